From an optimization exercise on the open Yosys and OpenROAD flow, aimed at small area; shortcuts taken in it are not production practice. Where RTL was checked, it was by simulation tests only, not by an equivalence proof against the original. Order is by start time. A run may have started before the one above it ended, and the first run may already hold edits. Not every run is shown, and edits may drop behaviour that the tests do not exercise. For runs 5, 21, 22, 25 to 27 and 30, only the layout was checked, not whether the RTL still works.

<file path="design/flow/run.sh">
#!/bin/bash
# synth_recipe.tcl (not shown) runs the flow's synth.tcl, then flattens the netlist and writes it again
# the make line also repeats each setting of config.mk as NAME=value (left out here)
make -C /OpenROAD-flow-scripts/flow DESIGN_CONFIG=/design/flow/config.mk WORK_HOME=/design/flow/orfs CLKGATE_MAP_FILE= SYNTH_SCRIPT=/design/flow/synth_recipe.tcl finish
</file>
<file path="design/flow/config.mk">
export PLATFORM = sky130hd
export DESIGN_NAME = MouseHandler
export DESIGN_NICKNAME = MouseHandler
export VERILOG_FILES = /design/flow/design.v
export SDC_FILE = /design/flow/constraint.sdc
export NUM_CORES = 4
export LEC_CHECK = 0
export CAP_MARGIN = 20
export CORE_MARGIN = 2
export CORE_UTILIZATION = 40
export SLEW_MARGIN = 20
</file>
<file path="design/flow/constraint.sdc">
create_clock -name core_clock -period 10.0 [get_ports {clk}]
set_input_delay 2.0000 -clock core_clock [delete_from_list [all_inputs] [get_ports {clk}]]
set_output_delay 2.0000 -clock core_clock [all_outputs]
set_load 0.01 [all_outputs]
</file>
<file path="design/flow/design.v">
`timescale 1ns / 1ps
module FiltroRuido8bits(input rst, input clk, input ps2_c_mouse, output wire fall_edge);
reg [7:0] filter_reg;
wire [7:0] next_filter;
wire edge_c_next;
reg edge_c;
always @(posedge clk or posedge rst)
		if (rst)
			begin
				filter_reg <= 0;
				edge_c <= 0;
			end 
		else 
			begin
				filter_reg <= next_filter;
				edge_c <= edge_c_next;
			end
assign next_filter = {ps2_c_mouse,filter_reg[7:1]};
assign edge_c_next = (filter_reg == 8'b11111111) ? 1'b1 :
							(filter_reg == 8'b00000000) ? 1'b0 :	
							edge_c;
assign fall_edge = edge_c & !edge_c_next;
endmodule
`timescale 1ns / 1ps
module CuentaBitsEnvio(input rst, input clr, input clk, output tiempo, input enable);
reg [3:0] cuenta;
assign tiempo = (cuenta==4'd10);
always @(posedge clk, posedge rst)
begin
	if (rst)
		cuenta <= 4'b0;
	else if (clr)
		cuenta <= 4'b0;
	else if (enable)
		cuenta <= cuenta + 4'd1;
		else
		cuenta <= cuenta;
end
endmodule
`timescale 1ns / 1ps
module Contador100us(input rst, input clk, input enable, output wire tiempo);
reg [12:0] cuenta;
wire  Loco;
assign Loco = (cuenta==13'h1490);
assign tiempo = (cuenta==13'h1388);
always @(posedge clk, posedge rst)
	if (rst)
		cuenta <= 13'b0;
	else if (Loco)
		cuenta <= 13'b0;
	else
		if(enable)
			cuenta <= cuenta + 13'd1;
		else
			cuenta <= cuenta;
endmodule
`timescale 1ns / 1ps
module Contador100us2(input rst, input clr, input clk, input enable, output wire tiempo, output wire tx_done);
reg [15:0] cuenta;
assign tiempo = (cuenta==16'hFDE8);
assign tx_done =  (cuenta==16'hFDE7);
always @(posedge clk, posedge rst)
	if (rst)
		cuenta <= 16'b0;
	else if (clr)
		cuenta <= 16'b0;
	else
		if(enable)
			cuenta <= cuenta + 16'd1;
		else
			cuenta <= cuenta;
endmodule
`timescale 1ns / 1ps
module FSM_tx_ps2(clk, rst,ps2_c_oe, ps2_d_oe, ps2_d_out,ps2_write,trama_terminada, fall_edge, ready_seg, cont_enasec,ps2_tx_idle, tx_done);
output wire ps2_c_oe, ps2_d_oe, ps2_d_out;
input clk,rst,fall_edge, ready_seg, ps2_write, trama_terminada;
output wire ps2_tx_idle, cont_enasec,tx_done;
reg [9:0] RegOut, RegOut_Next;
wire Par, cont_enasec2, tempo, rstc;
reg ps2c_out, ps2d_out,tri_c, tri_d;
assign Par = !(^(8'hF4));
assign ps2_d_oe = tri_d;
assign ps2_d_out = ps2d_out;
assign ps2_c_oe = tri_c;
parameter[1:0] 
	S0 = 2'b00,
	S1 = 2'b01,
	S2 = 2'b10,
	S3 = 2'b11;
reg [1:0] E_Presente, E_Siguiente;
assign ps2_tx_idle = (E_Presente == S0);
assign cont_enasec = (E_Presente == S1);
assign cont_enasec2 = (E_Presente == S3);
assign rstc = (E_Presente == S2);
Contador100us2 CC(rst, rstc, clk, cont_enasec2, tempo, tx_done);
always @(posedge clk, posedge rst)
	if (rst)
		begin
			E_Presente <= S0;
			RegOut <= 0;
		end
	else
		begin
			E_Presente <= E_Siguiente;
			RegOut <= RegOut_Next;
		end
always @*
	begin
	E_Siguiente = E_Presente;
	RegOut_Next = RegOut;
	ps2c_out = 1'b1;
	ps2d_out = 1'b1;
	tri_c = 1'b0;
	tri_d = 1'b0;
		case (E_Presente)
			S0: begin
			RegOut_Next = {Par, 8'hF4, 1'b0};
				if (ps2_write)	
					E_Siguiente = S1;					
			end
			S1: begin
			tri_c = 1'b1;
			ps2c_out = 1'b0;
				if (ready_seg)
					begin
					E_Siguiente = S2;
					end
			end
			S2: begin
			tri_d = 1'b1;
			ps2d_out = RegOut[0];
				if (fall_edge)
					begin
						RegOut_Next = {1'b1, RegOut[9:1]};
						if (trama_terminada)
							E_Siguiente = S3;
					end
			end
			S3: begin
					if (tempo)
					begin
					E_Siguiente = S0;
					end
				end
		endcase
	end
endmodule
`timescale 1ns / 1ps
module PS2_Tx(clk, rst, ps2_write, ps2_c_oe, ps2_d_oe, ps2_d_out, ps2_tx_idle,trama_terminada,fall_edge,tx_done);
input clk, rst, ps2_write, trama_terminada,fall_edge;
output ps2_tx_idle, tx_done;
output ps2_c_oe, ps2_d_oe, ps2_d_out;
wire cont_enasec,ready_seg;
Contador100us Segundos(rst,clk,cont_enasec, ready_seg);
FSM_tx_ps2 FSM(clk, rst,ps2_c_oe, ps2_d_oe, ps2_d_out,ps2_write,trama_terminada, fall_edge, ready_seg, cont_enasec,ps2_tx_idle,tx_done);
endmodule
`timescale 1ns / 1ps
module NewFSM_rx_ps2(clk, rst, ps2_d, ps2_c,fall_edge,trama_terminada, tx_idle, rx_done, ShiftEna, resetCbits);
input ps2_d, ps2_c;
input clk, rst, fall_edge, trama_terminada, tx_idle;
output wire resetCbits,ShiftEna, rx_done;
wire dato_entrante;
reg [2:0] E_Presente;
   parameter S0 = 3'b000;
   parameter S1 = 3'b001;
   parameter S2 = 3'b010;
   parameter S3 = 3'b011;  
	parameter S4 = 3'b100;
   parameter S5 = 3'b101;
   parameter S6 = 3'b110;
   parameter S7 = 3'b111;
assign dato_entrante = !ps2_d&&ps2_c;
assign resetCbits = (E_Presente==S0)&&tx_idle;
assign ShiftEna = (E_Presente==S2)&&(!trama_terminada);
assign rx_done = (E_Presente==S4);
   always@(posedge clk, posedge rst)
      if (rst) begin
         E_Presente <= S0;
      end
      else
				case (E_Presente)
            S0 : begin
               if (dato_entrante&&tx_idle)
                  E_Presente <= S1;
               else 
                  E_Presente <= S0;
            end
            S1 : begin
               if (fall_edge)
                  E_Presente <= S2;
               else
                  E_Presente <= S1;
            end
				S2 : begin
						E_Presente <= S3;	
            end
				S3 : begin
               if (trama_terminada)
                  E_Presente <= S4;
               else 
                  E_Presente <= S1;  
				end
				S4 : begin
					E_Presente <= S0;  
            end
            default: begin   
               E_Presente <= S0;
               end
         endcase
endmodule
`timescale 1ns / 1ps
module ShiftRightReg(input clk,input rst,input enable,input In, output reg[7:0] Dataout);
always @(posedge clk, posedge rst)
	begin
		if (rst)
			Dataout <= 8'b0;
		else  
			if (enable)
				Dataout <= {In, Dataout[7:1]};
			else
				Dataout <= Dataout;
	end
endmodule
`timescale 1ns / 1ps
module RxRxRx(clk, rst, ps2_d, ps2_c,fall_edge,trama_terminada, tx_idle, rx_done, RegOut, resetCbits);
input clk, rst, fall_edge, trama_terminada, tx_idle;
input ps2_d, ps2_c;
output rx_done, resetCbits;
output [7:0] RegOut;
wire ShiftEna;
NewFSM_rx_ps2 FSM(clk, rst, ps2_d, ps2_c,fall_edge,trama_terminada, tx_idle, rx_done, ShiftEna, resetCbits);
ShiftRightReg Shift(clk,rst,ShiftEna, ps2_d,RegOut);
endmodule
`timescale 1ns / 1ps
module FFD(clk,rst,datain,enable,dataout);
input clk, rst, datain, enable;
output reg dataout;
   always @(posedge clk, posedge rst)
      if (rst) begin
         dataout <= 1'b0;
      end else if (enable) begin
         dataout <= datain;
      end
endmodule
`timescale 1ns / 1ps
module ControlPS2Replica(clk, rst, ps2_d, ps2_c, ps2_c_oe, ps2_d_oe, ps2_d_out, dataout, rx_done);
input ps2_c, ps2_d;
output ps2_c_oe, ps2_d_oe, ps2_d_out;
input clk,rst;
output wire [7:0] dataout;
output rx_done;
wire fall_edge,resetCbitsRx, tx_write, tx_done, trama_terminada, tx_idle;
CuentaBitsEnvio Trama(rst, resetCbitsRx, clk, trama_terminada, fall_edge);
FiltroRuido8bits Flanco(rst, clk, ps2_c, fall_edge);
PS2_Tx Envio(clk, rst, tx_write, ps2_c_oe, ps2_d_oe, ps2_d_out, tx_idle,trama_terminada,fall_edge, tx_done);
RxRxRx FSMBLABLA(clk, rst, ps2_d, ps2_c,fall_edge,trama_terminada, tx_idle,rx_done, dataout,resetCbitsRx);
wire A;
assign A = 1'b1;
wire temp;
assign tx_write = !temp;
 FFD Subhandler(clk,rst,A,tx_done	,temp);
endmodule
`timescale 1ns / 1ps
module Contador4bits(input rst, input clr, input clk, input enable, output listo);
reg [1:0]cuenta;
assign listo = (cuenta==2'd3);
always @(posedge clk, posedge rst)
begin
	if (rst)
		cuenta <= 2'b0;
	else if (clr)
		cuenta <= 2'b0;
	else  if (enable)
			 	cuenta <= cuenta + 2'd1;
			else
				cuenta <= cuenta;
end
endmodule
`timescale 1ns / 1ps
module Reg8bits(input clk,input rst,input ena,input [7:0] DataIn,output reg [7:0] DataOut);
always @(posedge clk, posedge rst)
	begin
		if (rst)
			DataOut <= 8'b0;
		else
			begin
				if (ena)
					DataOut <= DataIn;
			end
	end
endmodule
`timescale 1ns / 1ps
module Reg5bits(input clk,input rst,input ena,input [4:0] DataIn,output reg [4:0] DataOut);
always @(posedge clk, posedge rst)
	begin
		if (rst)
			DataOut <= 5'b0;
		else
			begin
				if (ena)
					DataOut <= DataIn;
			end
	end
endmodule
`timescale 1ns / 1ps
module RegistrosTemporalesMouse(
    input [7:0] ByteEntrante,
    input RxListo, clk, rst,
    output wire DatosListos,
    output wire [8:0] XMouseTemp,
    output wire [8:0] YMouseTemp,
    output wire [2:0] Botones
    );
wire [7:0] Data1,Data2;
wire [4:0] Data3;
 Contador4bits GOGO(rst,DatosListos,clk,RxListo,DatosListos);
Reg8bits RegTemp3(clk,rst,RxListo,ByteEntrante,Data1);
Reg8bits RegTemp2(clk,rst,RxListo,Data1,Data2);
Reg5bits RegTemp1(clk,rst,RxListo,{Data2[5:4],Data2[2:0]},Data3);
assign XMouseTemp = {Data3[3],Data2};
assign YMouseTemp = {Data3[4],Data1};
assign Botones = Data3[2:0];
endmodule
`timescale 1ns / 1ps
module Reg10bits(input clk,input rst,input ena,input [9:0] DataIn,output reg [9:0] DataOut);
always @(posedge clk, posedge rst)
	begin
		if (rst)
			DataOut <= 10'b0;
		else
			begin
				if (ena)
					DataOut <= DataIn;
			end
	end
endmodule
`timescale 1ns / 1ps
module Reg3bits(input clk,input rst,input ena,input [2:0] DataIn,output reg [2:0] DataOut);
always @(posedge clk, posedge rst)
	begin
		if (rst)
			DataOut <= 3'b0;
		else
			begin
				if (ena)
					DataOut <= DataIn;
			end
	end
endmodule
`timescale 1ns / 1ps
module Subber(A, B, Sum);
   parameter ADDER_WIDTH = 10;
   input wire signed [ADDER_WIDTH-1:0] A;
   input wire signed [ADDER_WIDTH-1:0] B;
   output wire signed [ADDER_WIDTH-1:0] Sum;
   assign Sum = A - B; 
endmodule
`timescale 1ns / 1ps
module PosicionCursor(rst, clk, DatosListos, XMouseTemp, YMouseTemp, BotonesTemp, PosicionActualX, PosicionActualY, Botones);
input rst, clk, DatosListos;
input [8:0] XMouseTemp, YMouseTemp;
input [2:0] BotonesTemp;
wire [9:0] XMouseVGA, YMouseVGA;
output [2:0] Botones;
output  [9:0] PosicionActualX, PosicionActualY;
wire SignoX, SignoY;
assign SignoX = XMouseTemp[8];
assign SignoY = YMouseTemp[8];
wire [9:0] MenosX, MenosY;
assign MenosX = {SignoX,XMouseTemp};
assign MenosY = {SignoY,YMouseTemp};
Reg10bits PosicionPresenteX(clk,rst,DatosListos,XMouseVGA,PosicionActualX);
Reg10bits PosicionPresenteY(clk,rst,DatosListos,YMouseVGA,PosicionActualY);
Reg3bits Botones1(clk,rst,DatosListos,BotonesTemp,Botones);
Subber RestaX(PosicionActualX,MenosX,XMouseVGA);
Subber RestaY(PosicionActualY,MenosY,YMouseVGA);
endmodule
`timescale 1ns / 1ps
module MouseHandler(clk,rst,ps2_c_in,ps2_d_in,ps2_c_oe,ps2_d_oe,ps2_d_out,XMouseVGA,YMouseVGA,Botones);
input ps2_c_in, ps2_d_in;
output ps2_c_oe, ps2_d_oe, ps2_d_out;
input clk, rst;
output [9:0]XMouseVGA,YMouseVGA;
output [2:0]Botones;
wire [8:0] YMouseTemp;
wire [8:0] XMouseTemp;
wire [7:0]ByteEntrante;
wire [2:0] BotonesTemp;
wire rx_done, DatosListos;
ControlPS2Replica Control(clk, rst,ps2_d_in, ps2_c_in, ps2_c_oe, ps2_d_oe, ps2_d_out, ByteEntrante, rx_done);
RegistrosTemporalesMouse RegTemp(ByteEntrante,rx_done, clk, rst, DatosListos,XMouseTemp, YMouseTemp,BotonesTemp);
PosicionCursor PosCursor(rst, clk, DatosListos, XMouseTemp, YMouseTemp,BotonesTemp, XMouseVGA, YMouseVGA, Botones);
endmodule
</file>
==> results of run 1 <==
-- area by class of cell --
cell class	instances	area (um^2)
fillers	1335	7480
flip-flops and latches	112	2800
multi-input cells	386	2660
repair buffers	31	309
clock buffers	13	250
well taps	180	225
inverters	36	138
clock inverters	3	17.5
-- worst reg2reg max path, cell delays in order (launching register included) --
cell	delay, ns
dfrtp_1	0.37
ha_1	0.83
clkinv_1	0.99
or3_1	0.62
o31a_1	0.25
nand4_1	0.07
-- routing by layer --
| layer | part of all wire (%) | wire length (um) | GRT usage (%) |
|---|---|---|---|
| met5 | 0 | 0 | 0 |
| met4 | 1.0 | 115 | 4.05 |
| met3 | 3.0 | 335 | 3.27 |
| met2 | 46 | 5060 | 24.2 |
| met1 | 50 | 5490 | 21.6 |
-- cells by family after synthesis --
group           synth area share (%)
buf+inv                         3.77
xor+xnor                        5.09
fa+ha+maj                       7.32
simple gates                    16.6
flops                           49.4
compound gates                  13.2
mux                             4.70
-- placed cells by master (no fill, tap or decap), types with 6 or more instances in the layout --
cell,instances
dfrtp_1,112
nand2_1,57
nor2_1,47
inv_1,34
ha_1,30
clkdlybuf4s50_1,29
o21ai_0,26
mux2_2,20
xor2_1,19
a21oi_1,18
nand4_1,17
nor3_1,15
xnor2_1,14
o21a_1,9
clkbuf_16,9
a22o_1,8
nand3_1,7
o31ai_1,7
and3_1,6
nor2b_1,6
or3_1,6
-- path summary, 6_finish.rpt --
check | to | cells past startpoint | slack, ns | start
worst max register to register | PosCursor.PosicionPresenteY.DataOut[9]$_DFFE_PP0P_ | 5 | 6.82 | RegTemp.GOGO.cuenta[0]$_DFFE_PP0P_
worst min register to register | Control.Flanco.filter_reg[2]$_DFF_PP0_ | 0 | 0.41 | Control.Flanco.filter_reg[3]$_DFF_PP0_
worst max-delay path | ps2_d_oe | 3 | 5.55 | Control.Envio.FSM.E_Presente[0]$_DFFE_PP0P_
min in group asynchronous | PosCursor.PosicionPresenteY.DataOut[4]$_DFFE_PP0P_ | 2 | 1.98 | rst
worst min-delay path | Control.Flanco.filter_reg[2]$_DFF_PP0_ | 0 | 0.41 | Control.Flanco.filter_reg[3]$_DFF_PP0_
max in group asynchronous | Control.Envio.Segundos.cuenta[3]$_DFFE_PP0P_ | 3 | 6.96 | rst
-- stage by stage --
step	area, um^2	util [%]	std cells	setup slack, ns
6_report	6400	46.1	761	5.55
5_1_grt	6400	46.1	761	5.38
4_1_cts	6400	46.1	761	5.50
3_5_place_dp	6130	44.2	745	5.90
3_3_place_gp	6130	44.2	745	6.00
2_1_floorplan	5680	-	551	5.04
==> flow_metrics.py, run 1 <==
metrics = {
    "clocking": {
        "cts_buffers": 9,
        "clockBufferDepth": 2,
        "insertion_delay_ns": 0.35,
        "post_cts_resized": 0,
        "post_cts_buffers": 0,
        "cts_tree": "done",
        "clkTransAtPathRegs_ns": 0.07,
        "root_buffer": "clkbuf_16",
        "cts_hold_buf": 0,
        "cts.htree.levels": 3,
        "cts_num_sinks": 112,
    },
    "critical_path": {
        "worstPathArrival_ns": 2.45,
        "critPathMaxFanout": 29,
        "worstPathCellList": "inv_1 > ha_1 > clkdlybuf4s50_1",
        "crit_family": "adder cells",
        "cp-start-kind": "register",
        "end_kind": "output port",
        "crit_buf_inv": 2,
        "cp_slowest_cell": "ha_1",
        "critPathRequiredTime_ns": 8.00,
        "worstSetupPathType": "reg -> out",
        "critPathMaxStageDelay_ns": 0.87,
    },
    "floorplan": {
        "pin_count": 30,
        "coreArea_um2": 13900,
        "die-width_um": 123,
        "start_util_pct": 40.9,
        "row_count": 43,
        "die_y_um": 123,
        "dieArea_um2": 15200,
    },
    "yosys": {
        "synth_cells": 551,
        "synth_top_flop_cell": "dfrtp_1",
        "synth_area_per_cell_um2": 10.3,
        "seq_area_frac_synth_pct": 49.4,
        "synth_area_leaders": "dfrtp_1, ha_1, mux2_2",
        "syn_area_um2": 5680,
        "synthDistinctLibCells": 62,
        "synth_edf_count": 0,
        "ys_warn_count": 13,
        "yosysTopAreaCell": "dfrtp_1",
        "synth_common_cells": "dfrtp_1, nand2_1, nor2_1",
        "synth-seq-cells": 112,
        "synth.most_common_cell": "dfrtp_1",
        "async_flop_share_pct": 100,
        "syn_nets": 587,
        "synth_top_cell_area_share_pct": 49.4,
    },
    "layout": {
        "drive_above_1_share_pct": 7.57,
        "top_regs": "Control.Envio.FSM.CC.cuenta: 16 flops, Control.Envio.Segundos.cuenta: 13 flops",
        "fin_nets": 612,
        "top_register": "Control.Envio.FSM.CC.cuenta",
        "antenna_cells": 0,
        "synthToLayoutAreaGrowth_pct": 12.8,
        "largest_register_ffs": 16,
    },
    "global_routing": {
        "grt_pass1_vias": 3892,
        "antenna_found_initial": 0,
        "grt_pass1_wl_um": 18400,
        "grt_use_total_pct": 15.3,
        "overflow": 0,
        "grt_start_max_net_pins": 85,
    },
    "route": {
        "drt_iter0_markers": 195,
        "post-route-drc-count": 0,
        "viasPerCell": 5.30,
        "wirelength_um": 11000,
        "antenna_left": 0,
        "wire_per_inst_um": 14.5,
        "drt-pass1-iter-count": 4,
        "vias": 4030,
    },
    "timing": {
        "period_needed_ns": 4.45,
        "fin_crit_sh_pct": 44.5,
        "worst_slew_pin_slew_ns": 1.04,
        "timing.hold.ws_ns": 0.406,
        "finalHoldViolCount": 0,
        "setup_viol": 0,
        "timing.setup.tns_ns": 0,
        "max_freq_ghz": 0.225,
        "drv_slew": 0,
        "grt_setup_unrepaired": "false",
        "clock_skew_ns": 0.00744,
        "relSlewSlack_pct": 30.4,
    },
    "place": {
        "io_buffers": 29,
        "gp_congestion": 0.850,
        "dpl.hpwl_um": 7680,
    },
    "run": {
        "maxCapViolations": 0,
    },
    "min_path": {
        "holdCritPathClass": "reg -> reg",
    },
    "run_status": {
        "status": "finished clean",
    },
}
Power of run 1 is not shown: the default activity estimate is doubtful for this run.
==> run 2, diff against run 1 <==
==> design/flow/design.v (replaced) <==
`timescale 1ns / 1ps
module MouseHandler(clk,rst,ps2_c_in,ps2_d_in,ps2_c_oe,ps2_d_oe,ps2_d_out,XMouseVGA,YMouseVGA,Botones);
input clk, rst;
input ps2_c_in, ps2_d_in;
output ps2_c_oe, ps2_d_oe, ps2_d_out;
output reg [9:0] XMouseVGA, YMouseVGA;
output reg [2:0] Botones;
reg [7:0] filter_reg;
reg edge_c;
wire all1 = &filter_reg;
wire all0 = ~|filter_reg;
wire fall_edge = edge_c & all0;
always @(posedge clk or posedge rst)
	if (rst) begin
		filter_reg <= 8'b0;
		edge_c <= 1'b0;
	end else begin
		filter_reg <= {ps2_c_in, filter_reg[7:1]};
		edge_c <= all1 | (edge_c & ~all0);
	end
reg go, s1, s2, s3;
wire tx_idle = ~(s1 | s2 | s3);
assign ps2_c_oe = s1;
assign ps2_d_oe = s2;
localparam [15:0] LFSR_A = 16'hbbe8;   
localparam [15:0] LFSR_B = 16'hbbf8;   
localparam [15:0] LFSR_T = 16'h05bd;
reg [15:0] tmr;
wire hit = (tmr == LFSR_T);
always @(posedge clk)
	if (~go)
		tmr <= LFSR_A;
	else if (s2)
		tmr <= LFSR_B;
	else
		tmr <= {tmr[0] ^ tmr[2] ^ tmr[3] ^ tmr[5], tmr[15:1]};
reg [3:0] cuenta;
wire trama = (cuenta == 4'd10);
reg [3:0] txk;
always @(posedge clk)
	if (~s2)
		txk <= 4'd0;
	else if (fall_edge)
		txk <= txk + 4'd1;
reg txbit;
always @* begin
	case (txk)
		4'd3, 4'd5, 4'd6, 4'd7, 4'd8: txbit = 1'b1;
		4'd0, 4'd1, 4'd2, 4'd4, 4'd9: txbit = 1'b0;
		default: txbit = 1'b1;
	endcase
end
assign ps2_d_out = txbit;
always @(posedge clk or posedge rst)
	if (rst) begin
		go <= 1'b0;
		s1 <= 1'b0;
		s2 <= 1'b0;
		s3 <= 1'b0;
	end else begin
		go <= 1'b1;
		s1 <= ~go | (s1 & ~hit);
		s2 <= (s1 & hit) | (s2 & ~(fall_edge & trama));
		s3 <= (s2 & fall_edge & trama) | (s3 & ~hit);
	end
localparam R0 = 3'd0, R1 = 3'd1, R2 = 3'd2, R3 = 3'd3, R4 = 3'd4;
reg [2:0] rxs;
wire rx_start = ~ps2_d_in & ps2_c_in & tx_idle;
wire clr_bits = (rxs == R0) & tx_idle;
wire shift = (rxs == R2) & ~trama;
wire rx_done = (rxs == R4);
always @(posedge clk or posedge rst)
	if (rst)
		rxs <= R0;
	else
		case (rxs)
			R0: rxs <= rx_start ? R1 : R0;
			R1: rxs <= fall_edge ? R2 : R1;
			R2: rxs <= R3;
			R3: rxs <= trama ? R4 : R1;
			default: rxs <= R0;
		endcase
always @(posedge clk)
	if (clr_bits)
		cuenta <= 4'd0;
	else if (fall_edge)
		cuenta <= cuenta + 4'd1;
reg [1:0] nbyte;
wire listo = (nbyte == 2'd3);
always @(posedge clk or posedge rst)
	if (rst)
		nbyte <= 2'd0;
	else if (listo)
		nbyte <= 2'd0;
	else if (rx_done)
		nbyte <= nbyte + 2'd1;
reg [5:0] st;    
reg [7:0] dx, dy;
always @(posedge clk) begin
	if (shift & (nbyte == 2'd0) & ~cuenta[3])
		st <= {ps2_d_in, st[5:1]};
	if (shift & (nbyte == 2'd1))
		dx <= {ps2_d_in, dx[7:1]};
	if (shift & (nbyte == 2'd2))
		dy <= {ps2_d_in, dy[7:1]};
end
always @(posedge clk or posedge rst)
	if (rst) begin
		XMouseVGA <= 10'b0;
		YMouseVGA <= 10'b0;
		Botones <= 3'b0;
	end else if (listo) begin
		XMouseVGA <= XMouseVGA - {{2{st[4]}}, dx};
		YMouseVGA <= YMouseVGA - {{2{st[5]}}, dy};
		Botones <= st[2:0];
	end
endmodule
==> flow_metrics.py, run 2 <==
metrics = {
    "run_status": {
        "status": "finished clean",
    },
    "yosys": {
        "async_flop_share_pct": 46.6,
        "ys_warn_count": 1,
        "yosysTopAreaCell": "dfrtp_1",
        "syn_nets": 412,
        "synth.most_common_cell": "dfrtp_1",
        "synth_common_cells": "dfrtp_1, nand2_1, inv_1",
        "synth_area_per_cell_um2": 10.9,
        "seq_area_frac_synth_pct": 52.9,
        "syn_area_um2": 4130,
        "synthDistinctLibCells": 56,
        "synth_cells": 381,
        "synth_top_cell_area_share_pct": 24.8,
        "synth_top_flop_cell": "dfrtp_1",
        "synth_area_leaders": "dfrtp_1, edfxtp_1, dfxtp_1",
        "synth_edf_count": 22,
        "synth-seq-cells": 88,
    },
    "route": {
        "viasPerCell": 5.07,
        "vias": 2819,
        "wirelength_um": 7300,
        "drt-pass1-iter-count": 4,
        "wire_per_inst_um": 13.1,
        "drt_iter0_markers": 124,
        "antenna_left": 0,
        "post-route-drc-count": 0,
    },
    "floorplan": {
        "row_count": 37,
        "dieArea_um2": 11200,
        "coreArea_um2": 10200,
        "die_y_um": 106,
        "start_util_pct": 40.6,
        "pin_count": 30,
        "die-width_um": 106,
    },
    "layout": {
        "largest_register_ffs": 16,
        "top_regs": "tmr: 16 flops, XMouseVGA: 10 flops, YMouseVGA: 10 flops",
        "fin_nets": 446,
        "drive_above_1_share_pct": 8.33,
        "antenna_cells": 0,
        "n_fill_cell": 968,
        "layout_commonest_cell": "dfrtp_1",
        "synthToLayoutAreaGrowth_pct": 15.1,
        "final_cell_mix": "dfrtp_1, nand2_1, inv_1, clkdlybuf4s50_1",
        "top_register": "tmr",
        "fin_util_pct": 46.7,
    },
    "critical_path": {
        "crit_buf_inv": 1,
        "critPathRequiredTime_ns": 8.00,
        "end_kind": "output port",
        "crit_family": "buffers and inverters",
        "cp_slowest_cell": "clkdlybuf4s50_1",
        "worstSetupPathType": "reg -> out",
        "critPathMaxFanout": 13,
        "worstPathArrival_ns": 1.54,
        "r2r_cells": 9,
        "critPathMaxStageDelay_ns": 0.61,
        "r2r_start": "XMouseVGA[0]$_DFFE_PP0P_",
        "cp-start-kind": "register",
        "r2r-end": "XMouseVGA[8]$_DFFE_PP0P_",
        "worstPathCellList": "clkdlybuf4s50_1",
        "reg2reg_slack_ns": 7.78,
    },
    "timing": {
        "setup_viol": 0,
        "timing.setup.tns_ns": 0,
        "worst_slew_pin_slew_ns": 0.847,
        "finalHoldViolCount": 0,
        "max_freq_ghz": 0.283,
        "relSlewSlack_pct": 43.4,
        "fin_crit_sh_pct": 35.4,
        "period_needed_ns": 3.54,
        "drv_slew": 0,
        "grt_setup_unrepaired": "false",
        "clock_skew_ns": 0.0164,
    },
    "clocking": {
        "cts_num_sinks": 88,
        "cts.htree.levels": 3,
        "clockBufferDepth": 2,
        "post_cts_buffers": 0,
        "cts_hold_buf": 0,
        "post_cts_resized": 0,
        "cts_tree": "done",
        "cts_buffers": 9,
        "insertion_delay_ns": 0.37,
        "clkTransAtPathRegs_ns": 0.10,
        "root_buffer": "clkbuf_8",
    },
    "global_routing": {
        "grt_pass1_wl_um": 12800,
        "overflow": 0,
        "grt_start_max_net_pins": 42,
        "grt_pass1_vias": 2746,
        "grt_use_total_pct": 14.5,
        "antenna_found_initial": 0,
    },
    "min_path": {
        "holdPathEnd": "filter_reg[2]$_DFF_PP0_",
        "hp-start": "filter_reg[3]$_DFF_PP0_",
        "holdCritPathClass": "reg -> reg",
        "whs_path_depth": 0,
    },
    "place": {
        "dpl.hpwl_um": 5150,
        "io_buffers": 29,
        "gp_congestion": 0.810,
    },
    "run": {
        "maxCapViolations": 0,
    },
}
-- run 2: cell types whose count changed after synthesis, sizes merged, moves of 7 or more --
cell	before	now
nor2	47	23
xor2	19	6
dfrtp	112	41
nand4	18	8
a22o	8	1
o21ai	26	9
dfxtp	0	25
nand2b	2	11
clkbuf	14	5
edfxtp	0	22
nand2	57	31
mux2	21	8
xnor2	14	6
-- run 2: per-layer routing --
| layer | share of wire [%] | up-vias | GRT usage (%) |
|---|---|---|---|
| met3 | 3.1 | 7 | 4.70 |
| met2 | 46 | 30 | 23.0 |
| met4 | 1.3 | 0 | 5.17 |
| met5 | 0 | - | 0 |
| li1 | - | 1426 | - |
| met1 | 49 | 1356 | 18.8 |
-- run 2: area by class of cell --
class	count	area [um^2]	share of cell area, %
clock buffers	9	124	2.60
repair buffers	31	305	6.42
flip-flops and latches	88	2190	46.0
well taps	136	170	3.58
inverters	31	116	2.45
multi-input cells	254	1790	37.7
clock inverters	7	62.6	1.32
-- run 2: cell families after synthesis --
| family | share of synthesized area (%) |
|---|---|
| AOI/OAI and AO/OA | 12.3 |
| xor gates and xnor gates | 2.54 |
| adders and majority gates | 8.54 |
| buffers and inverters | 3.75 |
| DFF | 52.9 |
| muxes | 3.09 |
| other | 0.0907 |
| and+or+nand+nor | 16.8 |
-- run 2: how the worst max path moves through the flow --
stage | start | to | slack (ns) | cells after the start
after floorplan | rst | Botones[0]$_DFFE_PP0P_ | 7.05 | 1
after global placement | s2$_DFF_PP0_ | ps2_d_oe | 6.87 | 1
after detailed placement | s2$_DFF_PP0_ | ps2_d_oe | 6.87 | 1
after CTS | s2$_DFF_PP0_ | ps2_d_oe | 6.43 | 1
after global routing | s2$_DFF_PP0_ | ps2_d_oe | 6.33 | 1
final | s2$_DFF_PP0_ | ps2_d_oe | 6.46 | 1
-- run 2: worst reg2reg max path, stage by stage (launching register included) --
cell and delay, ns:
dfrtp_1 0.40, inv_1 0.07, ha_1 0.16, inv_1 0.06, fa_1 0.40, a21oi_1 0.36, o211ai_1 0.18, a31oi_1 0.23
xor2_1 0.16, o21ai_0 0.08
-- run 2: per-stage QoR --
step / std cells / worst slack [ns] / area [um^2] / hold WS, ns
finish: 556 / 6.46 / 4760 / 0.426
global placement: 540 / 6.87 / 4570 / 0.401
CTS: 556 / 6.43 / 4760 / 0.424
detailed placement: 540 / 6.87 / 4570 / 0.402
floorplan: 381 / 7.05 / 4130 / 0.392
global route: 556 / 6.33 / 4760 / 0.435
Power of run 2 is not shown: the default activity estimate is doubtful for this run.
==> run 3, diff against run 2 <==
--- a/design/flow/config.mk
+++ b/design/flow/config.mk
@@ -5,7 +5,8 @@
 export SDC_FILE = /design/flow/constraint.sdc
 export NUM_CORES = 4
 export LEC_CHECK = 0
+export ABC_AREA = 1
 export CAP_MARGIN = 20
 export CORE_MARGIN = 2
-export CORE_UTILIZATION = 40
+export CORE_UTILIZATION = 70
 export SLEW_MARGIN = 20
==> flow_metrics.py, run 3 <==
metrics = {
    "timing": {
        "max_freq_ghz": 0.283,
        "drv_slew": 0,
        "relSlewSlack_pct": 39.5,
        "grt_setup_unrepaired": "false",
        "setup_viol": 0,
        "worst_slew_pin_slew_ns": 0.907,
        "fin_crit_sh_pct": 35.4,
        "clock_skew_ns": 0.00541,
        "finalHoldViolCount": 0,
        "period_needed_ns": 3.54,
        "timing.setup.tns_ns": 0,
    },
    "clocking": {
        "post_cts_buffers": 0,
        "cts.htree.levels": 3,
        "post_cts_resized": 0,
        "cts_buffers": 9,
        "cts_tree": "done",
        "clockBufferDepth": 2,
        "cts_hold_buf": 0,
        "insertion_delay_ns": 0.36,
        "root_buffer": "clkbuf_8",
        "clkTransAtPathRegs_ns": 0.09,
        "cts_num_sinks": 88,
    },
    "global_routing": {
        "grt_pass1_vias": 3141,
        "grt_pass1_wl_um": 13700,
        "overflow": 0,
        "grt_start_max_net_pins": 42,
        "grt_use_total_pct": 27.9,
        "antenna_found_initial": 0,
    },
    "critical_path": {
        "critPathMaxFanout": 11,
        "r2r_start": "nbyte[0]$_DFFE_PP0P_",
        "end_kind": "output port",
        "crit_buf_inv": 1,
        "cp_slowest_cell": "clkdlybuf4s50_1",
        "cp-start-kind": "register",
        "r2r-end": "nbyte[0]$_DFFE_PP0P_",
        "critPathRequiredTime_ns": 8.00,
        "crit_family": "buffers and inverters",
        "critPathMaxStageDelay_ns": 0.61,
        "worstPathCellList": "clkdlybuf4s50_1",
        "worstPathArrival_ns": 1.54,
        "r2r_cells": 5,
        "reg2reg_slack_ns": 7.71,
        "worstSetupPathType": "reg -> out",
    },
    "layout": {
        "synthToLayoutAreaGrowth_pct": 14.1,
        "top_register": "tmr",
        "layout_commonest_cell": "nand2_1",
        "largest_register_ffs": 16,
        "antenna_cells": 0,
        "drive_above_1_share_pct": 6.41,
        "top_regs": "tmr: 16 flops, XMouseVGA: 10 flops, YMouseVGA: 10 flops",
        "fin_nets": 525,
        "final_cell_mix": "nand2_1, inv_1, dfrtp_1, nor2_1, clkdlybuf4s50_1",
    },
    "yosys": {
        "synth_common_cells": "nand2_1, inv_1, dfrtp_1",
        "async_flop_share_pct": 46.6,
        "synth-seq-cells": 88,
        "synth_area_per_cell_um2": 8.97,
        "syn_nets": 492,
        "syn_area_um2": 4140,
        "synth_cells": 461,
        "synth_top_flop_cell": "dfrtp_1",
        "synth_area_leaders": "dfrtp_1, edfxtp_1, dfxtp_1",
        "synthDistinctLibCells": 37,
        "synth_edf_count": 22,
        "ys_warn_count": 1,
        "seq_area_frac_synth_pct": 52.9,
        "synth.most_common_cell": "nand2_1",
        "synth_top_cell_area_share_pct": 24.8,
        "yosysTopAreaCell": "dfrtp_1",
    },
    "min_path": {
        "whs_path_depth": 0,
        "holdCritPathClass": "reg -> reg",
        "hp-start": "filter_reg[3]$_DFF_PP0_",
        "holdPathEnd": "filter_reg[2]$_DFF_PP0_",
    },
    "place": {
        "gp_congestion": 0.883,
        "dpl.hpwl_um": 5570,
        "io_buffers": 29,
    },
    "floorplan": {
        "row_count": 27,
        "pin_count": 30,
        "coreArea_um2": 5610,
        "die_y_um": 80.9,
        "start_util_pct": 73.8,
        "die-width_um": 80.9,
        "dieArea_um2": 6540,
    },
    "route": {
        "drt-pass1-iter-count": 4,
        "wirelength_um": 8390,
        "vias": 3184,
        "antenna_left": 0,
        "post-route-drc-count": 0,
        "wire_per_inst_um": 14.7,
        "drt_iter0_markers": 175,
        "viasPerCell": 5.58,
    },
    "run_status": {
        "status": "finished clean",
    },
    "run": {
        "maxCapViolations": 0,
    },
}
==> run 3: changes by cell type in the layout (fill, tap and decap cells not counted), moves of 7 or more <==
cell      previous run  this run
and2_1               7         0
inv_1               29        72
mux2_2               7         0
nand2_1             31        97
nand2b_1            11         0
nand3_1              7        27
nor2_1              23        40
nor2b_1              9         0
nor3_1              12         3
o21a_1              12         0
o21ai_0              9        19
o21ai_1              0         8
==> run 3: stage by stage <==
stage                     worst slack, ns  util, %  hold slack, ns  std cells  area [um^2]
after floorplan                      7.05        -           0.374        461         4140
final                                6.46     84.2           0.416        571         4720
after global routing                 6.40     84.2           0.427        571         4720
after detailed placement             6.85     80.0           0.392        555         4490
after global placement               6.88     80.0           0.383        555         4490
after CTS                            6.46     84.2           0.414        571         4720
==> run 3: final cells by class <==
| type | instances | area (um^2) |
|---|---|---|
| flip-flops and latches | 88 | 2190 |
| multi-input cells | 291 | 1630 |
| fillers | 337 | 888 |
| repair buffers | 30 | 298 |
| inverters | 74 | 278 |
| clock buffers | 9 | 124 |
| clock inverters | 7 | 109 |
| well taps | 72 | 90.1 |
==> run 3: worst max-delay path by stage <==
stage | start | end | slack, ns | cells past startpoint
after floorplan | rst | Botones[0]$_DFFE_PP0P_ | 7.05 | 1
after global placement | s2$_DFF_PP0_ | ps2_d_oe | 6.88 | 1
after detailed placement | s2$_DFF_PP0_ | ps2_d_oe | 6.85 | 1
after CTS | s2$_DFF_PP0_ | ps2_d_oe | 6.46 | 1
after global routing | s2$_DFF_PP0_ | ps2_d_oe | 6.40 | 1
final | s2$_DFF_PP0_ | ps2_d_oe | 6.46 | 1
==> run 3: cell families (layout without fill, tap and decap cells) <==
kind of cell	count (synthesis)	in the layout	share of synthesized area, %
fa+ha+maj	27	27	8.53
buf+inv	82	120	7.62
compound gates	57	57	7.41
simple gates	195	195	21.1
other cells	1	1	0.0907
xor+xnor	11	11	2.33
flops	88	88	52.9
==> run 3: routing by layer <==
metal / track usage (%) / routed length [um] / vias to the layer above
met2: 50.4 / 4440 / 87
met5: 0 / 0 / -
met1: 31.9 / 3430 / 1529
met3: 4.67 / 311 / 23
met4: 13.4 / 217 / 0
li1: - / - / 1545
Power of run 3 is not shown: the default activity estimate is doubtful for this run.
==> run 4, diff against run 3 <==
--- a/design/flow/design.v
+++ b/design/flow/design.v
@@ -104,14 +104,31 @@
 	if (shift & (nbyte == 2'd2))
 		dy <= {ps2_d_in, dy[7:1]};
 end
+wire [9:0] subx = listo ? {{2{st[4]}}, dx} : 10'd0;
+wire [9:0] suby = listo ? {{2{st[5]}}, dy} : 10'd0;
+reg [9:0] xn, yn;
+reg bx, by;
+integer i;
+always @* begin
+	bx = 1'b0; by = 1'b0;
+	for (i = 0; i < 10; i = i + 1) begin
+		xn[i] = XMouseVGA[i] ^ subx[i] ^ bx;
+		bx = (~XMouseVGA[i] & (subx[i] | bx)) | (subx[i] & bx);
+		yn[i] = YMouseVGA[i] ^ suby[i] ^ by;
+		by = (~YMouseVGA[i] & (suby[i] | by)) | (suby[i] & by);
+	end
+end
 always @(posedge clk or posedge rst)
 	if (rst) begin
 		XMouseVGA <= 10'b0;
 		YMouseVGA <= 10'b0;
+	end else begin
+		XMouseVGA <= xn;
+		YMouseVGA <= yn;
+	end
+always @(posedge clk or posedge rst)
+	if (rst)
 		Botones <= 3'b0;
-	end else if (listo) begin
-		XMouseVGA <= XMouseVGA - {{2{st[4]}}, dx};
-		YMouseVGA <= YMouseVGA - {{2{st[5]}}, dy};
+	else if (listo)
 		Botones <= st[2:0];
-	end
 endmodule
==> design/flow/flow/run.sh (new file) <==
#!/bin/bash
set -euo pipefail
export BUFFER_PORTS_ARGS="-buffer_cell sky130_fd_sc_hd__buf_1"
bash standard.sh finish > standard_flow.log 2>&1
==> design/flow/standard.sh (new file) <==
#!/bin/bash
# synth_recipe.tcl (not shown) runs the flow's synth.tcl, then flattens the netlist and writes it again
# the make line also repeats each setting of config.mk as NAME=value (left out here)
make -C /OpenROAD-flow-scripts/flow DESIGN_CONFIG=/design/flow/config.mk WORK_HOME=/design/flow/orfs CLKGATE_MAP_FILE= SYNTH_SCRIPT=/design/flow/synth_recipe.tcl "${@:-finish}"
--- a/design/flow/config.mk
+++ b/design/flow/config.mk
@@ -5,8 +5,7 @@
 export SDC_FILE = /design/flow/constraint.sdc
 export NUM_CORES = 4
 export LEC_CHECK = 0
-export ABC_AREA = 1
 export CAP_MARGIN = 20
 export CORE_MARGIN = 2
-export CORE_UTILIZATION = 70
+export CORE_UTILIZATION = 40
 export SLEW_MARGIN = 20
removed: design/flow/run.sh
==> flow_metrics.py, run 4 <==
metrics = {
    "clocking": {
        "post_cts_buffers": 0,
        "clockBufferDepth": 2,
        "cts_buffers": 9,
        "cts.htree.levels": 3,
        "clkTransAtPathRegs_ns": 0.08,
        "insertion_delay_ns": 0.35,
        "cts_hold_buf": 0,
        "cts_tree": "done",
        "post_cts_resized": 0,
        "root_buffer": "clkbuf_8",
        "cts_num_sinks": 88,
    },
    "timing": {
        "finalHoldViolCount": 0,
        "clock_skew_ns": 0.00776,
        "drv_slew": 0,
        "fin_crit_sh_pct": 46.7,
        "max_freq_ghz": 0.214,
        "worst_slew_pin_slew_ns": 0.949,
        "worst_slack_ns": 5.33,
        "relSlewSlack_pct": 36.6,
        "setup_viol": 0,
        "grt_setup_unrepaired": "false",
        "timing.setup.tns_ns": 0,
        "period_needed_ns": 4.67,
    },
    "layout": {
        "seqCellArea_um2": 2190,
        "fin_nets": 347,
        "layout_commonest_cell": "inv_1",
        "drive_above_1_share_pct": 8.36,
        "multi_input_area_um2": 1240,
        "largest_register_ffs": 16,
        "top_register": "tmr",
        "n_fill_cell": 810,
        "final_cell_mix": "inv_1, dfrtp_1, buf_1, and2_1, dfxtp_1",
        "antenna_cells": 0,
        "top_regs": "tmr: 16 flops, XMouseVGA: 10 flops, YMouseVGA: 10 flops",
        "synthToLayoutAreaGrowth_pct": 11.7,
        "final_cells": 431,
    },
    "yosys": {
        "ys_warn_count": 1,
        "synth.most_common_cell": "inv_1",
        "synth_area_leaders": "dfrtp_1, edfxtp_1, dfxtp_1",
        "synth-seq-cells": 88,
        "yosysTopAreaCell": "dfrtp_1",
        "synth_cells": 282,
        "synth_top_cell_area_share_pct": 28.2,
        "synth_common_cells": "inv_1, dfrtp_1, and2_1",
        "synth_edf_count": 22,
        "syn_nets": 311,
        "synth_area_per_cell_um2": 12.9,
        "synth_top_flop_cell": "dfrtp_1",
        "syn_area_um2": 3630,
        "seq_area_frac_synth_pct": 60.2,
        "async_flop_share_pct": 46.6,
        "synthDistinctLibCells": 41,
    },
    "route": {
        "wire_per_inst_um": 12.4,
        "wirelength_um": 5340,
        "drt_iter0_markers": 41,
        "viasPerCell": 4.58,
        "post-route-drc-count": 0,
        "vias": 1976,
        "antenna_left": 0,
        "drt-pass1-iter-count": 4,
    },
    "floorplan": {
        "coreArea_um2": 8760,
        "pin_count": 30,
        "row_count": 34,
        "dieArea_um2": 9860,
        "die-width_um": 99.3,
        "die_y_um": 99.3,
        "start_util_pct": 41.4,
    },
    "critical_path": {
        "critPathRequiredTime_ns": 10.27,
        "setup.worst_path.start": "nbyte[0]$_DFFE_PP0P_",
        "end_kind": "register",
        "worstPathArrival_ns": 4.94,
        "worstSetupPathType": "reg -> reg",
        "r2r_start": "nbyte[0]$_DFFE_PP0P_",
        "critPathMaxFanout": 23,
        "cp-start-kind": "register",
    },
    "global_routing": {
        "grt_start_max_net_pins": 42,
        "grt_pass1_wl_um": 9530,
        "grt_use_total_pct": 12.4,
        "grt_pass1_vias": 2026,
        "antenna_found_initial": 0,
        "overflow": 0,
    },
    "run_status": {
        "status": "finished clean",
    },
    "place": {
        "gp_congestion": 0.714,
        "post-place-ws_ns": 5.24,
        "io_buffers": 29,
        "place_inst": 415,
        "dpl.hpwl_um": 3740,
    },
    "min_path": {
        "holdCritPathClass": "reg -> reg",
        "hp-start": "filter_reg[4]$_DFF_PP0_",
    },
    "run": {
        "maxCapViolations": 0,
    },
}
==> run 4: changes by cell type in the layout (fill, tap and decap cells not counted), moves of 24 or more <==
cell,before,now
inv_1,72,44
nand2_1,97,13
clkdlybuf4s50_1,29,0
and2_1,0,26
nor2_1,40,10
nand3_1,27,3
buf_1,0,29
==> run 4: path summary, 6_finish.rpt <==
path                                            to  slack, ns  depth (start not counted)
max                         YMouseVGA[9]$_DFF_PP0_       5.33                         15
min                        filter_reg[3]$_DFF_PP0_       0.41                          0
max reg2reg                 YMouseVGA[9]$_DFF_PP0_       5.33                         15
min reg2reg                filter_reg[3]$_DFF_PP0_       0.41                          0
max in group asynchronous             s3$_DFF_PP0_       7.87                          3
min in group asynchronous   Botones[0]$_DFFE_PP0N_       1.75                          3
==> run 4: kinds of logic after synthesis <==
family                     count (synthesis)  share of synthesized area (%)
buffers and inverters                     49                           5.55
and+or+nand+nor                           85                           14.1
DFF                                       88                           60.2
AOI/OAI and AO/OA                         15                           3.24
adders and majority gates                 25                           11.9
other                                      1                          0.103
xor gates and xnor gates                  14                           3.38
muxes                                      5                           1.55
==> run 4: worst max-delay path, cell delays in order, from the launching register on <==
cell	delay, ns
dfrtp_1	0.41
ha_1	0.43
and2_1	0.25
ha_1	0.19
fa_1	0.38
inv_1	0.08
fa_1	0.15
inv_1	0.05
fa_1	0.38
fa_1	0.39
fa_1	0.38
fa_1	0.39
fa_1	0.39
fa_1	0.38
xnor2_1	0.20
xnor2_1	0.14
==> run 4: cell type report <==
| cell class | instances | share of cell area (%) |
|---|---|---|
| Clock buffer | 13 | 4.19 |
| Clock inverter | 3 | 0.956 |
| Inverter | 44 | 4.07 |
| Multi-Input combinational cell | 145 | 30.7 |
| Sequential cell | 88 | 53.9 |
| Tap cell | 108 | 3.33 |
| Timing Repair Buffer | 30 | 2.87 |
==> run 4: routing by layer <==
layer	vias up	share of wire, %	GRT usage, %	wire length [um]
li1	970	-	-	-
met1	969	45	16.0	2400
met2	31	50	19.6	2670
met3	6	4.2	4.64	225
met4	0	0.99	4.11	53
met5	-	0	0	0
==> run 4: through the flow <==
stage / hold WS (ns) / utilization, % / area (um^2)
floorplan: 0.374 / - / 3630
global placement: 0.381 / 43.9 / 3850
detailed placement: 0.396 / 43.9 / 3850
CTS: 0.415 / 46.3 / 4060
global route: 0.427 / 46.3 / 4060
finish: 0.410 / 46.3 / 4060
Power of run 4 is not shown: the default activity estimate is doubtful for this run.
==> run 5, diff against run 4 <==
--- a/design/flow/design.v
+++ b/design/flow/design.v
@@ -3,19 +3,26 @@
 input clk, rst;
 input ps2_c_in, ps2_d_in;
 output ps2_c_oe, ps2_d_oe, ps2_d_out;
-output reg [9:0] XMouseVGA, YMouseVGA;
+output [9:0] XMouseVGA, YMouseVGA;
 output reg [2:0] Botones;
-reg [7:0] filter_reg;
+reg fb;
+reg [2:0] frun;
 reg edge_c;
-wire all1 = &filter_reg;
-wire all0 = ~|filter_reg;
+wire fsat = (frun == 3'd0);
+wire all1 = fb & fsat;
+wire all0 = ~fb & fsat;
 wire fall_edge = edge_c & all0;
 always @(posedge clk or posedge rst)
 	if (rst) begin
-		filter_reg <= 8'b0;
+		fb <= 1'b0;
+		frun <= 3'd0;
 		edge_c <= 1'b0;
 	end else begin
-		filter_reg <= {ps2_c_in, filter_reg[7:1]};
+		fb <= ps2_c_in;
+		if (ps2_c_in != fb)
+			frun <= 3'b001;
+		else
+			frun <= {frun[1:0], (~frun[2] & frun[1]) | (frun[2] & ~frun[1] & frun[0])};
 		edge_c <= all1 | (edge_c & ~all0);
 	end
 reg go, s1, s2, s3;
@@ -40,8 +47,8 @@
 always @(posedge clk)
 	if (~s2)
 		txk <= 4'd0;
-	else if (fall_edge)
-		txk <= txk + 4'd1;
+	else
+		txk <= txk ^ {&{txk[2:0], fall_edge}, &{txk[1:0], fall_edge}, txk[0] & fall_edge, fall_edge};
 reg txbit;
 always @* begin
 	case (txk)
@@ -83,48 +90,54 @@
 always @(posedge clk)
 	if (clr_bits)
 		cuenta <= 4'd0;
-	else if (fall_edge)
-		cuenta <= cuenta + 4'd1;
+	else
+		cuenta <= cuenta ^ {&{cuenta[2:0], fall_edge}, &{cuenta[1:0], fall_edge}, cuenta[0] & fall_edge, fall_edge};
 reg [1:0] nbyte;
-wire listo = (nbyte == 2'd3);
+wire listo = nbyte[1] & ~nbyte[0];
+wire slot0 = ~nbyte[1] & ~nbyte[0];
+wire slot1 = ~nbyte[1] & nbyte[0];
+wire slot2 = nbyte[1] & nbyte[0];
 always @(posedge clk or posedge rst)
 	if (rst)
-		nbyte <= 2'd0;
-	else if (listo)
-		nbyte <= 2'd0;
-	else if (rx_done)
-		nbyte <= nbyte + 2'd1;
+		nbyte <= 2'b00;
+	else begin
+		nbyte[0] <= rx_done ? ~nbyte[1] : nbyte[0];
+		nbyte[1] <= nbyte[0] & (rx_done | nbyte[1]);
+	end
 reg [5:0] st;    
 reg [7:0] dx, dy;
 always @(posedge clk) begin
-	if (shift & (nbyte == 2'd0) & ~cuenta[3])
+	if (shift & slot0 & ~cuenta[3])
 		st <= {ps2_d_in, st[5:1]};
-	if (shift & (nbyte == 2'd1))
+	if (shift & slot1)
 		dx <= {ps2_d_in, dx[7:1]};
-	if (shift & (nbyte == 2'd2))
+	if (shift & slot2)
 		dy <= {ps2_d_in, dy[7:1]};
 end
-wire [9:0] subx = listo ? {{2{st[4]}}, dx} : 10'd0;
-wire [9:0] suby = listo ? {{2{st[5]}}, dy} : 10'd0;
+reg [9:0] nx, ny;
+assign XMouseVGA = ~nx;
+assign YMouseVGA = ~ny;
+wire [9:0] gdx = {10{listo}} & {{2{st[4]}}, dx};
+wire [9:0] gdy = {10{listo}} & {{2{st[5]}}, dy};
 reg [9:0] xn, yn;
-reg bx, by;
+reg cx, cy;
 integer i;
 always @* begin
-	bx = 1'b0; by = 1'b0;
+	cx = 1'b0; cy = 1'b0;
 	for (i = 0; i < 10; i = i + 1) begin
-		xn[i] = XMouseVGA[i] ^ subx[i] ^ bx;
-		bx = (~XMouseVGA[i] & (subx[i] | bx)) | (subx[i] & bx);
-		yn[i] = YMouseVGA[i] ^ suby[i] ^ by;
-		by = (~YMouseVGA[i] & (suby[i] | by)) | (suby[i] & by);
+		xn[i] = nx[i] ^ gdx[i] ^ cx;
+		cx = (nx[i] & gdx[i]) | (nx[i] & cx) | (gdx[i] & cx);
+		yn[i] = ny[i] ^ gdy[i] ^ cy;
+		cy = (ny[i] & gdy[i]) | (ny[i] & cy) | (gdy[i] & cy);
 	end
 end
 always @(posedge clk or posedge rst)
 	if (rst) begin
-		XMouseVGA <= 10'b0;
-		YMouseVGA <= 10'b0;
+		nx <= 10'h3ff;
+		ny <= 10'h3ff;
 	end else begin
-		XMouseVGA <= xn;
-		YMouseVGA <= yn;
+		nx <= xn;
+		ny <= yn;
 	end
 always @(posedge clk or posedge rst)
 	if (rst)
==> flow_metrics.py, run 5 <==
metrics = {
    "timing": {
        "fin_crit_sh_pct": 44.6,
        "clock_skew_ns": 0.00599,
        "setup_viol": 0,
        "grt_setup_unrepaired": "false",
        "finalHoldViolCount": 0,
        "drv_slew": 0,
        "max_freq_ghz": 0.224,
        "relSlewSlack_pct": 43.2,
        "period_needed_ns": 4.46,
        "worst_slew_pin_slew_ns": 0.850,
        "timing.setup.tns_ns": 0,
    },
    "place": {
        "gp_congestion": 0.751,
        "dpl.hpwl_um": 3290,
        "io_buffers": 29,
    },
    "clocking": {
        "insertion_delay_ns": 0.34,
        "cts_hold_buf": 0,
        "clkTransAtPathRegs_ns": 0.08,
        "cts.htree.levels": 3,
        "post_cts_buffers": 0,
        "cts_buffers": 9,
        "cts_num_sinks": 84,
        "post_cts_resized": 0,
        "root_buffer": "clkbuf_8",
        "cts_tree": "done",
        "clockBufferDepth": 2,
    },
    "critical_path": {
        "critPathMaxFanout": 21,
        "worstSetupPathType": "reg -> reg",
        "r2r_cells": 16,
        "r2r_start": "nbyte[1]$_DFF_PP0_",
        "critPathMaxStageDelay_ns": 0.44,
        "cp_common_cell": "fa_1",
        "reg2reg_slack_ns": 5.54,
        "critPathRequiredTime_ns": 10.27,
        "worstPathArrival_ns": 4.73,
        "cp_slowest_cell": "dfrtp_1",
        "r2r-end": "ny[9]$_DFF_PP1_",
        "end_kind": "register",
        "worstPathCellList": "nor2b_1 > buf_4 > and2_1 > ha_1 > fa_1 > inv_1 > fa_1 > inv_1 > fa_1 > fa_1 > fa_1 > fa_1 > fa_1 > fa_1 > xnor2_1 > xnor2_1",
        "cp-start-kind": "register",
    },
    "floorplan": {
        "die-width_um": 96.1,
        "pin_count": 30,
        "coreArea_um2": 8220,
        "start_util_pct": 41.3,
        "dieArea_um2": 9230,
        "row_count": 33,
        "die_y_um": 96.1,
    },
    "yosys": {
        "yosysTopAreaCell": "edfxtp_1",
        "synth_cells": 249,
        "synth_top_cell_area_share_pct": 19.5,
        "syn_area_um2": 3390,
        "synth-seq-cells": 84,
        "ys_warn_count": 1,
        "synth_edf_count": 22,
        "synth_top_flop_cell": "dfxtp_1",
        "synth.most_common_cell": "inv_1",
        "seq_area_frac_synth_pct": 62.3,
        "synth_area_leaders": "edfxtp_1, dfstp_2, dfxtp_1",
        "async_flop_share_pct": 44.0,
        "synthDistinctLibCells": 40,
        "synth_area_per_cell_um2": 13.6,
        "syn_nets": 275,
        "synth_common_cells": "inv_1, and2_1, dfxtp_1",
    },
    "min_path": {
        "holdPathEnd": "st[2]$_DFFE_PP_",
        "holdCritPathClass": "reg -> reg",
        "whs_path_depth": 0,
        "hp-start": "st[3]$_DFFE_PP_",
    },
    "layout": {
        "n_fill_cell": 744,
        "antenna_cells": 0,
        "top_regs": "tmr: 16 flops, nx: 10 flops, ny: 10 flops",
        "layout_commonest_cell": "inv_1",
        "fin_nets": 313,
        "drive_above_1_share_pct": 16.4,
        "synthToLayoutAreaGrowth_pct": 13.1,
        "final_cell_mix": "inv_1, buf_1, and2_1, dfxtp_1, edfxtp_1",
        "largest_register_ffs": 16,
        "top_register": "tmr",
    },
    "global_routing": {
        "overflow": 0,
        "use_met3_pct": 5.25,
        "busiest_layer": "met2",
        "use_met1_pct": 16.1,
        "grtUsageMet2_pct": 18.2,
        "grt_pass1_wl_um": 8380,
        "grt_use_total_pct": 12.3,
        "grt_start_max_net_pins": 38,
        "antenna_found_initial": 0,
        "grt_pass1_vias": 1825,
    },
    "run_status": {
        "status": "finished clean",
    },
    "route": {
        "antenna_left": 0,
        "wire_per_inst_um": 12.0,
        "vias": 1821,
        "drt-pass1-iter-count": 5,
        "wirelength_um": 4760,
        "drt_iter0_markers": 52,
        "post-route-drc-count": 0,
        "viasPerCell": 4.59,
    },
    "run": {
        "maxCapViolations": 0,
    },
}
## run 5: changes by cell type after synthesis, sizes merged, moves of 3 or more
cell and delta:
nand4 -4, nor2b +3, nand2 -6, dfstp +20, nand2b +3, nor2 -4
dfrtp -24, inv -10, ha -3
## run 5: cell families after synthesis
kind of cell	share of synthesized area, %
AOI/OAI and AO/OA	2.66
xor gates and xnor gates	2.84
adders and majority gates	11.7
buffers and inverters	4.28
DFF	62.3
muxes	1.62
other	0.111
and+or+nand+nor	14.5
## run 5: worst max-delay path, delay by kind of cell, from the launching register on
| family | cells | cell delay (ns) |
|---|---|---|
| AND/OR/NAND/NOR | 2 | 0.32 |
| buffers and inverters | 3 | 0.32 |
| XOR/XNOR | 2 | 0.31 |
| flip-flops | 1 | 0.44 |
| adder cells (fa/ha/maj) | 9 | 2.99 |
## run 5: how the worst max path moves through the flow
stage	slack, ns	startpoint	endpoint
floorplan	5.72	nbyte[1]$_DFF_PP0_	nx[9]$_DFF_PP1_
global placement	5.58	nbyte[1]$_DFF_PP0_	ny[9]$_DFF_PP1_
detailed placement	5.51	nbyte[1]$_DFF_PP0_	ny[9]$_DFF_PP1_
CTS	5.52	nbyte[1]$_DFF_PP0_	ny[9]$_DFF_PP1_
global route	5.29	nbyte[1]$_DFF_PP0_	nx[9]$_DFF_PP1_
finish	5.54	nbyte[1]$_DFF_PP0_	ny[9]$_DFF_PP1_
## run 5: cell type report
class	instances	area (um^2)	share of cell area, %
Inverter	34	128	3.33
Clock buffer	11	163	4.24
Clock inverter	5	38.8	1.01
Multi-Input combinational cell	127	1140	29.7
Timing Repair Buffer	31	124	3.23
Sequential cell	84	2110	55.1
Tap cell	105	131	3.43
## run 5: stage by stage
stage	utilization (%)	hold slack (ns)	cell area, um^2	std cells	setup slack [ns]
6_report	46.7	0.431	3830	397	5.54
2_1_floorplan	-	0.400	3390	249	5.72
4_1_cts	46.6	0.437	3830	397	5.52
3_3_place_gp	44.1	0.410	3630	381	5.58
3_5_place_dp	44.1	0.417	3630	381	5.51
5_1_grt	46.7	0.452	3830	397	5.29
## run 5: layer usage
| layer | wire, um | vias up |
|---|---|---|
| met2 | 2170 | 43 |
| li1 | - | 886 |
| met5 | 0 | - |
| met4 | 72 | 0 |
| met1 | 2260 | 886 |
| met3 | 261 | 6 |
Power of run 5 is not shown: the default activity estimate is doubtful for this run.
==> run 6, diff against run 5 <==
--- a/design/flow/design.v
+++ b/design/flow/design.v
@@ -29,35 +29,29 @@
 wire tx_idle = ~(s1 | s2 | s3);
 assign ps2_c_oe = s1;
 assign ps2_d_oe = s2;
-localparam [15:0] LFSR_A = 16'hbbe8;   
-localparam [15:0] LFSR_B = 16'hbbf8;   
-localparam [15:0] LFSR_T = 16'h05bd;
+reg [3:0] cuenta;
+wire trama = (cuenta == 4'd10);
+localparam [15:0] LFSR_A = 16'h5d4b;
+localparam [15:0] LFSR_B = 16'h5e0f;
+localparam [15:0] LFSR_T = 16'hfbd0;
 reg [15:0] tmr;
 wire hit = (tmr == LFSR_T);
-always @(posedge clk)
-	if (~go)
-		tmr <= LFSR_A;
-	else if (s2)
-		tmr <= LFSR_B;
-	else
-		tmr <= {tmr[0] ^ tmr[2] ^ tmr[3] ^ tmr[5], tmr[15:1]};
-reg [3:0] cuenta;
-wire trama = (cuenta == 4'd10);
-reg [3:0] txk;
-always @(posedge clk)
-	if (~s2)
-		txk <= 4'd0;
-	else
-		txk <= txk ^ {&{txk[2:0], fall_edge}, &{txk[1:0], fall_edge}, txk[0] & fall_edge, fall_edge};
-reg txbit;
-always @* begin
-	case (txk)
-		4'd3, 4'd5, 4'd6, 4'd7, 4'd8: txbit = 1'b1;
-		4'd0, 4'd1, 4'd2, 4'd4, 4'd9: txbit = 1'b0;
-		default: txbit = 1'b1;
-	endcase
+wire done = go & tx_idle;
+wire tmr_load = ~go | (s2 & fall_edge & trama);
+wire tmr_step = s1 | s3 | (s2 & fall_edge);
+wire lfsr_fb = tmr[0] ^ tmr[3] ^ tmr[4] ^ tmr[5];
+wire shift_x, shift_y;
+wire [15:0] tmr_next = tmr_load ? (go ? LFSR_B : LFSR_A) :
+	{done ? ps2_d_in : lfsr_fb, tmr[15:9], done ? ps2_d_in : tmr[8], tmr[7:1]};
+always @(posedge clk) begin
+	if (tmr_load | tmr_step | shift_x)
+		tmr[7:0] <= tmr_next[7:0];
+	if (tmr_load | tmr_step | shift_y)
+		tmr[15:8] <= tmr_next[15:8];
 end
-assign ps2_d_out = txbit;
+assign ps2_d_out = tmr[0];
+wire [7:0] dx = tmr[7:0];
+wire [7:0] dy = tmr[15:8];
 always @(posedge clk or posedge rst)
 	if (rst) begin
 		go <= 1'b0;
@@ -105,14 +99,11 @@
 		nbyte[1] <= nbyte[0] & (rx_done | nbyte[1]);
 	end
 reg [5:0] st;    
-reg [7:0] dx, dy;
+assign shift_x = done & shift & slot1;
+assign shift_y = done & shift & slot2;
 always @(posedge clk) begin
 	if (shift & slot0 & ~cuenta[3])
 		st <= {ps2_d_in, st[5:1]};
-	if (shift & slot1)
-		dx <= {ps2_d_in, dx[7:1]};
-	if (shift & slot2)
-		dy <= {ps2_d_in, dy[7:1]};
 end
 reg [9:0] nx, ny;
 assign XMouseVGA = ~nx;
==> flow_metrics.py, run 6 <==
metrics = {
    "yosys": {
        "synth-seq-cells": 63,
        "synth_area_per_cell_um2": 13.2,
        "seq_area_frac_synth_pct": 57.4,
        "synthDistinctLibCells": 47,
        "synth_cells": 223,
        "synth_common_cells": "inv_1, edfxtp_1, dfstp_2",
        "synth_top_flop_cell": "edfxtp_1",
        "synth_top_cell_area_share_pct": 22.4,
        "syn_area_um2": 2950,
        "yosysTopAreaCell": "edfxtp_1",
        "synth_area_leaders": "edfxtp_1, dfstp_2, dfrtp_1",
        "synth_edf_count": 22,
        "async_flop_share_pct": 58.7,
        "ys_warn_count": 1,
        "syn_nets": 247,
        "synth.most_common_cell": "inv_1",
    },
    "clocking": {
        "cts_num_sinks": 63,
        "clockBufferDepth": 2,
        "post_cts_resized": 0,
        "root_buffer": "clkbuf_8",
        "cts.htree.levels": 3,
        "post_cts_buffers": 0,
        "insertion_delay_ns": 0.34,
        "cts_hold_buf": 0,
        "cts_buffers": 9,
        "clkTransAtPathRegs_ns": 0.07,
        "cts_tree": "done",
    },
    "floorplan": {
        "die-width_um": 89.9,
        "die_y_um": 89.9,
        "start_util_pct": 40.9,
        "coreArea_um2": 7210,
        "pin_count": 30,
        "row_count": 31,
        "dieArea_um2": 8080,
    },
    "global_routing": {
        "grt_pass1_vias": 1766,
        "antenna_found_initial": 0,
        "use_met3_pct": 4.36,
        "use_met1_pct": 17.9,
        "grtUsageMet2_pct": 21.1,
        "grt_start_max_net_pins": 38,
        "overflow": 0,
        "grt_use_total_pct": 13.8,
        "busiest_layer": "met2",
        "grt_pass1_wl_um": 8630,
    },
    "timing": {
        "timing.setup.tns_ns": 0,
        "grt_setup_unrepaired": "false",
        "finalHoldViolCount": 0,
        "drv_slew": 0,
        "max_freq_ghz": 0.218,
        "relSlewSlack_pct": 35.3,
        "worst_slew_pin_slew_ns": 0.957,
        "fin_crit_sh_pct": 45.8,
        "setup_viol": 0,
        "clock_skew_ns": 0.00794,
        "period_needed_ns": 4.58,
    },
    "critical_path": {
        "end_kind": "register",
        "worstSetupPathType": "reg -> reg",
        "critPathRequiredTime_ns": 10.26,
        "critPathMaxFanout": 19,
        "cp_slowest_cell": "dfrtp_1",
        "worstPathCellList": "nor2b_1 > buf_4 > and2_1 > ha_1 > fa_1 > inv_1 > fa_1 > inv_1 > fa_1 > fa_1 > fa_1 > fa_1 > fa_1 > fa_1 > xnor2_1 > xnor2_1",
        "critPathMaxStageDelay_ns": 0.43,
        "cp_common_cell": "fa_1",
        "crit_family": "adder cells",
        "cp-start-kind": "register",
        "crit_buf_inv": 3,
        "worstPathArrival_ns": 4.84,
    },
    "layout": {
        "fin_nets": 286,
        "antenna_cells": 0,
        "top_register": "tmr",
        "drive_above_1_share_pct": 18.4,
        "synthToLayoutAreaGrowth_pct": 14.5,
        "layout_commonest_cell": "inv_1",
        "multi_input_area_um2": 1110,
        "final_cell_mix": "inv_1, buf_1, edfxtp_1, dfstp_2, and2_1",
        "seqCellArea_um2": 1690,
        "largest_register_ffs": 16,
        "n_fill_cell": 684,
        "top_regs": "tmr: 16 flops, nx: 10 flops, ny: 10 flops",
    },
    "route": {
        "wirelength_um": 4860,
        "drt-pass1-iter-count": 4,
        "vias": 1707,
        "antenna_left": 0,
        "viasPerCell": 4.66,
        "wire_per_inst_um": 13.3,
        "post-route-drc-count": 0,
        "drt_iter0_markers": 70,
    },
    "min_path": {
        "holdCritPathClass": "reg -> reg",
    },
    "place": {
        "io_buffers": 29,
        "gp_congestion": 0.698,
        "dpl.hpwl_um": 3430,
    },
    "run_status": {
        "status": "finished clean",
    },
    "run": {
        "maxCapViolations": 0,
    },
}
[run 6: metrics by stage]
| stage | std cells | setup WS, ns | hold slack [ns] | util, % | instance area [um^2] |
|---|---|---|---|---|---|
| 3_3_place_gp | 350 | 5.47 | 0.410 | 44.2 | 3190 |
| 5_1_grt | 366 | 5.25 | 0.455 | 46.8 | 3380 |
| 4_1_cts | 366 | 5.39 | 0.443 | 46.8 | 3380 |
| 6_report | 366 | 5.42 | 0.439 | 46.8 | 3380 |
| 2_1_floorplan | 223 | 5.58 | 0.400 | - | 2950 |
| 3_5_place_dp | 350 | 5.43 | 0.427 | 44.2 | 3190 |
[run 6: logic make-up (layout without fill, tap and decap cells)]
| family | count (synthesis) | in the layout | synth area share [%] |
|---|---|---|---|
| AOI/OAI and AO/OA | 18 | 18 | 4.16 |
| other | 1 | 1 | 0.127 |
| muxes | 5 | 5 | 1.87 |
| and+or+nand+nor | 67 | 67 | 15.9 |
| xor gates and xnor gates | 10 | 10 | 2.97 |
| buffers and inverters | 39 | 83 | 5.05 |
| DFF | 63 | 63 | 57.4 |
| adders and majority gates | 20 | 20 | 12.6 |
[run 6: layer usage]
layer / part of all wire, % / up-vias
met3: 4.2 / 5
met2: 47 / 34
met5: 0 / -
met1: 47 / 854
met4: 1.5 / 0
li1: - / 814
[run 6: worst paths after layout]
| check | from | endpoint | slack [ns] | depth (start not counted) |
|---|---|---|---|---|
| worst max-delay path | nbyte[1]$_DFF_PP0_ | ny[9]$_DFF_PP1_ | 5.42 | 16 |
| worst min-delay path | st[3]$_DFFE_PP_ | st[2]$_DFFE_PP_ | 0.44 | 0 |
| worst max register to register | nbyte[1]$_DFF_PP0_ | ny[9]$_DFF_PP1_ | 5.42 | 16 |
| worst min register to register | st[3]$_DFFE_PP_ | st[2]$_DFFE_PP_ | 0.44 | 0 |
| max in group asynchronous | rst | nx[8]$_DFF_PP1_ | 7.89 | 3 |
| min in group asynchronous | rst | s2$_DFF_PP0_ | 1.75 | 3 |
[run 6: final cells by class]
type	count	share of cell area, %
multi-input cells	121	32.8
flip-flops and latches	63	50.1
clock inverters	4	1.33
repair buffers	32	3.89
clock buffers	12	4.30
inverters	35	3.89
well taps	99	3.67
Power of run 6 is not shown: the default activity estimate is doubtful for this run.
==> run 7, diff against run 6 <==
--- a/design/flow/config.mk
+++ b/design/flow/config.mk
@@ -8,4 +8,5 @@
 export CAP_MARGIN = 20
 export CORE_MARGIN = 2
 export CORE_UTILIZATION = 40
+export CTS_BUF_LIST = sky130_fd_sc_hd__clkbuf_8
 export SLEW_MARGIN = 20
==> flow_metrics.py, run 7 <==
metrics = {
    "route": {
        "post-route-drc-count": 0,
        "wirelength_um": 4860,
        "drt-pass1-iter-count": 4,
        "wire_per_inst_um": 13.3,
        "viasPerCell": 4.66,
        "antenna_left": 0,
        "vias": 1707,
        "drt_iter0_markers": 70,
    },
    "yosys": {
        "async_flop_share_pct": 58.7,
        "ys_warn_count": 1,
        "synth_area_leaders": "edfxtp_1, dfstp_2, dfrtp_1",
        "syn_area_um2": 2950,
        "synth.most_common_cell": "inv_1",
        "yosysTopAreaCell": "edfxtp_1",
        "seq_area_frac_synth_pct": 57.4,
        "synth_area_per_cell_um2": 13.2,
        "synth-seq-cells": 63,
        "synth_common_cells": "inv_1, edfxtp_1, dfstp_2",
        "synth_cells": 223,
        "synth_top_cell_area_share_pct": 22.4,
        "synthDistinctLibCells": 47,
        "syn_nets": 247,
        "synth_top_flop_cell": "edfxtp_1",
        "synth_edf_count": 22,
    },
    "critical_path": {
        "r2r-end": "ny[9]$_DFF_PP1_",
        "end_kind": "register",
        "critPathRequiredTime_ns": 10.26,
        "cp-endpoint": "ny[9]$_DFF_PP1_",
        "cp-start-kind": "register",
        "worstPathArrival_ns": 4.84,
        "setup.worst_path.start": "nbyte[1]$_DFF_PP0_",
        "critPathMaxFanout": 19,
        "worstSetupPathType": "reg -> reg",
        "reg2reg_slack_ns": 5.42,
        "r2r_cells": 16,
        "r2r_start": "nbyte[1]$_DFF_PP0_",
    },
    "clocking": {
        "clockBufferDepth": 2,
        "cts_num_sinks": 63,
        "cts_buffers": 9,
        "insertion_delay_ns": 0.34,
        "clkTransAtPathRegs_ns": 0.07,
        "cts_tree": "done",
        "post_cts_resized": 0,
        "cts_hold_buf": 0,
        "post_cts_buffers": 0,
        "cts.htree.levels": 3,
        "root_buffer": "clkbuf_8",
    },
    "place": {
        "io_buffers": 29,
        "dpl.hpwl_um": 3430,
        "gp_congestion": 0.698,
    },
    "timing": {
        "fin_crit_sh_pct": 45.8,
        "worst_slew_pin_slew_ns": 0.957,
        "setup_viol": 0,
        "finalHoldViolCount": 0,
        "drv_slew": 0,
        "grt_setup_unrepaired": "false",
        "clock_skew_ns": 0.00802,
        "timing.setup.tns_ns": 0,
        "max_freq_ghz": 0.218,
        "period_needed_ns": 4.58,
        "relSlewSlack_pct": 35.3,
    },
    "global_routing": {
        "grt_use_total_pct": 13.8,
        "grt_pass1_wl_um": 8630,
        "overflow": 0,
        "antenna_found_initial": 0,
        "grt_start_max_net_pins": 38,
        "grt_pass1_vias": 1766,
    },
    "run_status": {
        "status": "finished clean",
    },
    "layout": {
        "layout_commonest_cell": "inv_1",
        "largest_register_ffs": 16,
        "synthToLayoutAreaGrowth_pct": 14.5,
        "n_fill_cell": 684,
        "antenna_cells": 0,
        "top_register": "tmr",
        "fin_nets": 286,
        "top_regs": "tmr: 16 flops, nx: 10 flops, ny: 10 flops",
        "final_cell_mix": "inv_1, buf_1, edfxtp_1, dfstp_2, and2_1",
        "drive_above_1_share_pct": 18.4,
    },
    "min_path": {
        "holdCritPathClass": "reg -> reg",
    },
    "floorplan": {
        "start_util_pct": 40.9,
        "pin_count": 30,
        "dieArea_um2": 8080,
        "die-width_um": 89.9,
        "die_y_um": 89.9,
        "row_count": 31,
        "coreArea_um2": 7210,
    },
    "run": {
        "maxCapViolations": 0,
    },
}
[run 7: cell counts after synthesis]
Identical to the previous run, type by type.
[run 7: through the flow]
step | setup slack, ns | utilization (%) | cell area [um^2] | std cells | hold slack [ns]
CTS | 5.39 | 46.8 | 3380 | 366 | 0.443
floorplan | 5.58 | - | 2950 | 223 | 0.400
finish | 5.42 | 46.8 | 3380 | 366 | 0.439
detailed placement | 5.43 | 44.2 | 3190 | 350 | 0.427
global placement | 5.47 | 44.2 | 3190 | 350 | 0.410
global route | 5.26 | 46.8 | 3380 | 366 | 0.455
[run 7: worst min path at each step]
stage | startpoint | endpoint | slack [ns] | cells past startpoint
2_1_floorplan | st[3]$_DFFE_PP_ | st[2]$_DFFE_PP_ | 0.40 | 0
3_3_place_gp | st[3]$_DFFE_PP_ | st[2]$_DFFE_PP_ | 0.41 | 0
3_5_place_dp | st[5]$_DFFE_PP_ | st[4]$_DFFE_PP_ | 0.43 | 0
4_1_cts | st[5]$_DFFE_PP_ | st[4]$_DFFE_PP_ | 0.44 | 0
5_1_grt | st[3]$_DFFE_PP_ | st[2]$_DFFE_PP_ | 0.46 | 0
6_report | st[3]$_DFFE_PP_ | st[2]$_DFFE_PP_ | 0.44 | 0
[run 7: worst max-delay path: stages (launching register included)]
cell and delay (ns):
dfrtp_1 0.43, nor2b_1 0.15, buf_4 0.19, and2_1 0.18, ha_1 0.19, fa_1 0.40, inv_1 0.10, fa_1 0.16
inv_1 0.05, fa_1 0.37, fa_1 0.38, fa_1 0.39, fa_1 0.40, fa_1 0.40, fa_1 0.39, xnor2_1 0.19
xnor2_1 0.15
[run 7: routing by layer]
layer	share of wire, %	global-route usage (%)
met5	0	0
met4	1.5	6.54
met3	4.2	4.36
met2	47	21.1
met1	47	17.9
[run 7: cells by family (layout without fill, tap and decap cells)]
group,after synthesis,in the layout,synth area share [%]
AND/OR/NAND/NOR,67,67,15.9
XOR/XNOR,10,10,2.97
other,1,1,0.127
flip-flops,63,63,57.4
adder cells (fa/ha/maj),20,20,12.6
buffers and inverters,39,83,5.05
multiplexers,5,5,1.87
AO/OA/AOI/OAI,18,18,4.16
[run 7: final cells by class]
type                       count  area (um^2)  area share (%)
sequential                    63         1690            50.1
multi-input combinational    121         1110            32.8
clock buffer                  10          138            4.08
timing repair buffer          32          131            3.89
inverter                      35          131            3.89
tap                           99          124            3.67
clock inverter                 6         52.6            1.56
Power of run 7 is not shown: the default activity estimate is doubtful for this run.
==> run 8, diff against run 7 <==
==> design/flow/flow/run.sh (replaced) <==
#!/bin/bash
set -euo pipefail
export BUFFER_PORTS_ARGS="-buffer_cell sky130_fd_sc_hd__buf_1"
export CTS_ARGS="-sink_clustering_enable -repair_clock_nets -dont_use_dummy_load -buf_list sky130_fd_sc_hd__clkbuf_16 -sink_clustering_size 64 -sink_clustering_max_diameter 300"
bash standard.sh finish > standard_flow.log 2>&1
--- a/design/flow/config.mk
+++ b/design/flow/config.mk
@@ -8,5 +8,4 @@
 export CAP_MARGIN = 20
 export CORE_MARGIN = 2
 export CORE_UTILIZATION = 40
-export CTS_BUF_LIST = sky130_fd_sc_hd__clkbuf_8
 export SLEW_MARGIN = 20
==> flow_metrics.py, run 8 <==
metrics = {
    "yosys": {
        "syn_area_um2": 2950,
        "yosysTopAreaCell": "edfxtp_1",
        "synth_top_cell_area_share_pct": 22.4,
        "synth_area_per_cell_um2": 13.2,
        "synth_cells": 223,
        "synth.most_common_cell": "inv_1",
        "synth-seq-cells": 63,
        "seq_area_frac_synth_pct": 57.4,
        "synth_common_cells": "inv_1, edfxtp_1, dfstp_2",
        "synth_area_leaders": "edfxtp_1, dfstp_2, dfrtp_1",
        "syn_nets": 247,
        "async_flop_share_pct": 58.7,
        "ys_warn_count": 1,
        "synth_top_flop_cell": "edfxtp_1",
        "synthDistinctLibCells": 47,
        "synth_edf_count": 22,
    },
    "floorplan": {
        "dieArea_um2": 8080,
        "coreArea_um2": 7210,
        "pin_count": 30,
        "row_count": 31,
        "die-width_um": 89.9,
        "die_y_um": 89.9,
        "start_util_pct": 40.9,
    },
    "critical_path": {
        "r2r_start": "nbyte[1]$_DFF_PP0_",
        "reg2reg_slack_ns": 5.42,
        "critPathMaxFanout": 19,
        "cp_common_cell": "fa_1",
        "critPathMaxStageDelay_ns": 0.42,
        "cp_slowest_cell": "dfrtp_1",
        "r2r-end": "ny[9]$_DFF_PP1_",
        "worstPathArrival_ns": 4.82,
        "critPathRequiredTime_ns": 10.24,
        "worstSetupPathType": "reg -> reg",
        "end_kind": "register",
        "r2r_cells": 16,
        "cp-start-kind": "register",
        "worstPathCellList": "nor2b_1 > buf_4 > and2_1 > ha_1 > fa_1 > inv_1 > fa_1 > inv_1 > fa_1 > fa_1 > fa_1 > fa_1 > fa_1 > fa_1 > xnor2_1 > xnor2_1",
    },
    "global_routing": {
        "antenna_found_initial": 0,
        "grt_use_total_pct": 13.8,
        "grt_start_max_net_pins": 38,
        "grt_pass1_wl_um": 8580,
        "grt_pass1_vias": 1753,
        "overflow": 0,
    },
    "route": {
        "drt_iter0_markers": 72,
        "wirelength_um": 4870,
        "vias": 1675,
        "post-route-drc-count": 0,
        "viasPerCell": 4.67,
        "antenna_left": 0,
        "drt-pass1-iter-count": 4,
        "wire_per_inst_um": 13.6,
    },
    "clocking": {
        "post_cts_resized": 0,
        "cts.htree.levels": 3,
        "root_buffer": "clkbuf_16",
        "clockBufferDepth": 2,
        "clkTransAtPathRegs_ns": 0.05,
        "cts_tree": "done",
        "cts_num_sinks": 63,
        "cts_buffers": 9,
        "insertion_delay_ns": 0.32,
        "cts_hold_buf": 0,
        "post_cts_buffers": 0,
    },
    "min_path": {
        "hp-start": "st[5]$_DFFE_PP_",
        "whs_path_depth": 0,
        "holdPathEnd": "st[4]$_DFFE_PP_",
        "holdCritPathClass": "reg -> reg",
    },
    "place": {
        "gp_congestion": 0.698,
        "io_buffers": 29,
        "post-place-ws_ns": 5.43,
        "dpl.hpwl_um": 3430,
    },
    "run_status": {
        "status": "finished clean",
    },
    "timing": {
        "relSlewSlack_pct": 37.1,
        "timing.setup.tns_ns": 0,
        "worst_slew_pin_slew_ns": 0.932,
        "worst_slack_ns": 5.42,
        "finalHoldViolCount": 0,
        "fin_crit_sh_pct": 45.8,
        "drv_slew": 0,
        "max_freq_ghz": 0.219,
        "period_needed_ns": 4.58,
        "clock_skew_ns": 0.0125,
        "timing.hold.ws_ns": 0.436,
        "grt_setup_unrepaired": "false",
        "setup_viol": 0,
    },
    "run": {
        "maxCapViolations": 0,
    },
    "layout": {
        "synthToLayoutAreaGrowth_pct": 15.7,
        "fin_nets": 286,
        "final_cell_mix": "inv_1, buf_1, edfxtp_1, dfstp_2, and2_1",
        "drive_above_1_share_pct": 16.9,
        "layout_commonest_cell": "inv_1",
        "top_register": "tmr",
        "top_regs": "tmr: 16 flops, nx: 10 flops, ny: 10 flops",
        "antenna_cells": 0,
        "largest_register_ffs": 16,
    },
}
[run 8: kinds of logic after synthesis]
group                      Yosys count  share of synthesized area (%)
AOI/OAI and AO/OA                   18                           4.16
muxes                                5                           1.87
and+or+nand+nor                     67                           15.9
xor gates and xnor gates            10                           2.97
other                                1                          0.127
DFF                                 63                           57.4
buffers and inverters               39                           5.05
adders and majority gates           20                           12.6
[run 8: layout make-up]
type	instances	area, um^2
Fill cell	673	3800
Clock buffer	9	225
Multi-Input combinational cell	121	1110
Tap cell	99	124
Sequential cell	63	1690
Inverter	35	131
Timing Repair Buffer	32	131
[run 8: critical path, delay by kind of cell (launching register included)]
| family | cells | cell delay, ns |
|---|---|---|
| DFF | 1 | 0.42 |
| buffers and inverters | 3 | 0.34 |
| and+or+nand+nor | 2 | 0.33 |
| adders and majority gates | 9 | 3.07 |
| xor gates and xnor gates | 2 | 0.34 |
[run 8: through the flow]
step	std cells	area, um^2	utilization, %
after floorplan	223	2950	-
after global placement	350	3190	44.2
after detailed placement	350	3190	44.2
after CTS	359	3410	47.3
after global routing	359	3410	47.3
final	359	3410	47.3
[run 8: worst max path at each step]
stage | startpoint | end | slack, ns | cells past startpoint
after CTS | nbyte[1]$_DFF_PP0_ | ny[9]$_DFF_PP1_ | 5.40 | 16
after floorplan | nbyte[1]$_DFF_PP0_ | nx[9]$_DFF_PP1_ | 5.58 | 17
after global routing | nbyte[1]$_DFF_PP0_ | ny[9]$_DFF_PP1_ | 5.26 | 16
after detailed placement | nbyte[1]$_DFF_PP0_ | ny[9]$_DFF_PP1_ | 5.43 | 16
after global placement | nbyte[1]$_DFF_PP0_ | ny[9]$_DFF_PP1_ | 5.47 | 16
final | nbyte[1]$_DFF_PP0_ | ny[9]$_DFF_PP1_ | 5.42 | 16
[run 8: metal layers]
layer	GRT usage, %	vias up	wire length, um
met5	0	-	0
met3	4.61	2	164
met1	17.6	837	2350
met4	6.15	0	29
met2	21.5	30	2330
li1	-	806	-
Power of run 8 is not shown: the default activity estimate is doubtful for this run.
==> run 9, diff against run 8 <==
==> design/flow/flow/run.sh (replaced) <==
#!/bin/bash
set -euo pipefail
export BUFFER_PORTS_ARGS="-buffer_cell sky130_fd_sc_hd__buf_1"
export CTS_ARGS="-sink_clustering_enable -repair_clock_nets -dont_use_dummy_load -buf_list sky130_fd_sc_hd__clkbuf_8 -sink_clustering_size 32 -sink_clustering_max_diameter 200"
bash standard.sh finish > standard_flow.log 2>&1
==> flow_metrics.py, run 9 <==
metrics = {
    "run_status": {
        "status": "finished clean",
    },
    "yosys": {
        "yosys-mux-area-fraction_pct": 1.87,
        "yosysTopAreaCell": "edfxtp_1",
        "syn_nets": 247,
        "synth_edf_count": 22,
        "synth_top_family_by_area": "simple AND/OR/NAND/NOR gates",
        "synthDistinctLibCells": 47,
        "synth_common_cells": "inv_1, edfxtp_1, dfstp_2",
        "synth_compound_area_share_pct": 4.16,
        "post_synth_fa_ha_maj_area_fraction_pct": 12.6,
        "syn_area_um2": 2950,
        "synth_area_leaders": "edfxtp_1, dfstp_2, dfrtp_1",
        "ys_warn_count": 1,
        "synth-seq-cells": 63,
        "synth_top_flop_cell": "edfxtp_1",
        "synth_area_per_cell_um2": 13.2,
        "synth_top_cell_area_share_pct": 22.4,
        "async_flop_share_pct": 58.7,
        "seq_area_frac_synth_pct": 57.4,
        "synth_cells": 223,
        "synth.most_common_cell": "inv_1",
        "yosys.area_share.xor_xnor_pct": 2.97,
        "synth-simple-area-share_pct": 15.9,
    },
    "clocking": {
        "cts_tree": "done",
        "cts_buffers": 9,
        "post_cts_buffers": 0,
        "cts_hold_buf": 0,
        "clkTransAtPathRegs_ns": 0.06,
        "clockBufferDepth": 2,
        "root_buffer": "clkbuf_8",
        "insertion_delay_ns": 0.33,
        "cts.htree.levels": 3,
        "cts_num_sinks": 63,
        "post_cts_resized": 0,
    },
    "route": {
        "drt-pass1-iter-count": 4,
        "top_layer": "met4",
        "wl_met2_um": 2270,
        "wirelength_um": 4860,
        "antenna_left": 0,
        "wire_per_inst_um": 13.5,
        "vias": 1699,
        "met1Wirelength_um": 2330,
        "viasPerCell": 4.73,
        "drt_iter0_markers": 77,
        "post-route-drc-count": 0,
        "wl_met3_um": 187,
    },
    "layout": {
        "synthToLayoutAreaGrowth_pct": 12.3,
        "final_cell_mix": "inv_1, buf_1, edfxtp_1, dfstp_2, and2_1",
        "drive_above_1_share_pct": 16.9,
        "fin_nets": 286,
        "layout_commonest_cell": "inv_1",
        "antenna_cells": 0,
        "n_fill_cell": 686,
        "largest_register_ffs": 16,
        "top_register": "tmr",
        "top_regs": "tmr: 16 flops, nx: 10 flops, ny: 10 flops",
    },
    "floorplan": {
        "pin_count": 30,
        "start_util_pct": 40.9,
        "die-width_um": 89.9,
        "dieArea_um2": 8080,
        "coreArea_um2": 7210,
        "die_y_um": 89.9,
        "row_count": 31,
    },
    "place": {
        "gp_congestion": 0.698,
        "dpl.hpwl_um": 3430,
        "io_buffers": 29,
        "post-place-ws_ns": 5.43,
    },
    "run": {
        "maxCapViolations": 0,
    },
    "timing": {
        "period_needed_ns": 4.58,
        "relSlewSlack_pct": 34.9,
        "finalHoldViolCount": 0,
        "timing.setup.tns_ns": 0,
        "fin_crit_sh_pct": 45.8,
        "drv_slew": 0,
        "timing.hold.ws_ns": 0.438,
        "setup_viol": 0,
        "worst_slew_pin_slew_ns": 0.964,
        "worst_slack_ns": 5.42,
        "clock_skew_ns": 0.0169,
        "max_freq_ghz": 0.218,
        "grt_setup_unrepaired": "false",
    },
    "global_routing": {
        "grt_start_max_net_pins": 38,
        "grt_pass1_wl_um": 8570,
        "grt_pass1_vias": 1753,
        "overflow": 0,
        "antenna_found_initial": 0,
        "grt_use_total_pct": 13.7,
    },
    "min_path": {
        "holdCritPathClass": "reg -> reg",
    },
    "critical_path": {
        "critPathMaxFanout": 19,
        "end_kind": "register",
        "worstPathArrival_ns": 4.83,
        "critPathRequiredTime_ns": 10.25,
        "worstSetupPathType": "reg -> reg",
        "cp-start-kind": "register",
    },
}
[run 9: cell count changes in the layout (fill, tap and decap cells not counted)]
cell,before,now
clkbuf_16,9,0
clkbuf_8,0,9
[run 9: area by class of cell]
class	instances	area (um^2)	share of cell area [%]
clock buffers	9	124	3.74
inverters	35	131	3.97
well taps	99	124	3.74
multi-input cells	121	1110	33.5
flip-flops and latches	63	1690	51.1
repair buffers	32	131	3.97
[run 9: worst max-delay path: stages, from the launching register on]
cell and delay (ns):
dfrtp_1 0.42, nor2b_1 0.15, buf_4 0.19, and2_1 0.18
ha_1 0.19, fa_1 0.40, inv_1 0.10, fa_1 0.16
inv_1 0.05, fa_1 0.37, fa_1 0.38, fa_1 0.39
fa_1 0.40, fa_1 0.40, fa_1 0.39, xnor2_1 0.19
xnor2_1 0.15
[run 9: final timing paths]
| path | from | end | slack (ns) | cells after the start |
|---|---|---|---|---|
| setup reg to reg | nbyte[1]$_DFF_PP0_ | ny[9]$_DFF_PP1_ | 5.42 | 16 |
| hold reg to reg | st[3]$_DFFE_PP_ | st[2]$_DFFE_PP_ | 0.44 | 0 |
| setup / recovery | nbyte[1]$_DFF_PP0_ | ny[9]$_DFF_PP1_ | 5.42 | 16 |
| max in group asynchronous | rst | nx[0]$_DFF_PP1_ | 7.88 | 3 |
| hold / removal | st[3]$_DFFE_PP_ | st[2]$_DFFE_PP_ | 0.44 | 0 |
| min in group asynchronous | rst | s2$_DFF_PP0_ | 1.76 | 3 |
[run 9: routing by layer]
layer  vias to the layer above  GRT usage [%]
met4                         0           4.62
met2                        39           21.1
met1                       850           17.7
li1                        806              -
met5                         -              0
met3                         4           5.36
[run 9: metrics by stage]
step                util [%]  instances  cell area (um^2)
CTS                     45.9        359              3310
detailed placement      44.2        350              3190
global route            45.9        359              3310
floorplan                  -        223              2950
finish                  45.9        359              3310
global placement        44.2        350              3190
[run 9: logic make-up (layout without fill, tap and decap cells)]
logic type,Yosys count,count (layout)
other,1,1
DFF,63,63
and+or+nand+nor,67,67
buffers and inverters,39,76
muxes,5,5
AOI/OAI and AO/OA,18,18
xor gates and xnor gates,10,10
adders and majority gates,20,20
Power of run 9 is not shown: the default activity estimate is doubtful for this run.
==> run 10, diff against run 9 <==
==> design/flow/flow/run.sh (replaced) <==
#!/bin/bash
set -euo pipefail
export BUFFER_PORTS_ARGS="-buffer_cell sky130_fd_sc_hd__buf_1"
export CTS_ARGS="-sink_clustering_enable -repair_clock_nets -dont_use_dummy_load -buf_list sky130_fd_sc_hd__clkbuf_4"
bash standard.sh finish > standard_flow.log 2>&1
==> flow_metrics.py, run 10 <==
metrics = {
    "timing": {
        "drv_slew": 0,
        "relSlewSlack_pct": 35.8,
        "fin_crit_sh_pct": 45.8,
        "setup_viol": 0,
        "worst_slew_pin_slew_ns": 0.951,
        "timing.setup.tns_ns": 0,
        "period_needed_ns": 4.58,
        "finalHoldViolCount": 0,
        "timing.hold.ws_ns": 0.444,
        "grt_setup_unrepaired": "false",
        "clock_skew_ns": 0.0304,
        "max_freq_ghz": 0.218,
    },
    "global_routing": {
        "overflow": 0,
        "grt_pass1_vias": 1751,
        "grt_pass1_wl_um": 8580,
        "antenna_found_initial": 0,
        "grt_start_max_net_pins": 38,
        "grt_use_total_pct": 13.5,
    },
    "yosys": {
        "synth_area_leaders": "edfxtp_1, dfstp_2, dfrtp_1",
        "synth-seq-cells": 63,
        "synth_cells": 223,
        "post_synth_fa_ha_maj_area_fraction_pct": 12.6,
        "yosysTopAreaCell": "edfxtp_1",
        "synth_edf_count": 22,
        "syn_area_um2": 2950,
        "yosys.area_share.xor_xnor_pct": 2.97,
        "synth_top_flop_cell": "edfxtp_1",
        "synth_area_per_cell_um2": 13.2,
        "synth-simple-area-share_pct": 15.9,
        "synth_top_family_by_area": "simple AND/OR/NAND/NOR gates",
        "synth_compound_area_share_pct": 4.16,
        "synth_top_cell_area_share_pct": 22.4,
        "seq_area_frac_synth_pct": 57.4,
        "async_flop_share_pct": 58.7,
        "syn_nets": 247,
        "synth.most_common_cell": "inv_1",
        "synthDistinctLibCells": 47,
        "synth_common_cells": "inv_1, edfxtp_1, dfstp_2",
        "ys_warn_count": 1,
        "yosys-mux-area-fraction_pct": 1.87,
    },
    "clocking": {
        "cts_hold_buf": 0,
        "cts_tree": "done",
        "cts_buffers": 9,
        "cts_num_sinks": 63,
        "post_cts_resized": 0,
        "insertion_delay_ns": 0.40,
        "cts.htree.levels": 3,
        "post_cts_buffers": 0,
        "clkTransAtPathRegs_ns": 0.09,
        "clockBufferDepth": 2,
        "root_buffer": "clkbuf_4",
    },
    "floorplan": {
        "coreArea_um2": 7210,
        "start_util_pct": 40.9,
        "pin_count": 30,
        "dieArea_um2": 8080,
        "row_count": 31,
        "die_y_um": 89.9,
        "die-width_um": 89.9,
    },
    "route": {
        "drt_iter0_markers": 73,
        "wire_per_inst_um": 13.5,
        "drt-pass1-iter-count": 4,
        "antenna_left": 0,
        "viasPerCell": 4.74,
        "wirelength_um": 4840,
        "post-route-drc-count": 0,
        "vias": 1703,
    },
    "layout": {
        "top_register": "tmr",
        "antenna_cells": 0,
        "fin_nets": 286,
        "drive_above_1_share_pct": 16.9,
        "synthToLayoutAreaGrowth_pct": 10.4,
        "largest_register_ffs": 16,
        "top_regs": "tmr: 16 flops, nx: 10 flops, ny: 10 flops",
        "final_cell_mix": "inv_1, buf_1, edfxtp_1, dfstp_2, and2_1",
        "layout_commonest_cell": "inv_1",
        "final_area_um2": 3250,
        "n_fill_cell": 694,
    },
    "critical_path": {
        "cp-start-kind": "register",
        "critPathMaxFanout": 19,
        "worstSetupPathType": "reg -> reg",
        "worstPathArrival_ns": 4.90,
        "critPathRequiredTime_ns": 10.31,
        "end_kind": "register",
    },
    "place": {
        "place_area_um2": 3190,
        "io_buffers": 29,
        "dpl.hpwl_um": 3430,
        "gp_congestion": 0.698,
    },
    "run_status": {
        "status": "finished clean",
    },
    "min_path": {
        "holdCritPathClass": "reg -> reg",
    },
    "run": {
        "maxCapViolations": 0,
    },
}
## run 10: through the flow
| stage | std cells | setup slack, ns | utilization (%) |
|---|---|---|---|
| floorplan | 223 | 5.58 | - |
| global placement | 350 | 5.47 | 44.2 |
| detailed placement | 350 | 5.43 | 44.2 |
| CTS | 359 | 5.40 | 45.1 |
| global route | 359 | 5.26 | 45.1 |
| finish | 359 | 5.42 | 45.1 |
## run 10: critical path, cell delays in order (launching register included)
cell,delay (ns)
dfrtp_1,0.43
nor2b_1,0.15
buf_4,0.19
and2_1,0.18
ha_1,0.19
fa_1,0.39
inv_1,0.10
fa_1,0.16
inv_1,0.05
fa_1,0.37
fa_1,0.39
fa_1,0.39
fa_1,0.40
fa_1,0.40
fa_1,0.39
xnor2_1,0.19
xnor2_1,0.15
## run 10: kinds of logic (layout without fill, tap and decap cells)
group,count (synthesis),in the layout
AOI/OAI and AO/OA,18,18
other,1,1
muxes,5,5
and+or+nand+nor,67,67
adders and majority gates,20,20
buffers and inverters,39,76
xor gates and xnor gates,10,10
DFF,63,63
## run 10: routing by layer
metal / vias up / GRT usage (%) / routed length (um) / share of wire (%)
met3: 6 / 4.86 / 199 / 4.1
met5: - / 0 / 0 / 0
li1: 809 / - / - / -
met1: 854 / 17.8 / 2290 / 47
met2: 34 / 21.4 / 2300 / 47
met4: 0 / 3.85 / 58 / 1.2
## run 10: final timing paths
| check | start | to | slack [ns] | cells after the start |
|---|---|---|---|---|
| worst max register to register | nbyte[1]$_DFF_PP0_ | ny[9]$_DFF_PP1_ | 5.42 | 16 |
| worst min register to register | st[3]$_DFFE_PP_ | st[2]$_DFFE_PP_ | 0.44 | 0 |
| min in group asynchronous | rst | rxs[2]$_DFF_PP0_ | 1.69 | 3 |
| worst max-delay path | nbyte[1]$_DFF_PP0_ | ny[9]$_DFF_PP1_ | 5.42 | 16 |
| worst min-delay path | st[3]$_DFFE_PP_ | st[2]$_DFFE_PP_ | 0.44 | 0 |
| max in group asynchronous | rst | nx[0]$_DFF_PP1_ | 7.94 | 3 |
## run 10: area by class of cell
cell class,count,area (um^2),share of cell area (%)
timing repair buffer,32,131,4.04
clock buffer,9,67.6,2.08
inverter,35,131,4.04
multi-input combinational,121,1110,34.1
sequential,63,1690,52.0
tap,99,124,3.81
Power of run 10 is not shown: the default activity estimate is doubtful for this run.
==> run 11, diff against run 10 <==
==> design/flow/flow/run.sh (replaced) <==
#!/bin/bash
set -euo pipefail
export BUFFER_PORTS_ARGS="-buffer_cell sky130_fd_sc_hd__buf_1"
export CTS_ARGS="-sink_clustering_enable -repair_clock_nets -dont_use_dummy_load -buf_list sky130_fd_sc_hd__clkbuf_8 -sink_buffer_max_cap_derate 1.0 -sink_clustering_size 30 -sink_clustering_max_diameter 300"
bash standard.sh finish > standard_flow.log 2>&1
==> flow_metrics.py, run 11 <==
metrics = {
    "run_status": {
        "status": "finished clean",
    },
    "route": {
        "drt-pass1-iter-count": 4,
        "wirelength_um": 4860,
        "post-route-drc-count": 0,
        "drt_iter0_markers": 77,
        "antenna_left": 0,
        "viasPerCell": 4.73,
        "vias": 1699,
        "wire_per_inst_um": 13.5,
    },
    "critical_path": {
        "worstPathArrival_ns": 4.83,
        "cp_common_cell": "fa_1",
        "cp_slowest_cell": "dfrtp_1",
        "end_kind": "register",
        "cp-start-kind": "register",
        "crit_buf_inv": 3,
        "critPathRequiredTime_ns": 10.25,
        "crit_family": "adder cells",
        "critPathMaxStageDelay_ns": 0.42,
        "worstPathCellList": "nor2b_1 > buf_4 > and2_1 > ha_1 > fa_1 > inv_1 > fa_1 > inv_1 > fa_1 > fa_1 > fa_1 > fa_1 > fa_1 > fa_1 > xnor2_1 > xnor2_1",
        "critPathMaxFanout": 19,
        "worstSetupPathType": "reg -> reg",
    },
    "timing": {
        "period_needed_ns": 4.58,
        "finalHoldViolCount": 0,
        "max_freq_ghz": 0.218,
        "grt_setup_unrepaired": "false",
        "setup_viol": 0,
        "clock_skew_ns": 0.0169,
        "relSlewSlack_pct": 34.9,
        "drv_slew": 0,
        "timing.setup.tns_ns": 0,
        "worst_slew_pin_slew_ns": 0.964,
        "fin_crit_sh_pct": 45.8,
    },
    "yosys": {
        "async_flop_share_pct": 58.7,
        "synth_edf_count": 22,
        "seq_area_frac_synth_pct": 57.4,
        "synth_top_cell_area_share_pct": 22.4,
        "synth_cells": 223,
        "ys_warn_count": 1,
        "synth_area_per_cell_um2": 13.2,
        "synthDistinctLibCells": 47,
        "syn_nets": 247,
        "synth-seq-cells": 63,
        "synth_common_cells": "inv_1, edfxtp_1, dfstp_2",
        "synth.most_common_cell": "inv_1",
        "yosysTopAreaCell": "edfxtp_1",
        "synth_top_flop_cell": "edfxtp_1",
        "synth_area_leaders": "edfxtp_1, dfstp_2, dfrtp_1",
        "syn_area_um2": 2950,
    },
    "layout": {
        "final_area_um2": 3310,
        "largest_register_ffs": 16,
        "fin_nets": 286,
        "final_cells": 359,
        "synthToLayoutAreaGrowth_pct": 12.3,
        "top_regs": "tmr: 16 flops, nx: 10 flops, ny: 10 flops",
        "final_cell_mix": "inv_1, buf_1, edfxtp_1, dfstp_2, and2_1",
        "top_register": "tmr",
        "fin_util_pct": 45.9,
        "antenna_cells": 0,
        "layout_commonest_cell": "inv_1",
        "n_fill_cell": 686,
        "drive_above_1_share_pct": 16.9,
    },
    "clocking": {
        "post_cts_resized": 0,
        "cts_tree": "done",
        "cts.htree.levels": 3,
        "clockBufferDepth": 2,
        "post_cts_buffers": 0,
        "cts_buffers": 9,
        "cts_hold_buf": 0,
        "insertion_delay_ns": 0.33,
        "root_buffer": "clkbuf_8",
        "cts_num_sinks": 63,
        "clkTransAtPathRegs_ns": 0.06,
    },
    "floorplan": {
        "pin_count": 30,
        "die-width_um": 89.9,
        "die_y_um": 89.9,
        "dieArea_um2": 8080,
        "row_count": 31,
        "coreArea_um2": 7210,
        "start_util_pct": 40.9,
    },
    "global_routing": {
        "grt_pass1_wl_um": 8570,
        "antenna_found_initial": 0,
        "grt_start_max_net_pins": 38,
        "busiest_layer": "met2",
        "use_met3_pct": 5.36,
        "use_met1_pct": 17.7,
        "grt_use_total_pct": 13.7,
        "grt_pass1_vias": 1753,
        "overflow": 0,
        "grtUsageMet2_pct": 21.1,
    },
    "place": {
        "place_area_um2": 3190,
        "place_inst": 350,
        "io_buffers": 29,
        "gp_congestion": 0.698,
        "dpl.hpwl_um": 3430,
    },
    "run": {
        "maxCapViolations": 0,
    },
    "min_path": {
        "holdCritPathClass": "reg -> reg",
    },
}
[run 11: worst paths after layout]
kind | from | to | slack (ns) | cells after the start
setup / recovery | nbyte[1]$_DFF_PP0_ | ny[9]$_DFF_PP1_ | 5.42 | 16
hold / removal | st[3]$_DFFE_PP_ | st[2]$_DFFE_PP_ | 0.44 | 0
setup reg to reg | nbyte[1]$_DFF_PP0_ | ny[9]$_DFF_PP1_ | 5.42 | 16
hold reg to reg | st[3]$_DFFE_PP_ | st[2]$_DFFE_PP_ | 0.44 | 0
max in group asynchronous | rst | nx[0]$_DFF_PP1_ | 7.88 | 3
min in group asynchronous | rst | s2$_DFF_PP0_ | 1.76 | 3
[run 11: metrics by stage]
stage	hold slack, ns	setup WS, ns
2_1_floorplan	0.400	5.58
3_3_place_gp	0.410	5.47
3_5_place_dp	0.427	5.43
4_1_cts	0.442	5.40
5_1_grt	0.454	5.26
6_report	0.438	5.42
[run 11: area by class of cell]
class / instances / area (um^2) / area share [%]
sequential: 63 / 1690 / 51.1
multi-input combinational: 121 / 1110 / 33.5
timing repair buffer: 32 / 131 / 3.97
inverter: 35 / 131 / 3.97
clock buffer: 9 / 124 / 3.74
tap: 99 / 124 / 3.74
[run 11: kinds of logic (layout without fill, tap and decap cells)]
group / count (synthesis) / count (layout) / share of synthesized area (%)
adders and majority gates: 20 / 20 / 12.6
and+or+nand+nor: 67 / 67 / 15.9
DFF: 63 / 63 / 57.4
muxes: 5 / 5 / 1.87
AOI/OAI and AO/OA: 18 / 18 / 4.16
buffers and inverters: 39 / 76 / 5.05
other: 1 / 1 / 0.127
xor gates and xnor gates: 10 / 10 / 2.97
[run 11: routing by layer]
metal  up-vias  wire (um)  part of all wire, %
met5         -          0                    0
met2        39       2270                   47
met3         4        187                  3.9
met1       850       2330                   48
met4         0         63                  1.3
li1        806          -                    -
Power of run 11 is not shown: the default activity estimate is doubtful for this run.
==> run 12, diff against run 11 <==
==> design/flow/flow/run.sh (replaced) <==
#!/bin/bash
# The standard layout with three changes:
#  * port buffers use the smallest buffer cell (sky130_fd_sc_hd__buf_1);
#  * the synthesized netlist's combinational cells are set to their smallest
#    drive strength before floorplanning (flip-flops untouched);
#  * clock tree built from clkbuf_4 without dummy loads.
set -euo pipefail
export BUFFER_PORTS_ARGS="-buffer_cell sky130_fd_sc_hd__buf_1"
export CTS_ARGS="-sink_clustering_enable -repair_clock_nets -dont_use_dummy_load -buf_list sky130_fd_sc_hd__clkbuf_4"
R=$PWD/orfs/results/$FLOW_PLATFORM/MouseHandler/base
bash standard.sh $R/1_2_yosys.v > synth_flow.log 2>&1
python3 flow/downsize.py $R/1_2_yosys.v $FLOW_HOME/platforms/$FLOW_PLATFORM/lib/sky130_fd_sc_hd__tt_025C_1v80.lib > downsize.log 2>&1
bash standard.sh finish > standard_flow.log 2>&1
==> design/flow/flow/downsize.py (new file) <==
#!/usr/bin/env python3
"""Replace each combinational cell of the synthesis netlist by the smallest
drive-strength variant of the same function in the library, when that is
smaller. Flip-flops are left as synthesis made them.
Usage: downsize.py NETLIST LIB"""
import re, sys
net, lib = sys.argv[1], sys.argv[2]
txt = open(lib).read()
area = {}
ms = list(re.finditer(r'cell\s*\(\s*"?(sky130_fd_sc_hd__\w+?)"?\s*\)', txt))
for i, m in enumerate(ms):
    end = ms[i + 1].start() if i + 1 < len(ms) else len(txt)
    a = re.search(r'area\s*:\s*([\d.]+)', txt[m.end():end])
    if a:
        area[m.group(1)] = float(a.group(1))
best = {}
for c, a in area.items():
    mm = re.match(r'(sky130_fd_sc_hd__[a-z0-9]+)_(\d+)$', c)
    if mm and 'lpflow' not in c:
        b = mm.group(1)
        if b not in best or a < area[best[b]]:
            best[b] = c
src = open(net).read()
count = {}
def sub(m):
    cell, base = m.group(0), m.group(1)
    kind = base.replace('sky130_fd_sc_hd__', '')
    if re.match(r'(e|s)?df|sedf|dl|clk|conb|tap|fill|decap', kind) or cell not in area:
        return cell
    cand = best.get(base, cell)
    if area[cand] < area[cell]:
        count[cell + ' -> ' + cand] = count.get(cell + ' -> ' + cand, 0) + 1
        return cand
    return cell
src = re.sub(r'\b(sky130_fd_sc_hd__[a-z0-9]+)_(\d+)\b(?=\s+\S+\s*\()', sub, src)
open(net, 'w').write(src)
for k, v in sorted(count.items()):
    print(v, k)
==> flow_metrics.py, run 12 <==
metrics = {
    "timing": {
        "grt_setup_unrepaired": "false",
        "period_needed_ns": 4.51,
        "setup_viol": 0,
        "finalHoldViolCount": 0,
        "clock_skew_ns": 0.0406,
        "drv_slew": 0,
        "timing.setup.tns_ns": 0,
        "fin_crit_sh_pct": 45.1,
        "max_freq_ghz": 0.222,
        "relSlewSlack_pct": 35.6,
        "worst_slew_pin_slew_ns": 0.954,
    },
    "route": {
        "wire_per_inst_um": 13.3,
        "drt_iter0_markers": 87,
        "viasPerCell": 4.73,
        "antenna_left": 0,
        "post-route-drc-count": 0,
        "drt-pass1-iter-count": 4,
        "vias": 1702,
        "wirelength_um": 4800,
    },
    "critical_path": {
        "critPathMaxStageDelay_ns": 0.43,
        "worstPathArrival_ns": 4.85,
        "r2r_start": "nbyte[1]$_DFF_PP0_",
        "end_kind": "register",
        "cp.depth": 15,
        "reg2reg_slack_ns": 5.49,
        "cp_slowest_cell": "dfrtp_1",
        "crit_family": "adder cells",
        "setup.worst_path.start": "nbyte[1]$_DFF_PP0_",
        "critPathRequiredTime_ns": 10.34,
        "cp-endpoint": "ny[9]$_DFF_PP1_",
        "cp-start-kind": "register",
        "r2r_cells": 15,
        "critPathMaxFanout": 19,
        "crit_buf_inv": 2,
        "worstSetupPathType": "reg -> reg",
        "cp_common_cell": "fa_1",
        "worstPathCellList": "nor2b_2 > and2_1 > ha_1 > fa_1 > inv_1 > fa_1 > inv_1 > fa_1 > fa_1 > fa_1 > fa_1 > fa_1 > fa_1 > xnor2_1 > xnor2_1",
        "r2r-end": "ny[9]$_DFF_PP1_",
    },
    "layout": {
        "drive_above_1_share_pct": 15.3,
        "synthToLayoutAreaGrowth_pct": 10.8,
        "final_cell_mix": "inv_1, buf_1, edfxtp_1, dfstp_2, and2_1",
        "top_regs": "tmr: 16 flops, nx: 10 flops, ny: 10 flops",
        "top_register": "tmr",
        "layout_commonest_cell": "inv_1",
        "antenna_cells": 0,
        "fin_nets": 287,
        "largest_register_ffs": 16,
    },
    "place": {
        "gp_congestion": 0.714,
        "io_buffers": 29,
        "dpl.hpwl_um": 3510,
    },
    "clocking": {
        "cts_num_sinks": 63,
        "post_cts_resized": 0,
        "root_buffer": "clkbuf_4",
        "cts_hold_buf": 0,
        "cts.htree.levels": 3,
        "cts_buffers": 9,
        "insertion_delay_ns": 0.40,
        "cts_tree": "done",
        "clockBufferDepth": 2,
        "clkTransAtPathRegs_ns": 0.12,
        "post_cts_buffers": 0,
    },
    "global_routing": {
        "grt_pass1_vias": 1633,
        "grt_pass1_wl_um": 7760,
        "grt_start_max_net_pins": 38,
        "overflow": 0,
        "antenna_found_initial": 0,
        "grt_use_total_pct": 13.4,
    },
    "min_path": {
        "holdCritPathClass": "reg -> reg",
    },
    "floorplan": {
        "row_count": 31,
        "pin_count": 30,
        "start_util_pct": 40.7,
        "dieArea_um2": 7970,
        "die_y_um": 89.3,
        "die-width_um": 89.3,
        "coreArea_um2": 7140,
    },
    "yosys": {
        "synth_area_per_cell_um2": 13.0,
        "syn_area_um2": 2910,
        "ys_warn_count": 1,
        "syn_nets": 247,
        "synth_cells": 223,
    },
    "run": {
        "maxCapViolations": 0,
    },
    "run_status": {
        "status": "finished clean",
    },
}
run 12: final cells by class:
cell class | count | area (um^2)
Tap cell | 99 | 124
Fill cell | 699 | 3910
Inverter | 35 | 131
Clock buffer | 9 | 67.6
Timing Repair Buffer | 33 | 136
Sequential cell | 63 | 1690
Multi-Input combinational cell | 121 | 1070
run 12: per-layer routing:
layer	GRT usage, %	up-vias	routed length, um
met1	18.0	850	2280
met5	0	-	0
met4	5.29	0	53
met3	4.71	6	187
li1	-	809	-
met2	20.1	37	2280
run 12: worst min-delay path by stage:
stage,from,to,slack (ns),depth (start not counted)
4_1_cts,st[3]$_DFFE_PP_,st[2]$_DFFE_PP_,0.44,0
2_1_floorplan,st[3]$_DFFE_PP_,st[2]$_DFFE_PP_,0.40,0
6_report,st[3]$_DFFE_PP_,st[2]$_DFFE_PP_,0.43,0
3_5_place_dp,st[3]$_DFFE_PP_,st[2]$_DFFE_PP_,0.41,0
3_3_place_gp,st[3]$_DFFE_PP_,st[2]$_DFFE_PP_,0.40,0
5_1_grt,st[1]$_DFFE_PP_,st[0]$_DFFE_PP_,0.45,0
run 12: through the flow:
stage               cells  instance area, um^2  hold WS (ns)  worst slack (ns)  utilization [%]
global route          360                 3220         0.446              5.29             45.2
finish                360                 3220         0.433              5.49             45.2
detailed placement    350                 3150         0.413              5.31             44.1
floorplan             223                 2910         0.400              5.55                -
global placement      350                 3150         0.403              5.41             44.1
CTS                   359                 3220         0.437              5.34             45.1
Power of run 12 is not shown: the default activity estimate is doubtful for this run.
==> run 13, diff against run 12 <==
--- a/design/flow/flow/run.sh
+++ b/design/flow/flow/run.sh
@@ -6,7 +6,7 @@
 #  * clock tree built from clkbuf_4 without dummy loads.
 set -euo pipefail
 export BUFFER_PORTS_ARGS="-buffer_cell sky130_fd_sc_hd__buf_1"
-export CTS_ARGS="-sink_clustering_enable -repair_clock_nets -dont_use_dummy_load -buf_list sky130_fd_sc_hd__clkbuf_4"
+export CTS_ARGS="-repair_clock_nets -dont_use_dummy_load -buf_list sky130_fd_sc_hd__clkbuf_4"
 R=$PWD/orfs/results/$FLOW_PLATFORM/MouseHandler/base
 bash standard.sh $R/1_2_yosys.v > synth_flow.log 2>&1
 python3 flow/downsize.py $R/1_2_yosys.v $FLOW_HOME/platforms/$FLOW_PLATFORM/lib/sky130_fd_sc_hd__tt_025C_1v80.lib > downsize.log 2>&1
==> flow_metrics.py, run 13 <==
metrics = {
    "route": {
        "antenna_left": 0,
        "wl_met2_um": 2280,
        "wire_per_inst_um": 13.3,
        "top_layer": "met4",
        "met1Wirelength_um": 2280,
        "wirelength_um": 4800,
        "wl_met3_um": 187,
        "post-route-drc-count": 0,
        "drt-pass1-iter-count": 4,
        "viasPerCell": 4.73,
        "vias": 1702,
        "drt_iter0_markers": 87,
    },
    "timing": {
        "setup_viol": 0,
        "grt_setup_unrepaired": "false",
        "fin_crit_sh_pct": 45.1,
        "finalHoldViolCount": 0,
        "period_needed_ns": 4.51,
        "drv_slew": 0,
        "relSlewSlack_pct": 35.6,
        "max_freq_ghz": 0.222,
        "clock_skew_ns": 0.0406,
        "timing.setup.tns_ns": 0,
        "worst_slew_pin_slew_ns": 0.954,
    },
    "critical_path": {
        "cp_common_cell": "fa_1",
        "worstPathCellList": "nor2b_2 > and2_1 > ha_1 > fa_1 > inv_1 > fa_1 > inv_1 > fa_1 > fa_1 > fa_1 > fa_1 > fa_1 > fa_1 > xnor2_1 > xnor2_1",
        "crit_family": "adder cells",
        "worstPathArrival_ns": 4.85,
        "crit_buf_inv": 2,
        "critPathRequiredTime_ns": 10.34,
        "critPathMaxFanout": 19,
        "worstSetupPathType": "reg -> reg",
        "cp_slowest_cell": "dfrtp_1",
        "r2r_cells": 15,
        "reg2reg_slack_ns": 5.49,
        "cp.depth": 15,
        "critPathMaxStageDelay_ns": 0.43,
        "end_kind": "register",
        "cp-start-kind": "register",
    },
    "min_path": {
        "holdCritPathClass": "reg -> reg",
        "whs_path_depth": 0,
    },
    "floorplan": {
        "start_util_pct": 40.7,
        "coreArea_um2": 7140,
        "die_y_um": 89.3,
        "dieArea_um2": 7970,
        "die-width_um": 89.3,
        "row_count": 31,
        "pin_count": 30,
    },
    "layout": {
        "final_cell_mix": "inv_1, buf_1, edfxtp_1, dfstp_2, and2_1",
        "antenna_cells": 0,
        "drive_above_1_share_pct": 15.3,
        "largest_register_ffs": 16,
        "fin_nets": 287,
        "layout_commonest_cell": "inv_1",
        "synthToLayoutAreaGrowth_pct": 10.8,
        "top_regs": "tmr: 16 flops, nx: 10 flops, ny: 10 flops",
        "top_register": "tmr",
    },
    "run": {
        "maxCapViolations": 0,
    },
    "yosys": {
        "synth_area_per_cell_um2": 13.0,
        "ys_warn_count": 1,
        "syn_nets": 247,
        "syn_area_um2": 2910,
        "synth_cells": 223,
    },
    "global_routing": {
        "grt_pass1_wl_um": 7760,
        "overflow": 0,
        "antenna_found_initial": 0,
        "grt_pass1_vias": 1633,
        "grt_start_max_net_pins": 38,
        "grt_use_total_pct": 13.4,
    },
    "place": {
        "gp_congestion": 0.714,
        "dpl.hpwl_um": 3510,
        "io_buffers": 29,
    },
    "clocking": {
        "cts_buffers": 9,
        "clockBufferDepth": 2,
        "root_buffer": "clkbuf_4",
        "post_cts_buffers": 0,
        "cts_hold_buf": 0,
        "clkTransAtPathRegs_ns": 0.12,
        "cts_tree": "done",
        "cts_num_sinks": 63,
        "cts.htree.levels": 3,
        "insertion_delay_ns": 0.40,
        "post_cts_resized": 0,
    },
    "run_status": {
        "status": "finished clean",
    },
}
## run 13: final timing paths
path                                     from                     end
setup / recovery           nbyte[1]$_DFF_PP0_         ny[9]$_DFF_PP1_
hold / removal                st[3]$_DFFE_PP_         st[2]$_DFFE_PP_
setup reg to reg           nbyte[1]$_DFF_PP0_         ny[9]$_DFF_PP1_
hold reg to reg               st[3]$_DFFE_PP_         st[2]$_DFFE_PP_
max in group asynchronous                 rst         nx[0]$_DFF_PP1_
min in group asynchronous                 rst  Botones[1]$_DFFE_PP0N_
## run 13: layer usage
metal	vias up	track usage (%)
li1	809	-
met1	850	18.0
met2	37	20.1
met3	6	4.71
met4	0	5.29
met5	-	0
## run 13: worst reg2reg max path: cells and delay by family, from the launching register on
| kind | cells | cell delay [ns] |
|---|---|---|
| adders and majority gates | 9 | 3.08 |
| DFF | 1 | 0.43 |
| and+or+nand+nor | 2 | 0.50 |
| xor gates and xnor gates | 2 | 0.32 |
| buffers and inverters | 2 | 0.14 |
## run 13: stage by stage
step                hold slack, ns  instances  utilization, %  cell area, um^2  setup slack [ns]
floorplan                    0.400        223               -             2910              5.55
global placement             0.403        350            44.1             3150              5.41
detailed placement           0.413        350            44.1             3150              5.31
CTS                          0.437        359            45.1             3220              5.34
global route                 0.446        360            45.2             3220              5.29
finish                       0.433        360            45.2             3220              5.49
## run 13: layout make-up
| class | instances | area, um^2 |
|---|---|---|
| Clock buffer | 9 | 67.6 |
| Fill cell | 699 | 3910 |
| Inverter | 35 | 131 |
| Multi-Input combinational cell | 121 | 1070 |
| Sequential cell | 63 | 1690 |
| Tap cell | 99 | 124 |
| Timing Repair Buffer | 33 | 136 |
Power of run 13 is not shown: the default activity estimate is doubtful for this run.
==> run 14, diff against run 13 <==
--- a/design/flow/flow/run.sh
+++ b/design/flow/flow/run.sh
@@ -6,7 +6,7 @@
 #  * clock tree built from clkbuf_4 without dummy loads.
 set -euo pipefail
 export BUFFER_PORTS_ARGS="-buffer_cell sky130_fd_sc_hd__buf_1"
-export CTS_ARGS="-repair_clock_nets -dont_use_dummy_load -buf_list sky130_fd_sc_hd__clkbuf_4"
+export CTS_ARGS="-sink_clustering_enable -sink_clustering_levels 1 -repair_clock_nets -dont_use_dummy_load -buf_list sky130_fd_sc_hd__clkbuf_8 -sink_clustering_size 30 -sink_clustering_max_diameter 500"
 R=$PWD/orfs/results/$FLOW_PLATFORM/MouseHandler/base
 bash standard.sh $R/1_2_yosys.v > synth_flow.log 2>&1
 python3 flow/downsize.py $R/1_2_yosys.v $FLOW_HOME/platforms/$FLOW_PLATFORM/lib/sky130_fd_sc_hd__tt_025C_1v80.lib > downsize.log 2>&1
==> flow_metrics.py, run 14 <==
metrics = {
    "clocking": {
        "cts.htree.levels": 3,
        "cts_tree": "done",
        "post_cts_buffers": 0,
        "insertion_delay_ns": 0.34,
        "clkTransAtPathRegs_ns": 0.07,
        "post_cts_resized": 0,
        "root_buffer": "clkbuf_8",
        "clockBufferDepth": 2,
        "cts_num_sinks": 63,
        "cts_buffers": 9,
        "cts_hold_buf": 0,
    },
    "floorplan": {
        "row_count": 31,
        "die_y_um": 89.3,
        "coreArea_um2": 7140,
        "die-width_um": 89.3,
        "dieArea_um2": 7970,
        "pin_count": 30,
        "start_util_pct": 40.7,
    },
    "yosys": {
        "syn_nets": 247,
        "syn_area_um2": 2910,
        "synth_area_per_cell_um2": 13.0,
        "synth_cells": 223,
        "ys_warn_count": 1,
    },
    "route": {
        "post-route-drc-count": 0,
        "drt-pass1-iter-count": 4,
        "wire_per_inst_um": 13.4,
        "drt_iter0_markers": 77,
        "vias": 1676,
        "wirelength_um": 4810,
        "antenna_left": 0,
        "viasPerCell": 4.66,
    },
    "global_routing": {
        "overflow": 0,
        "antenna_found_initial": 0,
        "grt_pass1_wl_um": 7820,
        "grt_start_max_net_pins": 38,
        "grt_use_total_pct": 13.5,
        "grt_pass1_vias": 1634,
    },
    "run": {
        "maxCapViolations": 0,
    },
    "layout": {
        "layout_commonest_cell": "inv_1",
        "top_register": "tmr",
        "synthToLayoutAreaGrowth_pct": 12.8,
        "largest_register_ffs": 16,
        "antenna_cells": 0,
        "fin_nets": 287,
        "top_regs": "tmr: 16 flops, nx: 10 flops, ny: 10 flops",
        "final_cell_mix": "inv_1, buf_1, edfxtp_1, dfstp_2, and2_1",
        "drive_above_1_share_pct": 15.3,
        "n_fill_cell": 687,
    },
    "timing": {
        "clock_skew_ns": 0.0254,
        "finalHoldViolCount": 0,
        "fin_crit_sh_pct": 45.0,
        "worst_slew_pin_slew_ns": 0.932,
        "setup_viol": 0,
        "timing.hold.ws_ns": 0.427,
        "relSlewSlack_pct": 37.0,
        "drv_slew": 0,
        "max_freq_ghz": 0.222,
        "period_needed_ns": 4.50,
        "timing.setup.tns_ns": 0,
        "grt_setup_unrepaired": "false",
    },
    "run_status": {
        "status": "finished clean",
    },
    "critical_path": {
        "cp-start-kind": "register",
        "reg2reg_slack_ns": 5.50,
        "worstSetupPathType": "reg -> reg",
        "critPathMaxFanout": 19,
        "r2r_start": "nbyte[1]$_DFF_PP0_",
        "cp_common_cell": "fa_1",
        "cp_slowest_cell": "dfrtp_1",
        "r2r-end": "ny[9]$_DFF_PP1_",
        "worstPathArrival_ns": 4.77,
        "worstPathCellList": "nor2b_2 > and2_1 > ha_1 > fa_1 > inv_1 > fa_1 > inv_1 > fa_1 > fa_1 > fa_1 > fa_1 > fa_1 > fa_1 > xnor2_1 > xnor2_1",
        "critPathMaxStageDelay_ns": 0.42,
        "end_kind": "register",
        "r2r_cells": 15,
        "crit_buf_inv": 2,
        "critPathRequiredTime_ns": 10.27,
        "crit_family": "adder cells",
    },
    "min_path": {
        "holdPathEnd": "st[2]$_DFFE_PP_",
        "hp-start": "st[3]$_DFFE_PP_",
        "whs_path_depth": 0,
        "holdCritPathClass": "reg -> reg",
    },
    "place": {
        "io_buffers": 29,
        "gp_congestion": 0.714,
        "dpl.hpwl_um": 3510,
    },
}
[run 14: changes by cell type in the layout (fill, tap and decap cells not counted)]
cell	delta
clkbuf_8	+9
clkbuf_4	-9
[run 14: per-stage QoR]
stage | instances | worst slack [ns] | instance area (um^2) | util [%]
after floorplan | 223 | 5.55 | 2910 | -
after global placement | 350 | 5.41 | 3150 | 44.1
after detailed placement | 350 | 5.31 | 3150 | 44.1
after CTS | 359 | 5.33 | 3270 | 45.8
after global routing | 360 | 5.29 | 3280 | 46.0
final | 360 | 5.50 | 3280 | 46.0
[run 14: cell type report]
class	count	area (um^2)	share of cell area (%)
sequential	63	1690	51.6
multi-input combinational	121	1070	32.7
timing repair buffer	33	136	4.16
inverter	35	131	4.01
clock buffer	9	124	3.78
tap	99	124	3.78
[run 14: per-layer routing]
metal | GRT usage [%] | wire [um]
met1 | 18.2 | 2270
met3 | 5.54 | 206
met4 | 4.48 | 48
met5 | 0 | 0
met2 | 20.1 | 2290
[run 14: worst max path at each step]
stage | start | endpoint | cells after the start
6_report | nbyte[1]$_DFF_PP0_ | ny[9]$_DFF_PP1_ | 15
4_1_cts | nbyte[1]$_DFF_PP0_ | ny[9]$_DFF_PP1_ | 15
3_3_place_gp | nbyte[1]$_DFF_PP0_ | ny[9]$_DFF_PP1_ | 15
3_5_place_dp | nbyte[1]$_DFF_PP0_ | ny[9]$_DFF_PP1_ | 15
5_1_grt | nbyte[1]$_DFF_PP0_ | ny[9]$_DFF_PP1_ | 15
2_1_floorplan | nbyte[1]$_DFF_PP0_ | nx[9]$_DFF_PP1_ | 17
Power of run 14 is not shown: the default activity estimate is doubtful for this run.
==> run 15, diff against run 14 <==
--- a/design/flow/flow/run.sh
+++ b/design/flow/flow/run.sh
@@ -6,7 +6,7 @@
 #  * clock tree built from clkbuf_4 without dummy loads.
 set -euo pipefail
 export BUFFER_PORTS_ARGS="-buffer_cell sky130_fd_sc_hd__buf_1"
-export CTS_ARGS="-sink_clustering_enable -sink_clustering_levels 1 -repair_clock_nets -dont_use_dummy_load -buf_list sky130_fd_sc_hd__clkbuf_8 -sink_clustering_size 30 -sink_clustering_max_diameter 500"
+export CTS_ARGS="-sink_clustering_enable -repair_clock_nets -dont_use_dummy_load -buf_list sky130_fd_sc_hd__clkbuf_4"
 R=$PWD/orfs/results/$FLOW_PLATFORM/MouseHandler/base
 bash standard.sh $R/1_2_yosys.v > synth_flow.log 2>&1
 python3 flow/downsize.py $R/1_2_yosys.v $FLOW_HOME/platforms/$FLOW_PLATFORM/lib/sky130_fd_sc_hd__tt_025C_1v80.lib > downsize.log 2>&1
--- a/design/flow/config.mk
+++ b/design/flow/config.mk
@@ -7,5 +7,5 @@
 export LEC_CHECK = 0
 export CAP_MARGIN = 20
 export CORE_MARGIN = 2
-export CORE_UTILIZATION = 40
+export CORE_UTILIZATION = 60
 export SLEW_MARGIN = 20
==> flow_metrics.py, run 15 <==
metrics = {
    "run_status": {
        "status": "finished clean",
    },
    "layout": {
        "seqCellArea_um2": 1690,
        "drive_above_1_share_pct": 14.7,
        "synthToLayoutAreaGrowth_pct": 8.48,
        "n_fill_cell": 378,
        "final_area_um2": 3150,
        "top_register": "tmr",
        "layout_commonest_cell": "inv_1",
        "final_cell_mix": "inv_1, buf_1, edfxtp_1, dfstp_2, and2_1",
        "multi_input_area_um2": 1070,
        "top_regs": "tmr: 16 flops, nx: 10 flops, ny: 10 flops",
        "fin_nets": 285,
        "antenna_cells": 0,
        "largest_register_ffs": 16,
        "fin_util_pct": 67.2,
    },
    "clocking": {
        "clockBufferDepth": 2,
        "cts_buffers": 9,
        "cts_tree": "done",
        "clkTransAtPathRegs_ns": 0.10,
        "insertion_delay_ns": 0.38,
        "post_cts_buffers": 0,
        "root_buffer": "clkbuf_4",
        "cts_hold_buf": 0,
        "cts.htree.levels": 3,
        "post_cts_resized": 0,
        "cts_num_sinks": 63,
    },
    "yosys": {
        "synth_area_per_cell_um2": 13.0,
        "syn_nets": 247,
        "syn_area_um2": 2910,
        "ys_warn_count": 1,
        "synth_cells": 223,
    },
    "timing": {
        "period_needed_ns": 4.50,
        "finalHoldViolCount": 0,
        "worst_slew_pin_slew_ns": 0.906,
        "timing.hold.ws_ns": 0.422,
        "grt_setup_unrepaired": "false",
        "clock_skew_ns": 0.0139,
        "timing.setup.tns_ns": 0,
        "relSlewSlack_pct": 38.8,
        "setup_viol": 0,
        "drv_slew": 0,
        "fin_crit_sh_pct": 45.0,
        "max_freq_ghz": 0.222,
    },
    "floorplan": {
        "pin_count": 30,
        "start_util_pct": 62.0,
        "dieArea_um2": 5420,
        "coreArea_um2": 4690,
        "die-width_um": 73.6,
        "die_y_um": 73.6,
        "row_count": 25,
    },
    "critical_path": {
        "critPathRequiredTime_ns": 10.32,
        "crit_buf_inv": 2,
        "cp_slowest_cell": "dfrtp_1",
        "cp-start-kind": "register",
        "r2r_start": "nbyte[1]$_DFF_PP0_",
        "setup.worst_path.start": "nbyte[1]$_DFF_PP0_",
        "worstPathCellList": "nor2b_2 > and2_1 > ha_1 > fa_1 > inv_1 > fa_1 > inv_1 > fa_1 > fa_1 > fa_1 > fa_1 > fa_1 > fa_1 > xnor2_1 > xnor2_1",
        "worstPathArrival_ns": 4.82,
        "critPathMaxStageDelay_ns": 0.43,
        "crit_family": "adder cells",
        "end_kind": "register",
        "worstSetupPathType": "reg -> reg",
        "cp_common_cell": "fa_1",
        "critPathMaxFanout": 19,
    },
    "route": {
        "viasPerCell": 5.34,
        "wire_per_inst_um": 15.0,
        "antenna_left": 0,
        "drt_iter0_markers": 108,
        "post-route-drc-count": 0,
        "drt-pass1-iter-count": 4,
        "wirelength_um": 4700,
        "vias": 1671,
    },
    "global_routing": {
        "grt_start_max_net_pins": 38,
        "grt_pass1_wl_um": 7870,
        "antenna_found_initial": 0,
        "grt_use_total_pct": 20.4,
        "overflow": 0,
        "grt_pass1_vias": 1645,
    },
    "place": {
        "place_area_um2": 3080,
        "dpl.hpwl_um": 3440,
        "io_buffers": 29,
        "gp_congestion": 0.843,
    },
    "min_path": {
        "holdCritPathClass": "reg -> reg",
        "hp-start": "st[3]$_DFFE_PP_",
    },
    "run": {
        "maxCapViolations": 0,
    },
}
==> run 15: cell type report <==
| type | instances | share of cell area [%] |
|---|---|---|
| Inverter | 35 | 4.17 |
| Sequential cell | 63 | 53.6 |
| Multi-Input combinational cell | 121 | 34.0 |
| Tap cell | 54 | 2.14 |
| Clock buffer | 9 | 2.14 |
| Timing Repair Buffer | 31 | 3.93 |
==> run 15: worst paths after layout <==
path	endpoint	slack, ns	cells past startpoint
worst min-delay path	st[2]$_DFFE_PP_	0.42	0
max in group asynchronous	nx[7]$_DFF_PP1_	7.95	3
worst max-delay path	ny[9]$_DFF_PP1_	5.50	15
worst min register to register	st[2]$_DFFE_PP_	0.42	0
worst max register to register	ny[9]$_DFF_PP1_	5.50	15
min in group asynchronous	Botones[2]$_DFFE_PP0N_	1.69	3
==> run 15: metrics by stage <==
step           cells  setup slack, ns
2_1_floorplan    223             5.55
5_1_grt          313             5.23
4_1_cts          313             5.33
6_report         313             5.50
3_3_place_gp     304             5.44
3_5_place_dp     304             5.37
==> run 15: per-layer routing <==
metal	wire length, um	GRT usage [%]
met1	2150	27.6
met2	2320	30.2
met3	171	6.31
met4	51	9.70
met5	0	0
Power of run 15 is not shown: the default activity estimate is doubtful for this run.
==> run 16, diff against run 15 <==
--- a/design/flow/config.mk
+++ b/design/flow/config.mk
@@ -8,4 +8,5 @@
 export CAP_MARGIN = 20
 export CORE_MARGIN = 2
 export CORE_UTILIZATION = 60
+export PLACE_DENSITY = 0.8
 export SLEW_MARGIN = 20
==> flow_metrics.py, run 16 <==
metrics = {
    "clocking": {
        "cts_buffers": 9,
        "cts_num_sinks": 63,
        "clkTransAtPathRegs_ns": 0.09,
        "post_cts_buffers": 0,
        "post_cts_resized": 0,
        "clockBufferDepth": 2,
        "cts.htree.levels": 3,
        "cts_hold_buf": 0,
        "cts_tree": "done",
        "insertion_delay_ns": 0.40,
        "root_buffer": "clkbuf_4",
    },
    "timing": {
        "fin_crit_sh_pct": 46.2,
        "setup_viol": 0,
        "period_needed_ns": 4.62,
        "drv_slew": 0,
        "grt_setup_unrepaired": "false",
        "timing.setup.tns_ns": 0,
        "max_freq_ghz": 0.216,
        "relSlewSlack_pct": 42.4,
        "clock_skew_ns": 0.0217,
        "finalHoldViolCount": 0,
        "worst_slew_pin_slew_ns": 0.852,
    },
    "route": {
        "vias": 1681,
        "antenna_left": 0,
        "viasPerCell": 5.35,
        "wire_per_inst_um": 14.9,
        "wirelength_um": 4670,
        "drt_iter0_markers": 96,
        "post-route-drc-count": 0,
        "drt-pass1-iter-count": 5,
    },
    "place": {
        "gp_congestion": 0.763,
        "io_buffers": 29,
        "dpl.hpwl_um": 3410,
    },
    "floorplan": {
        "die-width_um": 73.6,
        "start_util_pct": 62.0,
        "die_y_um": 73.6,
        "dieArea_um2": 5420,
        "row_count": 25,
        "pin_count": 30,
        "coreArea_um2": 4690,
    },
    "yosys": {
        "synth_cells": 223,
        "syn_nets": 247,
        "ys_warn_count": 1,
        "syn_area_um2": 2910,
        "synth_area_per_cell_um2": 13.0,
    },
    "global_routing": {
        "grt_pass1_vias": 1749,
        "grt_use_total_pct": 21.2,
        "grt_start_max_net_pins": 38,
        "antenna_found_initial": 0,
        "overflow": 0,
        "grt_pass1_wl_um": 8140,
    },
    "min_path": {
        "holdCritPathClass": "reg -> reg",
    },
    "critical_path": {
        "critPathMaxFanout": 19,
        "end_kind": "register",
        "cp-start-kind": "register",
        "worstPathArrival_ns": 4.92,
        "worstSetupPathType": "reg -> reg",
        "critPathRequiredTime_ns": 10.30,
    },
    "layout": {
        "final_cell_mix": "inv_1, buf_1, edfxtp_1, dfstp_2, and2_1",
        "layout_commonest_cell": "inv_1",
        "synthToLayoutAreaGrowth_pct": 8.65,
        "drive_above_1_share_pct": 14.6,
        "fin_nets": 286,
        "largest_register_ffs": 16,
        "top_register": "tmr",
        "top_regs": "tmr: 16 flops, nx: 10 flops, ny: 10 flops",
        "antenna_cells": 0,
    },
    "run_status": {
        "status": "finished clean",
    },
    "run": {
        "maxCapViolations": 0,
    },
}
run 16: worst max-delay path, cell delays in order (launching register included):
cell and delay [ns]:
dfrtp_1 0.44, nor2b_1 0.16, buf_4 0.20, and2_1 0.17
ha_1 0.18, fa_1 0.35, inv_1 0.07, fa_1 0.16
inv_1 0.05, fa_1 0.37, fa_1 0.40, fa_1 0.40
fa_1 0.44, fa_1 0.41, fa_1 0.39, xnor2_1 0.18
xnor2_1 0.15
run 16: area by class of cell:
type / instances / area, um^2
fillers: 354 / 1530
multi-input cells: 121 / 1070
inverters: 35 / 131
repair buffers: 32 / 131
clock buffers: 9 / 67.6
flip-flops and latches: 63 / 1690
well taps: 54 / 67.6
run 16: path summary, 6_finish.rpt:
check,from,to,slack (ns),cells after the start
max in group asynchronous,rst,nx[8]$_DFF_PP1_,7.95,3
setup / recovery,nbyte[1]$_DFF_PP0_,nx[9]$_DFF_PP1_,5.38,16
min in group asynchronous,rst,Botones[0]$_DFFE_PP0N_,1.67,3
hold / removal,st[2]$_DFFE_PP_,st[1]$_DFFE_PP_,0.43,0
setup reg to reg,nbyte[1]$_DFF_PP0_,nx[9]$_DFF_PP1_,5.38,16
hold reg to reg,st[2]$_DFFE_PP_,st[1]$_DFFE_PP_,0.43,0
run 16: metrics by stage:
step | setup WS [ns] | instance area [um^2] | utilization, % | cells | hold WS [ns]
final | 5.38 | 3160 | 67.3 | 314 | 0.432
after global routing | 5.14 | 3160 | 67.3 | 314 | 0.456
after CTS | 5.36 | 3160 | 67.3 | 314 | 0.437
after detailed placement | 5.40 | 3090 | 65.9 | 305 | 0.421
after global placement | 5.49 | 3090 | 65.9 | 305 | 0.406
after floorplan | 5.55 | 2910 | - | 223 | 0.400
run 16: metal layers:
layer	vias up	wire length (um)	GRT usage [%]
met4	0	133	11.3
met2	34	2290	30.4
li1	807	-	-
met5	-	0	0
met3	11	201	6.72
met1	829	2050	28.9
Power of run 16 is not shown: the default activity estimate is doubtful for this run.
==> run 17, diff against run 16 <==
--- a/design/flow/config.mk
+++ b/design/flow/config.mk
@@ -7,6 +7,5 @@
 export LEC_CHECK = 0
 export CAP_MARGIN = 20
 export CORE_MARGIN = 2
-export CORE_UTILIZATION = 60
-export PLACE_DENSITY = 0.8
+export CORE_UTILIZATION = 75
 export SLEW_MARGIN = 20
==> flow_metrics.py, run 17 <==
metrics = {
    "run_status": {
        "status": "finished clean",
    },
    "clocking": {
        "cts_tree": "done",
        "cts.htree.levels": 3,
        "cts_num_sinks": 63,
        "root_buffer": "clkbuf_4",
        "post_cts_resized": 0,
        "cts_buffers": 9,
        "clkTransAtPathRegs_ns": 0.10,
        "post_cts_buffers": 0,
        "cts_hold_buf": 0,
        "insertion_delay_ns": 0.40,
        "clockBufferDepth": 2,
    },
    "global_routing": {
        "overflow": 0,
        "grt_use_total_pct": 27.1,
        "grt_pass1_vias": 1829,
        "grt_start_max_net_pins": 38,
        "grt_pass1_wl_um": 8430,
        "antenna_found_initial": 0,
    },
    "critical_path": {
        "crit_buf_inv": 2,
        "end_kind": "register",
        "cp-start-kind": "register",
        "worstPathCellList": "nor2b_2 > and2_1 > ha_1 > fa_1 > inv_1 > fa_1 > inv_1 > fa_1 > fa_1 > fa_1 > fa_1 > fa_1 > fa_1 > xnor2_1 > xnor2_1",
        "critPathMaxStageDelay_ns": 0.43,
        "cp_common_cell": "fa_1",
        "cp_slowest_cell": "dfrtp_1",
        "worstSetupPathType": "reg -> reg",
        "critPathRequiredTime_ns": 10.33,
        "worstPathArrival_ns": 4.93,
        "crit_family": "adder cells",
        "critPathMaxFanout": 19,
    },
    "place": {
        "io_buffers": 29,
        "dpl.hpwl_um": 3850,
        "gp_congestion": 0.773,
    },
    "timing": {
        "setup_viol": 0,
        "drv_slew": 0,
        "worst_slew_pin_slew_ns": 0.858,
        "clock_skew_ns": 0.0275,
        "timing.setup.tns_ns": 0,
        "relSlewSlack_pct": 42.0,
        "max_freq_ghz": 0.217,
        "finalHoldViolCount": 0,
        "grt_setup_unrepaired": "false",
        "fin_crit_sh_pct": 46.0,
        "period_needed_ns": 4.60,
    },
    "layout": {
        "antenna_cells": 0,
        "drive_above_1_share_pct": 14.7,
        "final_cell_mix": "inv_1, buf_1, edfxtp_1, dfstp_2, and2_1",
        "layout_commonest_cell": "inv_1",
        "synthToLayoutAreaGrowth_pct": 8.22,
        "top_register": "tmr",
        "largest_register_ffs": 16,
        "fin_nets": 285,
        "top_regs": "tmr: 16 flops, nx: 10 flops, ny: 10 flops",
    },
    "route": {
        "antenna_left": 0,
        "drt_iter0_markers": 116,
        "drt-pass1-iter-count": 4,
        "viasPerCell": 5.57,
        "post-route-drc-count": 0,
        "wirelength_um": 5140,
        "wire_per_inst_um": 16.7,
        "vias": 1710,
    },
    "run": {
        "maxCapViolations": 0,
    },
    "floorplan": {
        "start_util_pct": 78.8,
        "row_count": 22,
        "coreArea_um2": 3690,
        "die-width_um": 66.3,
        "die_y_um": 66.3,
        "dieArea_um2": 4390,
        "pin_count": 30,
    },
    "yosys": {
        "synth_cells": 223,
        "syn_nets": 247,
        "syn_area_um2": 2910,
        "ys_warn_count": 1,
        "synth_area_per_cell_um2": 13.0,
    },
    "min_path": {
        "holdCritPathClass": "reg -> reg",
    },
}
run 17: cell type report:
type                    instances  area [um^2]
clock buffers                   9         67.6
fillers                       217          542
inverters                      35          131
multi-input cells             121         1070
flip-flops and latches         63         1690
well taps                      48         60.1
repair buffers                 31          124
run 17: final timing paths:
kind | startpoint | end | slack [ns] | cells after the start
min in group asynchronous | rst | Botones[0]$_DFFE_PP0N_ | 1.66 | 3
min | st[3]$_DFFE_PP_ | st[2]$_DFFE_PP_ | 0.43 | 0
max reg2reg | nbyte[1]$_DFF_PP0_ | ny[9]$_DFF_PP1_ | 5.40 | 15
max | nbyte[1]$_DFF_PP0_ | ny[9]$_DFF_PP1_ | 5.40 | 15
min reg2reg | st[3]$_DFFE_PP_ | st[2]$_DFFE_PP_ | 0.43 | 0
max in group asynchronous | rst | ny[0]$_DFF_PP1_ | 7.98 | 3
run 17: metal layers:
| layer | up-vias | part of all wire [%] | global-route usage [%] |
|---|---|---|---|
| li1 | 806 | - | - |
| met1 | 860 | 41 | 32.8 |
| met2 | 33 | 53 | 47.1 |
| met3 | 11 | 3.7 | 5.96 |
| met4 | 0 | 1.8 | 11.0 |
| met5 | - | 0 | 0 |
run 17: metrics by stage:
step,instance area (um^2),instances,util (%),setup slack [ns],hold WS (ns)
3_5_place_dp,3080,298,83.4,5.30,0.406
4_1_cts,3140,307,85.2,5.27,0.430
2_1_floorplan,2910,223,-,5.55,0.400
3_3_place_gp,3080,298,83.4,5.49,0.410
5_1_grt,3150,307,85.3,5.21,0.462
6_report,3150,307,85.3,5.40,0.429
Power of run 17 is not shown: the default activity estimate is doubtful for this run.
==> run 18, diff against run 17 <==
--- a/design/flow/flow/run.sh
+++ b/design/flow/flow/run.sh
@@ -6,7 +6,7 @@
 #  * clock tree built from clkbuf_4 without dummy loads.
 set -euo pipefail
 export BUFFER_PORTS_ARGS="-buffer_cell sky130_fd_sc_hd__buf_1"
-export CTS_ARGS="-sink_clustering_enable -repair_clock_nets -dont_use_dummy_load -buf_list sky130_fd_sc_hd__clkbuf_4"
+export CTS_ARGS="-sink_clustering_enable -repair_clock_nets -dont_use_dummy_load -root_buf sky130_fd_sc_hd__clkbuf_4 -buf_list sky130_fd_sc_hd__clkbuf_2"
 R=$PWD/orfs/results/$FLOW_PLATFORM/MouseHandler/base
 bash standard.sh $R/1_2_yosys.v > synth_flow.log 2>&1
 python3 flow/downsize.py $R/1_2_yosys.v $FLOW_HOME/platforms/$FLOW_PLATFORM/lib/sky130_fd_sc_hd__tt_025C_1v80.lib > downsize.log 2>&1
--- a/design/flow/config.mk
+++ b/design/flow/config.mk
@@ -7,5 +7,5 @@
 export LEC_CHECK = 0
 export CAP_MARGIN = 20
 export CORE_MARGIN = 2
-export CORE_UTILIZATION = 75
+export CORE_UTILIZATION = 60
 export SLEW_MARGIN = 20
==> flow_metrics.py, run 18 <==
metrics = {
    "critical_path": {
        "crit_family": "adder cells",
        "cp.depth": 15,
        "cp-start-kind": "register",
        "reg2reg_slack_ns": 5.50,
        "cp_slowest_cell": "dfrtp_1",
        "worstPathCellList": "nor2b_2 > and2_1 > ha_1 > fa_1 > inv_1 > fa_1 > inv_1 > fa_1 > fa_1 > fa_1 > fa_1 > fa_1 > fa_1 > xnor2_1 > xnor2_1",
        "worstSetupPathType": "reg -> reg",
        "r2r-end": "ny[9]$_DFF_PP1_",
        "critPathMaxFanout": 19,
        "r2r_start": "nbyte[1]$_DFF_PP0_",
        "cp_common_cell": "fa_1",
        "setup.worst_path.start": "nbyte[1]$_DFF_PP0_",
        "cp-endpoint": "ny[9]$_DFF_PP1_",
        "r2r_cells": 15,
        "end_kind": "register",
        "crit_buf_inv": 2,
        "critPathRequiredTime_ns": 10.32,
        "worstPathArrival_ns": 4.82,
        "critPathMaxStageDelay_ns": 0.43,
    },
    "place": {
        "dpl.hpwl_um": 3440,
        "post-place-ws_ns": 5.37,
        "gp_congestion": 0.843,
        "io_buffers": 29,
    },
    "timing": {
        "max_freq_ghz": 0.222,
        "worst_slack_ns": 5.50,
        "timing.hold.ws_ns": 0.422,
        "period_needed_ns": 4.50,
        "worst_slew_pin_slew_ns": 0.906,
        "timing.setup.tns_ns": 0,
        "setup_viol": 0,
        "drv_slew": 0,
        "grt_setup_unrepaired": "false",
        "relSlewSlack_pct": 38.8,
        "clock_skew_ns": 0.0139,
        "finalHoldViolCount": 0,
        "fin_crit_sh_pct": 45.0,
    },
    "clocking": {
        "cts_buffers": 9,
        "post_cts_resized": 0,
        "post_cts_buffers": 0,
        "root_buffer": "clkbuf_4",
        "cts_num_sinks": 63,
        "cts.htree.levels": 3,
        "clkTransAtPathRegs_ns": 0.10,
        "insertion_delay_ns": 0.38,
        "clockBufferDepth": 2,
        "cts_tree": "done",
        "cts_hold_buf": 0,
    },
    "layout": {
        "drive_above_1_share_pct": 14.7,
        "antenna_cells": 0,
        "synthToLayoutAreaGrowth_pct": 8.48,
        "final_cell_mix": "inv_1, buf_1, edfxtp_1, dfstp_2, and2_1",
        "top_regs": "tmr: 16 flops, nx: 10 flops, ny: 10 flops",
        "top_register": "tmr",
        "layout_commonest_cell": "inv_1",
        "largest_register_ffs": 16,
        "fin_nets": 285,
    },
    "yosys": {
        "synth_area_per_cell_um2": 13.0,
        "ys_warn_count": 1,
        "syn_area_um2": 2910,
        "synth_cells": 223,
        "syn_nets": 247,
    },
    "run_status": {
        "status": "finished clean",
    },
    "floorplan": {
        "row_count": 25,
        "die_y_um": 73.6,
        "coreArea_um2": 4690,
        "dieArea_um2": 5420,
        "pin_count": 30,
        "start_util_pct": 62.0,
        "die-width_um": 73.6,
    },
    "global_routing": {
        "grt_pass1_wl_um": 7870,
        "grt_start_max_net_pins": 38,
        "grt_use_total_pct": 20.4,
        "grt_pass1_vias": 1645,
        "antenna_found_initial": 0,
        "overflow": 0,
    },
    "route": {
        "antenna_left": 0,
        "wire_per_inst_um": 15.0,
        "vias": 1671,
        "drt_iter0_markers": 108,
        "drt-pass1-iter-count": 4,
        "viasPerCell": 5.34,
        "wirelength_um": 4700,
        "post-route-drc-count": 0,
    },
    "min_path": {
        "holdCritPathClass": "reg -> reg",
        "whs_path_depth": 0,
    },
    "run": {
        "maxCapViolations": 0,
    },
}
-- run 18: worst min-delay path by stage --
| stage | start | to |
|---|---|---|
| floorplan | st[3]$_DFFE_PP_ | st[2]$_DFFE_PP_ |
| global route | st[3]$_DFFE_PP_ | st[2]$_DFFE_PP_ |
| global placement | st[3]$_DFFE_PP_ | st[2]$_DFFE_PP_ |
| detailed placement | st[3]$_DFFE_PP_ | st[2]$_DFFE_PP_ |
| finish | st[3]$_DFFE_PP_ | st[2]$_DFFE_PP_ |
| CTS | st[3]$_DFFE_PP_ | st[2]$_DFFE_PP_ |
-- run 18: stage by stage --
step | cell area (um^2) | util [%] | cells
2_1_floorplan | 2910 | - | 223
3_3_place_gp | 3080 | 65.7 | 304
3_5_place_dp | 3080 | 65.7 | 304
4_1_cts | 3150 | 67.2 | 313
5_1_grt | 3150 | 67.2 | 313
6_report | 3150 | 67.2 | 313
-- run 18: area by class of cell --
type,count,area (um^2)
clock buffer,9,67.6
fill,378,1540
inverter,35,131
multi-input combinational,121,1070
sequential,63,1690
tap,54,67.6
timing repair buffer,31,124
-- run 18: layer usage --
layer / global-route usage (%) / share of wire, % / wire, um / up-vias
li1: - / - / - / 802
met1: 27.6 / 46 / 2150 / 830
met2: 30.2 / 49 / 2320 / 33
met3: 6.31 / 3.6 / 171 / 6
met4: 9.70 / 1.1 / 51 / 0
met5: 0 / 0 / 0 / -
Power of run 18 is not shown: the default activity estimate is doubtful for this run.
==> run 19, diff against run 18 <==
==> design/flow/flow/run.sh (replaced) <==
#!/bin/bash
# The standard layout with these changes:
#  * after the standard synthesis, the combinational logic is re-mapped by
#    ABC for area (flip-flops, adder and tie cells kept as they are), the
#    result is proven equivalent to the standard netlist, and combinational
#    cells are set to their smallest drive strength;
#  * port buffers use the smallest buffer cell (sky130_fd_sc_hd__buf_1);
#  * clock tree built from clkbuf_4 without dummy loads.
set -euo pipefail
export PATH=$PATH:/OpenROAD-flow-scripts/tools/install/yosys/bin
export BUFFER_PORTS_ARGS="-buffer_cell sky130_fd_sc_hd__buf_1"
export CTS_ARGS="-sink_clustering_enable -repair_clock_nets -dont_use_dummy_load -buf_list sky130_fd_sc_hd__clkbuf_4"
R=$PWD/orfs/results/$FLOW_PLATFORM/MouseHandler/base
LIB=$FLOW_HOME/platforms/$FLOW_PLATFORM/lib/sky130_fd_sc_hd__tt_025C_1v80.lib
bash standard.sh $R/1_2_yosys.v > synth_flow.log 2>&1
cp $R/1_2_yosys.v standard_synth.v
bash flow/reabc.sh $R/1_2_yosys.v $LIB > reabc.log 2>&1
python3 flow/downsize.py $R/1_2_yosys.v $LIB > downsize.log 2>&1
bash flow/eqcheck.sh standard_synth.v $R/1_2_yosys.v $LIB > eqcheck.log 2>&1
bash standard.sh finish > standard_flow.log 2>&1
==> design/flow/flow/eqcheck.sh (new file) <==
#!/bin/bash
# Prove that the re-mapped netlist ($2) does what the standard synthesis
# netlist ($1) does, flip-flops paired by instance name. Exits non-zero if not.
set -euo pipefail
LIB=$3
yosys -p "read_liberty -ignore_miss_func $LIB; read_verilog $1; rename $FLOW_TOP gold; read_verilog $2; rename $FLOW_TOP gate; hierarchy -check; flatten gold gate; opt_clean; async2sync; equiv_make gold gate eq; hierarchy -top eq; equiv_simple -seq 2; equiv_induct; equiv_status -assert"
==> design/flow/flow/reabc.sh (new file) <==
#!/bin/bash
# Re-map the combinational logic of the standard synthesis netlist with ABC
# for area. Flip-flops, adder cells and tie cells are kept as they are (same
# instances, names and cell types). Usage: reabc.sh NETLIST LIB
set -euo pipefail
NET=$1; LIB=$2
DONTUSE=$(grep -o 'cell *( *"\?sky130_fd_sc_hd__\(lpflow\|probe\)[a-z0-9_]*' "$LIB" | sed 's/.*(\s*"\?/-dont_use /' | sort -u | tr '\n' ' ')
KEEP=$(grep -o 'sky130_fd_sc_hd__[a-z0-9_]*' "$NET" | sort -u | grep -E '__(e|s)?df|__sedf|__dl|__fa_|__ha_|__conb' | tr '\n' ' ')
cat > reabc.ys <<EOT
read_liberty -ignore_miss_func $LIB
read_verilog $NET
hierarchy -check -top $FLOW_TOP
blackbox $KEEP
flatten
rename -hide w:*.*
opt -purge
abc -liberty $LIB $DONTUSE -script +strash;dc2;dch,-f;map,-a;strash;dc2;dch,-f;map,-a;topo
read_liberty -lib $LIB
hierarchy -top $FLOW_TOP
opt_clean -purge
splitnets
opt_clean -purge
hilomap -singleton -hicell sky130_fd_sc_hd__conb_1 HI -locell sky130_fd_sc_hd__conb_1 LO
insbuf -buf sky130_fd_sc_hd__buf_4 A X
check -assert -mapped
tee -o reabc_stat.txt stat -liberty $LIB
write_verilog -noattr -nohex -nodec -selected $NET.reabc
EOT
yosys -s reabc.ys
mv $NET.reabc $NET
==> flow_metrics.py, run 19 <==
metrics = {
    "critical_path": {
        "crit_family": "adder cells",
        "reg2reg_slack_ns": 5.34,
        "cp_slowest_cell": "dfrtp_1",
        "cp_common_cell": "fa_1",
        "worstSetupPathType": "reg -> reg",
        "end_kind": "register",
        "crit_buf_inv": 4,
        "worstPathArrival_ns": 4.97,
        "worstPathCellList": "clkinv_1 > nor2_1 > clkinv_1 > nor2_1 > ha_1 > fa_1 > clkinv_1 > fa_1 > clkinv_1 > fa_1 > fa_1 > fa_1 > fa_1 > fa_1 > fa_1 > xnor2_1 > xor2_1",
        "cp-start-kind": "register",
        "critPathMaxFanout": 17,
        "critPathMaxStageDelay_ns": 0.41,
        "critPathRequiredTime_ns": 10.32,
    },
    "clocking": {
        "insertion_delay_ns": 0.40,
        "root_buffer": "clkbuf_4",
        "cts_num_sinks": 63,
        "post_cts_resized": 0,
        "cts_tree": "done",
        "cts.htree.levels": 3,
        "clockBufferDepth": 2,
        "clkTransAtPathRegs_ns": 0.09,
        "cts_buffers": 9,
        "cts_hold_buf": 0,
        "post_cts_buffers": 0,
    },
    "route": {
        "drt_iter0_markers": 87,
        "vias": 1769,
        "antenna_left": 0,
        "post-route-drc-count": 0,
        "wirelength_um": 4970,
        "wire_per_inst_um": 14.0,
        "drt-pass1-iter-count": 4,
        "viasPerCell": 4.98,
    },
    "place": {
        "gp_congestion": 0.806,
        "dpl.hpwl_um": 3790,
        "io_buffers": 29,
        "post-place-ws_ns": 5.34,
        "place_area_um2": 3030,
    },
    "layout": {
        "fin_nets": 327,
        "fin_util_pct": 67.1,
        "seqCellArea_um2": 1690,
        "drive_above_1_share_pct": 11.0,
        "top_regs": "tmr: 16 flops, nx: 10 flops, ny: 10 flops",
        "synthToLayoutAreaGrowth_pct": 9.54,
        "multi_input_area_um2": 905,
        "largest_register_ffs": 16,
        "n_fill_cell": 399,
        "final_cell_mix": "clkinv_1, nor2_1, nand2_1, buf_1, edfxtp_1",
        "antenna_cells": 0,
        "layout_commonest_cell": "clkinv_1",
        "top_register": "tmr",
        "final_area_um2": 3100,
    },
    "timing": {
        "max_freq_ghz": 0.215,
        "period_needed_ns": 4.66,
        "grt_setup_unrepaired": "false",
        "finalHoldViolCount": 0,
        "drv_slew": 0,
        "worst_slew_pin_slew_ns": 0.781,
        "timing.setup.tns_ns": 0,
        "clock_skew_ns": 0.0303,
        "worst_slack_ns": 5.34,
        "fin_crit_sh_pct": 46.6,
        "setup_viol": 0,
        "relSlewSlack_pct": 47.4,
    },
    "global_routing": {
        "grt_use_total_pct": 21.4,
        "grt_pass1_vias": 1716,
        "overflow": 0,
        "antenna_found_initial": 0,
        "grt_pass1_wl_um": 8000,
        "grt_start_max_net_pins": 38,
    },
    "floorplan": {
        "die_y_um": 72.7,
        "row_count": 25,
        "dieArea_um2": 5290,
        "pin_count": 30,
        "die-width_um": 72.7,
        "start_util_pct": 61.2,
        "coreArea_um2": 4630,
    },
    "yosys": {
        "synth_area_per_cell_um2": 10.9,
        "ys_warn_count": 1,
        "syn_nets": 284,
        "synth_cells": 260,
        "syn_area_um2": 2830,
    },
    "run": {
        "maxCapViolations": 0,
    },
    "run_status": {
        "status": "finished clean",
    },
    "min_path": {
        "holdCritPathClass": "reg -> reg",
    },
}
run 19: metal layers:
metal | global-route usage (%) | wire length [um]
met5 | 0 | 0
met4 | 11.5 | 117
met3 | 4.14 | 148
met2 | 35.9 | 2480
met1 | 26.4 | 2230
run 19: worst register-to-register path, stage by stage (launching register included):
cell and delay, ns:
dfrtp_1 0.41, clkinv_1 0.08, nor2_1 0.13, clkinv_1 0.32
nor2_1 0.09, ha_1 0.20, fa_1 0.37, clkinv_1 0.06
fa_1 0.17, clkinv_1 0.08, fa_1 0.37, fa_1 0.40
fa_1 0.39, fa_1 0.38, fa_1 0.38, fa_1 0.38
xnor2_1 0.18, xor2_1 0.19
run 19: worst paths after layout:
check,startpoint,endpoint,depth (start not counted)
setup / recovery,nbyte[1]$_DFF_PP0_,nx[9]$_DFF_PP1_,17
hold reg to reg,st[3]$_DFFE_PP_,st[2]$_DFFE_PP_,0
min in group asynchronous,rst,go$_DFF_PP0_,3
setup reg to reg,nbyte[1]$_DFF_PP0_,nx[9]$_DFF_PP1_,17
hold / removal,st[3]$_DFFE_PP_,st[2]$_DFFE_PP_,0
max in group asynchronous,rst,ny[7]$_DFF_PP1_,3
run 19: through the flow:
| stage | std cells | hold slack, ns |
|---|---|---|
| after floorplan | 260 | 0.400 |
| after global placement | 345 | 0.413 |
| after detailed placement | 346 | 0.418 |
| after CTS | 355 | 0.444 |
| after global routing | 355 | 0.449 |
| final | 355 | 0.439 |
run 19: layout make-up:
class	instances	area share [%]
tap	54	2.18
sequential	63	54.5
clock buffer	9	2.18
timing repair buffer	32	4.15
multi-input combinational	132	29.1
inverter	65	7.86
Power of run 19 is not shown: the default activity estimate is doubtful for this run.
==> run 20, diff against run 19 <==
==> design/flow/flow/reabc.sh (replaced) <==
#!/bin/bash
# Re-map the combinational logic of the standard synthesis netlist with ABC
# for area. Flip-flops, adder cells and tie cells are kept as they are (same
# instances, names and cell types). Three ABC scripts are tried and the
# smallest result is kept. Usage: reabc.sh NETLIST LIB
set -euo pipefail
NET=$1; LIB=$2
DONTUSE=$(grep -o 'cell *( *"\?sky130_fd_sc_hd__\(lpflow\|probe\)[a-z0-9_]*' "$LIB" | sed 's/.*(\s*"\?/-dont_use /' | sort -u | tr '\n' ' ')
KEEP=$(grep -o 'sky130_fd_sc_hd__[a-z0-9_]*' "$NET" | sort -u | grep -E '__(e|s)?df|__sedf|__dl|__fa_|__ha_|__conb' | tr '\n' ' ')
SCRIPTS=(
  "+strash;dc2;dch,-f;map,-a;strash;dc2;dch,-f;map,-a;topo"
  "+strash;dc2;dch,-f;amap;strash;dc2;dch,-f;amap;topo"
  "+strash;dc2;dch,-f;&get,-n;&nf,-R,1000,-p;&put;topo"
)
best=""; best_area=""
for i in "${!SCRIPTS[@]}"; do
cat > reabc_$i.ys <<EOT
read_liberty -ignore_miss_func $LIB
read_verilog $NET
hierarchy -check -top $FLOW_TOP
blackbox $KEEP
flatten
rename -hide w:*.*
opt -purge
abc -liberty $LIB $DONTUSE -script ${SCRIPTS[$i]}
read_liberty -lib $LIB
hierarchy -top $FLOW_TOP
opt_clean -purge
splitnets
opt_clean -purge
hilomap -singleton -hicell sky130_fd_sc_hd__conb_1 HI -locell sky130_fd_sc_hd__conb_1 LO
insbuf -buf sky130_fd_sc_hd__buf_4 A X
check -assert -mapped
tee -o reabc_stat_$i.txt stat -liberty $LIB
write_verilog -noattr -nohex -nodec -selected $NET.reabc_$i
EOT
  if yosys -s reabc_$i.ys > reabc_$i.log 2>&1; then
    a=$(grep -o "Chip area for module .*: [0-9.]*" reabc_stat_$i.txt | awk '{print $NF}')
    echo "script $i area $a"
    if [[ -z "$best" ]] || awk "BEGIN{exit !($a < $best_area)}"; then best=$i; best_area=$a; fi
  else
    echo "script $i failed"
  fi
done
[[ -n "$best" ]]
echo "kept script $best area $best_area"
mv $NET.reabc_$best $NET
==> flow_metrics.py, run 20 <==
metrics = {
    "floorplan": {
        "die_y_um": 72.5,
        "start_util_pct": 63.3,
        "die-width_um": 72.5,
        "dieArea_um2": 5250,
        "coreArea_um2": 4440,
        "row_count": 24,
        "pin_count": 30,
    },
    "layout": {
        "synthToLayoutAreaGrowth_pct": 9.07,
        "largest_register_ffs": 16,
        "antenna_cells": 0,
        "fin_nets": 315,
        "drive_above_1_share_pct": 10.7,
        "layout_commonest_cell": "clkinv_1",
        "final_cell_mix": "clkinv_1, nor2_1, buf_1, edfxtp_1, dfstp_2",
        "top_register": "tmr",
        "n_fill_cell": 338,
        "top_regs": "tmr: 16 flops, nx: 10 flops, ny: 10 flops",
    },
    "clocking": {
        "cts.htree.levels": 3,
        "cts_num_sinks": 63,
        "post_cts_resized": 0,
        "post_cts_buffers": 0,
        "clkTransAtPathRegs_ns": 0.09,
        "root_buffer": "clkbuf_4",
        "cts_tree": "done",
        "clockBufferDepth": 2,
        "cts_buffers": 9,
        "insertion_delay_ns": 0.39,
        "cts_hold_buf": 0,
    },
    "critical_path": {
        "r2r_cells": 18,
        "cp.depth": 18,
        "worstSetupPathType": "reg -> reg",
        "critPathMaxFanout": 19,
        "critPathRequiredTime_ns": 10.31,
        "cp-start-kind": "register",
        "worstPathCellList": "clkinv_1 > nor2_1 > clkinv_1 > nor2_1 > ha_1 > fa_1 > clkinv_1 > fa_1 > clkinv_1 > fa_1 > fa_1 > fa_1 > fa_1 > fa_1 > fa_1 > a21oi_1 > nor2_1 > a21oi_1",
        "crit_family": "adder cells",
        "crit_buf_inv": 4,
        "end_kind": "register",
        "critPathMaxStageDelay_ns": 0.42,
        "cp_common_cell": "fa_1",
        "cp_slowest_cell": "dfrtp_1",
        "worstPathArrival_ns": 5.00,
    },
    "timing": {
        "timing.setup.tns_ns": 0,
        "max_freq_ghz": 0.213,
        "worst_slack_ns": 5.31,
        "period_needed_ns": 4.69,
        "timing.hold.ws_ns": 0.465,
        "finalHoldViolCount": 0,
        "fin_crit_sh_pct": 46.9,
        "grt_setup_unrepaired": "false",
        "worst_slew_pin_slew_ns": 0.761,
        "setup_viol": 0,
        "relSlewSlack_pct": 48.9,
        "clock_skew_ns": 0.0202,
        "drv_slew": 0,
    },
    "global_routing": {
        "grt_start_max_net_pins": 38,
        "antenna_found_initial": 0,
        "use_met3_pct": 4.44,
        "use_met1_pct": 26.5,
        "overflow": 0,
        "busiest_layer": "met2",
        "grt_pass1_vias": 1722,
        "grt_pass1_wl_um": 7770,
        "grtUsageMet2_pct": 32.3,
        "grt_use_total_pct": 20.3,
    },
    "yosys": {
        "syn_nets": 274,
        "synth_area_per_cell_um2": 11.3,
        "ys_warn_count": 1,
        "synth_cells": 250,
        "syn_area_um2": 2810,
    },
    "route": {
        "antenna_left": 0,
        "vias": 1766,
        "post-route-drc-count": 0,
        "drt-pass1-iter-count": 4,
        "drt_iter0_markers": 64,
        "wire_per_inst_um": 13.4,
        "wirelength_um": 4580,
        "viasPerCell": 5.18,
    },
    "place": {
        "gp_congestion": 0.787,
        "io_buffers": 29,
        "post-place-ws_ns": 5.37,
        "dpl.hpwl_um": 3510,
    },
    "min_path": {
        "whs_path_depth": 0,
        "holdCritPathClass": "reg -> reg",
    },
    "run": {
        "maxCapViolations": 0,
    },
    "run_status": {
        "status": "finished clean",
    },
}
-- run 20: layer usage --
| metal | share of wire (%) | up-vias |
|---|---|---|
| li1 | - | 877 |
| met1 | 44 | 830 |
| met4 | 2.0 | 0 |
| met3 | 5.2 | 10 |
| met2 | 48 | 49 |
| met5 | 0 | - |
-- run 20: metrics by stage --
stage                     area [um^2]  utilization [%]  std cells
after global routing             3070             69.1        341
after global placement           3000             67.4        332
after floorplan                  2810                -        250
final                            3070             69.1        341
after CTS                        3060             68.9        341
after detailed placement         3000             67.4        332
-- run 20: cell type report --
| type | count | area, um^2 | share of cell area (%) |
|---|---|---|---|
| Sequential cell | 63 | 1690 | 55.1 |
| Tap cell | 52 | 65.1 | 2.12 |
| Timing Repair Buffer | 30 | 116 | 3.79 |
| Inverter | 59 | 221 | 7.22 |
| Clock buffer | 9 | 67.6 | 2.20 |
| Multi-Input combinational cell | 128 | 907 | 29.6 |
-- run 20: final timing paths --
| check | to | slack [ns] | from |
|---|---|---|---|
| max | ny[9]$_DFF_PP1_ | 5.31 | nbyte[1]$_DFF_PP0_ |
| max in group asynchronous | nx[1]$_DFF_PP1_ | 7.96 | rst |
| max reg2reg | ny[9]$_DFF_PP1_ | 5.31 | nbyte[1]$_DFF_PP0_ |
| min | st[0]$_DFFE_PP_ | 0.46 | st[1]$_DFFE_PP_ |
| min reg2reg | st[0]$_DFFE_PP_ | 0.46 | st[1]$_DFFE_PP_ |
| min in group asynchronous | frun[1]$_DFF_PP0_ | 1.65 | rst |
-- run 20: worst reg2reg max path: stages, from the launching register on --
cell and delay, ns:
dfrtp_1 0.42, clkinv_1 0.08, nor2_1 0.10, clkinv_1 0.31
nor2_1 0.08, ha_1 0.20, fa_1 0.37, clkinv_1 0.07
fa_1 0.17, clkinv_1 0.07, fa_1 0.38, fa_1 0.39
fa_1 0.40, fa_1 0.39, fa_1 0.39, fa_1 0.39
a21oi_1 0.20, nor2_1 0.06, a21oi_1 0.13
Power of run 20 is not shown: the default activity estimate is doubtful for this run.
==> run 21, diff against run 20 <==
--- a/design/flow/design.v
+++ b/design/flow/design.v
@@ -3,7 +3,7 @@
 input clk, rst;
 input ps2_c_in, ps2_d_in;
 output ps2_c_oe, ps2_d_oe, ps2_d_out;
-output [9:0] XMouseVGA, YMouseVGA;
+output reg [9:0] XMouseVGA, YMouseVGA;
 output reg [2:0] Botones;
 reg fb;
 reg [2:0] frun;
@@ -105,30 +105,27 @@
 	if (shift & slot0 & ~cuenta[3])
 		st <= {ps2_d_in, st[5:1]};
 end
-reg [9:0] nx, ny;
-assign XMouseVGA = ~nx;
-assign YMouseVGA = ~ny;
-wire [9:0] gdx = {10{listo}} & {{2{st[4]}}, dx};
-wire [9:0] gdy = {10{listo}} & {{2{st[5]}}, dy};
+wire [9:0] subx = listo ? {{2{st[4]}}, dx} : 10'd0;
+wire [9:0] suby = listo ? {{2{st[5]}}, dy} : 10'd0;
 reg [9:0] xn, yn;
-reg cx, cy;
+reg bx, by;
 integer i;
 always @* begin
-	cx = 1'b0; cy = 1'b0;
+	bx = 1'b0; by = 1'b0;
 	for (i = 0; i < 10; i = i + 1) begin
-		xn[i] = nx[i] ^ gdx[i] ^ cx;
-		cx = (nx[i] & gdx[i]) | (nx[i] & cx) | (gdx[i] & cx);
-		yn[i] = ny[i] ^ gdy[i] ^ cy;
-		cy = (ny[i] & gdy[i]) | (ny[i] & cy) | (gdy[i] & cy);
+		xn[i] = XMouseVGA[i] ^ subx[i] ^ bx;
+		bx = (~XMouseVGA[i] & (subx[i] | bx)) | (subx[i] & bx);
+		yn[i] = YMouseVGA[i] ^ suby[i] ^ by;
+		by = (~YMouseVGA[i] & (suby[i] | by)) | (suby[i] & by);
 	end
 end
 always @(posedge clk or posedge rst)
 	if (rst) begin
-		nx <= 10'h3ff;
-		ny <= 10'h3ff;
+		XMouseVGA <= 10'b0;
+		YMouseVGA <= 10'b0;
 	end else begin
-		nx <= xn;
-		ny <= yn;
+		XMouseVGA <= xn;
+		YMouseVGA <= yn;
 	end
 always @(posedge clk or posedge rst)
 	if (rst)
==> flow_metrics.py, run 21 <==
metrics = {
    "route": {
        "antenna_left": 0,
        "viasPerCell": 5.18,
        "wire_per_inst_um": 13.2,
        "drt_iter0_markers": 86,
        "drt-pass1-iter-count": 4,
        "post-route-drc-count": 0,
        "vias": 1762,
        "wirelength_um": 4480,
    },
    "layout": {
        "largest_register_ffs": 16,
        "layout_commonest_cell": "clkinv_1",
        "antenna_cells": 0,
        "top_regs": "tmr: 16 flops, XMouseVGA: 10 flops, YMouseVGA: 10 flops",
        "final_cell_mix": "clkinv_1, dfrtp_1, nor2_1, buf_1, edfxtp_1",
        "synthToLayoutAreaGrowth_pct": 9.03,
        "n_fill_cell": 357,
        "fin_nets": 314,
        "drive_above_1_share_pct": 3.82,
        "top_register": "tmr",
        "final_area_um2": 3080,
    },
    "floorplan": {
        "dieArea_um2": 5270,
        "die_y_um": 72.6,
        "pin_count": 30,
        "row_count": 24,
        "coreArea_um2": 4440,
        "start_util_pct": 63.6,
        "die-width_um": 72.6,
    },
    "critical_path": {
        "end_kind": "register",
        "cp_common_cell": "fa_1",
        "worstPathCellList": "clkinv_1 > nor2_1 > clkinv_1 > nor2b_1 > ha_1 > fa_1 > clkinv_1 > fa_1 > clkinv_1 > fa_1 > fa_1 > fa_1 > fa_1 > fa_1 > fa_1 > nor2_1 > a21oi_1 > nor2_1 > a21oi_1",
        "cp-start-kind": "register",
        "cp_slowest_cell": "dfrtp_1",
        "critPathRequiredTime_ns": 10.25,
        "r2r_start": "nbyte[1]$_DFF_PP0_",
        "critPathMaxStageDelay_ns": 0.43,
        "r2r-end": "YMouseVGA[9]$_DFF_PP0_",
        "worstPathArrival_ns": 5.03,
        "critPathMaxFanout": 19,
        "crit_family": "adder cells",
        "worstSetupPathType": "reg -> reg",
        "reg2reg_slack_ns": 5.22,
        "r2r_cells": 19,
        "crit_buf_inv": 4,
        "cp.depth": 19,
    },
    "global_routing": {
        "grt_pass1_vias": 1794,
        "grt_start_max_net_pins": 38,
        "grt_pass1_wl_um": 7960,
        "overflow": 0,
        "grt_use_total_pct": 20.2,
        "antenna_found_initial": 0,
    },
    "min_path": {
        "hp-start": "st[3]$_DFFE_PP_",
        "holdPathEnd": "st[2]$_DFFE_PP_",
        "holdCritPathClass": "reg -> reg",
        "whs_path_depth": 0,
    },
    "place": {
        "io_buffers": 29,
        "place_area_um2": 3010,
        "gp_congestion": 0.767,
        "dpl.hpwl_um": 3290,
    },
    "timing": {
        "fin_crit_sh_pct": 47.8,
        "max_freq_ghz": 0.209,
        "worst_slew_pin_slew_ns": 0.810,
        "clock_skew_ns": 0.0275,
        "finalHoldViolCount": 0,
        "period_needed_ns": 4.78,
        "relSlewSlack_pct": 45.5,
        "drv_slew": 0,
        "setup_viol": 0,
        "grt_setup_unrepaired": "false",
        "timing.setup.tns_ns": 0,
    },
    "yosys": {
        "ys_warn_count": 1,
        "synth_cells": 249,
        "synth_area_per_cell_um2": 11.3,
        "syn_area_um2": 2830,
        "syn_nets": 273,
    },
    "clocking": {
        "post_cts_resized": 0,
        "cts_hold_buf": 0,
        "cts_num_sinks": 63,
        "root_buffer": "clkbuf_4",
        "insertion_delay_ns": 0.40,
        "clockBufferDepth": 2,
        "post_cts_buffers": 0,
        "cts.htree.levels": 3,
        "cts_tree": "done",
        "cts_buffers": 9,
        "clkTransAtPathRegs_ns": 0.10,
    },
    "run": {
        "maxCapViolations": 0,
    },
    "run_status": {
        "status": "finished clean",
    },
}
## run 21: metrics by stage
step / util, % / instances / setup WS [ns] / hold slack [ns]
2_1_floorplan: - / 249 / 5.64 / 0.400
3_5_place_dp: 67.7 / 331 / 5.22 / 0.405
5_1_grt: 69.3 / 340 / 4.92 / 0.449
6_report: 69.3 / 340 / 5.22 / 0.428
4_1_cts: 69.2 / 340 / 5.22 / 0.429
3_3_place_gp: 67.7 / 331 / 5.40 / 0.403
## run 21: metal layers
metal	vias to the layer above	global-route usage, %	share of wire, %
li1	878	-	-
met3	10	4.14	2.8
met2	30	32.0	48
met4	0	10.5	2.4
met1	844	26.7	46
met5	-	0	0
## run 21: how the worst max path moves through the flow
stage | startpoint | endpoint
after detailed placement | nbyte[1]$_DFF_PP0_ | YMouseVGA[9]$_DFF_PP0_
after global placement | nbyte[1]$_DFF_PP0_ | YMouseVGA[9]$_DFF_PP0_
final | nbyte[1]$_DFF_PP0_ | YMouseVGA[9]$_DFF_PP0_
after CTS | nbyte[1]$_DFF_PP0_ | YMouseVGA[9]$_DFF_PP0_
after global routing | nbyte[1]$_DFF_PP0_ | YMouseVGA[9]$_DFF_PP0_
after floorplan | nbyte[1]$_DFF_PP0_ | YMouseVGA[9]$_DFF_PP0_
## run 21: layout make-up
cell class / instances / area (um^2) / area share [%]
Clock buffer: 9 / 67.6 / 2.19
Inverter: 62 / 233 / 7.55
Multi-Input combinational cell: 124 / 932 / 30.3
Sequential cell: 63 / 1670 / 54.1
Tap cell: 52 / 65.1 / 2.11
Timing Repair Buffer: 30 / 116 / 3.78
Power of run 21 is not shown: the default activity estimate is doubtful for this run.
==> run 22, diff against run 21 <==
--- a/design/flow/design.v
+++ b/design/flow/design.v
@@ -3,7 +3,7 @@
 input clk, rst;
 input ps2_c_in, ps2_d_in;
 output ps2_c_oe, ps2_d_oe, ps2_d_out;
-output reg [9:0] XMouseVGA, YMouseVGA;
+output [9:0] XMouseVGA, YMouseVGA;
 output reg [2:0] Botones;
 reg fb;
 reg [2:0] frun;
@@ -42,7 +42,7 @@
 wire lfsr_fb = tmr[0] ^ tmr[3] ^ tmr[4] ^ tmr[5];
 wire shift_x, shift_y;
 wire [15:0] tmr_next = tmr_load ? (go ? LFSR_B : LFSR_A) :
-	{done ? ps2_d_in : lfsr_fb, tmr[15:9], done ? ps2_d_in : tmr[8], tmr[7:1]};
+	{done ? ~ps2_d_in : lfsr_fb, tmr[15:9], done ? ~ps2_d_in : tmr[8], tmr[7:1]};
 always @(posedge clk) begin
 	if (tmr_load | tmr_step | shift_x)
 		tmr[7:0] <= tmr_next[7:0];
@@ -50,8 +50,8 @@
 		tmr[15:8] <= tmr_next[15:8];
 end
 assign ps2_d_out = tmr[0];
-wire [7:0] dx = tmr[7:0];
-wire [7:0] dy = tmr[15:8];
+wire [7:0] dx = ~tmr[7:0];    
+wire [7:0] dy = ~tmr[15:8];
 always @(posedge clk or posedge rst)
 	if (rst) begin
 		go <= 1'b0;
@@ -105,27 +105,30 @@
 	if (shift & slot0 & ~cuenta[3])
 		st <= {ps2_d_in, st[5:1]};
 end
-wire [9:0] subx = listo ? {{2{st[4]}}, dx} : 10'd0;
-wire [9:0] suby = listo ? {{2{st[5]}}, dy} : 10'd0;
+reg [9:0] nx, ny;
+assign XMouseVGA = ~nx;
+assign YMouseVGA = ~ny;
+wire [9:0] gdx = {10{listo}} & {{2{st[4]}}, dx};
+wire [9:0] gdy = {10{listo}} & {{2{st[5]}}, dy};
 reg [9:0] xn, yn;
-reg bx, by;
+reg cx, cy;
 integer i;
 always @* begin
-	bx = 1'b0; by = 1'b0;
+	cx = 1'b0; cy = 1'b0;
 	for (i = 0; i < 10; i = i + 1) begin
-		xn[i] = XMouseVGA[i] ^ subx[i] ^ bx;
-		bx = (~XMouseVGA[i] & (subx[i] | bx)) | (subx[i] & bx);
-		yn[i] = YMouseVGA[i] ^ suby[i] ^ by;
-		by = (~YMouseVGA[i] & (suby[i] | by)) | (suby[i] & by);
+		xn[i] = nx[i] ^ gdx[i] ^ cx;
+		cx = (nx[i] & gdx[i]) | (nx[i] & cx) | (gdx[i] & cx);
+		yn[i] = ny[i] ^ gdy[i] ^ cy;
+		cy = (ny[i] & gdy[i]) | (ny[i] & cy) | (gdy[i] & cy);
 	end
 end
 always @(posedge clk or posedge rst)
 	if (rst) begin
-		XMouseVGA <= 10'b0;
-		YMouseVGA <= 10'b0;
+		nx <= 10'h3ff;
+		ny <= 10'h3ff;
 	end else begin
-		XMouseVGA <= xn;
-		YMouseVGA <= yn;
+		nx <= xn;
+		ny <= yn;
 	end
 always @(posedge clk or posedge rst)
 	if (rst)
==> flow_metrics.py, run 22 <==
metrics = {
    "run_status": {
        "status": "finished clean",
    },
    "yosys": {
        "synth_cells": 235,
        "ys_warn_count": 1,
        "synth_area_per_cell_um2": 12.0,
        "syn_area_um2": 2810,
        "syn_nets": 259,
    },
    "route": {
        "post-route-drc-count": 0,
        "viasPerCell": 5.19,
        "wirelength_um": 4400,
        "wire_per_inst_um": 13.4,
        "antenna_left": 0,
        "drt_iter0_markers": 75,
        "drt-pass1-iter-count": 4,
        "vias": 1696,
    },
    "timing": {
        "clock_skew_ns": 0.0196,
        "drv_slew": 0,
        "timing.setup.tns_ns": 0,
        "grt_setup_unrepaired": "false",
        "relSlewSlack_pct": 50.1,
        "max_freq_ghz": 0.210,
        "setup_viol": 0,
        "fin_crit_sh_pct": 47.5,
        "worst_slew_pin_slew_ns": 0.748,
        "period_needed_ns": 4.75,
        "timing.hold.ws_ns": 0.445,
        "finalHoldViolCount": 0,
    },
    "layout": {
        "final_cell_mix": "clkinv_1, nor2_1, buf_1, nand2_1, edfxtp_1",
        "layout_commonest_cell": "clkinv_1",
        "largest_register_ffs": 16,
        "seqCellArea_um2": 1690,
        "top_register": "tmr",
        "n_fill_cell": 348,
        "fin_nets": 301,
        "multi_input_area_um2": 996,
        "fin_util_pct": 69.0,
        "synthToLayoutAreaGrowth_pct": 9.12,
        "top_regs": "tmr: 16 flops, nx: 10 flops, ny: 10 flops",
        "drive_above_1_share_pct": 11.3,
        "antenna_cells": 0,
    },
    "floorplan": {
        "die-width_um": 72.5,
        "die_y_um": 72.5,
        "coreArea_um2": 4440,
        "row_count": 24,
        "pin_count": 30,
        "start_util_pct": 63.3,
        "dieArea_um2": 5250,
    },
    "min_path": {
        "holdCritPathClass": "reg -> reg",
        "whs_path_depth": 2,
        "holdPathEnd": "Botones[0]$_DFFE_PP0N_",
        "hp-start": "st[0]$_DFFE_PP_",
    },
    "global_routing": {
        "use_met1_pct": 27.3,
        "grt_use_total_pct": 20.1,
        "overflow": 0,
        "grtUsageMet2_pct": 30.9,
        "use_met3_pct": 5.00,
        "antenna_found_initial": 0,
        "grt_start_max_net_pins": 38,
        "grt_pass1_wl_um": 7640,
        "busiest_layer": "met2",
        "grt_pass1_vias": 1642,
    },
    "clocking": {
        "post_cts_buffers": 0,
        "cts.htree.levels": 3,
        "clockBufferDepth": 2,
        "cts_buffers": 9,
        "cts_hold_buf": 0,
        "insertion_delay_ns": 0.39,
        "clkTransAtPathRegs_ns": 0.09,
        "post_cts_resized": 0,
        "root_buffer": "clkbuf_4",
        "cts_num_sinks": 63,
        "cts_tree": "done",
    },
    "place": {
        "dpl.hpwl_um": 3190,
        "io_buffers": 29,
        "gp_congestion": 0.771,
    },
    "critical_path": {
        "cp-start-kind": "register",
        "reg2reg_slack_ns": 5.25,
        "r2r_cells": 15,
        "critPathRequiredTime_ns": 10.31,
        "end_kind": "register",
        "critPathMaxFanout": 21,
        "r2r-end": "nx[9]$_DFF_PP1_",
        "r2r_start": "nbyte[0]$_DFFE_PP0P_",
        "worstSetupPathType": "reg -> reg",
        "worstPathArrival_ns": 5.06,
    },
    "run": {
        "maxCapViolations": 0,
    },
}
[run 22: routing by layer]
metal	part of all wire (%)	wire length, um	up-vias
met1	48	2130	811
li1	-	-	837
met2	47	2060	38
met3	3.0	130	10
met4	1.9	85	0
met5	0	0	-
[run 22: critical path, cell delays in order, from the launching register on]
cell and delay [ns]:
dfrtp_1 0.42, nand2b_1 0.62, nor2_1 0.09, ha_1 0.22, fa_1 0.36, clkinv_1 0.06, fa_1 0.16, clkinv_1 0.08
fa_1 0.38, fa_1 0.40, fa_1 0.39, fa_1 0.38, fa_1 0.39, fa_1 0.39, xnor2_1 0.20, xnor2_1 0.14
[run 22: per-stage QoR]
step | setup slack [ns] | area [um^2] | cells
after floorplan | 5.61 | 2810 | 235
after global placement | 5.30 | 3000 | 318
after detailed placement | 5.19 | 3000 | 318
after CTS | 5.18 | 3070 | 327
after global routing | 4.91 | 3070 | 327
final | 5.25 | 3070 | 327
[run 22: how the worst max path moves through the flow]
stage	startpoint	endpoint	slack [ns]	cells after the start
after floorplan	nbyte[0]$_DFFE_PP0P_	nx[9]$_DFF_PP1_	5.61	15
after global placement	nbyte[0]$_DFFE_PP0P_	nx[9]$_DFF_PP1_	5.30	15
after detailed placement	nbyte[0]$_DFFE_PP0P_	ny[9]$_DFF_PP1_	5.19	15
after CTS	nbyte[0]$_DFFE_PP0P_	ny[9]$_DFF_PP1_	5.18	15
after global routing	nbyte[0]$_DFFE_PP0P_	nx[9]$_DFF_PP1_	4.91	15
final	nbyte[0]$_DFFE_PP0P_	nx[9]$_DFF_PP1_	5.25	15
[run 22: area by class of cell]
class / instances / share of cell area, %
well taps: 52 / 2.12
multi-input cells: 139 / 32.5
repair buffers: 31 / 4.04
clock buffers: 9 / 2.20
flip-flops and latches: 63 / 55.1
inverters: 33 / 4.04
Power of run 22 is not shown: the default activity estimate is doubtful for this run.
==> run 23, diff against run 22 <==
--- a/design/flow/design.v
+++ b/design/flow/design.v
@@ -42,7 +42,7 @@
 wire lfsr_fb = tmr[0] ^ tmr[3] ^ tmr[4] ^ tmr[5];
 wire shift_x, shift_y;
 wire [15:0] tmr_next = tmr_load ? (go ? LFSR_B : LFSR_A) :
-	{done ? ~ps2_d_in : lfsr_fb, tmr[15:9], done ? ~ps2_d_in : tmr[8], tmr[7:1]};
+	{done ? ps2_d_in : lfsr_fb, tmr[15:9], done ? ps2_d_in : tmr[8], tmr[7:1]};
 always @(posedge clk) begin
 	if (tmr_load | tmr_step | shift_x)
 		tmr[7:0] <= tmr_next[7:0];
@@ -50,8 +50,8 @@
 		tmr[15:8] <= tmr_next[15:8];
 end
 assign ps2_d_out = tmr[0];
-wire [7:0] dx = ~tmr[7:0];    
-wire [7:0] dy = ~tmr[15:8];
+wire [7:0] dx = tmr[7:0];
+wire [7:0] dy = tmr[15:8];
 always @(posedge clk or posedge rst)
 	if (rst) begin
 		go <= 1'b0;
--- a/design/flow/flow/run.sh
+++ b/design/flow/flow/run.sh
@@ -9,7 +9,7 @@
 set -euo pipefail
 export PATH=$PATH:/OpenROAD-flow-scripts/tools/install/yosys/bin
 export BUFFER_PORTS_ARGS="-buffer_cell sky130_fd_sc_hd__buf_1"
-export CTS_ARGS="-sink_clustering_enable -repair_clock_nets -dont_use_dummy_load -buf_list sky130_fd_sc_hd__clkbuf_4"
+export CTS_ARGS="-sink_clustering_enable -repair_clock_nets -dont_use_dummy_load -buf_list sky130_fd_sc_hd__clkbuf_4 -sink_buffer_max_cap_derate 3"
 R=$PWD/orfs/results/$FLOW_PLATFORM/MouseHandler/base
 LIB=$FLOW_HOME/platforms/$FLOW_PLATFORM/lib/sky130_fd_sc_hd__tt_025C_1v80.lib
 bash standard.sh $R/1_2_yosys.v > synth_flow.log 2>&1
==> flow_metrics.py, run 23 <==
metrics = {
    "run_status": {
        "status": "did not finish",
        "stop_stage": "clock tree synthesis",
        "firstError": "[ERROR CTS-0109] sink_buffer_max_cap_derate needs to be between 0 and 1.0.",
    },
    "yosys": {
        "syn_area_um2": 2810,
        "synth_cells": 250,
        "synth_area_per_cell_um2": 11.3,
        "syn_nets": 274,
        "ys_warn_count": 1,
    },
    "floorplan": {
        "pin_count": 30,
        "row_count": 24,
        "die-width_um": 72.5,
        "start_util_pct": 63.3,
        "die_y_um": 72.5,
    },
    "place": {
        "dpl.hpwl_um": 3510,
        "gp_congestion": 0.787,
        "io_buffers": 29,
    },
}
-- run 23: metrics by stage --
stage          area, um^2  setup WS, ns  hold WS [ns]  instances
3_5_place_dp         3000          5.37         0.438        332
3_3_place_gp         3000          5.47         0.408        332
2_1_floorplan        2810          5.70         0.400        250
-- run 23: worst max-delay path by stage --
stage	from	endpoint	slack, ns
global placement	nbyte[1]$_DFF_PP0_	nx[9]$_DFF_PP1_	5.47
floorplan	nbyte[1]$_DFF_PP0_	nx[9]$_DFF_PP1_	5.70
detailed placement	nbyte[1]$_DFF_PP0_	nx[9]$_DFF_PP1_	5.37
==> run 24, diff against run 23 <==
--- a/design/flow/flow/run.sh
+++ b/design/flow/flow/run.sh
@@ -9,7 +9,7 @@
 set -euo pipefail
 export PATH=$PATH:/OpenROAD-flow-scripts/tools/install/yosys/bin
 export BUFFER_PORTS_ARGS="-buffer_cell sky130_fd_sc_hd__buf_1"
-export CTS_ARGS="-sink_clustering_enable -repair_clock_nets -dont_use_dummy_load -buf_list sky130_fd_sc_hd__clkbuf_4 -sink_buffer_max_cap_derate 3"
+export CTS_ARGS="-sink_clustering_enable -repair_clock_nets -dont_use_dummy_load -buf_list sky130_fd_sc_hd__clkbuf_4 -sink_clustering_size 40 -sink_clustering_max_diameter 500 -sink_buffer_max_cap_derate 0.5"
 R=$PWD/orfs/results/$FLOW_PLATFORM/MouseHandler/base
 LIB=$FLOW_HOME/platforms/$FLOW_PLATFORM/lib/sky130_fd_sc_hd__tt_025C_1v80.lib
 bash standard.sh $R/1_2_yosys.v > synth_flow.log 2>&1
==> flow_metrics.py, run 24 <==
metrics = {
    "clocking": {
        "cts_tree": "done",
        "root_buffer": "clkbuf_4",
        "insertion_delay_ns": 0.39,
        "cts_buffers": 9,
        "cts.htree.levels": 3,
        "clkTransAtPathRegs_ns": 0.09,
        "cts_num_sinks": 63,
        "clockBufferDepth": 2,
        "post_cts_resized": 0,
        "post_cts_buffers": 0,
        "cts_hold_buf": 0,
    },
    "route": {
        "drt_iter0_markers": 64,
        "vias": 1766,
        "antenna_left": 0,
        "viasPerCell": 5.18,
        "wire_per_inst_um": 13.4,
        "wirelength_um": 4580,
        "post-route-drc-count": 0,
        "drt-pass1-iter-count": 4,
    },
    "floorplan": {
        "coreArea_um2": 4440,
        "die-width_um": 72.5,
        "row_count": 24,
        "dieArea_um2": 5250,
        "start_util_pct": 63.3,
        "die_y_um": 72.5,
        "pin_count": 30,
    },
    "layout": {
        "antenna_cells": 0,
        "fin_nets": 315,
        "layout_commonest_cell": "clkinv_1",
        "n_fill_cell": 338,
        "top_register": "tmr",
        "synthToLayoutAreaGrowth_pct": 9.07,
        "multi_input_area_um2": 907,
        "seqCellArea_um2": 1690,
        "largest_register_ffs": 16,
        "top_regs": "tmr: 16 flops, nx: 10 flops, ny: 10 flops",
        "final_cell_mix": "clkinv_1, nor2_1, buf_1, edfxtp_1, dfstp_2",
        "drive_above_1_share_pct": 10.7,
    },
    "timing": {
        "drv_slew": 0,
        "clock_skew_ns": 0.0202,
        "setup_viol": 0,
        "relSlewSlack_pct": 48.9,
        "timing.hold.ws_ns": 0.465,
        "period_needed_ns": 4.69,
        "max_freq_ghz": 0.213,
        "finalHoldViolCount": 0,
        "worst_slew_pin_slew_ns": 0.761,
        "grt_setup_unrepaired": "false",
        "fin_crit_sh_pct": 46.9,
        "timing.setup.tns_ns": 0,
    },
    "global_routing": {
        "grt_pass1_wl_um": 7770,
        "overflow": 0,
        "grt_pass1_vias": 1722,
        "grt_start_max_net_pins": 38,
        "grt_use_total_pct": 20.3,
        "antenna_found_initial": 0,
    },
    "place": {
        "gp_congestion": 0.787,
        "io_buffers": 29,
        "dpl.hpwl_um": 3510,
    },
    "min_path": {
        "holdCritPathClass": "reg -> reg",
    },
    "critical_path": {
        "worstPathArrival_ns": 5.00,
        "cp_common_cell": "fa_1",
        "critPathMaxFanout": 19,
        "critPathRequiredTime_ns": 10.31,
        "worstPathCellList": "clkinv_1 > nor2_1 > clkinv_1 > nor2_1 > ha_1 > fa_1 > clkinv_1 > fa_1 > clkinv_1 > fa_1 > fa_1 > fa_1 > fa_1 > fa_1 > fa_1 > a21oi_1 > nor2_1 > a21oi_1",
        "end_kind": "register",
        "cp-start-kind": "register",
        "critPathMaxStageDelay_ns": 0.42,
        "worstSetupPathType": "reg -> reg",
        "cp_slowest_cell": "dfrtp_1",
    },
    "yosys": {
        "synth_cells": 250,
        "syn_nets": 274,
        "synth_area_per_cell_um2": 11.3,
        "ys_warn_count": 1,
        "syn_area_um2": 2810,
    },
    "run": {
        "maxCapViolations": 0,
    },
    "run_status": {
        "status": "finished clean",
    },
}
==> run 24: critical path: cells and delay by family (launching register included) <==
kind | cells | cell delay [ns]
and+or+nand+nor | 3 | 0.24
DFF | 1 | 0.42
buffers and inverters | 4 | 0.53
AOI/OAI and AO/OA | 2 | 0.33
adders and majority gates | 9 | 3.08
==> run 24: cell type report <==
class	instances	area share, %
Clock buffer	9	2.20
Timing Repair Buffer	30	3.79
Tap cell	52	2.12
Multi-Input combinational cell	128	29.6
Inverter	59	7.22
Sequential cell	63	55.1
==> run 24: final timing paths <==
| check | from | end | slack, ns | depth (start not counted) |
|---|---|---|---|---|
| setup reg to reg | nbyte[1]$_DFF_PP0_ | ny[9]$_DFF_PP1_ | 5.31 | 18 |
| max in group asynchronous | rst | nx[1]$_DFF_PP1_ | 7.96 | 3 |
| min in group asynchronous | rst | frun[1]$_DFF_PP0_ | 1.65 | 3 |
| hold reg to reg | st[1]$_DFFE_PP_ | st[0]$_DFFE_PP_ | 0.46 | 0 |
| hold / removal | st[1]$_DFFE_PP_ | st[0]$_DFFE_PP_ | 0.46 | 0 |
| setup / recovery | nbyte[1]$_DFF_PP0_ | ny[9]$_DFF_PP1_ | 5.31 | 18 |
==> run 24: stage by stage <==
| stage | cell area (um^2) | std cells | utilization (%) | setup slack [ns] |
|---|---|---|---|---|
| 6_report | 3070 | 341 | 69.1 | 5.31 |
| 5_1_grt | 3070 | 341 | 69.1 | 4.94 |
| 4_1_cts | 3060 | 341 | 68.9 | 5.33 |
| 3_5_place_dp | 3000 | 332 | 67.4 | 5.37 |
| 3_3_place_gp | 3000 | 332 | 67.4 | 5.47 |
| 2_1_floorplan | 2810 | 250 | - | 5.70 |
==> run 24: layer usage <==
metal | GRT usage [%] | up-vias | share of wire (%)
met2 | 32.3 | 49 | 48
met3 | 4.44 | 10 | 5.2
met4 | 10.5 | 0 | 2.0
met5 | 0 | - | 0
li1 | - | 877 | -
met1 | 26.5 | 830 | 44
Power of run 24 is not shown: the default activity estimate is doubtful for this run.
==> run 25, diff against run 24 <==
--- a/design/flow/design.v
+++ b/design/flow/design.v
@@ -25,10 +25,14 @@
 			frun <= {frun[1:0], (~frun[2] & frun[1]) | (frun[2] & ~frun[1] & frun[0])};
 		edge_c <= all1 | (edge_c & ~all0);
 	end
-reg go, s1, s2, s3;
-wire tx_idle = ~(s1 | s2 | s3);
+reg s1, s2, s3;
+wire init = s2 & s3;
+wire go = ~init;
+wire p2 = s2 & ~s3;
+wire p3 = s3 & ~s2;
+wire tx_idle = ~s1 & ~(s2 ^ s3);
 assign ps2_c_oe = s1;
-assign ps2_d_oe = s2;
+assign ps2_d_oe = p2;
 reg [3:0] cuenta;
 wire trama = (cuenta == 4'd10);
 localparam [15:0] LFSR_A = 16'h5d4b;
@@ -36,9 +40,9 @@
 localparam [15:0] LFSR_T = 16'hfbd0;
 reg [15:0] tmr;
 wire hit = (tmr == LFSR_T);
-wire done = go & tx_idle;
-wire tmr_load = ~go | (s2 & fall_edge & trama);
-wire tmr_step = s1 | s3 | (s2 & fall_edge);
+wire done = ~s1 & ~s2 & ~s3;
+wire tmr_load = init | (p2 & fall_edge & trama);
+wire tmr_step = s1 | p3 | (p2 & fall_edge);
 wire lfsr_fb = tmr[0] ^ tmr[3] ^ tmr[4] ^ tmr[5];
 wire shift_x, shift_y;
 wire [15:0] tmr_next = tmr_load ? (go ? LFSR_B : LFSR_A) :
@@ -54,15 +58,13 @@
 wire [7:0] dy = tmr[15:8];
 always @(posedge clk or posedge rst)
 	if (rst) begin
-		go <= 1'b0;
 		s1 <= 1'b0;
-		s2 <= 1'b0;
-		s3 <= 1'b0;
+		s2 <= 1'b1;
+		s3 <= 1'b1;
 	end else begin
-		go <= 1'b1;
-		s1 <= ~go | (s1 & ~hit);
-		s2 <= (s1 & hit) | (s2 & ~(fall_edge & trama));
-		s3 <= (s2 & fall_edge & trama) | (s3 & ~hit);
+		s1 <= init | (s1 & ~hit);
+		s2 <= (s1 & hit) | (p2 & ~(fall_edge & trama));
+		s3 <= (p2 & fall_edge & trama) | (p3 & ~hit);
 	end
 localparam R0 = 3'd0, R1 = 3'd1, R2 = 3'd2, R3 = 3'd3, R4 = 3'd4;
 reg [2:0] rxs;
--- a/design/flow/flow/run.sh
+++ b/design/flow/flow/run.sh
@@ -9,7 +9,7 @@
 set -euo pipefail
 export PATH=$PATH:/OpenROAD-flow-scripts/tools/install/yosys/bin
 export BUFFER_PORTS_ARGS="-buffer_cell sky130_fd_sc_hd__buf_1"
-export CTS_ARGS="-sink_clustering_enable -repair_clock_nets -dont_use_dummy_load -buf_list sky130_fd_sc_hd__clkbuf_4 -sink_clustering_size 40 -sink_clustering_max_diameter 500 -sink_buffer_max_cap_derate 0.5"
+export CTS_ARGS="-sink_clustering_enable -repair_clock_nets -dont_use_dummy_load -buf_list sky130_fd_sc_hd__clkbuf_4"
 R=$PWD/orfs/results/$FLOW_PLATFORM/MouseHandler/base
 LIB=$FLOW_HOME/platforms/$FLOW_PLATFORM/lib/sky130_fd_sc_hd__tt_025C_1v80.lib
 bash standard.sh $R/1_2_yosys.v > synth_flow.log 2>&1
==> flow_metrics.py, run 25 <==
metrics = {
    "layout": {
        "top_register": "tmr",
        "antenna_cells": 0,
        "synthToLayoutAreaGrowth_pct": 9.02,
        "final_cell_mix": "clkinv_1, buf_1, nor2_1, dfstp_2, edfxtp_1",
        "drive_above_1_share_pct": 11.4,
        "largest_register_ffs": 16,
        "final_area_um2": 3090,
        "top_regs": "tmr: 16 flops, nx: 10 flops, ny: 10 flops",
        "fin_nets": 318,
        "layout_commonest_cell": "clkinv_1",
    },
    "clocking": {
        "cts_tree": "done",
        "clockBufferDepth": 2,
        "post_cts_resized": 0,
        "root_buffer": "clkbuf_4",
        "insertion_delay_ns": 0.38,
        "clkTransAtPathRegs_ns": 0.09,
        "cts.htree.levels": 3,
        "cts_buffers": 9,
        "cts_hold_buf": 0,
        "cts_num_sinks": 62,
        "post_cts_buffers": 0,
    },
    "min_path": {
        "holdPathEnd": "st[2]$_DFFE_PP_",
        "whs_path_depth": 0,
        "holdCritPathClass": "reg -> reg",
        "hp-start": "st[3]$_DFFE_PP_",
    },
    "floorplan": {
        "die-width_um": 72.7,
        "row_count": 24,
        "coreArea_um2": 4440,
        "dieArea_um2": 5280,
        "pin_count": 30,
        "die_y_um": 72.7,
        "start_util_pct": 63.7,
    },
    "timing": {
        "grt_setup_unrepaired": "false",
        "fin_crit_sh_pct": 47.2,
        "worst_slew_pin_slew_ns": 0.693,
        "drv_slew": 0,
        "setup_viol": 0,
        "max_freq_ghz": 0.212,
        "relSlewSlack_pct": 53.5,
        "timing.setup.tns_ns": 0,
        "period_needed_ns": 4.72,
        "finalHoldViolCount": 0,
        "clock_skew_ns": 0.0246,
    },
    "route": {
        "drt-pass1-iter-count": 4,
        "antenna_left": 0,
        "wire_per_inst_um": 12.9,
        "wirelength_um": 4410,
        "viasPerCell": 5.15,
        "drt_iter0_markers": 51,
        "vias": 1755,
        "post-route-drc-count": 0,
    },
    "global_routing": {
        "grt_use_total_pct": 20.1,
        "grt_pass1_vias": 1803,
        "overflow": 0,
        "antenna_found_initial": 0,
        "grt_pass1_wl_um": 7890,
        "grt_start_max_net_pins": 37,
    },
    "critical_path": {
        "r2r-end": "ny[9]$_DFF_PP1_",
        "critPathMaxStageDelay_ns": 0.42,
        "r2r_start": "nbyte[1]$_DFF_PP0_",
        "r2r_cells": 18,
        "cp_common_cell": "fa_1",
        "cp-start-kind": "register",
        "worstPathArrival_ns": 5.01,
        "cp_slowest_cell": "dfrtp_1",
        "critPathMaxFanout": 19,
        "worstPathCellList": "clkinv_1 > nor2_1 > clkinv_1 > nor2_1 > ha_1 > fa_1 > clkinv_1 > fa_1 > clkinv_1 > fa_1 > fa_1 > fa_1 > fa_1 > fa_1 > fa_1 > a21oi_1 > nor2_1 > a21oi_1",
        "critPathRequiredTime_ns": 10.29,
        "worstSetupPathType": "reg -> reg",
        "reg2reg_slack_ns": 5.28,
        "end_kind": "register",
    },
    "run_status": {
        "status": "finished clean",
    },
    "run": {
        "maxCapViolations": 0,
    },
    "yosys": {
        "synth_area_per_cell_um2": 11.3,
        "ys_warn_count": 1,
        "synth_cells": 250,
        "syn_area_um2": 2830,
        "syn_nets": 277,
    },
    "place": {
        "dpl.hpwl_um": 3410,
        "io_buffers": 29,
        "place_area_um2": 3010,
        "gp_congestion": 0.794,
    },
}
run 25: worst max-delay path, delay by kind of cell, from the launching register on:
kind,cells,cell delay (ns)
fa+ha+maj,9,3.07
buf+inv,4,0.56
simple gates,3,0.26
compound gates,2,0.32
flops,1,0.42
run 25: worst max path at each step:
stage / startpoint / endpoint / slack [ns] / cells past startpoint
CTS: nbyte[1]$_DFF_PP0_ / ny[9]$_DFF_PP1_ / 5.31 / 18
global placement: nbyte[1]$_DFF_PP0_ / ny[9]$_DFF_PP1_ / 5.45 / 18
finish: nbyte[1]$_DFF_PP0_ / ny[9]$_DFF_PP1_ / 5.28 / 18
floorplan: nbyte[1]$_DFF_PP0_ / ny[9]$_DFF_PP1_ / 5.69 / 18
global route: nbyte[1]$_DFF_PP0_ / ny[9]$_DFF_PP1_ / 4.90 / 18
detailed placement: nbyte[1]$_DFF_PP0_ / ny[9]$_DFF_PP1_ / 5.32 / 18
run 25: cell type report:
class                      instances  area [um^2]
tap                               52         65.1
fill                             349         1360
clock buffer                       9         67.6
timing repair buffer              30          116
sequential                        62         1670
multi-input combinational        129          946
inverter                          59          221
run 25: layer usage:
layer	GRT usage (%)	share of wire [%]
met5	0	0
met4	11.3	2.1
met3	4.97	3.9
met2	32.1	48
met1	25.2	46
run 25: per-stage QoR:
step                      std cells  hold slack [ns]  util, %  setup WS [ns]
after floorplan                 250            0.400        -           5.69
after global placement          332            0.403     67.8           5.45
after detailed placement        332            0.412     67.8           5.32
after CTS                       341            0.445     69.3           5.31
after global routing            341            0.452     69.4           4.90
final                           341            0.442     69.4           5.28
Power of run 25 is not shown: the default activity estimate is doubtful for this run.
==> run 26, diff against run 25 <==
--- a/design/flow/design.v
+++ b/design/flow/design.v
@@ -25,14 +25,10 @@
 			frun <= {frun[1:0], (~frun[2] & frun[1]) | (frun[2] & ~frun[1] & frun[0])};
 		edge_c <= all1 | (edge_c & ~all0);
 	end
-reg s1, s2, s3;
-wire init = s2 & s3;
-wire go = ~init;
-wire p2 = s2 & ~s3;
-wire p3 = s3 & ~s2;
-wire tx_idle = ~s1 & ~(s2 ^ s3);
+reg go, s1, s2, s3;
+wire tx_idle = ~(s1 | s2 | s3);
 assign ps2_c_oe = s1;
-assign ps2_d_oe = p2;
+assign ps2_d_oe = s2;
 reg [3:0] cuenta;
 wire trama = (cuenta == 4'd10);
 localparam [15:0] LFSR_A = 16'h5d4b;
@@ -40,9 +36,9 @@
 localparam [15:0] LFSR_T = 16'hfbd0;
 reg [15:0] tmr;
 wire hit = (tmr == LFSR_T);
-wire done = ~s1 & ~s2 & ~s3;
-wire tmr_load = init | (p2 & fall_edge & trama);
-wire tmr_step = s1 | p3 | (p2 & fall_edge);
+wire done = go & tx_idle;
+wire tmr_load = ~go | (s2 & fall_edge & trama);
+wire tmr_step = s1 | s3 | (s2 & fall_edge);
 wire lfsr_fb = tmr[0] ^ tmr[3] ^ tmr[4] ^ tmr[5];
 wire shift_x, shift_y;
 wire [15:0] tmr_next = tmr_load ? (go ? LFSR_B : LFSR_A) :
@@ -58,31 +54,30 @@
 wire [7:0] dy = tmr[15:8];
 always @(posedge clk or posedge rst)
 	if (rst) begin
+		go <= 1'b0;
 		s1 <= 1'b0;
-		s2 <= 1'b1;
-		s3 <= 1'b1;
+		s2 <= 1'b0;
+		s3 <= 1'b0;
 	end else begin
-		s1 <= init | (s1 & ~hit);
-		s2 <= (s1 & hit) | (p2 & ~(fall_edge & trama));
-		s3 <= (p2 & fall_edge & trama) | (p3 & ~hit);
+		go <= 1'b1;
+		s1 <= ~go | (s1 & ~hit);
+		s2 <= (s1 & hit) | (s2 & ~(fall_edge & trama));
+		s3 <= (s2 & fall_edge & trama) | (s3 & ~hit);
 	end
-localparam R0 = 3'd0, R1 = 3'd1, R2 = 3'd2, R3 = 3'd3, R4 = 3'd4;
 reg [2:0] rxs;
+wire rx_idle = ~rxs[2] & ~rxs[1] & ~rxs[0];
 wire rx_start = ~ps2_d_in & ps2_c_in & tx_idle;
-wire clr_bits = (rxs == R0) & tx_idle;
-wire shift = (rxs == R2) & ~trama;
-wire rx_done = (rxs == R4);
+wire clr_bits = rx_idle & tx_idle;
+wire shift = rxs[1] & ~rxs[0] & ~trama;
+wire rx_done = rxs[2];
 always @(posedge clk or posedge rst)
 	if (rst)
-		rxs <= R0;
-	else
-		case (rxs)
-			R0: rxs <= rx_start ? R1 : R0;
-			R1: rxs <= fall_edge ? R2 : R1;
-			R2: rxs <= R3;
-			R3: rxs <= trama ? R4 : R1;
-			default: rxs <= R0;
-		endcase
+		rxs <= 3'b000;
+	else begin
+		rxs[0] <= (rx_idle & rx_start) | (~rxs[1] & rxs[0] & ~fall_edge) | (rxs[1] & ~(rxs[0] & trama));
+		rxs[1] <= (~rxs[1] & rxs[0] & fall_edge) | (rxs[1] & ~rxs[0]);
+		rxs[2] <= rxs[1] & rxs[0] & trama;
+	end
 always @(posedge clk)
 	if (clr_bits)
 		cuenta <= 4'd0;
==> flow_metrics.py, run 26 <==
metrics = {
    "clocking": {
        "cts.htree.levels": 3,
        "cts_hold_buf": 0,
        "insertion_delay_ns": 0.39,
        "post_cts_resized": 0,
        "clockBufferDepth": 2,
        "cts_tree": "done",
        "cts_num_sinks": 63,
        "cts_buffers": 9,
        "root_buffer": "clkbuf_4",
        "post_cts_buffers": 0,
        "clkTransAtPathRegs_ns": 0.10,
    },
    "yosys": {
        "syn_nets": 270,
        "synth_cells": 246,
        "synth_area_per_cell_um2": 11.4,
        "syn_area_um2": 2810,
        "ys_warn_count": 1,
    },
    "global_routing": {
        "overflow": 0,
        "antenna_found_initial": 0,
        "grt_start_max_net_pins": 38,
        "grt_use_total_pct": 21.2,
        "grt_pass1_vias": 1821,
        "grt_pass1_wl_um": 8180,
    },
    "critical_path": {
        "crit_buf_inv": 4,
        "cp_common_cell": "fa_1",
        "end_kind": "register",
        "critPathMaxFanout": 19,
        "worstPathCellList": "clkinv_1 > nor2_1 > clkinv_1 > nor2b_1 > ha_1 > fa_1 > clkinv_1 > fa_1 > clkinv_1 > fa_1 > fa_1 > fa_1 > fa_1 > fa_1 > fa_1 > a21oi_1 > nor2_1 > a21oi_1",
        "cp-start-kind": "register",
        "worstSetupPathType": "reg -> reg",
        "worstPathArrival_ns": 4.96,
        "cp_slowest_cell": "dfrtp_1",
        "critPathMaxStageDelay_ns": 0.41,
        "crit_family": "adder cells",
        "critPathRequiredTime_ns": 10.33,
    },
    "route": {
        "vias": 1751,
        "viasPerCell": 5.17,
        "drt_iter0_markers": 85,
        "antenna_left": 0,
        "drt-pass1-iter-count": 4,
        "wirelength_um": 4630,
        "wire_per_inst_um": 13.7,
        "post-route-drc-count": 0,
    },
    "timing": {
        "timing.hold.ws_ns": 0.446,
        "max_freq_ghz": 0.216,
        "worst_slew_pin_slew_ns": 0.594,
        "drv_slew": 0,
        "setup_viol": 0,
        "fin_crit_sh_pct": 46.3,
        "timing.setup.tns_ns": 0,
        "clock_skew_ns": 0.0235,
        "relSlewSlack_pct": 60.1,
        "period_needed_ns": 4.63,
        "grt_setup_unrepaired": "false",
        "finalHoldViolCount": 0,
    },
    "place": {
        "dpl.hpwl_um": 3480,
        "gp_congestion": 0.823,
        "io_buffers": 29,
    },
    "floorplan": {
        "start_util_pct": 63.3,
        "dieArea_um2": 5250,
        "die_y_um": 72.5,
        "die-width_um": 72.5,
        "pin_count": 30,
        "row_count": 24,
        "coreArea_um2": 4440,
    },
    "layout": {
        "antenna_cells": 0,
        "synthToLayoutAreaGrowth_pct": 9.30,
        "fin_nets": 313,
        "layout_commonest_cell": "clkinv_1",
        "top_register": "tmr",
        "final_cell_mix": "clkinv_1, nor2_1, buf_1, edfxtp_1, dfstp_2",
        "top_regs": "tmr: 16 flops, nx: 10 flops, ny: 10 flops",
        "drive_above_1_share_pct": 11.1,
        "largest_register_ffs": 16,
    },
    "run": {
        "maxCapViolations": 0,
    },
    "min_path": {
        "holdCritPathClass": "reg -> reg",
    },
    "run_status": {
        "status": "finished clean",
    },
}
run 26: changes by cell type in the layout (fill, tap and decap cells not counted), moves of 3 or more:
cell      delta
nand2_1      -3
ha_1         -3
clkinv_1     -4
o21ai_0      -3
nor2_1       +9
dfrtp_1      +3
run 26: layout make-up:
type,count,area (um^2)
repair buffers,32,129
multi-input cells,128,915
fillers,347,1370
well taps,52,65.1
clock buffers,9,67.6
inverters,55,206
flip-flops and latches,63,1690
run 26: routing by layer:
layer  share of wire (%)  vias to the layer above  track usage [%]
met1                  46                      845             27.5
met4                 1.8                        0             10.3
met2                  49                       25             34.0
li1                    -                      872                -
met3                 2.9                        9             5.00
met5                   0                        -                0
run 26: per-stage QoR:
step,instances,utilization (%),instance area [um^2],setup slack [ns]
after CTS,338,69.1,3070,5.37
after global routing,339,69.2,3070,5.05
after global placement,328,67.4,2990,5.47
final,339,69.2,3070,5.37
after floorplan,246,-,2810,5.70
after detailed placement,329,67.5,3000,5.36
run 26: final timing paths:
kind / depth (start not counted) / slack [ns] / startpoint / end
max: 18 / 5.37 / nbyte[1]$_DFF_PP0_ / ny[9]$_DFF_PP1_
min: 0 / 0.45 / st[3]$_DFFE_PP_ / st[2]$_DFFE_PP_
max reg2reg: 18 / 5.37 / nbyte[1]$_DFF_PP0_ / ny[9]$_DFF_PP1_
min reg2reg: 0 / 0.45 / st[3]$_DFFE_PP_ / st[2]$_DFFE_PP_
max in group asynchronous: 3 / 7.96 / rst / ny[6]$_DFF_PP1_
min in group asynchronous: 3 / 1.67 / rst / frun[1]$_DFF_PP0_
run 26: worst register-to-register path, stage by stage, from the launching register on:
cell,delay (ns)
dfrtp_1,0.41
clkinv_1,0.07
nor2_1,0.11
clkinv_1,0.32
nor2b_1,0.10
ha_1,0.21
fa_1,0.36
clkinv_1,0.06
fa_1,0.16
clkinv_1,0.07
fa_1,0.38
fa_1,0.40
fa_1,0.39
fa_1,0.38
fa_1,0.39
fa_1,0.40
a21oi_1,0.18
nor2_1,0.06
a21oi_1,0.13
Power of run 26 is not shown: the default activity estimate is doubtful for this run.
==> run 27, diff against run 26 <==
--- a/design/flow/design.v
+++ b/design/flow/design.v
@@ -3,7 +3,7 @@
 input clk, rst;
 input ps2_c_in, ps2_d_in;
 output ps2_c_oe, ps2_d_oe, ps2_d_out;
-output [9:0] XMouseVGA, YMouseVGA;
+output reg [9:0] XMouseVGA, YMouseVGA;
 output reg [2:0] Botones;
 reg fb;
 reg [2:0] frun;
@@ -64,20 +64,23 @@
 		s2 <= (s1 & hit) | (s2 & ~(fall_edge & trama));
 		s3 <= (s2 & fall_edge & trama) | (s3 & ~hit);
 	end
+localparam R0 = 3'd0, R1 = 3'd1, R2 = 3'd2, R3 = 3'd3, R4 = 3'd4;
 reg [2:0] rxs;
-wire rx_idle = ~rxs[2] & ~rxs[1] & ~rxs[0];
 wire rx_start = ~ps2_d_in & ps2_c_in & tx_idle;
-wire clr_bits = rx_idle & tx_idle;
-wire shift = rxs[1] & ~rxs[0] & ~trama;
-wire rx_done = rxs[2];
+wire clr_bits = (rxs == R0) & tx_idle;
+wire shift = (rxs == R2) & ~trama;
+wire rx_done = (rxs == R4);
 always @(posedge clk or posedge rst)
 	if (rst)
-		rxs <= 3'b000;
-	else begin
-		rxs[0] <= (rx_idle & rx_start) | (~rxs[1] & rxs[0] & ~fall_edge) | (rxs[1] & ~(rxs[0] & trama));
-		rxs[1] <= (~rxs[1] & rxs[0] & fall_edge) | (rxs[1] & ~rxs[0]);
-		rxs[2] <= rxs[1] & rxs[0] & trama;
-	end
+		rxs <= R0;
+	else
+		case (rxs)
+			R0: rxs <= rx_start ? R1 : R0;
+			R1: rxs <= fall_edge ? R2 : R1;
+			R2: rxs <= R3;
+			R3: rxs <= trama ? R4 : R1;
+			default: rxs <= R0;
+		endcase
 always @(posedge clk)
 	if (clr_bits)
 		cuenta <= 4'd0;
@@ -102,9 +105,8 @@
 	if (shift & slot0 & ~cuenta[3])
 		st <= {ps2_d_in, st[5:1]};
 end
-reg [9:0] nx, ny;
-assign XMouseVGA = ~nx;
-assign YMouseVGA = ~ny;
+wire [9:0] nx = ~XMouseVGA;
+wire [9:0] ny = ~YMouseVGA;
 wire [9:0] gdx = {10{listo}} & {{2{st[4]}}, dx};
 wire [9:0] gdy = {10{listo}} & {{2{st[5]}}, dy};
 reg [9:0] xn, yn;
@@ -121,11 +123,11 @@
 end
 always @(posedge clk or posedge rst)
 	if (rst) begin
-		nx <= 10'h3ff;
-		ny <= 10'h3ff;
+		XMouseVGA <= 10'b0;
+		YMouseVGA <= 10'b0;
 	end else begin
-		nx <= xn;
-		ny <= yn;
+		XMouseVGA <= ~xn;
+		YMouseVGA <= ~yn;
 	end
 always @(posedge clk or posedge rst)
 	if (rst)
==> flow_metrics.py, run 27 <==
metrics = {
    "floorplan": {
        "start_util_pct": 63.5,
        "coreArea_um2": 4440,
        "die_y_um": 72.6,
        "dieArea_um2": 5270,
        "pin_count": 30,
        "die-width_um": 72.6,
        "row_count": 24,
    },
    "timing": {
        "finalHoldViolCount": 0,
        "period_needed_ns": 4.41,
        "max_freq_ghz": 0.227,
        "drv_slew": 0,
        "fin_crit_sh_pct": 44.1,
        "relSlewSlack_pct": 39.3,
        "clock_skew_ns": 0.0267,
        "setup_viol": 0,
        "timing.setup.tns_ns": 0,
        "grt_setup_unrepaired": "false",
        "worst_slew_pin_slew_ns": 0.904,
    },
    "critical_path": {
        "worstSetupPathType": "reg -> reg",
        "r2r-end": "XMouseVGA[9]$_DFF_PP0_",
        "end_kind": "register",
        "r2r_cells": 19,
        "worstPathArrival_ns": 4.67,
        "cp-start-kind": "register",
        "r2r_start": "nbyte[1]$_DFF_PP0_",
        "reg2reg_slack_ns": 5.59,
        "critPathMaxFanout": 17,
        "critPathRequiredTime_ns": 10.26,
    },
    "min_path": {
        "holdPathEnd": "st[2]$_DFFE_PP_",
        "holdCritPathClass": "reg -> reg",
        "hp-start": "st[3]$_DFFE_PP_",
        "whs_path_depth": 0,
    },
    "clocking": {
        "cts_hold_buf": 0,
        "cts_buffers": 9,
        "post_cts_buffers": 0,
        "clockBufferDepth": 2,
        "root_buffer": "clkbuf_4",
        "cts_tree": "done",
        "clkTransAtPathRegs_ns": 0.11,
        "insertion_delay_ns": 0.39,
        "post_cts_resized": 0,
        "cts_num_sinks": 63,
        "cts.htree.levels": 3,
    },
    "layout": {
        "final_area_um2": 3080,
        "layout_commonest_cell": "clkinv_1",
        "synthToLayoutAreaGrowth_pct": 9.09,
        "fin_nets": 323,
        "antenna_cells": 0,
        "final_cell_mix": "clkinv_1, nor2_1, dfrtp_1, buf_1, edfxtp_1",
        "top_regs": "tmr: 16 flops, XMouseVGA: 10 flops, YMouseVGA: 10 flops",
        "largest_register_ffs": 16,
        "fin_util_pct": 69.3,
        "drive_above_1_share_pct": 3.70,
        "top_register": "tmr",
    },
    "yosys": {
        "syn_area_um2": 2820,
        "ys_warn_count": 1,
        "syn_nets": 281,
        "synth_cells": 257,
        "synth_area_per_cell_um2": 11.0,
    },
    "place": {
        "io_buffers": 29,
        "place_area_um2": 3010,
        "gp_congestion": 0.774,
        "dpl.hpwl_um": 3410,
    },
    "route": {
        "antenna_left": 0,
        "post-route-drc-count": 0,
        "wire_per_inst_um": 13.0,
        "viasPerCell": 5.19,
        "drt-pass1-iter-count": 4,
        "wirelength_um": 4520,
        "vias": 1812,
        "drt_iter0_markers": 142,
    },
    "global_routing": {
        "grt_start_max_net_pins": 38,
        "antenna_found_initial": 0,
        "grt_pass1_vias": 1786,
        "overflow": 0,
        "grt_use_total_pct": 20.6,
        "grt_pass1_wl_um": 7910,
    },
    "run_status": {
        "status": "finished clean",
    },
    "run": {
        "maxCapViolations": 0,
    },
}
==> run 27: worst max path at each step <==
stage,startpoint,to,slack [ns],depth (start not counted)
2_1_floorplan,nbyte[1]$_DFF_PP0_,YMouseVGA[9]$_DFF_PP0_,5.91,18
3_3_place_gp,nbyte[1]$_DFF_PP0_,XMouseVGA[9]$_DFF_PP0_,5.58,19
3_5_place_dp,nbyte[1]$_DFF_PP0_,XMouseVGA[9]$_DFF_PP0_,5.49,18
4_1_cts,nbyte[1]$_DFF_PP0_,XMouseVGA[9]$_DFF_PP0_,5.53,19
5_1_grt,nbyte[1]$_DFF_PP0_,YMouseVGA[9]$_DFF_PP0_,5.32,18
6_report,nbyte[1]$_DFF_PP0_,XMouseVGA[9]$_DFF_PP0_,5.59,19
==> run 27: stage by stage <==
stage | hold slack, ns | worst slack, ns | cells
global route | 0.433 | 5.32 | 349
floorplan | 0.400 | 5.91 | 257
finish | 0.418 | 5.59 | 349
detailed placement | 0.428 | 5.49 | 340
global placement | 0.401 | 5.58 | 340
CTS | 0.440 | 5.53 | 349
==> run 27: critical path, stage by stage, from the launching register on <==
cell,delay (ns)
dfrtp_1,0.38
clkinv_1,0.08
nor2_1,0.12
clkinv_1,0.30
nor2_1,0.10
ha_1,0.20
clkinv_1,0.05
fa_1,0.16
fa_1,0.16
clkinv_1,0.08
fa_1,0.39
fa_1,0.39
fa_1,0.39
fa_1,0.39
fa_1,0.39
fa_1,0.39
nor2_1,0.11
a21oi_1,0.05
nor2_1,0.09
a21oi_1,0.04
==> run 27: layout make-up <==
| cell class | count | area (um^2) |
|---|---|---|
| flip-flops and latches | 63 | 1670 |
| fillers | 333 | 1370 |
| multi-input cells | 130 | 915 |
| inverters | 64 | 240 |
| repair buffers | 31 | 124 |
| clock buffers | 9 | 67.6 |
| well taps | 52 | 65.1 |
==> run 27: per-layer routing <==
layer	vias to the layer above	share of wire (%)	GRT usage (%)
li1	900	-	-
met1	852	47	29.1
met2	51	46	31.0
met3	9	4.9	3.73
met4	0	1.9	10.5
met5	-	0	0
Power of run 27 is not shown: the default activity estimate is doubtful for this run.
==> run 28, diff against run 27 <==
--- a/design/flow/design.v
+++ b/design/flow/design.v
@@ -3,7 +3,7 @@
 input clk, rst;
 input ps2_c_in, ps2_d_in;
 output ps2_c_oe, ps2_d_oe, ps2_d_out;
-output reg [9:0] XMouseVGA, YMouseVGA;
+output [9:0] XMouseVGA, YMouseVGA;
 output reg [2:0] Botones;
 reg fb;
 reg [2:0] frun;
@@ -102,11 +102,14 @@
 assign shift_x = done & shift & slot1;
 assign shift_y = done & shift & slot2;
 always @(posedge clk) begin
-	if (shift & slot0 & ~cuenta[3])
-		st <= {ps2_d_in, st[5:1]};
+	if (shift & slot0 & ~cuenta[3] & ~(cuenta[2] & (cuenta[1] | cuenta[0])))
+		st[2:0] <= {ps2_d_in, st[2:1]};
+	if (shift & slot0 & ~cuenta[3] & cuenta[2] & cuenta[1])
+		st[5:4] <= {ps2_d_in, st[5]};
 end
-wire [9:0] nx = ~XMouseVGA;
-wire [9:0] ny = ~YMouseVGA;
+reg [9:0] nx, ny;
+assign XMouseVGA = ~nx;
+assign YMouseVGA = ~ny;
 wire [9:0] gdx = {10{listo}} & {{2{st[4]}}, dx};
 wire [9:0] gdy = {10{listo}} & {{2{st[5]}}, dy};
 reg [9:0] xn, yn;
@@ -123,11 +126,11 @@
 end
 always @(posedge clk or posedge rst)
 	if (rst) begin
-		XMouseVGA <= 10'b0;
-		YMouseVGA <= 10'b0;
+		nx <= 10'h3ff;
+		ny <= 10'h3ff;
 	end else begin
-		XMouseVGA <= ~xn;
-		YMouseVGA <= ~yn;
+		nx <= xn;
+		ny <= yn;
 	end
 always @(posedge clk or posedge rst)
 	if (rst)
==> flow_metrics.py, run 28 <==
metrics = {
    "floorplan": {
        "coreArea_um2": 4410,
        "die-width_um": 72.4,
        "dieArea_um2": 5240,
        "pin_count": 30,
        "start_util_pct": 63.5,
        "die_y_um": 72.4,
        "row_count": 24,
    },
    "critical_path": {
        "cp-start-kind": "register",
        "end_kind": "register",
        "setup.worst_path.start": "nbyte[1]$_DFF_PP0_",
        "reg2reg_slack_ns": 5.30,
        "critPathMaxFanout": 19,
        "cp-endpoint": "ny[9]$_DFF_PP1_",
        "r2r_start": "nbyte[1]$_DFF_PP0_",
        "worstPathArrival_ns": 5.02,
        "critPathRequiredTime_ns": 10.32,
        "r2r-end": "ny[9]$_DFF_PP1_",
        "worstSetupPathType": "reg -> reg",
        "r2r_cells": 18,
    },
    "route": {
        "post-route-drc-count": 0,
        "drt_iter0_markers": 37,
        "drt-pass1-iter-count": 4,
        "antenna_left": 0,
        "wire_per_inst_um": 13.7,
        "wirelength_um": 4730,
        "vias": 1765,
        "viasPerCell": 5.10,
    },
    "layout": {
        "multi_input_area_um2": 922,
        "drive_above_1_share_pct": 10.5,
        "layout_commonest_cell": "clkinv_1",
        "synthToLayoutAreaGrowth_pct": 9.05,
        "fin_nets": 320,
        "top_register": "tmr",
        "final_cell_mix": "clkinv_1, nor2_1, buf_1, edfxtp_1, dfstp_2",
        "largest_register_ffs": 16,
        "n_fill_cell": 359,
        "antenna_cells": 0,
        "seqCellArea_um2": 1660,
        "final_area_um2": 3060,
        "top_regs": "tmr: 16 flops, nx: 10 flops, ny: 10 flops",
    },
    "run_status": {
        "status": "finished clean",
    },
    "clocking": {
        "clockBufferDepth": 2,
        "cts.htree.levels": 3,
        "insertion_delay_ns": 0.40,
        "clkTransAtPathRegs_ns": 0.09,
        "cts_num_sinks": 62,
        "root_buffer": "clkbuf_4",
        "cts_buffers": 9,
        "post_cts_buffers": 0,
        "cts_hold_buf": 0,
        "post_cts_resized": 0,
        "cts_tree": "done",
    },
    "yosys": {
        "synth_cells": 254,
        "synth_area_per_cell_um2": 11.0,
        "syn_area_um2": 2810,
        "syn_nets": 278,
        "ys_warn_count": 1,
    },
    "timing": {
        "max_freq_ghz": 0.213,
        "fin_crit_sh_pct": 47.0,
        "drv_slew": 0,
        "relSlewSlack_pct": 51.5,
        "setup_viol": 0,
        "finalHoldViolCount": 0,
        "clock_skew_ns": 0.0282,
        "grt_setup_unrepaired": "false",
        "period_needed_ns": 4.70,
        "worst_slew_pin_slew_ns": 0.722,
        "timing.setup.tns_ns": 0,
    },
    "global_routing": {
        "grt_start_max_net_pins": 38,
        "grt_use_total_pct": 21.3,
        "grt_pass1_wl_um": 8070,
        "overflow": 0,
        "grt_pass1_vias": 1721,
        "antenna_found_initial": 0,
    },
    "place": {
        "dpl.hpwl_um": 3590,
        "io_buffers": 29,
        "place_area_um2": 2990,
        "gp_congestion": 0.765,
    },
    "run": {
        "maxCapViolations": 0,
    },
    "min_path": {
        "holdCritPathClass": "reg -> reg",
        "whs_path_depth": 0,
    },
}
## run 28: final cells by class
class                      count  share of cell area (%)
multi-input combinational    133                    30.1
timing repair buffer          31                    3.97
clock buffer                   9                    2.21
tap                           52                    2.13
sequential                    62                    54.3
inverter                      59                    7.24
## run 28: worst min path at each step
stage,startpoint,endpoint,slack (ns)
after floorplan,st[5]$_DFFE_PP_,st[4]$_DFFE_PP_,0.42
after global placement,st[5]$_DFFE_PP_,st[4]$_DFFE_PP_,0.43
after detailed placement,st[5]$_DFFE_PP_,st[4]$_DFFE_PP_,0.44
after CTS,st[5]$_DFFE_PP_,st[4]$_DFFE_PP_,0.44
after global routing,st[5]$_DFFE_PP_,st[4]$_DFFE_PP_,0.44
final,st[5]$_DFFE_PP_,st[4]$_DFFE_PP_,0.43
## run 28: metrics by stage
stage	hold slack, ns	std cells	setup WS (ns)	utilization (%)
after floorplan	0.418	254	5.70	-
after global placement	0.434	336	5.43	67.7
after detailed placement	0.443	337	5.29	67.8
after CTS	0.437	346	5.28	69.3
after global routing	0.443	346	5.02	69.3
final	0.435	346	5.30	69.3
## run 28: critical path, stage by stage (launching register included)
cell,delay [ns]
dfrtp_1,0.40
clkinv_1,0.08
nor2_1,0.11
clkinv_1,0.32
nor2_1,0.08
ha_1,0.20
fa_1,0.37
clkinv_1,0.06
fa_1,0.17
clkinv_1,0.09
fa_1,0.40
fa_1,0.40
fa_1,0.40
fa_1,0.41
fa_1,0.39
fa_1,0.39
a21oi_1,0.19
nor2_1,0.05
a21oi_1,0.12
## run 28: per-layer routing
| layer | vias up | GRT usage (%) | share of wire [%] | routed length, um |
|---|---|---|---|---|
| li1 | 895 | - | - | - |
| met5 | - | 0 | 0 | 0 |
| met4 | 0 | 9.26 | 1.7 | 82 |
| met2 | 35 | 32.9 | 47 | 2240 |
| met3 | 9 | 5.83 | 3.8 | 179 |
| met1 | 826 | 28.7 | 47 | 2230 |
Power of run 28 is not shown: the default activity estimate is doubtful for this run.
==> run 29, diff against run 28 <==
--- a/design/flow/flow/run.sh
+++ b/design/flow/flow/run.sh
@@ -1,7 +1,7 @@
 #!/bin/bash
 # The standard layout with these changes:
 #  * after the standard synthesis, the combinational logic is re-mapped by
-#    ABC for area (flip-flops, adder and tie cells kept as they are), the
+#    ABC for area (flip-flops, full-adder and tie cells kept as they are), the
 #    result is proven equivalent to the standard netlist, and combinational
 #    cells are set to their smallest drive strength;
 #  * port buffers use the smallest buffer cell (sky130_fd_sc_hd__buf_1);
--- a/design/flow/flow/reabc.sh
+++ b/design/flow/flow/reabc.sh
@@ -1,12 +1,12 @@
 #!/bin/bash
 # Re-map the combinational logic of the standard synthesis netlist with ABC
-# for area. Flip-flops, adder cells and tie cells are kept as they are (same
+# for area. Flip-flops, full-adder cells and tie cells are kept as they are (same
 # instances, names and cell types). Three ABC scripts are tried and the
 # smallest result is kept. Usage: reabc.sh NETLIST LIB
 set -euo pipefail
 NET=$1; LIB=$2
 DONTUSE=$(grep -o 'cell *( *"\?sky130_fd_sc_hd__\(lpflow\|probe\)[a-z0-9_]*' "$LIB" | sed 's/.*(\s*"\?/-dont_use /' | sort -u | tr '\n' ' ')
-KEEP=$(grep -o 'sky130_fd_sc_hd__[a-z0-9_]*' "$NET" | sort -u | grep -E '__(e|s)?df|__sedf|__dl|__fa_|__ha_|__conb' | tr '\n' ' ')
+KEEP=$(grep -o 'sky130_fd_sc_hd__[a-z0-9_]*' "$NET" | sort -u | grep -E '__(e|s)?df|__sedf|__dl|__fa_|__conb' | tr '\n' ' ')
 SCRIPTS=(
   "+strash;dc2;dch,-f;map,-a;strash;dc2;dch,-f;map,-a;topo"
   "+strash;dc2;dch,-f;amap;strash;dc2;dch,-f;amap;topo"
==> flow_metrics.py, run 29 <==
metrics = {
    "run_status": {
        "status": "finished clean",
    },
    "clocking": {
        "cts_tree": "done",
        "cts_num_sinks": 62,
        "cts_buffers": 9,
        "post_cts_buffers": 0,
        "root_buffer": "clkbuf_4",
        "clockBufferDepth": 2,
        "cts.htree.levels": 3,
        "cts_hold_buf": 0,
        "insertion_delay_ns": 0.40,
        "clkTransAtPathRegs_ns": 0.09,
        "post_cts_resized": 0,
    },
    "global_routing": {
        "antenna_found_initial": 0,
        "overflow": 0,
        "grt_use_total_pct": 22.2,
        "grt_start_max_net_pins": 38,
        "grt_pass1_wl_um": 8290,
        "grt_pass1_vias": 1836,
    },
    "run": {
        "maxCapViolations": 0,
    },
    "route": {
        "wl_met2_um": 2150,
        "drt_iter0_markers": 97,
        "top_layer": "met4",
        "met1Wirelength_um": 2160,
        "post-route-drc-count": 0,
        "antenna_left": 0,
        "wirelength_um": 4580,
        "vias": 1770,
        "wl_met3_um": 164,
        "drt-pass1-iter-count": 4,
        "viasPerCell": 5.12,
        "wire_per_inst_um": 13.2,
    },
    "layout": {
        "drive_above_1_share_pct": 10.9,
        "synthToLayoutAreaGrowth_pct": 9.44,
        "fin_util_pct": 68.7,
        "layout_commonest_cell": "clkinv_1",
        "n_fill_cell": 358,
        "final_cell_mix": "clkinv_1, nor2_1, buf_1, edfxtp_1, dfstp_2",
        "fin_nets": 316,
        "largest_register_ffs": 16,
        "top_register": "tmr",
        "antenna_cells": 0,
        "top_regs": "tmr: 16 flops, nx: 10 flops, ny: 10 flops",
    },
    "min_path": {
        "whs_path_depth": 0,
        "holdCritPathClass": "reg -> reg",
        "hp-start": "st[2]$_DFFE_PP_",
        "holdPathEnd": "st[1]$_DFFE_PP_",
    },
    "yosys": {
        "synth_cells": 253,
        "syn_nets": 273,
        "synth_area_per_cell_um2": 10.9,
        "syn_area_um2": 2770,
        "ys_warn_count": 1,
    },
    "critical_path": {
        "cp-start-kind": "register",
        "critPathMaxStageDelay_ns": 0.42,
        "worstPathCellList": "clkinv_1 > nor2_1 > clkinv_1 > nor2_1 > fa_1 > clkinv_1 > fa_1 > clkinv_1 > fa_1 > fa_1 > fa_1 > fa_1 > fa_1 > fa_1 > a21oi_1 > nor2_1 > a21oi_1",
        "cp_slowest_cell": "dfrtp_1",
        "critPathRequiredTime_ns": 10.32,
        "r2r_start": "nbyte[1]$_DFF_PP0_",
        "r2r_cells": 17,
        "crit_family": "adder cells",
        "cp_common_cell": "fa_1",
        "critPathMaxFanout": 17,
        "worstSetupPathType": "reg -> reg",
        "crit_buf_inv": 4,
        "r2r-end": "ny[9]$_DFF_PP1_",
        "end_kind": "register",
        "reg2reg_slack_ns": 5.42,
        "worstPathArrival_ns": 4.90,
    },
    "place": {
        "dpl.hpwl_um": 3440,
        "gp_congestion": 0.832,
        "io_buffers": 29,
        "post-place-ws_ns": 5.38,
    },
    "timing": {
        "clock_skew_ns": 0.0231,
        "relSlewSlack_pct": 43.2,
        "worst_slack_ns": 5.42,
        "setup_viol": 0,
        "timing.hold.ws_ns": 0.461,
        "drv_slew": 0,
        "finalHoldViolCount": 0,
        "grt_setup_unrepaired": "false",
        "fin_crit_sh_pct": 45.8,
        "worst_slew_pin_slew_ns": 0.844,
        "period_needed_ns": 4.58,
        "max_freq_ghz": 0.218,
        "timing.setup.tns_ns": 0,
    },
    "floorplan": {
        "die-width_um": 71.9,
        "pin_count": 30,
        "coreArea_um2": 4410,
        "row_count": 24,
        "dieArea_um2": 5180,
        "start_util_pct": 62.8,
        "die_y_um": 71.9,
    },
}
## run 29: changes by cell type in the layout (fill, tap and decap cells not counted), moves of 2 or more
cell,delta
nor3_1,-2
a211oi_1,+2
nor2_1,+4
nor2b_1,-3
nand2_1,+2
ha_1,-4
## run 29: metal layers
layer	vias to the layer above	global-route usage, %
met2	35	33.1
met4	0	12.2
met5	-	0
li1	897	-
met3	8	6.39
met1	830	29.6
## run 29: worst max path at each step
| stage | start | endpoint | slack (ns) | depth (start not counted) |
|---|---|---|---|---|
| 3_3_place_gp | nbyte[1]$_DFF_PP0_ | ny[9]$_DFF_PP1_ | 5.49 | 17 |
| 3_5_place_dp | nbyte[1]$_DFF_PP0_ | ny[9]$_DFF_PP1_ | 5.38 | 17 |
| 2_1_floorplan | nbyte[1]$_DFF_PP0_ | ny[9]$_DFF_PP1_ | 5.82 | 17 |
| 5_1_grt | nbyte[1]$_DFF_PP0_ | ny[9]$_DFF_PP1_ | 5.09 | 17 |
| 4_1_cts | nbyte[1]$_DFF_PP0_ | ny[9]$_DFF_PP1_ | 5.37 | 17 |
| 6_report | nbyte[1]$_DFF_PP0_ | ny[9]$_DFF_PP1_ | 5.42 | 17 |
## run 29: final cells by class
type,instances,area (um^2),area share [%]
flip-flops and latches,62,1660,54.8
multi-input cells,133,891,29.4
inverters,58,218,7.18
repair buffers,32,129,4.25
clock buffers,9,67.6,2.23
well taps,52,65.1,2.15
## run 29: metrics by stage
step / cells / area, um^2
6_report: 346 / 3030
4_1_cts: 346 / 3030
5_1_grt: 346 / 3030
2_1_floorplan: 253 / 2770
3_5_place_dp: 337 / 2960
3_3_place_gp: 336 / 2960
Power of run 29 is not shown: the default activity estimate is doubtful for this run.
==> run 30, diff against run 29 <==
--- a/design/flow/design.v
+++ b/design/flow/design.v
@@ -3,7 +3,7 @@
 input clk, rst;
 input ps2_c_in, ps2_d_in;
 output ps2_c_oe, ps2_d_oe, ps2_d_out;
-output [9:0] XMouseVGA, YMouseVGA;
+output reg [9:0] XMouseVGA, YMouseVGA;
 output reg [2:0] Botones;
 reg fb;
 reg [2:0] frun;
@@ -107,30 +107,27 @@
 	if (shift & slot0 & ~cuenta[3] & cuenta[2] & cuenta[1])
 		st[5:4] <= {ps2_d_in, st[5]};
 end
-reg [9:0] nx, ny;
-assign XMouseVGA = ~nx;
-assign YMouseVGA = ~ny;
-wire [9:0] gdx = {10{listo}} & {{2{st[4]}}, dx};
-wire [9:0] gdy = {10{listo}} & {{2{st[5]}}, dy};
+wire [9:0] subx = listo ? {{2{st[4]}}, dx} : 10'd0;
+wire [9:0] suby = listo ? {{2{st[5]}}, dy} : 10'd0;
 reg [9:0] xn, yn;
-reg cx, cy;
+reg bx, by;
 integer i;
 always @* begin
-	cx = 1'b0; cy = 1'b0;
+	bx = 1'b0; by = 1'b0;
 	for (i = 0; i < 10; i = i + 1) begin
-		xn[i] = nx[i] ^ gdx[i] ^ cx;
-		cx = (nx[i] & gdx[i]) | (nx[i] & cx) | (gdx[i] & cx);
-		yn[i] = ny[i] ^ gdy[i] ^ cy;
-		cy = (ny[i] & gdy[i]) | (ny[i] & cy) | (gdy[i] & cy);
+		xn[i] = XMouseVGA[i] ^ subx[i] ^ bx;
+		bx = (~XMouseVGA[i] & (subx[i] | bx)) | (subx[i] & bx);
+		yn[i] = YMouseVGA[i] ^ suby[i] ^ by;
+		by = (~YMouseVGA[i] & (suby[i] | by)) | (suby[i] & by);
 	end
 end
 always @(posedge clk or posedge rst)
 	if (rst) begin
-		nx <= 10'h3ff;
-		ny <= 10'h3ff;
+		XMouseVGA <= 10'b0;
+		YMouseVGA <= 10'b0;
 	end else begin
-		nx <= xn;
-		ny <= yn;
+		XMouseVGA <= xn;
+		YMouseVGA <= yn;
 	end
 always @(posedge clk or posedge rst)
 	if (rst)
==> flow_metrics.py, run 30 <==
metrics = {
    "yosys": {
        "synth_cells": 256,
        "ys_warn_count": 1,
        "synth_area_per_cell_um2": 10.9,
        "syn_area_um2": 2790,
        "syn_nets": 276,
    },
    "clocking": {
        "clkTransAtPathRegs_ns": 0.10,
        "cts.htree.levels": 3,
        "cts_tree": "done",
        "cts_num_sinks": 62,
        "post_cts_resized": 0,
        "cts_hold_buf": 0,
        "insertion_delay_ns": 0.40,
        "cts_buffers": 9,
        "root_buffer": "clkbuf_4",
        "post_cts_buffers": 0,
        "clockBufferDepth": 2,
    },
    "layout": {
        "top_register": "tmr",
        "top_regs": "tmr: 16 flops, XMouseVGA: 10 flops, YMouseVGA: 10 flops",
        "antenna_cells": 0,
        "fin_nets": 317,
        "drive_above_1_share_pct": 3.73,
        "synthToLayoutAreaGrowth_pct": 9.10,
        "final_cell_mix": "clkinv_1, nor2_1, dfrtp_1, buf_1, edfxtp_1",
        "largest_register_ffs": 16,
        "final_area_um2": 3040,
        "layout_commonest_cell": "clkinv_1",
    },
    "route": {
        "wirelength_um": 4630,
        "post-route-drc-count": 0,
        "antenna_left": 0,
        "top_layer": "met4",
        "drt_iter0_markers": 78,
        "wl_met3_um": 145,
        "wire_per_inst_um": 13.3,
        "met1Wirelength_um": 2190,
        "drt-pass1-iter-count": 4,
        "wl_met2_um": 2220,
        "vias": 1805,
        "viasPerCell": 5.20,
    },
    "floorplan": {
        "row_count": 24,
        "die-width_um": 72.2,
        "dieArea_um2": 5210,
        "die_y_um": 72.2,
        "coreArea_um2": 4410,
        "pin_count": 30,
        "start_util_pct": 63.2,
    },
    "global_routing": {
        "grt_pass1_vias": 1833,
        "grt_pass1_wl_um": 8280,
        "overflow": 0,
        "grt_start_max_net_pins": 38,
        "grt_use_total_pct": 21.3,
        "antenna_found_initial": 0,
    },
    "place": {
        "dpl.hpwl_um": 3400,
        "gp_congestion": 0.831,
        "place_area_um2": 2980,
        "io_buffers": 29,
    },
    "timing": {
        "finalHoldViolCount": 0,
        "relSlewSlack_pct": 48.8,
        "worst_slew_pin_slew_ns": 0.762,
        "fin_crit_sh_pct": 45.0,
        "max_freq_ghz": 0.222,
        "timing.setup.tns_ns": 0,
        "period_needed_ns": 4.50,
        "drv_slew": 0,
        "setup_viol": 0,
        "grt_setup_unrepaired": "false",
        "clock_skew_ns": 0.0258,
    },
    "critical_path": {
        "worstSetupPathType": "reg -> reg",
        "end_kind": "register",
        "cp-start-kind": "register",
        "worstPathArrival_ns": 4.82,
        "critPathMaxFanout": 17,
        "critPathRequiredTime_ns": 10.32,
    },
    "min_path": {
        "holdCritPathClass": "reg -> reg",
    },
    "run_status": {
        "status": "finished clean",
    },
    "run": {
        "maxCapViolations": 0,
    },
}
## run 30: cell type report
| cell class | count | area [um^2] |
|---|---|---|
| clock buffers | 9 | 67.6 |
| fillers | 365 | 1370 |
| inverters | 61 | 229 |
| multi-input cells | 133 | 930 |
| flip-flops and latches | 62 | 1640 |
| well taps | 52 | 65.1 |
| repair buffers | 30 | 116 |
## run 30: final timing paths
check	from	end	slack, ns	cells after the start
max	nbyte[1]$_DFF_PP0_	YMouseVGA[9]$_DFF_PP0_	5.50	17
max reg2reg	nbyte[1]$_DFF_PP0_	YMouseVGA[9]$_DFF_PP0_	5.50	17
min reg2reg	st[1]$_DFFE_PP_	st[0]$_DFFE_PP_	0.47	0
min	st[1]$_DFFE_PP_	st[0]$_DFFE_PP_	0.47	0
max in group asynchronous	rst	rxs[0]$_DFF_PP0_	7.98	3
min in group asynchronous	rst	XMouseVGA[4]$_DFF_PP0_	1.66	3
## run 30: through the flow
stage	instances	hold slack, ns	worst slack, ns	utilization, %
after floorplan	256	0.418	5.86	-
after global placement	338	0.434	5.58	67.3
after detailed placement	338	0.457	5.42	67.4
after CTS	347	0.478	5.43	69.0
after global routing	347	0.491	5.16	69.0
final	347	0.473	5.50	69.0
## run 30: per-layer routing
layer  track usage [%]  up-vias
met1              29.0      862
met4              11.3        0
met5                 0        -
met3              4.58        7
li1                  -      899
met2              32.5       37
## run 30: critical path, stage by stage, from the launching register on
cell,delay (ns)
dfrtp_1,0.40
clkinv_1,0.09
nor2_1,0.15
clkinv_1,0.33
nor2_1,0.12
fa_1,0.38
clkinv_1,0.06
fa_1,0.15
clkinv_1,0.07
fa_1,0.39
fa_1,0.39
fa_1,0.38
fa_1,0.39
fa_1,0.39
fa_1,0.38
a21oi_1,0.18
nor2_1,0.06
a21oi_1,0.13
Power of run 30 is not shown: the default activity estimate is doubtful for this run.
==> run 31, diff against run 30 <==
--- a/design/flow/design.v
+++ b/design/flow/design.v
@@ -107,18 +107,20 @@
 	if (shift & slot0 & ~cuenta[3] & cuenta[2] & cuenta[1])
 		st[5:4] <= {ps2_d_in, st[5]};
 end
-wire [9:0] subx = listo ? {{2{st[4]}}, dx} : 10'd0;
-wire [9:0] suby = listo ? {{2{st[5]}}, dy} : 10'd0;
+wire [9:0] nx = ~XMouseVGA;
+wire [9:0] ny = ~YMouseVGA;
+wire [9:0] gdx = {10{listo}} & {{2{st[4]}}, dx};
+wire [9:0] gdy = {10{listo}} & {{2{st[5]}}, dy};
 reg [9:0] xn, yn;
-reg bx, by;
+reg cx, cy;
 integer i;
 always @* begin
-	bx = 1'b0; by = 1'b0;
+	cx = 1'b0; cy = 1'b0;
 	for (i = 0; i < 10; i = i + 1) begin
-		xn[i] = XMouseVGA[i] ^ subx[i] ^ bx;
-		bx = (~XMouseVGA[i] & (subx[i] | bx)) | (subx[i] & bx);
-		yn[i] = YMouseVGA[i] ^ suby[i] ^ by;
-		by = (~YMouseVGA[i] & (suby[i] | by)) | (suby[i] & by);
+		xn[i] = nx[i] ^ gdx[i] ^ cx;
+		cx = (nx[i] & gdx[i]) | (nx[i] & cx) | (gdx[i] & cx);
+		yn[i] = ny[i] ^ gdy[i] ^ cy;
+		cy = (ny[i] & gdy[i]) | (ny[i] & cy) | (gdy[i] & cy);
 	end
 end
 always @(posedge clk or posedge rst)
@@ -126,8 +128,8 @@
 		XMouseVGA <= 10'b0;
 		YMouseVGA <= 10'b0;
 	end else begin
-		XMouseVGA <= xn;
-		YMouseVGA <= yn;
+		XMouseVGA <= ~xn;
+		YMouseVGA <= ~yn;
 	end
 always @(posedge clk or posedge rst)
 	if (rst)
==> flow_metrics.py, run 31 <==
metrics = {
    "global_routing": {
        "grt_use_total_pct": 22.1,
        "use_met1_pct": 29.5,
        "grt_pass1_wl_um": 8290,
        "use_met3_pct": 4.64,
        "grtUsageMet2_pct": 35.1,
        "grt_start_max_net_pins": 38,
        "antenna_found_initial": 0,
        "busiest_layer": "met2",
        "overflow": 0,
        "grt_pass1_vias": 1785,
    },
    "clocking": {
        "post_cts_buffers": 0,
        "cts_buffers": 9,
        "root_buffer": "clkbuf_4",
        "clkTransAtPathRegs_ns": 0.09,
        "insertion_delay_ns": 0.40,
        "cts_hold_buf": 0,
        "cts.htree.levels": 3,
        "clockBufferDepth": 2,
        "post_cts_resized": 0,
        "cts_tree": "done",
        "cts_num_sinks": 62,
    },
    "critical_path": {
        "crit_buf_inv": 3,
        "end_kind": "register",
        "critPathMaxFanout": 17,
        "r2r_cells": 17,
        "reg2reg_slack_ns": 5.56,
        "r2r-end": "XMouseVGA[9]$_DFF_PP0_",
        "cp_common_cell": "fa_1",
        "critPathRequiredTime_ns": 10.31,
        "crit_family": "adder cells",
        "r2r_start": "nbyte[1]$_DFF_PP0_",
        "worstPathCellList": "clkinv_1 > nor2_1 > clkinv_1 > nor2_1 > nand2_1 > fa_1 > fa_1 > clkinv_1 > fa_1 > fa_1 > fa_1 > fa_1 > fa_1 > fa_1 > a21oi_1 > nor2_1 > a21oi_1",
        "worstSetupPathType": "reg -> reg",
        "cp-start-kind": "register",
        "worstPathArrival_ns": 4.75,
        "critPathMaxStageDelay_ns": 0.42,
        "cp_slowest_cell": "dfrtp_1",
    },
    "route": {
        "drt_iter0_markers": 70,
        "antenna_left": 0,
        "drt-pass1-iter-count": 4,
        "post-route-drc-count": 0,
        "wirelength_um": 4670,
        "wire_per_inst_um": 13.5,
        "viasPerCell": 5.06,
        "vias": 1757,
    },
    "layout": {
        "top_register": "tmr",
        "top_regs": "tmr: 16 flops, XMouseVGA: 10 flops, YMouseVGA: 10 flops",
        "synthToLayoutAreaGrowth_pct": 9.01,
        "fin_nets": 317,
        "final_cell_mix": "clkinv_1, dfrtp_1, nor2_1, buf_1, edfxtp_1",
        "drive_above_1_share_pct": 3.39,
        "antenna_cells": 0,
        "layout_commonest_cell": "clkinv_1",
        "largest_register_ffs": 16,
    },
    "timing": {
        "max_freq_ghz": 0.225,
        "fin_crit_sh_pct": 44.4,
        "finalHoldViolCount": 0,
        "relSlewSlack_pct": 48.8,
        "worst_slew_pin_slew_ns": 0.763,
        "period_needed_ns": 4.44,
        "grt_setup_unrepaired": "false",
        "timing.setup.tns_ns": 0,
        "drv_slew": 0,
        "setup_viol": 0,
        "clock_skew_ns": 0.0252,
    },
    "run": {
        "maxCapViolations": 0,
    },
    "floorplan": {
        "die-width_um": 71.9,
        "pin_count": 30,
        "dieArea_um2": 5160,
        "row_count": 24,
        "coreArea_um2": 4380,
        "die_y_um": 71.9,
        "start_util_pct": 63.0,
    },
    "run_status": {
        "status": "finished clean",
    },
    "yosys": {
        "syn_area_um2": 2760,
        "synth_cells": 256,
        "synth_area_per_cell_um2": 10.8,
        "ys_warn_count": 1,
        "syn_nets": 276,
    },
    "place": {
        "gp_congestion": 0.783,
        "dpl.hpwl_um": 3550,
        "io_buffers": 29,
    },
    "min_path": {
        "hp-start": "st[5]$_DFFE_PP_",
        "holdCritPathClass": "reg -> reg",
        "whs_path_depth": 0,
        "holdPathEnd": "st[4]$_DFFE_PP_",
    },
}
[run 31: cell count changes in the layout (fill, tap and decap cells not counted), sizes merged, moves of 2 or more]
cell    before  now
a211oi       3    1
a21o         3    0
nand2        9   19
nor2        41   37
nor2b        6    4
nor3         5    7
nor4         4    1
o21ai       10   14
or2          8    1
[run 31: metrics by stage]
step                cells  worst slack [ns]  utilization [%]  hold WS (ns)  instance area [um^2]
floorplan             256              6.01                -         0.418                  2760
global placement      338              5.71             67.2         0.432                  2940
detailed placement    338              5.50             67.2         0.439                  2940
CTS                   347              5.50             68.7         0.462                  3010
global route          347              5.17             68.7         0.456                  3010
finish                347              5.56             68.7         0.459                  3010
[run 31: how the worst max path moves through the flow]
stage	from	end	slack (ns)	cells past startpoint
2_1_floorplan	nbyte[1]$_DFF_PP0_	YMouseVGA[9]$_DFF_PP0_	6.01	17
3_3_place_gp	nbyte[1]$_DFF_PP0_	YMouseVGA[9]$_DFF_PP0_	5.71	17
3_5_place_dp	nbyte[1]$_DFF_PP0_	XMouseVGA[9]$_DFF_PP0_	5.50	18
4_1_cts	nbyte[1]$_DFF_PP0_	XMouseVGA[9]$_DFF_PP0_	5.50	18
5_1_grt	nbyte[1]$_DFF_PP0_	XMouseVGA[9]$_DFF_PP0_	5.17	18
6_report	nbyte[1]$_DFF_PP0_	XMouseVGA[9]$_DFF_PP0_	5.56	17
[run 31: layer usage]
| layer | vias up | wire length [um] |
|---|---|---|
| li1 | 901 | - |
| met1 | 817 | 2200 |
| met2 | 29 | 2220 |
| met3 | 10 | 126 |
| met4 | 0 | 117 |
| met5 | - | 0 |
[run 31: final cells by class]
type	count	area (um^2)
well taps	52	65.1
clock buffers	9	67.6
multi-input cells	132	893
flip-flops and latches	62	1640
inverters	62	233
repair buffers	30	116
fillers	362	1370
Power of run 31 is not shown: the default activity estimate is doubtful for this run.

afterwards: timing with drivers on the ports:
The results above use ideal ports. As a check the final layouts listed here were re-extracted and re-timed, cells and wires unchanged. Step 1 sets driving cells, clkbuf_16 on the clock port and buf_2 on the other inputs (assumed; they add their load-dependent delay and slew). Step 2 moves the port delays by t, midway between the first and last clock arrival at a register: inputs arrive t later, outputs are due t later. That takes back most of the time a late clock gives input paths. Slacks: no drivers / after step 1 / after step 2; pairs: no drivers / after step 1.
run	t, ns	setup WS [ns]	hold slack, ns	worst setup path after step 2	slew at the worst register clock pin (ns)
run 1	0.383	5.547 / 5.506 / 5.889	0.406 / 0.406 / 0.406	register to output	0.07 / 0.07
run 2	0.391	6.464 / 6.433 / 6.823	0.426 / 0.426 / 0.426	register to output	0.10 / 0.10
run 3	0.393	6.463 / 6.429 / 6.822	0.416 / 0.416 / 0.416	register to output	0.10 / 0.10
run 4	0.370	5.330 / 5.330 / 5.330	0.410 / 0.410 / 0.410	register to register	0.08 / 0.08
run 5	0.373	5.539 / 5.539 / 5.539	0.431 / 0.431 / 0.431	register to register	0.09 / 0.09
run 6	0.362	5.422 / 5.422 / 5.422	0.439 / 0.439 / 0.439	register to register	0.07 / 0.07
run 7	0.362	5.422 / 5.422 / 5.422	0.439 / 0.439 / 0.439	register to register	0.07 / 0.07
run 8	0.348	5.425 / 5.425 / 5.425	0.436 / 0.436 / 0.436	register to register	0.05 / 0.05
run 9	0.354	5.422 / 5.422 / 5.422	0.438 / 0.438 / 0.438	register to register	0.07 / 0.07
run 10	0.411	5.416 / 5.416 / 5.416	0.444 / 0.444 / 0.444	register to register	0.11 / 0.11
run 11	0.354	5.422 / 5.422 / 5.422	0.438 / 0.438 / 0.438	register to register	0.07 / 0.07
run 12	0.406	5.490 / 5.490 / 5.490	0.433 / 0.433 / 0.433	register to register	0.12 / 0.12
run 13	0.406	5.490 / 5.490 / 5.490	0.433 / 0.433 / 0.433	register to register	0.12 / 0.12
run 14	0.353	5.499 / 5.499 / 5.499	0.427 / 0.427 / 0.427	register to register	0.07 / 0.07
run 15	0.402	5.499 / 5.499 / 5.499	0.422 / 0.422 / 0.422	register to register	0.10 / 0.10
run 16	0.410	5.379 / 5.379 / 5.379	0.432 / 0.432 / 0.432	register to register	0.10 / 0.10
run 17	0.409	5.400 / 5.400 / 5.400	0.429 / 0.429 / 0.429	register to register	0.10 / 0.10
run 18	0.402	5.499 / 5.499 / 5.499	0.422 / 0.422 / 0.422	register to register	0.10 / 0.10
run 19	0.414	5.345 / 5.345 / 5.345	0.439 / 0.439 / 0.439	register to register	0.11 / 0.11
run 20	0.404	5.310 / 5.310 / 5.310	0.465 / 0.465 / 0.465	register to register	0.09 / 0.09
run 21	0.409	5.224 / 5.224 / 5.224	0.428 / 0.428 / 0.428	register to register	0.10 / 0.10
run 22	0.403	5.248 / 5.248 / 5.248	0.445 / 0.445 / 0.445	register to register	0.10 / 0.10
run 24	0.404	5.310 / 5.310 / 5.310	0.465 / 0.465 / 0.465	register to register	0.09 / 0.09
run 25	0.394	5.282 / 5.282 / 5.282	0.442 / 0.442 / 0.442	register to register	0.10 / 0.10
run 26	0.404	5.369 / 5.369 / 5.369	0.446 / 0.446 / 0.446	register to register	0.10 / 0.10
run 27	0.406	5.591 / 5.591 / 5.591	0.418 / 0.418 / 0.418	register to register	0.11 / 0.11
run 28	0.409	5.303 / 5.303 / 5.303	0.435 / 0.435 / 0.435	register to register	0.10 / 0.10
run 29	0.409	5.419 / 5.419 / 5.419	0.461 / 0.461 / 0.461	register to register	0.10 / 0.10
run 30	0.408	5.503 / 5.503 / 5.503	0.473 / 0.473 / 0.473	register to register	0.10 / 0.10
run 31	0.409	5.558 / 5.558 / 5.558	0.459 / 0.459 / 0.459	register to register	0.10 / 0.10
After both steps setup and hold are still met in every run listed.
